From an optimization exercise on the open Yosys and OpenROAD flow, aimed at small area; shortcuts taken in it are not production practice.
The RTL was checked by simulation tests, not by an equivalence proof against the original design.
Runs are listed by start time; runs that overlapped did not see each other's results, and the first one shown may already differ from the original design.
The series may have gaps, and a smaller design here may also do less where the tests do not look.
The clock port is modelled as an ideal driver; clocking choices that lean on that would not hold on a real chip.
Power figures rest on the tool's default switching activity, not on a simulated workload.

==> flow/config.mk <==
export PLATFORM = sky130hd
export DESIGN_NAME = snake_top
export DESIGN_NICKNAME = snake_top
export VERILOG_FILES = /design/flow/design.v
export SDC_FILE = /design/flow/constraint.sdc
export NUM_CORES = 4
export LEC_CHECK = 0
export CAP_MARGIN = 20
export CORE_MARGIN = 2
export CORE_UTILIZATION = 40
export SLEW_MARGIN = 20
==> flow/constraint.sdc <==
create_clock -name core_clock -period 5.0 [get_ports {clk}]
set_input_delay 1.0000 -clock core_clock [delete_from_list [all_inputs] [get_ports {clk}]]
set_output_delay 1.0000 -clock core_clock [all_outputs]
set_load 0.01 [all_outputs]
==> flow/design.v <==
module colors(sw, Rout, Gout, Bout);
  input[7:0] sw;
  output[3:0] Rout, Gout, Bout;
  reg[3:0] R, G, B;
  reg colorsIndex;
  assign {Rout, Gout, Bout} = {R, G, B};
  always@(*) begin 
    case(sw)
      1: begin {R, G, B} <= 12'h000; end
      2: begin {R, G, B} <= 12'hF0F; end
      4: begin {R, G, B} <= 12'h040; end
      8: begin {R, G, B} <= 12'h00F; end
      16: begin {R, G, B} <= 12'hF00; end
      32: begin {R, G, B} <= 12'hF60; end
      64: begin {R, G, B} <= 12'hFF0; end
      128: begin {R, G, B} <= 12'hFFF; end
      default: begin {R, G, B} <= 12'h000; end
    endcase
  end
endmodule
module vga_ctlr(pxlClk25Mhz, rst, Rin, Gin, Bin, R, G, B, hSync, vSync, x, y);
  input pxlClk25Mhz;
  input rst;
  input[3:0] Rin, Gin, Bin;
  output reg[3:0] R, G, B;
  output reg hSync, vSync;
  output[9:0] x, y;
  wire[3:0] RInternal, GInternal, BInternal; 
  reg[9:0] hSyncCtr;
  reg[9:0] vSyncCtr;  
  assign x = hSyncCtr;
  assign y = vSyncCtr;
  always@(posedge pxlClk25Mhz) begin
    if(rst) begin
      hSyncCtr <= 0;
      vSyncCtr <= 0;
      hSync <= 1;
      vSync <= 1;
      {R, G, B} <= {4'h0, 4'h0, 4'h0};
    end else begin
    hSyncCtr <= (hSyncCtr == 799)? 0: hSyncCtr + 1;
    hSync <= (hSyncCtr < 659 - 1)
              || (hSyncCtr >= 755);
    if(hSyncCtr == 799) begin 
      vSyncCtr <= (vSyncCtr == 524)? 0: vSyncCtr + 1;
    end
    vSync <= !(vSyncCtr == 493 - 1);
    {R, G, B} <= (((hSyncCtr < 639)
                || (hSyncCtr == 799))  
                && ((vSyncCtr < 479)
                ||(hSyncCtr == 524)))? {Rin, Gin, Bin}
                : {4'h0, 4'h0, 4'h0};      
    end
  end
endmodule
module snake_ctlr(start, pause, resume, stop, u, d, l, r, sw, x, y, clk, rst, tick, Rout, Gout, Bout);
  input start, pause, resume, stop, u, d, l, r, clk, rst, tick;
  input[7:0] sw;
  input[9:0] x, y;
  output[3:0] Rout, Gout, Bout;
  integer i;
  wire[7:0] pxl_color;
  reg[9:0] snakeX[0:20 - 1];
  reg[9:0] snakeY[0:20 - 1];
  reg[0:20 - 1] drawSnake;
  localparam[2:0] snakeSize = 5;
  reg[1:0] gameState;
  reg paused;
  reg gameOverState;
  reg stopped;
  reg[7:0] dir;
  reg[0:20 - 1] gameOver;
  reg[1:0] frameCtr;
  always@(posedge clk) begin
   if(rst) begin
    frameCtr <= 0;
    gameState <= 0;
    paused <= 0;
    gameOverState <= 0;
    stopped <= 1;
    dir <= 8'h74;
    for(i = 20 - 1; i >= 0; i = i - 1) begin 
      if(i < snakeSize) begin
          snakeX[(snakeSize - 1) - i] <= i * 10;
          snakeY[(snakeSize - 1) - i] <= 0;
      end
    end
   end else if(tick) begin
    frameCtr <= (frameCtr == 3)? 0: frameCtr + 1;
    case(gameState)
      0: begin
        if(paused) begin 
          if(resume) begin 
            paused <= 0;
            gameState <= 1;
          end
        end else if(gameOverState) begin 
            if(start) begin 
              gameOverState <= 0;  
            end
        end else if(stopped) begin
            if(start) begin 
                stopped <= 0;
            end
        end else begin
            dir <= 8'h74;
            for(i = 20 - 1; i >= 0; i = i - 1) begin 
              if(i < snakeSize) begin
                  snakeX[(snakeSize - 1) - i] <= i * 10;
                  snakeY[(snakeSize - 1) - i] <= 0;
              end
            end
            gameState <= 1;
        end    
      end
      1: begin
        if(start) begin 
            gameState <= 0;
        end else if(stop) begin 
          stopped <= 1;
          gameState <= 0;
        end else if(pause) begin 
          paused <= 1;
          gameState <= 0;
        end else if(|gameOver) begin
          gameOverState <= 1;
          gameState <= 0;
        end else begin
          if(u && (dir != 8'h72)) begin
            dir <= 8'h75;
          end if(r && (dir != 8'h6B)) begin 
            dir <= 8'h74;
          end if(l && (dir != 8'h74)) begin 
            dir <= 8'h6B;
          end if(d && (dir != 8'h75)) begin
            dir <= 8'h72;
          end
          if(frameCtr == 0) begin
              if(dir == 8'h75) begin 
                  snakeY[0] <= snakeY[0]
                                                  - 10;
                end if(dir == 8'h74) begin 
                  snakeX[0] <= snakeX[0]
                                                  + 10;
                end if(dir == 8'h6B) begin 
                  snakeX[0] <= snakeX[0]
                                                  - 10;
                end if(dir == 8'h72) begin 
                  snakeY[0] <= snakeY[0]
                                                  + 10;
                end
              for(i = 1; i < 20; i = i + 1) begin 
                if(i < snakeSize) begin
                    snakeX[i] <= snakeX[i - 1];
                    snakeY[i] <= snakeY[i - 1];
                end
              end
          end
        end
      end
    endcase
   end
  end
  always@(*) begin 
    drawSnake = 0;
    if(!stopped && (x < 640)
       && (y < 480)) begin
      for(i = 0; i < 20; i = i + 1) begin 
        if(i < snakeSize) begin
          drawSnake[i] = ((x < (snakeX[i] + 10)
                                 && x > snakeX[i]) &&
                                 (y < (snakeY[i] + 10)
                                 && y > snakeY[i]));
        end                           
      end 
    end
  end
  assign pxl_color = (|drawSnake)? 16: sw;
  colors vga_color(pxl_color, Rout, Gout, Bout);
  always@(*) begin 
    gameOver = ((snakeX[0] > 640)
                 || (snakeY[0] > 480));
    for(i = 1; i < 20; i = i + 1) begin 
      if(i < snakeSize) begin
        gameOver[i] = ((snakeX[0] < (snakeX[i] + 10)
                     && snakeX[0] > snakeX[i]) &&
                     (snakeY[0] < (snakeY[i] + 10)
                     && snakeY[0] > snakeY[i]));
      end
    end 
  end
endmodule
module snake_top(clk, rst, tick, start, pause, resume, stop, up, down, left, right,
                 sw, vgaRed, vgaGreen, vgaBlue, Hsync, Vsync);
  input clk, rst, tick;
  input start, pause, resume, stop, up, down, left, right;
  input[7:0] sw;
  output[3:0] vgaRed, vgaGreen, vgaBlue;
  output Hsync, Vsync;
  wire[9:0] x, y;
  wire[3:0] R, G, B;
  vga_ctlr top_vga_ctlr(clk, rst, R, G, B, vgaRed, vgaGreen, vgaBlue, Hsync, Vsync, x, y);
  snake_ctlr top_snake_ctlr(start, pause, resume, stop, up, down, left, right,
                            sw, x, y, clk, rst, tick, R, G, B);
endmodule
==> flow/run.sh <==
#!/bin/bash
# synth_recipe.tcl (not shown) runs the flow's synth.tcl, then flattens the netlist and writes it again
# the make line also repeats each setting of config.mk as NAME=value (left out here)
make -C /OpenROAD-flow-scripts/flow DESIGN_CONFIG=/design/flow/config.mk WORK_HOME=/design/flow/orfs CLKGATE_MAP_FILE= SYNTH_SCRIPT=/design/flow/synth_recipe.tcl finish
==> flow_summary.yaml, run 1 <==
cells_and_area:
  multiInputGateArea_um2: 11100
  final-seq-area_um2: 2560
  fin_nets: 2137
  finish.instance_area_um2: 15900
  diodes: 0
  finish.utilization: 0.446
  drive_gt1_frac: 0.0584
  fillerInstances: 3594
  synthToLayoutAreaGrowth_pct: 9.82
synth:
  synth_cells: 1856
  async_reset_ff_frac: 0
  synth_commonest_cells: "ha_1, nand2_1, dfxtp_1"
  synth_cell_type_count: 84
  synth_edf_count: 0
  synth.top_cells.by_area: "ha_1, dfxtp_1, o221ai_1"
  dominantRegCellSynth: "dfxtp_1"
  synth_largest_area_cell: "ha_1"
  avgSynthCellArea_um2: 7.81
  yosys.cell_count.top_type: "ha_1"
  synth_area_um2: 14500
  synth_top_cell_area_share: 0.228
  ys_ff_latch: 128
  ys_seq_area_frac: 0.177
  syn_nets: 2139
  ys_warn_count: 5
timing:
  rsz0062_at_grt: "no"
  fin_crit_ns: 4.35
  slew_violations: 0
  setup_viol: 0
  fmax_ghz: 0.230
  skew_ns: 0.00968
  finalHoldViolations: 0
  slew_headroom: 0.134
  tightest_slew_ns: 1.29
  timing.final.crit_share: 0.870
  setup_tns_ns: 0
die:
  io-pin-count: 33
  initial_core_util: 0.406
  core-area_um2: 35700
  num_rows: 69
  die_h_um: 194
  die_x_um: 194
  die-area_um2: 37800
cts:
  htreeDepth: 4
  cts_setup_buffers: 0
  numCtsBuffers: 17
  clockBufferDepth: 2
  cts.repair.resized: 0
  cts_sinks: 128
  root_buffer: "clkbuf_16"
  hold_buffers: 0
  clk_latency_ns: 0.44
  cts_tree: "done"
  cts.clk_slew.worst_paths_ns: 0.06
power:
  power.density_nw_per_um2: 154
  ir_drop_mv: 0.227
  leakagePower_nw: 6.64
  swShare: 0.271
  p_int_mw: 1.79
  seqPwrFrac: 0.425
  totalPowerFinal_mw: 2.46
  net-switching-power_uw: 665
  comb_power_share: 0.080
  clock_power_share: 0.495
routing:
  drt_iter0_markers: 1426
  routed_wl_um: 51700
  drc: 0
  drtPass1Iterations: 6
  top_layer: "met5"
  avgRoutedWirePerCell_um: 22.2
  route.met3.wl_um: 3830
  wl_met1_um: 23400
  met2_length_um: 22800
  final_antenna_net_count: 0
  vias: 14700
  routed_via_density: 6.33
place:
  place_hpwl_um: 39200
  placed_area_um2: 15400
  portBuffers: 32
  gp_congestion: 0.957
outcome:
  outcome: "complete, no violations"
grt:
  grt_pass1_vias: 13900
  grt_pass1_wl_um: 80500
  grt_max_degree: 76
  antenna_found_initial: 2
  grtUsageTotal: 0.270
  grt-ovfl-total: 0
setup_path:
  arrival_ns: 4.64
  path_class: "reg -> reg"
  path_max_fanout: 35
  cp-end-kind: "flop"
  required_ns: 5.29
  critPathLaunchType: "flop"
job:
  drv_cap: 0
hold_path:
  worst_hold_path_type: "reg -> reg"
[power groups by stage]
stage          Sequential [mW]  Clock (mW)  Combinational, mW
5_1_grt                   1.04        1.27              0.212
6_report                  1.04        1.22              0.196
4_1_cts                   1.04        1.22              0.193
3_3_place_gp              1.07           0              0.190
2_1_floorplan             1.06           0              0.116
3_5_place_dp              1.07           0              0.192
[metrics by stage]
step,setup slack [ns],std cells,hold WS [ns]
after floorplan,1.65,1856,0.449
final,0.651,2327,0.487
after detailed placement,0.744,2296,0.474
after global routing,0.342,2327,0.536
after global placement,0.799,2296,0.474
after CTS,0.739,2327,0.486
[layout make-up]
cell class | count | area share
Multi-Input combinational cell | 1502 | 0.695
Sequential cell | 128 | 0.161
Timing Repair Buffer | 80 | 0.0436
Tap cell | 461 | 0.0363
Inverter | 125 | 0.0295
Clock buffer | 20 | 0.0287
Clock inverter | 11 | 0.00574
[per-layer routing]
metal	GRT usage	up-vias
met5	0	-
met4	0.0917	2
met3	0.0423	90
met2	0.428	611
met1	0.373	7016
li1	-	7021
[worst max-delay path, cell delays in order, from the launching register on]
cell	delay, ns
dfxtp_1	0.45
ha_1	0.25
o2111ai_1	0.21
nor3_1	0.24
xnor2_1	0.13
ha_1	0.34
o21a_1	0.14
o22ai_1	0.06
a221o_1	0.38
or2_1	0.25
nand4b_1	0.25
nand3_2	0.28
nor2_4	0.78
buf_12	0.29
o221ai_1	0.15
[registers in the layout, summed over array words and instances (netlist names), 2 cells and up]
| name | flops |
|---|---|
| top_vga_ctlr.G | 3 |
| top_snake_ctlr.dir | 5 |
| top_vga_ctlr.hSyncCtr | 10 |
| top_snake_ctlr.snakeY | 45 |
| top_snake_ctlr.frameCtr | 2 |
| top_snake_ctlr.snakeX | 45 |
| top_vga_ctlr.vSyncCtr | 10 |
[layout by cell type (no fill, tap or decap), types with 18 or more instances in the layout]
cell | synthesis | routed
o211ai_1 | 22 | 22
nor2_1 | 117 | 115
clkdlybuf4s50_1 | 0 | 32
nand2_1 | 149 | 149
o221ai_1 | 70 | 70
o21ai_0 | 89 | 89
a21o_1 | 59 | 59
xor2_1 | 19 | 19
nor4_1 | 21 | 21
nand3_1 | 108 | 108
a211oi_1 | 27 | 27
o2111ai_1 | 18 | 18
buf_4 | 7 | 47
dfxtp_1 | 128 | 128
nor2b_1 | 19 | 19
inv_1 | 119 | 119
nand2b_1 | 24 | 24
xnor2_1 | 67 | 67
a21oi_1 | 76 | 76
nand4_1 | 49 | 49
ha_1 | 264 | 264
nor3_1 | 47 | 47
a31oi_1 | 24 | 24
[kinds of logic after synthesis]
kind of cell               count (synthesis)  share of synthesized area
adders and majority gates                270                      0.232
xor gates and xnor gates                  86                     0.0520
buffers and inverters                    226                     0.0615
and+or+nand+nor                          608                      0.209
DFF                                      128                      0.177
muxes                                     10                    0.00700
AOI/OAI and AO/OA                        528                      0.261
[path summary, 6_finish.rpt]
path                                    start                          end  slack [ns]  cells after the start
hold / removal         top_snake_ctlr.stopped       top_snake_ctlr.stopped        0.49                      2
setup / recovery  top_snake_ctlr.snakeX[2][1]  top_snake_ctlr.snakeY[2][1]        0.65                     14
hold reg to reg        top_snake_ctlr.stopped       top_snake_ctlr.stopped        0.49                      2
setup reg to reg  top_snake_ctlr.snakeX[2][1]  top_snake_ctlr.snakeY[2][1]        0.65                     14
==> inputs of run 2 (changes only) <==
==> flow/design.v (replaced) <==
module colors(sw, c);
  input[7:0] sw;
  output reg[4:0] c;
  always@(*) begin
    case(sw)
      2:   c = 5'b1_0_0_0_1;  
      4:   c = 5'b0_0_1_0_0;  
      8:   c = 5'b0_0_0_0_1;  
      16:  c = 5'b1_0_0_0_0;  
      32:  c = 5'b1_0_1_1_0;  
      64:  c = 5'b1_1_1_1_0;  
      128: c = 5'b1_1_1_1_1;  
      default: c = 5'b0_0_0_0_0;
    endcase
  end
endmodule
module vga_ctlr(clk, rst, hit, bg, R, G, B, hSync, vSync, hq, hr, vq, vr);
  input clk, rst;
  input hit;           
  input[4:0] bg;       
  output[3:0] R, G, B;
  output hSync, vSync;
  output reg[6:0] hq;
  output reg[3:0] hr;
  output reg[5:0] vq;
  output reg[3:0] vr;
  reg[4:0] c;
  wire hr9 = hr[3] & hr[0];
  wire hend = hr9 & hq[6] & (&hq[3:0]);             
  wire vr9 = vr[3] & vr[0];
  wire vend = vq[5] & vq[4] & vq[2] & vr[2];        
  always@(posedge clk) begin
    if(rst) begin
      hr <= 0; hq <= 0; vr <= 0; vq <= 0;
    end else begin
      if(hr9) begin
        hr <= 0;
        hq <= hend ? 7'd0 : hq + 7'd1;
      end else
        hr <= hr + 4'd1;
      if(hend) begin
        if(vend) begin
          vr <= 0; vq <= 0;
        end else if(vr9) begin
          vr <= 0; vq <= vq + 6'd1;
        end else
          vr <= vr + 4'd1;
      end
    end
  end
  wire hvis = (hq < 7'd63) | ((hq == 7'd63) & ~hr9) | hend;
  wire vvis = (vq < 6'd47) | ((vq == 6'd47) & ~vr9) | ((hq == 7'd52) & (hr == 4'd4));
  always@(posedge clk) begin
    if(rst | ~(hvis & vvis))
      c <= 0;
    else if(hit)
      c <= 5'b1_0_0_0_0;
    else
      c <= bg;
  end
  assign R = {4{c[4]}};
  assign G = {c[3], c[2], c[1], c[3]};
  assign B = {4{c[0]}};
  assign hSync = ~(((hq == 7'd65) & hr9) | ((hq > 7'd65) & (hq < 7'd75)) |
                   ((hq == 7'd75) & (hr <= 4'd5)));
  wire h0 = (hq == 7'd0) & (hr == 4'd0);
  assign vSync = ~((vq == 6'd49) & (h0 ? (vr == 4'd3) : (vr == 4'd2)));
endmodule
module snake_ctlr(start, pause, resume, stop, u, d, l, r, clk, rst, tick,
                  hq, hr, vq, vr, hit);
  input start, pause, resume, stop, u, d, l, r, clk, rst, tick;
  input[6:0] hq;
  input[3:0] hr;
  input[5:0] vq;
  input[3:0] vr;
  output hit;
  localparam[1:0] RT = 2'b00, LF = 2'b01, UP = 2'b10, DN = 2'b11;
  localparam[2:0] M_RUN = 3'd0, M_PAUSED = 3'd1, M_OVER = 3'd2, M_RESTART = 3'd3,
                  M_STOPPED = 3'd4;
  reg[2:0] mode;
  wire stopped = mode[2];
  reg[1:0] frameCtr;
  reg[1:0] dir;
  reg[6:0] hx;             
  reg[5:0] hy;             
  reg[1:0] md1, md2, md3, md4;   
  wire out = (hx[6] & hx[0]) | (hy[5] & hy[4] & hy[0]);
  reg[1:0] ndir;
  always@(*) begin
    ndir = dir;
    if(u && (dir != DN)) ndir = UP;
    if(r && (dir != LF)) ndir = RT;
    if(l && (dir != RT)) ndir = LF;
    if(d && (dir != UP)) ndir = DN;
  end
  always@(posedge clk) begin
    if(rst) begin
      frameCtr <= 0;
      mode <= M_STOPPED;
      dir <= RT;
      hx <= 7'd4; hy <= 6'd0;
      md1 <= RT; md2 <= RT; md3 <= RT; md4 <= RT;
    end else if(tick) begin
      frameCtr <= frameCtr + 2'd1;
      case(mode)
        M_PAUSED: if(resume) mode <= M_RUN;
        M_OVER, M_STOPPED: if(start) mode <= M_RESTART;
        M_RESTART: begin
          dir <= RT;
          hx <= 7'd4; hy <= 6'd0;
          md1 <= RT; md2 <= RT; md3 <= RT; md4 <= RT;
          mode <= M_RUN;
        end
        default: begin
          if(start) mode <= M_RESTART;
          else if(stop) mode <= M_STOPPED;
          else if(pause) mode <= M_PAUSED;
          else if(out) mode <= M_OVER;
          else begin
            dir <= ndir;
            if(frameCtr == 2'd0) begin
              case(dir)
                RT: hx <= hx + 7'd1;
                LF: hx <= hx - 7'd1;
                UP: hy <= hy - 6'd1;
                DN: hy <= hy + 6'd1;
              endcase
              md1 <= dir; md2 <= md1; md3 <= md2; md4 <= md3;
            end
          end
        end
      endcase
    end
  end
  function [3:0] ox(input[1:0] m);
    ox = (m == RT) ? 4'hF : (m == LF) ? 4'h1 : 4'h0;
  endfunction
  function [3:0] oy(input[1:0] m);
    oy = (m == DN) ? 4'hF : (m == UP) ? 4'h1 : 4'h0;
  endfunction
  wire[3:0] cx1 = ox(md1), cy1 = oy(md1);
  wire[3:0] cx2 = cx1 + ox(md2), cy2 = cy1 + oy(md2);
  wire[3:0] cx3 = cx2 + ox(md3), cy3 = cy2 + oy(md3);
  wire[3:0] cx4 = cx3 + ox(md4), cy4 = cy3 + oy(md4);
  wire[6:0] dx = hq - hx;
  wire[5:0] dy = vq - hy;
  wire near = ((dx[6:3] == 4'h0) | (dx[6:3] == 4'hF)) & ((dy[5:3] == 3'h0) | (dy[5:3] == 3'h7));
  wire on = ((dx[3:0] == 4'h0) & (dy[3:0] == 4'h0)) |
            ((dx[3:0] == cx1) & (dy[3:0] == cy1)) |
            ((dx[3:0] == cx2) & (dy[3:0] == cy2)) |
            ((dx[3:0] == cx3) & (dy[3:0] == cy3)) |
            ((dx[3:0] == cx4) & (dy[3:0] == cy4));
  assign hit = ~stopped & ~hq[6] & ~(vq[5] & vq[4]) & (hr != 4'd0) & (vr != 4'd0) & near & on;
endmodule
module snake_top(clk, rst, tick, start, pause, resume, stop, up, down, left, right,
                 sw, vgaRed, vgaGreen, vgaBlue, Hsync, Vsync);
  input clk, rst, tick;
  input start, pause, resume, stop, up, down, left, right;
  input[7:0] sw;
  output[3:0] vgaRed, vgaGreen, vgaBlue;
  output Hsync, Vsync;
  wire[6:0] hq;
  wire[3:0] hr;
  wire[5:0] vq;
  wire[3:0] vr;
  wire hit;
  wire[4:0] bg;
  vga_ctlr top_vga_ctlr(clk, rst, hit, bg, vgaRed, vgaGreen, vgaBlue, Hsync, Vsync,
                        hq, hr, vq, vr);
  snake_ctlr top_snake_ctlr(start, pause, resume, stop, up, down, left, right,
                            clk, rst, tick, hq, hr, vq, vr, hit);
  colors bg_color(sw, bg);
endmodule
==> flow_summary.yaml, run 2 <==
outcome:
  outcome: "complete, no violations"
timing:
  rsz0062_at_grt: "no"
  fin_crit_ns: 3.66
  setup_viol: 0
  setup_tns_ns: 0
  slew_violations: 0
  skew_ns: 0.00440
  finalHoldViolations: 0
  timing.final.crit_share: 0.731
  tightest_slew_ns: 0.871
  slew_headroom: 0.418
  fmax_ghz: 0.273
  setup_slack_ns: 1.34
cts:
  root_buffer: "clkbuf_16"
  numCtsBuffers: 5
  cts.repair.resized: 0
  clk_latency_ns: 0.30
  cts_tree: "done"
  hold_buffers: 0
  cts.clk_slew.worst_paths_ns: 0.07
  cts_setup_buffers: 0
  cts_sinks: 54
  htreeDepth: 2
  clockBufferDepth: 2
power:
  comb_power_share: 0.160
  totalPowerFinal_uw: 968
  leakagePower_nw: 2.07
  p_int_uw: 712
  seqPwrFrac: 0.471
  clock_power_share: 0.369
  swShare: 0.265
  ir_drop_mv: 0.125
  net-switching-power_uw: 256
  power.density_nw_per_um2: 183
place:
  dp.cells: 750
  gp_congestion: 0.803
  dp_slack_ns: 1.34
  place_hpwl_um: 7970
  portBuffers: 32
  placed_area_um2: 5140
synth:
  avgSynthCellArea_um2: 7.92
  synth_area_um2: 4800
  ys_ff_latch: 54
  synth_cells: 607
  synth_largest_area_cell: "dfxtp_1"
  dominantRegCellSynth: "dfxtp_1"
  synth_edf_count: 0
  synth_cell_type_count: 64
  yosys.cell_count.top_type: "dfxtp_1"
  ys_seq_area_frac: 0.225
  async_reset_ff_frac: 0
  synth_top_cell_area_share: 0.225
  syn_nets: 681
  ys_warn_count: 3
  synth.top_cells.by_area: "dfxtp_1, ha_1, xnor2_1"
  synth_commonest_cells: "dfxtp_1, nand2_1, inv_1"
grt:
  grt_pass1_wl_um: 17900
  antenna_found_initial: 0
  grt_max_degree: 27
  grtUsageTotal: 0.167
  grt-ovfl-total: 0
  grt_pass1_vias: 3945
cells_and_area:
  layout_common_cells: "dfxtp_1, nand2_1, inv_1"
  top_regs: "top_snake_ctlr.hx (7), top_vga_ctlr.hq (7)"
  drive_gt1_frac: 0.0475
  final-seq-area_um2: 1080
  diodes: 0
  fin_nets: 684
  multiInputGateArea_um2: 3370
  final_common_cell: "dfxtp_1"
  fillerInstances: 1165
  synthToLayoutAreaGrowth_pct: 10.2
  finish.instance_area_um2: 5290
  final-instance-count-excl-fill: 758
routing:
  vias: 4028
  routed_via_density: 5.31
  drt_iter0_markers: 207
  drc: 0
  routed_wl_um: 10200
  final_antenna_net_count: 0
  drtPass1Iterations: 4
  avgRoutedWirePerCell_um: 13.5
setup_path:
  path_max_fanout: 7
  critPathLaunchType: "flop"
  rr_endpoint: "top_vga_ctlr.c[2]"
  arrival_ns: 3.84
  reg2reg_slack_ns: 1.34
  path_class: "reg -> reg"
  required_ns: 5.18
  r2r_start: "top_snake_ctlr.md1[0]"
  r2r_cells: 15
  cp-end-kind: "flop"
job:
  drv_cap: 0
die:
  die_x_um: 114
  io-pin-count: 33
  core-area_um2: 11900
  num_rows: 40
  die_h_um: 114
  initial_core_util: 0.405
  die-area_um2: 12900
hold_path:
  hold_start: "top_snake_ctlr.hy[2]"
  worst_hold_path_type: "reg -> reg"
  holdPathEnd: "top_snake_ctlr.hy[2]"
  holdPathStages: 2
==> run 2: changes by cell type after synthesis, moves of 24 or more <==
| cell | before | now |
|---|---|---|
| nand4_1 | 49 | 9 |
| a211oi_1 | 27 | 3 |
| o21ai_0 | 89 | 15 |
| ha_1 | 264 | 47 |
| dfxtp_1 | 128 | 54 |
| nand3_1 | 108 | 26 |
| a21oi_1 | 76 | 47 |
| clkbuf_1 | 75 | 24 |
| xnor2_1 | 67 | 42 |
| nor2_1 | 117 | 46 |
| inv_1 | 119 | 48 |
| a21o_1 | 59 | 11 |
| nand2_1 | 149 | 49 |
| o221ai_1 | 70 | 2 |
==> run 2: final cells by class <==
class	instances	share of cell area
inverter	49	0.0348
clock inverter	1	0.000946
sequential	54	0.204
tap	147	0.0348
multi-input combinational	467	0.636
clock buffer	7	0.0270
timing repair buffer	33	0.0619
==> run 2: power groups by stage <==
| stage | logic (mW) | registers, mW | clock network, mW |
|---|---|---|---|
| 6_report | 0.155 | 0.456 | 0.357 |
| 4_1_cts | 0.157 | 0.456 | 0.370 |
| 3_5_place_dp | 0.156 | 0.466 | 0 |
| 2_1_floorplan | 0.123 | 0.456 | 0 |
| 3_3_place_gp | 0.152 | 0.465 | 0 |
| 5_1_grt | 0.177 | 0.459 | 0.387 |
==> run 2: through the flow <==
step,hold WS [ns],util
6_report,0.483,0.446
3_3_place_gp,0.470,0.434
4_1_cts,0.483,0.446
5_1_grt,0.500,0.446
2_1_floorplan,0.446,-
3_5_place_dp,0.475,0.434
==> run 2: cells by family (layout without fill, tap and decap cells) <==
kind of cell | after synthesis | after routing | share of synthesized area
AO/OA/AOI/OAI | 123 | 123 | 0.166
XOR/XNOR | 65 | 65 | 0.127
adder cells (fa/ha/maj) | 55 | 55 | 0.156
buffers and inverters | 86 | 90 | 0.0740
flip-flops | 54 | 54 | 0.225
multiplexers | 9 | 9 | 0.0224
AND/OR/NAND/NOR | 215 | 215 | 0.230
==> run 2: how the worst max path moves through the flow <==
stage / from / to / slack (ns) / cells after the start
after floorplan: top_snake_ctlr.md1[0] / top_vga_ctlr.c[2] / 1.63 / 16
after global placement: top_snake_ctlr.md1[1] / top_vga_ctlr.c[2] / 1.46 / 15
after detailed placement: top_snake_ctlr.md1[0] / top_vga_ctlr.c[2] / 1.34 / 15
after CTS: top_snake_ctlr.md1[0] / top_vga_ctlr.c[2] / 1.34 / 15
after global routing: top_snake_ctlr.md1[0] / top_vga_ctlr.c[1] / 1.02 / 15
final: top_snake_ctlr.md1[0] / top_vga_ctlr.c[2] / 1.34 / 15
==> run 2: per-layer routing <==
layer | wire (um) | GRT usage | vias to the layer above | part of all wire
met2 | 5150 | 0.301 | 32 | 0.50
li1 | - | - | 2104 | -
met5 | 0 | 0 | - | 0
met1 | 4870 | 0.214 | 1888 | 0.48
met3 | 146 | 0.0181 | 4 | 0.014
met4 | 50 | 0.0423 | 0 | 0.0049
==> run 2: worst max-delay path, stage by stage (launching register included) <==
cell      delay [ns]
dfxtp_1         0.45
and2_1          0.30
xnor2_1         0.12
ha_1            0.34
inv_1           0.07
fa_1            0.62
inv_1           0.07
ha_1            0.29
a21o_1          0.17
a21oi_1         0.17
xnor2_1         0.15
xnor3_1         0.25
nor3_2          0.13
nor3_2          0.07
o211ai_2        0.23
nor3_1          0.09
==> inputs of run 3 (changes only) <==
--- a/flow/design.v
+++ b/flow/design.v
@@ -2,15 +2,14 @@
   input[7:0] sw;
-  output reg[4:0] c;
-  always@(*) begin
-    case(sw)
-      2:   c = 5'b1_0_0_0_1;  
-      4:   c = 5'b0_0_1_0_0;  
-      8:   c = 5'b0_0_0_0_1;  
-      16:  c = 5'b1_0_0_0_0;  
-      32:  c = 5'b1_0_1_1_0;  
-      64:  c = 5'b1_1_1_1_0;  
-      128: c = 5'b1_1_1_1_1;  
-      default: c = 5'b0_0_0_0_0;
-    endcase
-  end
+  output[4:0] c;
+  wire lo0 = ~|sw[3:0];
+  wire hi0 = ~|sw[7:4];
+  wire lo1 = (sw[0] ^ sw[1]) & ~(sw[2] | sw[3]) | (sw[2] ^ sw[3]) & ~(sw[0] | sw[1]);
+  wire hi1 = (sw[4] ^ sw[5]) & ~(sw[6] | sw[7]) | (sw[6] ^ sw[7]) & ~(sw[4] | sw[5]);
+  wire lo = lo1 & hi0;    
+  wire hi = hi1 & lo0;    
+  assign c[4] = lo & sw[1] | hi;                     
+  assign c[3] = hi & (sw[6] | sw[7]);                
+  assign c[2] = lo & sw[2] | hi & ~sw[4];            
+  assign c[1] = hi & ~sw[4];                         
+  assign c[0] = lo & (sw[1] | sw[3]) | hi & sw[7];   
 endmodule
@@ -27,2 +26,12 @@
   reg[4:0] c;
+  function [6:0] inc7(input [6:0] a);
+    integer i; reg cy;
+    begin
+      cy = 1'b1;
+      for (i = 0; i < 7; i = i + 1) begin
+        inc7[i] = a[i] ^ cy;
+        cy = a[i] & cy;
+      end
+    end
+  endfunction
   wire hr9 = hr[3] & hr[0];
@@ -31,2 +40,6 @@
   wire vend = vq[5] & vq[4] & vq[2] & vr[2];        
+  wire[6:0] hq1 = inc7(hq);
+  wire[6:0] vq1 = inc7({1'b0, vq});
+  wire[6:0] hr1 = inc7({3'b0, hr});
+  wire[6:0] vr1 = inc7({3'b0, vr});
   always@(posedge clk) begin
@@ -37,5 +50,5 @@
         hr <= 0;
-        hq <= hend ? 7'd0 : hq + 7'd1;
+        hq <= hend ? 7'd0 : hq1;
       end else
-        hr <= hr + 4'd1;
+        hr <= hr1[3:0];
       if(hend) begin
@@ -44,10 +57,10 @@
         end else if(vr9) begin
-          vr <= 0; vq <= vq + 6'd1;
+          vr <= 0; vq <= vq1[5:0];
         end else
-          vr <= vr + 4'd1;
-      end
-    end
-  end
-  wire hvis = (hq < 7'd63) | ((hq == 7'd63) & ~hr9) | hend;
-  wire vvis = (vq < 6'd47) | ((vq == 6'd47) & ~vr9) | ((hq == 7'd52) & (hr == 4'd4));
+          vr <= vr1[3:0];
+      end
+    end
+  end
+  wire hvis = ~hq[6] & ~(&hq[5:0] & hr9) | hend;
+  wire vvis = ~(vq[5] & vq[4]) & ~(&vq[3:0] & ~vq[4] & vq[5] & vr9) | ((hq == 7'd52) & (hr == 4'd4));
   always@(posedge clk) begin
@@ -83,6 +96,36 @@
   reg[1:0] dir;
-  reg[6:0] hx;             
-  reg[5:0] hy;             
+  reg[6:0] hxn;            
+  reg[5:0] hyn;            
   reg[1:0] md1, md2, md3, md4;   
-  wire out = (hx[6] & hx[0]) | (hy[5] & hy[4] & hy[0]);
+  function [6:0] step7(input [6:0] a, input s);
+    integer i; reg cy;
+    begin
+      cy = 1'b1;
+      for (i = 0; i < 7; i = i + 1) begin
+        step7[i] = a[i] ^ cy;
+        cy = cy & (a[i] ^ s);
+      end
+    end
+  endfunction
+  function [6:0] add7(input [6:0] a, input [6:0] b);
+    integer i; reg cy;
+    begin
+      cy = 1'b0;
+      for (i = 0; i < 7; i = i + 1) begin
+        add7[i] = a[i] ^ b[i] ^ cy;
+        cy = (a[i] & b[i]) | (a[i] & cy) | (b[i] & cy);
+      end
+    end
+  endfunction
+  function [3:0] add4(input [3:0] a, input [3:0] b);
+    integer i; reg cy;
+    begin
+      cy = 1'b0;
+      for (i = 0; i < 4; i = i + 1) begin
+        add4[i] = a[i] ^ b[i] ^ cy;
+        cy = (a[i] & b[i]) | (a[i] & cy) | (b[i] & cy);
+      end
+    end
+  endfunction
+  wire out = (~hxn[6] & hxn[0]) | (~hyn[5] & ~hyn[4] & hyn[0]);
   reg[1:0] ndir;
@@ -95,2 +138,4 @@
   end
+  wire[6:0] hxs = step7(hxn, dir == RT);
+  wire[6:0] hys = step7({1'b0, hyn}, dir == DN);
   always@(posedge clk) begin
@@ -100,6 +145,6 @@
       dir <= RT;
-      hx <= 7'd4; hy <= 6'd0;
+      hxn <= 7'd124; hyn <= 6'd0;
       md1 <= RT; md2 <= RT; md3 <= RT; md4 <= RT;
     end else if(tick) begin
-      frameCtr <= frameCtr + 2'd1;
+      frameCtr <= {frameCtr[1] ^ frameCtr[0], ~frameCtr[0]};
       case(mode)
@@ -109,3 +154,3 @@
           dir <= RT;
-          hx <= 7'd4; hy <= 6'd0;
+          hxn <= 7'd124; hyn <= 6'd0;
           md1 <= RT; md2 <= RT; md3 <= RT; md4 <= RT;
@@ -121,8 +166,4 @@
             if(frameCtr == 2'd0) begin
-              case(dir)
-                RT: hx <= hx + 7'd1;
-                LF: hx <= hx - 7'd1;
-                UP: hy <= hy - 6'd1;
-                DN: hy <= hy + 6'd1;
-              endcase
+              if(dir[1]) hyn <= hys[5:0];
+              else hxn <= hxs;
               md1 <= dir; md2 <= md1; md3 <= md2; md4 <= md3;
@@ -141,7 +182,7 @@
   wire[3:0] cx1 = ox(md1), cy1 = oy(md1);
-  wire[3:0] cx2 = cx1 + ox(md2), cy2 = cy1 + oy(md2);
-  wire[3:0] cx3 = cx2 + ox(md3), cy3 = cy2 + oy(md3);
-  wire[3:0] cx4 = cx3 + ox(md4), cy4 = cy3 + oy(md4);
-  wire[6:0] dx = hq - hx;
-  wire[5:0] dy = vq - hy;
+  wire[3:0] cx2 = add4(cx1, ox(md2)), cy2 = add4(cy1, oy(md2));
+  wire[3:0] cx3 = add4(cx2, ox(md3)), cy3 = add4(cy2, oy(md3));
+  wire[3:0] cx4 = add4(cx3, ox(md4)), cy4 = add4(cy3, oy(md4));
+  wire[6:0] dx = add7(hq, hxn);
+  wire[6:0] dy = add7({1'b0, vq}, {1'b0, hyn});
   wire near = ((dx[6:3] == 4'h0) | (dx[6:3] == 4'hF)) & ((dy[5:3] == 3'h0) | (dy[5:3] == 3'h7));
==> flow/flow/run.sh (new file) <==
#!/bin/bash
# Own layout flow: the standard flow (standard.sh) with three changes.
#  1. Synthesis maps the logic for area: the abc call of the standard
#     synthesis script runs flow/abc_area.script instead of ORFS's script.
#     Everything else in synthesis (registers, flattening, renaming) is the
#     standard script, unchanged.
#  2. Full and half adder cells are not used, so the adder extraction step
#     leaves adders to abc as plain logic.
#  3. Ports are buffered with sky130_fd_sc_hd__buf_1.
# Each tool's log is in orfs/logs/; this script's own output is in run.log.
set -euo pipefail
W=$(pwd)
exec > >(tee -a "$W/run.log") 2>&1

# 1. synthesis script: the standard one, with abc's script replaced
{
  head -1 synth_recipe.tcl
  cat <<EOT
proc abc {args} {
  set i [lsearch -exact \$args -script]
  if { \$i >= 0 } { set args [lreplace \$args [expr {\$i + 1}] [expr {\$i + 1}] $W/flow/abc_area.script] }
  yosys abc {*}\$args
}
EOT
  tail -n +2 synth_recipe.tcl
} > own_synth.tcl

# 2. no adder cells (the platform's own list is appended to this one)
cat >> config.mk <<EOT
export DONT_USE_CELLS = sky130_fd_sc_hd__fa_1 sky130_fd_sc_hd__fa_2 sky130_fd_sc_hd__fa_4 sky130_fd_sc_hd__ha_1 sky130_fd_sc_hd__ha_2 sky130_fd_sc_hd__ha_4
EOT

# 3. port buffers
export BUFFER_PORTS_ARGS="-buffer_cell sky130_fd_sc_hd__buf_1"

bash standard.sh SYNTH_SCRIPT="$W/own_synth.tcl" finish > standard.log 2>&1
grep -c "abc_area.script" orfs/logs/*/*/*/1_2_yosys.log || true
==> flow/flow/abc_area.script (new file) <==
strash
&get -n
&deepsyn -T 20
&put
dch -f
amap
topo
==> flow/standard.sh (new file) <==
#!/bin/bash
# synth_recipe.tcl (not shown) runs the flow's synth.tcl, then flattens the netlist and writes it again
# the make line also repeats each setting of config.mk as NAME=value (left out here)
make -C /OpenROAD-flow-scripts/flow DESIGN_CONFIG=/design/flow/config.mk WORK_HOME=/design/flow/orfs CLKGATE_MAP_FILE= SYNTH_SCRIPT=/design/flow/synth_recipe.tcl "${@:-finish}"
--- a/flow/config.mk
+++ b/flow/config.mk
@@ -7,2 +7,3 @@
 export LEC_CHECK = 0
+export ABC_AREA = 1
 export CAP_MARGIN = 20
@@ -10,2 +11,4 @@
 export CORE_UTILIZATION = 40
+export CTS_BUF_LIST = sky130_fd_sc_hd__clkbuf_8
 export SLEW_MARGIN = 20
+export DONT_USE_CELLS = sky130_fd_sc_hd__fa_1 sky130_fd_sc_hd__fa_2 sky130_fd_sc_hd__fa_4 sky130_fd_sc_hd__ha_1 sky130_fd_sc_hd__ha_2 sky130_fd_sc_hd__ha_4
removed: flow/run.sh
==> flow_summary.yaml, run 3 <==
outcome:
  outcome: "complete, no violations"
timing:
  finalHoldViolations: 0
  hold_slack_ns: 0.455
  setup_slack_ns: 1.02
  skew_ns: 0.00821
  fin_crit_ns: 3.98
  setup_tns_ns: 0
  slew_headroom: 0.433
  rsz0062_at_grt: "no"
  tightest_slew_ns: 0.842
  fmax_ghz: 0.251
  timing.final.crit_share: 0.797
  setup_viol: 0
  slew_violations: 0
setup_path:
  critPathLaunchType: "flop"
  crit_start: "top_snake_ctlr.md1[1]"
  path_class: "reg -> reg"
  required_ns: 5.21
  cp.buffers_inverters: 4
  max_stage_delay_ns: 0.39
  reg2reg_slack_ns: 1.02
  crit_chain: "clkinv_1 > nor2_1 > nor2_1 > clkinv_1 > o22ai_1 > nand2_1 > o21ai_0 > clkinv_1 > o21a_1 > nor3_1 > clkinv_1 > o311a_1 > a2111oi_0 > a311oi_1 > nor4_1 > nand2b_1 > or2_0 > o22ai_1"
  path_max_fanout: 6
  critPathTopFamily: "compound AO/OA/AOI/OAI gates"
  critPathMostFrequentCell: "clkinv_1"
  cp_slowest_cell: "o22ai_1"
  arrival_ns: 4.19
  r2r_cells: 18
  path_depth: 18
  r2r_start: "top_snake_ctlr.md1[1]"
  cp-end-kind: "flop"
synth:
  yosys.cell_count.top_type: "nor2_1"
  ys_seq_area_frac: 0.338
  dominantRegCellSynth: "dfxtp_1"
  synth_edf_count: 0
  ys_ff_latch: 54
  avgSynthCellArea_um2: 6.74
  synth_cells: 474
  syn_nets: 493
  synth_top_cell_area_share: 0.338
  synth_largest_area_cell: "dfxtp_1"
  ys_warn_count: 2
  synth_cell_type_count: 39
  synth_area_um2: 3200
  synth.top_cells.by_area: "dfxtp_1, nor2_1, clkinv_1"
  async_reset_ff_frac: 0
  synth_commonest_cells: "nor2_1, clkinv_1, dfxtp_1"
routing:
  route.met3.wl_um: 335
  routed_wl_um: 8240
  final_antenna_net_count: 0
  wl_met1_um: 3830
  routed_via_density: 5.50
  drc: 0
  avgRoutedWirePerCell_um: 13.5
  drt_iter0_markers: 155
  drtPass1Iterations: 4
  met2_length_um: 3950
  top_layer: "met4"
  vias: 3352
cts:
  cts.repair.resized: 0
  cts.clk_slew.worst_paths_ns: 0.10
  numCtsBuffers: 5
  root_buffer: "clkbuf_8"
  cts_setup_buffers: 0
  hold_buffers: 0
  cts_sinks: 54
  clockBufferDepth: 2
  htreeDepth: 2
  clk_latency_ns: 0.31
  cts_tree: "done"
die:
  core-area_um2: 7730
  die-area_um2: 8720
  initial_core_util: 0.414
  io-pin-count: 33
  die_h_um: 93.4
  die_x_um: 93.4
  num_rows: 32
hold_path:
  holdPathStages: 1
  worst_hold_path_type: "reg -> reg"
  hold_start: "top_snake_ctlr.frameCtr[1]"
power:
  totalPowerFinal_uw: 800
  leakagePower_nw: 1.16
  ir_drop_mv: 0.0917
  power.density_nw_per_um2: 229
job:
  drv_cap: 0
cells_and_area:
  synthToLayoutAreaGrowth_pct: 9.40
  drive_gt1_frac: 0.0158
  final_common_cell: "nor2_1"
  diodes: 0
  layout_common_cells: "nor2_1, clkinv_1, dfxtp_1"
  fin_nets: 525
  top_regs: "top_snake_ctlr.hxn (7), top_vga_ctlr.hq (7)"
grt:
  grt_max_degree: 17
  grt_pass1_vias: 3007
  grtUsageTotal: 0.196
  antenna_found_initial: 0
  grt_pass1_wl_um: 13800
  grt-ovfl-total: 0
place:
  place_hpwl_um: 6570
  portBuffers: 32
  gp_congestion: 0.875
  dp_slack_ns: 1.05
==> run 3: cell count changes after synthesis, moves of 27 or more <==
cell	delta
inv_1	-48
o21ai_0	+27
nor2_1	+51
ha_1	-47
xnor2_1	-42
clkinv_1	+69
==> run 3: path summary, 6_finish.rpt <==
check / endpoint
min reg2reg: top_snake_ctlr.frameCtr[1]
max: top_vga_ctlr.c[2]
max reg2reg: top_vga_ctlr.c[2]
min: top_snake_ctlr.frameCtr[1]
==> run 3: cell type report <==
class / count / area (um2)
clock inverter: 1 / 8.76
timing repair buffer: 32 / 120
tap: 102 / 128
clock buffer: 7 / 96.3
inverter: 69 / 259
fill: 803 / 4230
multi-input combinational: 344 / 1800
sequential: 54 / 1080
==> run 3: logic make-up (layout without fill, tap and decap cells) <==
logic type             Yosys count  in the layout  share of synthesized area
AOI/OAI and AO/OA              152            152                      0.305
buffers and inverters           76            109                     0.0975
DFF                             54             54                      0.338
and+or+nand+nor                192            192                      0.259
==> run 3: power breakdown <==
part	total, mW	switching, mW	internal [mW]
clock network	0.272	0.145	0.127
registers	0.446	0.00851	0.437
logic	0.0820	0.0528	0.0292
==> run 3: per-stage QoR <==
stage	util	cell area, um2	std cells
3_3_place_gp	0.439	3390	601
5_1_grt	0.452	3500	609
2_1_floorplan	-	3200	474
6_report	0.452	3500	609
3_5_place_dp	0.439	3390	601
4_1_cts	0.452	3500	609
==> run 3: per-layer routing <==
metal | track usage | up-vias
li1 | - | 1750
met1 | 0.247 | 1518
met2 | 0.348 | 74
met3 | 0.0274 | 10
met4 | 0.0576 | 0
met5 | 0 | -
==> inputs of run 4 (changes only) <==
--- a/flow/design.v
+++ b/flow/design.v
@@ -2,3 +2,3 @@
   input[7:0] sw;
-  output[4:0] c;
+  output[2:0] c;
   wire lo0 = ~|sw[3:0];
@@ -7,9 +7,6 @@
   wire hi1 = (sw[4] ^ sw[5]) & ~(sw[6] | sw[7]) | (sw[6] ^ sw[7]) & ~(sw[4] | sw[5]);
-  wire lo = lo1 & hi0;    
-  wire hi = hi1 & lo0;    
-  assign c[4] = lo & sw[1] | hi;                     
-  assign c[3] = hi & (sw[6] | sw[7]);                
-  assign c[2] = lo & sw[2] | hi & ~sw[4];            
-  assign c[1] = hi & ~sw[4];                         
-  assign c[0] = lo & (sw[1] | sw[3]) | hi & sw[7];   
+  wire oh = lo1 & hi0 | hi1 & lo0;    
+  assign c[2] = oh & (sw[2] | sw[5] | sw[6] | sw[7]);    
+  assign c[1] = oh & (sw[1] | sw[4] | sw[6] | sw[7]);    
+  assign c[0] = oh & (sw[1] | sw[3] | sw[5] | sw[7]);    
 endmodule
@@ -18,3 +15,3 @@
   input hit;           
-  input[4:0] bg;       
+  input[2:0] bg;       
   output[3:0] R, G, B;
@@ -25,3 +22,3 @@
   output reg[3:0] vr;
-  reg[4:0] c;
+  reg[2:0] c;          
   function [6:0] inc7(input [6:0] a);
@@ -69,3 +66,3 @@
     else if(hit)
-      c <= 5'b1_0_0_0_0;
+      c <= 3'b010;
     else
@@ -73,5 +70,10 @@
   end
-  assign R = {4{c[4]}};
-  assign G = {c[3], c[2], c[1], c[3]};
-  assign B = {4{c[0]}};
+  wire g = c[2], a = c[1], b = c[0];
+  wire r4 = a | (g & b);
+  wire g3 = g & a;
+  wire g1 = g & (a | b);
+  wire b4 = b & (~g | a);
+  assign R = {4{r4}};
+  assign G = {g3, g, g1, g3};
+  assign B = {4{b4}};
   assign hSync = ~(((hq == 7'd65) & hr9) | ((hq > 7'd65) & (hq < 7'd75)) |
@@ -95,3 +97,3 @@
   reg[1:0] frameCtr;
-  reg[1:0] dir;
+  reg[1:0] dir;            
   reg[6:0] hxn;            
@@ -144,3 +146,2 @@
       mode <= M_STOPPED;
-      dir <= RT;
       hxn <= 7'd124; hyn <= 6'd0;
@@ -207,3 +208,3 @@
   wire hit;
-  wire[4:0] bg;
+  wire[2:0] bg;
   vga_ctlr top_vga_ctlr(clk, rst, hit, bg, vgaRed, vgaGreen, vgaBlue, Hsync, Vsync,
--- a/flow/config.mk
+++ b/flow/config.mk
@@ -11,3 +11,5 @@
 export CORE_UTILIZATION = 40
-export CTS_BUF_LIST = sky130_fd_sc_hd__clkbuf_8
+export CTS_BUF_LIST = sky130_fd_sc_hd__clkbuf_16
+export CTS_CLUSTER_DIAMETER = 500
+export CTS_CLUSTER_SIZE = 60
 export SLEW_MARGIN = 20
==> flow_summary.yaml, run 4 <==
outcome:
  outcome: "complete, no violations"
synth:
  ys_ff_latch: 52
  yosys.cell_count.top_type: "nor2_1"
  synth_top_cell_area_share: 0.303
  synthAdderAreaFrac: 0
  avgSynthCellArea_um2: 6.63
  synth_commonest_cells: "nor2_1, clkinv_1, dfxtp_1"
  synth_area_um2: 3300
  syn_nets: 517
  ys_warn_count: 2
  synth_largest_area_cell: "dfxtp_1"
  synth_edf_count: 2
  synth_mux_area_frac: 0
  synth_cell_type_count: 41
  synthXorXnorAreaFrac: 0
  synth_cells: 498
  synth_top_family_by_area: "compound AO/OA/AOI/OAI gates"
  synth_simple_gate_area_share: 0.281
  dominantRegCellSynth: "dfxtp_1"
  synth_compound_area_frac: 0.287
  async_reset_ff_frac: 0
  ys_seq_area_frac: 0.322
  synth.top_cells.by_area: "dfxtp_1, nor2_1, clkinv_1"
place:
  gp_congestion: 0.894
  place_hpwl_um: 6530
  dp.cells: 624
  portBuffers: 32
power:
  ir_drop_mv: 0.168
  swShare: 0.210
  net-switching-power_uw: 188
  seqPwrFrac: 0.478
  p_int_uw: 709
  power.density_nw_per_um2: 246
  comb_power_share: 0.062
  leakagePower_nw: 1.18
  clock_power_share: 0.460
setup_path:
  path_class: "in -> reg"
  cp_slowest_cell: "a2111oi_0"
  critPathTopFamily: "simple AND/OR/NAND/NOR gates"
  max_stage_delay_ns: 0.71
  arrival_ns: 4.28
  required_ns: 5.12
  crit_chain: "buf_1 > nor2_1 > o21ai_0 > nor4_1 > o211ai_1 > nor3_1 > clkinv_1 > nor2_1 > clkinv_1 > a2111oi_0 > o22ai_1 > nor3_1 > or2_0 > o21ai_0 > nand2_1 > o211ai_1"
  cp.buffers_inverters: 3
  critPathLaunchType: "input port"
  path_max_fanout: 6
  cp-end-kind: "flop"
cts:
  hold_buffers: 0
  clk_latency_ns: 0.29
  cts.repair.resized: 0
  cts_setup_buffers: 0
  cts_tree: "done"
  clockBufferDepth: 2
  numCtsBuffers: 5
  cts_sinks: 52
  root_buffer: "clkbuf_16"
  htreeDepth: 2
  cts.clk_slew.worst_paths_ns: 0.07
timing:
  slew_violations: 0
  tightest_slew_ns: 0.807
  skew_ns: 0.0105
  slew_headroom: 0.462
  fmax_ghz: 0.241
  rsz0062_at_grt: "no"
  setup_tns_ns: 0
  fin_crit_ns: 4.15
  timing.final.crit_share: 0.830
  finalHoldViolations: 0
  setup_viol: 0
cells_and_area:
  finish.utilization: 0.451
  final_common_cell: "nor2_1"
  final-seq-area_um2: 1060
  synthToLayoutAreaGrowth_pct: 10.7
  final-instance-count-excl-fill: 632
  fin_nets: 545
  fillerInstances: 895
  diodes: 0
  drive_gt1_frac: 0.0152
  multiInputGateArea_um2: 1870
  top_regs: "top_snake_ctlr.hxn (7), top_vga_ctlr.hq (7)"
  layout_common_cells: "nor2_1, clkinv_1, dfxtp_1"
routing:
  routed_via_density: 5.45
  final_antenna_net_count: 0
  routed_wl_um: 8120
  vias: 3444
  drc: 0
  drtPass1Iterations: 5
  avgRoutedWirePerCell_um: 12.8
  drt_iter0_markers: 154
die:
  die_h_um: 94.8
  die_x_um: 94.8
  core-area_um2: 8090
  initial_core_util: 0.408
  die-area_um2: 8990
  io-pin-count: 33
  num_rows: 33
hold_path:
  worst_hold_path_type: "reg -> reg"
grt:
  grt_pass1_wl_um: 13700
  grt_pass1_vias: 3014
  grt_max_degree: 17
  grtUsageTotal: 0.187
  antenna_found_initial: 0
  grt-ovfl-total: 0
job:
  drv_cap: 0
[run 4: changes by cell type in the layout (fill, tap and decap cells not counted), moves of 4 or more]
| cell | delta |
|---|---|
| o211ai_1 | +4 |
| nand2_1 | -10 |
| clkbuf_16 | +6 |
| dfxtp_1 | -4 |
| clkinv_1 | +4 |
| a31oi_1 | -8 |
| clkbuf_8 | -7 |
| nor3_1 | +17 |
| nor2_1 | +19 |
[run 4: area by class of cell]
class,count,share of cell area
multi-input combinational,361,0.513
sequential,52,0.291
inverter,73,0.0750
clock buffer,6,0.0411
tap,105,0.0360
timing repair buffer,33,0.0349
clock inverter,2,0.00925
[run 4: through the flow]
step / setup slack [ns] / area (um2) / power (mW) / hold WS, ns
after floorplan: 1.25 / 3300 / 0.474 / 0.431
after global placement: 0.794 / 3470 / 0.492 / 0.447
after detailed placement: 0.621 / 3470 / 0.494 / 0.453
after CTS: 0.918 / 3650 / 0.909 / 0.471
after global routing: 0.475 / 3650 / 0.934 / 0.497
final: 0.848 / 3650 / 0.897 / 0.464
[run 4: path summary, 6_finish.rpt]
| check | startpoint | endpoint | slack (ns) | depth (start not counted) |
|---|---|---|---|---|
| max | stop | top_snake_ctlr.hxn[6] | 0.85 | 16 |
| max reg2reg | top_snake_ctlr.md1[1] | top_vga_ctlr.c[0] | 1.09 | 16 |
| min reg2reg | top_vga_ctlr.hr[0] | top_vga_ctlr.hr[0] | 0.46 | 1 |
| min | top_vga_ctlr.hr[0] | top_vga_ctlr.hr[0] | 0.46 | 1 |
[run 4: power by group through the flow]
stage,logic [mW],registers (mW),clock network [mW]
2_1_floorplan,0.0374,0.436,0
3_3_place_gp,0.0544,0.438,0
3_5_place_dp,0.0556,0.438,0
4_1_cts,0.0558,0.428,0.425
5_1_grt,0.0634,0.429,0.441
6_report,0.0557,0.429,0.413
[run 4: layer usage]
metal,up-vias,GRT usage,part of all wire
li1,1815,-,-
met1,1559,0.264,0.50
met2,64,0.312,0.45
met3,6,0.0192,0.036
met4,0,0.0362,0.0075
met5,-,0,0
[run 4: cells by family after synthesis]
| group | after synthesis |
|---|---|
| simple gates | 215 |
| flops | 52 |
| buf+inv | 85 |
| compound gates | 146 |
[run 4: worst register-to-register path, delay by kind of cell (launching register included)]
kind,cells,cell delay (ns)
buf+inv,3,0.49
flops,1,0.41
compound gates,9,1.86
simple gates,4,1.04
==> inputs of run 5 (changes only) <==
--- a/flow/config.mk
+++ b/flow/config.mk
@@ -11,5 +11,3 @@
 export CORE_UTILIZATION = 40
-export CTS_BUF_LIST = sky130_fd_sc_hd__clkbuf_16
-export CTS_CLUSTER_DIAMETER = 500
-export CTS_CLUSTER_SIZE = 60
+export CTS_BUF_LIST = sky130_fd_sc_hd__clkbuf_8
 export SLEW_MARGIN = 20
==> flow_summary.yaml, run 5 <==
cells_and_area:
  final-instance-count-excl-fill: 632
  top_regs: "top_snake_ctlr.hxn (7), top_vga_ctlr.hq (7)"
  diodes: 0
  drive_gt1_frac: 0.0152
  finish.utilization: 0.445
  fin_nets: 545
  synthToLayoutAreaGrowth_pct: 9.14
  layout_common_cells: "nor2_1, clkinv_1, dfxtp_1"
  final_common_cell: "nor2_1"
routing:
  routed_via_density: 5.46
  drtPass1Iterations: 5
  routed_wl_um: 8110
  avgRoutedWirePerCell_um: 12.8
  vias: 3453
  drt_iter0_markers: 161
  drc: 0
  final_antenna_net_count: 0
timing:
  setup_viol: 0
  finalHoldViolations: 0
  rsz0062_at_grt: "no"
  slew_violations: 0
  hold_slack_ns: 0.470
  setup_tns_ns: 0
  timing.final.crit_share: 0.822
  fin_crit_ns: 4.11
  skew_ns: 0.0110
  fmax_ghz: 0.243
  slew_headroom: 0.473
  tightest_slew_ns: 0.790
setup_path:
  reg2reg_slack_ns: 1.11
  cp.buffers_inverters: 3
  critPathTopFamily: "simple AND/OR/NAND/NOR gates"
  path_class: "in -> reg"
  cp-end-kind: "flop"
  max_stage_delay_ns: 0.70
  crit_chain: "buf_1 > nor2_1 > o21ai_0 > nor4_1 > o211ai_1 > nor3_1 > clkinv_1 > nor2_1 > clkinv_1 > a2111oi_0 > o22ai_1 > nor3_1 > or2_0 > o21ai_0 > nand2_1 > o211ai_1"
  critPathLaunchType: "input port"
  required_ns: 5.15
  cp_slowest_cell: "a2111oi_0"
  path_max_fanout: 6
  arrival_ns: 4.26
die:
  die_h_um: 94.8
  initial_core_util: 0.408
  io-pin-count: 33
  die-area_um2: 8990
  num_rows: 33
  core-area_um2: 8090
  die_x_um: 94.8
hold_path:
  worst_hold_path_type: "reg -> reg"
grt:
  grt_pass1_vias: 3015
  grt-ovfl-total: 0
  grt.met1_usage: 0.265
  grt_max_degree: 17
  grt_busiest_layer: "met2"
  grtUsageTotal: 0.187
  grt_use_met3: 0.0239
  antenna_found_initial: 0
  met2_usage: 0.311
  grt_pass1_wl_um: 13700
synth:
  yosys.cell_count.top_type: "nor2_1"
  ys_ff_latch: 52
  avgSynthCellArea_um2: 6.63
  synth_area_um2: 3300
  async_reset_ff_frac: 0
  ys_warn_count: 2
  syn_nets: 517
  synth_top_cell_area_share: 0.303
  synth_largest_area_cell: "dfxtp_1"
  synth_cells: 498
  dominantRegCellSynth: "dfxtp_1"
  synth.top_cells.by_area: "dfxtp_1, nor2_1, clkinv_1"
  synth_commonest_cells: "nor2_1, clkinv_1, dfxtp_1"
  ys_seq_area_frac: 0.322
  synth_edf_count: 2
  synth_cell_type_count: 41
cts:
  clockBufferDepth: 2
  htreeDepth: 2
  numCtsBuffers: 5
  root_buffer: "clkbuf_8"
  cts.repair.resized: 0
  cts.clk_slew.worst_paths_ns: 0.09
  clk_latency_ns: 0.30
  cts_tree: "done"
  cts_setup_buffers: 0
  cts_sinks: 52
  hold_buffers: 0
power:
  leakagePower_nw: 1.16
  power.density_nw_per_um2: 228
  ir_drop_mv: 0.150
place:
  place_hpwl_um: 6530
  dp.cells: 624
  gp_congestion: 0.894
  portBuffers: 32
outcome:
  outcome: "complete, no violations"
job:
  drv_cap: 0
==> run 5: cell counts after synthesis <==
Identical to the previous run, type by type.
==> run 5: metrics by stage <==
| stage | total power, mW | cell area [um2] | worst slack (ns) |
|---|---|---|---|
| 2_1_floorplan | 0.474 | 3300 | 1.25 |
| 6_report | 0.820 | 3600 | 0.889 |
| 3_3_place_gp | 0.492 | 3470 | 0.794 |
| 3_5_place_dp | 0.494 | 3470 | 0.621 |
| 5_1_grt | 0.856 | 3600 | 0.504 |
| 4_1_cts | 0.830 | 3600 | 0.943 |
==> run 5: cell families (layout without fill, tap and decap cells) <==
family	after synthesis	in the layout	synth area share
flip-flops	52	52	0.322
buffers and inverters	85	114	0.110
AO/OA/AOI/OAI	146	146	0.287
AND/OR/NAND/NOR	215	215	0.281
==> run 5: report_power, final <==
group	total (mW)	switching [mW]	internal (mW)	leakage, nW
clock	0.336	0.138	0.198	0.0695
combinational	0.0558	0.0343	0.0215	0.665
sequential	0.428	0.00605	0.422	0.422
==> run 5: final timing paths <==
path,from,end,cells after the start
worst max-delay path,stop,top_snake_ctlr.hxn[6],16
worst min-delay path,top_vga_ctlr.hr[0],top_vga_ctlr.hr[0],1
worst max register to register,top_snake_ctlr.md1[1],top_vga_ctlr.c[0],16
worst min register to register,top_vga_ctlr.hr[0],top_vga_ctlr.hr[0],1
==> run 5: per-layer routing <==
layer	wire length [um]	part of all wire
met3	295	0.036
met1	4060	0.50
met2	3710	0.46
met4	48	0.0059
met5	0	0
==> run 5: final cells by class <==
cell class                 instances  area, um2
multi-input combinational        361       1870
sequential                        52       1060
fill                             899       4490
timing repair buffer              33        128
clock inverter                     3       63.8
clock buffer                       5       68.8
inverter                          73        274
tap                              105        131
==> inputs of run 6 (changes only) <==
--- a/flow/design.v
+++ b/flow/design.v
@@ -2,3 +2,3 @@
   input[7:0] sw;
-  output[2:0] c;
+  output[4:0] c;
   wire lo0 = ~|sw[3:0];
@@ -7,6 +7,9 @@
   wire hi1 = (sw[4] ^ sw[5]) & ~(sw[6] | sw[7]) | (sw[6] ^ sw[7]) & ~(sw[4] | sw[5]);
-  wire oh = lo1 & hi0 | hi1 & lo0;    
-  assign c[2] = oh & (sw[2] | sw[5] | sw[6] | sw[7]);    
-  assign c[1] = oh & (sw[1] | sw[4] | sw[6] | sw[7]);    
-  assign c[0] = oh & (sw[1] | sw[3] | sw[5] | sw[7]);    
+  wire lo = lo1 & hi0;    
+  wire hi = hi1 & lo0;    
+  assign c[4] = lo & sw[1] | hi;                     
+  assign c[3] = hi & (sw[6] | sw[7]);                
+  assign c[2] = lo & sw[2] | hi & ~sw[4];            
+  assign c[1] = hi & ~sw[4];                         
+  assign c[0] = lo & (sw[1] | sw[3]) | hi & sw[7];   
 endmodule
@@ -15,3 +18,3 @@
   input hit;           
-  input[2:0] bg;       
+  input[4:0] bg;       
   output[3:0] R, G, B;
@@ -22,3 +25,3 @@
   output reg[3:0] vr;
-  reg[2:0] c;          
+  reg[4:0] c;
   function [6:0] inc7(input [6:0] a);
@@ -66,3 +69,3 @@
     else if(hit)
-      c <= 3'b010;
+      c <= 5'b1_0_0_0_0;
     else
@@ -70,10 +73,5 @@
   end
-  wire g = c[2], a = c[1], b = c[0];
-  wire r4 = a | (g & b);
-  wire g3 = g & a;
-  wire g1 = g & (a | b);
-  wire b4 = b & (~g | a);
-  assign R = {4{r4}};
-  assign G = {g3, g, g1, g3};
-  assign B = {4{b4}};
+  assign R = {4{c[4]}};
+  assign G = {c[3], c[2], c[1], c[3]};
+  assign B = {4{c[0]}};
   assign hSync = ~(((hq == 7'd65) & hr9) | ((hq > 7'd65) & (hq < 7'd75)) |
@@ -97,3 +95,3 @@
   reg[1:0] frameCtr;
-  reg[1:0] dir;            
+  reg[1:0] dir;
   reg[6:0] hxn;            
@@ -146,2 +144,3 @@
       mode <= M_STOPPED;
+      dir <= RT;
       hxn <= 7'd124; hyn <= 6'd0;
@@ -208,3 +207,3 @@
   wire hit;
-  wire[2:0] bg;
+  wire[4:0] bg;
   vga_ctlr top_vga_ctlr(clk, rst, hit, bg, vgaRed, vgaGreen, vgaBlue, Hsync, Vsync,
==> flow/flow/run.sh (replaced) <==
#!/bin/bash
# Own layout flow: the standard flow (standard.sh) with these changes.
#  1. Synthesis maps the logic for area: the abc call of the standard
#     synthesis script runs abc with each of flow/abc_*.script and keeps the
#     smallest netlist (flow/abc_pick.tcl). Everything else in synthesis
#     (registers, flattening, renaming) is the standard script, unchanged.
#  2. Full and half adder cells are not used, so the adder extraction step
#     leaves adders to abc as plain logic.
#  3. Ports are buffered with sky130_fd_sc_hd__buf_1.
#  4. Clock tree options from flow/cts_args, if that file exists.
# Each tool's log is in orfs/logs/; this script's own output is in run.log,
# standard.sh's in standard.log.
set -euo pipefail
W=$(pwd)
exec > >(tee -a "$W/run.log") 2>&1
export OWN_FLOW_DIR="$W/flow"

{
  head -1 synth_recipe.tcl
  cat flow/abc_pick.tcl
  tail -n +2 synth_recipe.tcl
} > own_synth.tcl

cat >> config.mk <<EOT
export DONT_USE_CELLS = sky130_fd_sc_hd__fa_1 sky130_fd_sc_hd__fa_2 sky130_fd_sc_hd__fa_4 sky130_fd_sc_hd__ha_1 sky130_fd_sc_hd__ha_2 sky130_fd_sc_hd__ha_4
EOT

export BUFFER_PORTS_ARGS="-buffer_cell sky130_fd_sc_hd__buf_1"
if [[ -f flow/cts_args ]]; then
  export CTS_ARGS="$(cat flow/cts_args)"
fi

bash standard.sh SYNTH_SCRIPT="$W/own_synth.tcl" finish > standard.log 2>&1
grep "OWN_FLOW" orfs/logs/*/*/*/1_2_yosys.log || true
==> flow/flow/abc_a.script (new file) <==
strash
&get -n
&deepsyn -T 20
&put
dch -f
amap
topo
==> flow/flow/abc_b.script (new file) <==
strash
&get -n
&deepsyn -T 20
&put
dch
amap
topo
==> flow/flow/abc_c.script (new file) <==
strash
&get -n
&deepsyn -T 20
&put
dch -f
amap
topo
strash
dch -f
amap
topo
==> flow/flow/abc_d.script (new file) <==
strash
&get -n
&deepsyn -T 20
&dch -f
&nf -a -R 1000
&put
topo
==> flow/flow/abc_e.script (new file) <==
strash
dch -f
amap
topo
==> flow/flow/abc_pick.tcl (new file) <==
# Replaces the abc call of the standard synthesis script: runs abc with each
# of the flow's area scripts on the same netlist and keeps the smallest result.
proc abc {args} {
  set i [lsearch -exact $args -script]
  set lib [lindex $args [expr {[lsearch -exact $args -liberty] + 1}]]
  yosys design -save my_pre_abc
  set best_area 1e18
  set best ""
  foreach s [lsort [glob $::env(OWN_FLOW_DIR)/abc_*.script]] {
    yosys design -load my_pre_abc
    yosys abc {*}[lreplace $args [expr {$i + 1}] [expr {$i + 1}] $s]
    set st [yosys tee -q -s result.string stat -liberty $lib]
    if { [regexp {Chip area for module '[^']*': ([0-9.]+)} $st -> area] } {
      puts "OWN_FLOW abc script [file tail $s]: area $area"
      if { $area < $best_area } { set best_area $area; set best $s }
    }
  }
  puts "OWN_FLOW abc script chosen: [file tail $best] ($best_area)"
  yosys design -load my_pre_abc
  yosys abc {*}[lreplace $args [expr {$i + 1}] [expr {$i + 1}] $best]
}
==> flow/flow/cts_args (new file) <==
-sink_clustering_enable -repair_clock_nets -buf_list sky130_fd_sc_hd__clkbuf_8 -sink_buffer_max_cap_derate 1.0
removed: flow/flow/abc_area.script
==> flow_summary.yaml, run 6 <==
grt:
  grt_max_degree: 17
  grt-ovfl-total: 0
  grtUsageTotal: 0.196
  grt_pass1_vias: 3007
  grt_pass1_wl_um: 13800
  antenna_found_initial: 0
power:
  ir_drop_mv: 0.0917
  clock_power_share: 0.340
  totalPowerFinal_uw: 800
  seqPwrFrac: 0.557
  swShare: 0.258
  net-switching-power_uw: 206
  leakagePower_nw: 1.16
  p_int_uw: 594
  power.density_nw_per_um2: 229
  comb_power_share: 0.103
routing:
  routed_wl_um: 8240
  route.met3.wl_um: 335
  drtPass1Iterations: 4
  avgRoutedWirePerCell_um: 13.5
  drc: 0
  final_antenna_net_count: 0
  vias: 3352
  routed_via_density: 5.50
  drt_iter0_markers: 155
  met2_length_um: 3950
  wl_met1_um: 3830
  top_layer: "met4"
cells_and_area:
  drive_gt1_frac: 0.0158
  layout_common_cells: "nor2_1, clkinv_1, dfxtp_1"
  final-seq-area_um2: 1080
  final_common_cell: "nor2_1"
  fin_nets: 525
  final-instance-count-excl-fill: 609
  finish.utilization: 0.452
  multiInputGateArea_um2: 1800
  fillerInstances: 803
  diodes: 0
  synthToLayoutAreaGrowth_pct: 9.40
  top_regs: "top_snake_ctlr.hxn (7), top_vga_ctlr.hq (7)"
place:
  dp.cells: 601
  place_hpwl_um: 6570
  gp_congestion: 0.875
  portBuffers: 32
synth:
  synth_area_um2: 3200
  ys_seq_area_frac: 0.338
  avgSynthCellArea_um2: 6.74
  synth_largest_area_cell: "dfxtp_1"
  dominantRegCellSynth: "dfxtp_1"
  synth_edf_count: 0
  synth_commonest_cells: "nor2_1, clkinv_1, dfxtp_1"
  syn_nets: 493
  synth_cells: 474
  synth_top_cell_area_share: 0.338
  synth.top_cells.by_area: "dfxtp_1, nor2_1, clkinv_1"
  synth_cell_type_count: 39
  async_reset_ff_frac: 0
  ys_ff_latch: 54
  yosys.cell_count.top_type: "nor2_1"
  ys_warn_count: 2
timing:
  skew_ns: 0.00821
  timing.final.crit_share: 0.797
  rsz0062_at_grt: "no"
  setup_tns_ns: 0
  fin_crit_ns: 3.98
  setup_viol: 0
  slew_headroom: 0.433
  finalHoldViolations: 0
  tightest_slew_ns: 0.842
  fmax_ghz: 0.251
  slew_violations: 0
  hold_slack_ns: 0.455
cts:
  hold_buffers: 0
  cts.clk_slew.worst_paths_ns: 0.10
  clk_latency_ns: 0.31
  cts.repair.resized: 0
  htreeDepth: 2
  numCtsBuffers: 5
  root_buffer: "clkbuf_8"
  cts_sinks: 54
  cts_tree: "done"
  clockBufferDepth: 2
  cts_setup_buffers: 0
die:
  die_x_um: 93.4
  io-pin-count: 33
  initial_core_util: 0.414
  core-area_um2: 7730
  num_rows: 32
  die-area_um2: 8720
  die_h_um: 93.4
hold_path:
  worst_hold_path_type: "reg -> reg"
  hold_start: "top_snake_ctlr.frameCtr[1]"
  holdPathEnd: "top_snake_ctlr.frameCtr[1]"
  holdPathStages: 1
setup_path:
  arrival_ns: 4.19
  r2r_cells: 18
  max_stage_delay_ns: 0.39
  cp_slowest_cell: "o22ai_1"
  cp-end-kind: "flop"
  critPathMostFrequentCell: "clkinv_1"
  path_max_fanout: 6
  path_class: "reg -> reg"
  reg2reg_slack_ns: 1.02
  r2r_start: "top_snake_ctlr.md1[1]"
  critPathLaunchType: "flop"
  rr_endpoint: "top_vga_ctlr.c[2]"
  crit_chain: "clkinv_1 > nor2_1 > nor2_1 > clkinv_1 > o22ai_1 > nand2_1 > o21ai_0 > clkinv_1 > o21a_1 > nor3_1 > clkinv_1 > o311a_1 > a2111oi_0 > a311oi_1 > nor4_1 > nand2b_1 > or2_0 > o22ai_1"
  required_ns: 5.21
outcome:
  outcome: "complete, no violations"
job:
  drv_cap: 0
-- run 6: changes by cell type after synthesis, sizes merged, moves of 4 or more --
cell / previous run / this run
nand2: 33 / 43
nor2: 116 / 97
clkinv: 73 / 69
nor3: 34 / 17
o211ai: 5 / 1
buf: 12 / 7
a31oi: 2 / 10
dfxtp: 50 / 54
-- run 6: area by class of cell --
cell class,count,share of cell area
well taps,102,0.0365
clock buffers,7,0.0276
multi-input cells,344,0.516
repair buffers,32,0.0344
inverters,69,0.0741
flip-flops and latches,54,0.309
clock inverters,1,0.00251
-- run 6: layer usage --
layer,vias up,global-route usage
met5,-,0
met4,0,0.0576
met3,10,0.0274
met2,74,0.348
met1,1518,0.247
li1,1750,-
-- run 6: cell families after synthesis --
kind of cell | after synthesis | synth area share
simple gates | 192 | 0.259
compound gates | 152 | 0.305
buf+inv | 76 | 0.0975
flops | 54 | 0.338
-- run 6: worst max-delay path by stage --
stage | startpoint | endpoint | slack [ns]
finish | top_snake_ctlr.md1[1] | top_vga_ctlr.c[2] | 1.02
global route | top_snake_ctlr.md1[1] | top_vga_ctlr.c[2] | 0.33
CTS | top_snake_ctlr.md1[1] | top_vga_ctlr.c[2] | 1.00
detailed placement | top_snake_ctlr.md1[1] | top_vga_ctlr.c[2] | 1.05
global placement | top_snake_ctlr.md1[1] | top_vga_ctlr.c[2] | 1.28
floorplan | top_snake_ctlr.md1[1] | top_vga_ctlr.c[2] | 1.69
-- run 6: worst max-delay path, delay by kind of cell (launching register included) --
family	cells	cell delay, ns
AO/OA/AOI/OAI	7	1.62
buffers and inverters	4	0.53
AND/OR/NAND/NOR	7	1.38
flip-flops	1	0.36
-- run 6: power groups by stage --
stage | registers (mW) | clock network, mW | logic [mW]
2_1_floorplan | 0.454 | 0 | 0.0577
3_3_place_gp | 0.456 | 0 | 0.0805
3_5_place_dp | 0.456 | 0 | 0.0813
4_1_cts | 0.446 | 0.284 | 0.0818
5_1_grt | 0.447 | 0.299 | 0.0940
6_report | 0.446 | 0.272 | 0.0820
-- run 6: through the flow --
| stage | instance area [um2] | setup slack, ns |
|---|---|---|
| final | 3500 | 1.02 |
| after global routing | 3500 | 0.325 |
| after CTS | 3500 | 1.00 |
| after detailed placement | 3390 | 1.05 |
| after global placement | 3390 | 1.28 |
| after floorplan | 3200 | 1.69 |
==> inputs of run 7 (changes only) <==
==> flow/flow/cts_args (replaced) <==
-sink_clustering_enable -repair_clock_nets -buf_list sky130_fd_sc_hd__clkbuf_16 -root_buf sky130_fd_sc_hd__clkbuf_16 -sink_clustering_size 60 -sink_clustering_max_diameter 500 -sink_buffer_max_cap_derate 1.0 -dont_use_dummy_load
==> flow_summary.yaml, run 7 <==
routing:
  routed_via_density: 5.53
  vias: 3351
  drtPass1Iterations: 5
  drc: 0
  drt_iter0_markers: 152
  avgRoutedWirePerCell_um: 13.5
  routed_wl_um: 8190
  final_antenna_net_count: 0
die:
  die_x_um: 93.4
  num_rows: 32
  core-area_um2: 7730
  initial_core_util: 0.414
  die_h_um: 93.4
  io-pin-count: 33
  die-area_um2: 8720
setup_path:
  crit_start: "top_snake_ctlr.md1[1]"
  arrival_ns: 4.12
  path_class: "reg -> reg"
  path_max_fanout: 6
  r2r_start: "top_snake_ctlr.md1[1]"
  required_ns: 5.17
  cp-end-kind: "flop"
  critPathLaunchType: "flop"
power:
  p_int_uw: 644
  power.density_nw_per_um2: 241
  leakagePower_nw: 1.16
  ir_drop_mv: 0.119
  seqPwrFrac: 0.527
  swShare: 0.239
  clock_power_share: 0.376
  net-switching-power_uw: 202
  comb_power_share: 0.097
  totalPowerFinal_uw: 847
timing:
  timing.final.crit_share: 0.789
  tightest_slew_ns: 0.847
  fin_crit_ns: 3.95
  slew_headroom: 0.429
  rsz0062_at_grt: "no"
  skew_ns: 0.0173
  setup_tns_ns: 0
  fmax_ghz: 0.253
  slew_violations: 0
  setup_viol: 0
  finalHoldViolations: 0
cells_and_area:
  layout_common_cells: "nor2_1, clkinv_1, dfxtp_1"
  diodes: 0
  final_common_cell: "nor2_1"
  drive_gt1_frac: 0.00992
  fin_nets: 525
  synthToLayoutAreaGrowth_pct: 10.0
  finish.utilization: 0.455
  top_regs: "top_snake_ctlr.hxn (7), top_vga_ctlr.hq (7)"
  finish.instance_area_um2: 3520
cts:
  root_buffer: "clkbuf_16"
  hold_buffers: 0
  clockBufferDepth: 2
  cts_tree: "done"
  clk_latency_ns: 0.29
  numCtsBuffers: 5
  cts.repair.resized: 0
  cts_setup_buffers: 0
  htreeDepth: 2
  cts.clk_slew.worst_paths_ns: 0.07
  cts_sinks: 54
synth:
  synth_top_cell_area_share: 0.338
  synth_edf_count: 0
  synth.top_cells.by_area: "dfxtp_1, nor2_1, clkinv_1"
  syn_nets: 493
  synth_cell_type_count: 39
  avgSynthCellArea_um2: 6.74
  dominantRegCellSynth: "dfxtp_1"
  ys_seq_area_frac: 0.338
  yosys.cell_count.top_type: "nor2_1"
  async_reset_ff_frac: 0
  ys_warn_count: 2
  synth_area_um2: 3200
  synth_commonest_cells: "nor2_1, clkinv_1, dfxtp_1"
  synth_largest_area_cell: "dfxtp_1"
  synth_cells: 474
  ys_ff_latch: 54
hold_path:
  hold_start: "top_snake_ctlr.frameCtr[1]"
  worst_hold_path_type: "reg -> reg"
job:
  drv_cap: 0
grt:
  grt-ovfl-total: 0
  grt_pass1_vias: 3034
  grtUsageTotal: 0.195
  grt_max_degree: 17
  antenna_found_initial: 0
  grt_pass1_wl_um: 13800
outcome:
  outcome: "complete, no violations"
place:
  placed_area_um2: 3390
  portBuffers: 32
  gp_congestion: 0.875
  place_hpwl_um: 6570
## run 7: power by group through the flow
stage,logic [mW],clock network (mW),registers [mW]
after floorplan,0.0577,0,0.454
after global placement,0.0805,0,0.456
after detailed placement,0.0813,0,0.456
after CTS,0.0818,0.328,0.446
after global routing,0.0940,0.343,0.447
final,0.0821,0.318,0.446
## run 7: logic make-up after synthesis
kind of cell	share of synthesized area
buffers and inverters	0.0975
DFF	0.338
and+or+nand+nor	0.259
AOI/OAI and AO/OA	0.305
## run 7: worst paths after layout
path	endpoint	slack, ns	cells past startpoint
setup / recovery	top_vga_ctlr.c[2]	1.05	18
hold / removal	top_snake_ctlr.frameCtr[1]	0.45	1
setup reg to reg	top_vga_ctlr.c[2]	1.05	18
hold reg to reg	top_snake_ctlr.frameCtr[1]	0.45	1
## run 7: worst max-delay path, stage by stage, from the launching register on
cell       delay [ns]
dfxtp_1          0.35
clkinv_1         0.11
nor2_1           0.06
nor2_1           0.22
clkinv_1         0.18
o22ai_1          0.39
nand2_1          0.13
o21ai_0          0.15
clkinv_1         0.11
o21a_1           0.17
nor3_1           0.24
clkinv_1         0.13
o311a_1          0.30
a2111oi_0        0.33
a311oi_1         0.18
nor4_1           0.31
nand2b_1         0.17
or2_0            0.22
o22ai_1          0.11
## run 7: cell type report
type	instances	area, um2
Clock buffer	5	125
Tap cell	102	128
Inverter	69	259
Sequential cell	54	1080
Multi-Input combinational cell	344	1800
Fill cell	801	4210
Timing Repair Buffer	32	120
## run 7: routing by layer
layer | global-route usage | part of all wire | vias up
li1 | - | - | 1745
met1 | 0.245 | 0.47 | 1517
met2 | 0.345 | 0.47 | 75
met3 | 0.0250 | 0.038 | 14
met4 | 0.0650 | 0.021 | 0
met5 | 0 | 0 | -
## run 7: through the flow
| step | setup WS (ns) | hold WS [ns] | cells |
|---|---|---|---|
| finish | 1.05 | 0.451 | 606 |
| global route | 0.331 | 0.494 | 606 |
| global placement | 1.28 | 0.428 | 601 |
| floorplan | 1.69 | 0.411 | 474 |
| detailed placement | 1.05 | 0.435 | 601 |
| CTS | 1.01 | 0.447 | 606 |
==> inputs of run 8 (changes only) <==
--- a/flow/flow/run.sh
+++ b/flow/flow/run.sh
@@ -9,3 +9,5 @@
 #  3. Ports are buffered with sky130_fd_sc_hd__buf_1.
-#  4. Clock tree options from flow/cts_args, if that file exists.
+#  4. Clock tree options from flow/cts_args, if that file exists, and
+#     flow/post_cts.tcl run after clock tree synthesis (shrinks the root
+#     clock buffer).
 # Each tool's log is in orfs/logs/; this script's own output is in run.log,
@@ -31,2 +33,5 @@
 fi
+if [[ -f flow/post_cts.tcl ]]; then
+  export POST_CTS_TCL="$W/flow/post_cts.tcl"
+fi
 
==> flow/flow/abc_f.script (new file) <==
strash
&get -n
&deepsyn -T 40
&put
dch
amap
topo
==> flow/flow/abc_g.script (new file) <==
strash
&get -n
&deepsyn -T 20
&put
dch -f
map -a
topo
==> flow/flow/abc_h.script (new file) <==
strash
dc2
&get -n
&deepsyn -T 20
&put
dch -f
amap
topo
==> flow/flow/cts_args (replaced) <==
-sink_clustering_enable -repair_clock_nets -buf_list sky130_fd_sc_hd__clkbuf_8 -dont_use_dummy_load
==> flow/flow/post_cts.tcl (new file) <==
# After clock tree synthesis: the root buffer of the clock tree only drives
# the few leaf buffers, so it is made the smallest clock buffer. The leaf
# buffers that drive the registers are left as they are.
foreach inst [[ord::get_db_block] getInsts] {
  if { [[$inst getMaster] getName] eq "sky130_fd_sc_hd__clkbuf_8" && [string match "clkbuf_0_*" [$inst getName]] } {
    puts "post_cts: [$inst getName] -> sky130_fd_sc_hd__clkbuf_1"
    replace_cell [$inst getName] sky130_fd_sc_hd__clkbuf_1
  }
}
estimate_parasitics -placement
==> flow_summary.yaml, run 8 <==
synth:
  synth_edf_count: 0
  synth_cells: 474
  ys_seq_area_frac: 0.338
  ys_warn_count: 2
  yosys.cell_count.top_type: "nor2_1"
  avgSynthCellArea_um2: 6.74
  dominantRegCellSynth: "dfxtp_1"
  syn_nets: 493
  synth_commonest_cells: "nor2_1, clkinv_1, dfxtp_1"
  synth_top_cell_area_share: 0.338
  synth_area_um2: 3200
  async_reset_ff_frac: 0
  synth.top_cells.by_area: "dfxtp_1, nor2_1, clkinv_1"
  ys_ff_latch: 54
  synth_cell_type_count: 39
  synth_largest_area_cell: "dfxtp_1"
routing:
  drt_iter0_markers: 152
  drtPass1Iterations: 5
  final_antenna_net_count: 0
  routed_via_density: 5.54
  routed_wl_um: 8200
  drc: 0
  vias: 3360
  avgRoutedWirePerCell_um: 13.5
setup_path:
  cp-end-kind: "flop"
  rr_endpoint: "top_vga_ctlr.c[2]"
  reg2reg_slack_ns: 1.01
  r2r_cells: 18
  critPathLaunchType: "flop"
  path_class: "reg -> reg"
  crit_path_end: "top_vga_ctlr.c[2]"
  r2r_start: "top_snake_ctlr.md1[1]"
  crit_start: "top_snake_ctlr.md1[1]"
  arrival_ns: 4.42
  required_ns: 5.44
  path_max_fanout: 6
grt:
  grt-ovfl-total: 0
  grtUsageTotal: 0.196
  grt_max_degree: 17
  antenna_found_initial: 0
  grt_pass1_vias: 3032
  grt_pass1_wl_um: 13800
place:
  gp_congestion: 0.875
  place_hpwl_um: 6570
  placed_area_um2: 3390
  portBuffers: 32
power:
  power.density_nw_per_um2: 212
  leakagePower_nw: 1.13
  ir_drop_mv: 0.101
  totalPowerFinal_uw: 733
timing:
  setup_tns_ns: 0
  finalHoldViolations: 0
  slew_headroom: 0.432
  slew_violations: 0
  fmax_ghz: 0.251
  fin_crit_ns: 3.99
  skew_ns: 0.0279
  tightest_slew_ns: 0.844
  rsz0062_at_grt: "no"
  timing.final.crit_share: 0.797
  setup_viol: 0
cells_and_area:
  final_common_cell: "nor2_1"
  top_regs: "top_snake_ctlr.hxn (7), top_vga_ctlr.hq (7)"
  drive_gt1_frac: 0.00794
  multiInputGateArea_um2: 1800
  synthToLayoutAreaGrowth_pct: 7.95
  diodes: 0
  layout_common_cells: "nor2_1, clkinv_1, dfxtp_1"
  fillerInstances: 806
  fin_nets: 525
  final-seq-area_um2: 1080
  finish.instance_area_um2: 3450
job:
  drv_cap: 0
die:
  num_rows: 32
  die-area_um2: 8720
  initial_core_util: 0.414
  die_h_um: 93.4
  die_x_um: 93.4
  core-area_um2: 7730
  io-pin-count: 33
outcome:
  outcome: "complete, no violations"
hold_path:
  holdPathStages: 1
  worst_hold_path_type: "reg -> reg"
cts:
  clk_latency_ns: 0.55
  cts.clk_slew.worst_paths_ns: 0.10
  cts_tree: "done"
  cts_sinks: 54
==> run 8: cell count changes in the layout (fill, tap and decap cells not counted) <==
| cell | before | now |
|---|---|---|
| clkbuf_1 | 0 | 1 |
| clkbuf_8 | 0 | 4 |
| clkbuf_16 | 5 | 0 |
==> run 8: per-stage QoR <==
step	utilization	worst slack (ns)	hold slack [ns]	std cells
finish	0.446	1.01	0.457	606
global placement	0.439	1.28	0.428	601
detailed placement	0.439	1.05	0.435	601
floorplan	-	1.69	0.411	474
global route	0.446	0.324	0.501	606
==> run 8: metal layers <==
layer,up-vias,global-route usage,share of wire
met5,-,0,0
met2,70,0.340,0.47
li1,1752,-,-
met3,14,0.0306,0.037
met4,0,0.0748,0.023
met1,1524,0.245,0.47
==> run 8: how the worst min path moves through the flow <==
stage,endpoint,start,slack (ns)
global route,top_vga_ctlr.hr[0],top_vga_ctlr.hr[0],0.50
floorplan,top_snake_ctlr.frameCtr[1],top_snake_ctlr.frameCtr[1],0.41
detailed placement,top_snake_ctlr.frameCtr[1],top_snake_ctlr.frameCtr[1],0.43
global placement,top_snake_ctlr.frameCtr[1],top_snake_ctlr.frameCtr[1],0.43
finish,top_snake_ctlr.frameCtr[1],top_snake_ctlr.frameCtr[1],0.46
==> run 8: cells by family (layout without fill, tap and decap cells) <==
kind of cell / count (synthesis) / in the layout / synth area share
flip-flops: 54 / 54 / 0.338
buffers and inverters: 76 / 106 / 0.0975
AND/OR/NAND/NOR: 192 / 192 / 0.259
AO/OA/AOI/OAI: 152 / 152 / 0.305
==> run 8: layout make-up <==
cell class	instances	share of cell area
clock buffer	5	0.0170
sequential	54	0.313
inverter	69	0.0751
multi-input combinational	344	0.523
tap	102	0.0370
timing repair buffer	32	0.0348
==> run 8: where the power goes <==
part | switching, mW | internal, mW
Clock | 0.131 | 0.0738
Combinational | 0.0528 | 0.0292
Sequential | 0.00846 | 0.437
Total | 0.192 | 0.541
==> run 8: worst max-delay path: stages, from the launching register on <==
cell and delay (ns):
dfxtp_1 0.36, clkinv_1 0.11, nor2_1 0.06, nor2_1 0.22
clkinv_1 0.18, o22ai_1 0.39, nand2_1 0.13, o21ai_0 0.15
clkinv_1 0.11, o21a_1 0.17, nor3_1 0.24, clkinv_1 0.13
o311a_1 0.30, a2111oi_0 0.33, a311oi_1 0.17, nor4_1 0.34
nand2b_1 0.17, or2_0 0.22, o22ai_1 0.11
==> inputs of run 9 (changes only) <==
--- a/flow/design.v
+++ b/flow/design.v
@@ -193,3 +193,3 @@
             ((dx[3:0] == cx4) & (dy[3:0] == cy4));
-  assign hit = ~stopped & ~hq[6] & ~(vq[5] & vq[4]) & (hr != 4'd0) & (vr != 4'd0) & near & on;
+  assign hit = ~stopped & ~(vq[5] & vq[4]) & (hr != 4'd0) & (vr != 4'd0) & near & on;
 endmodule
==> flow_summary.yaml, run 9 <==
synth:
  synth_edf_count: 0
  ys_seq_area_frac: 0.334
  async_reset_ff_frac: 0
  dominantRegCellSynth: "dfxtp_1"
  yosys.cell_count.top_type: "nor2_1"
  syn_nets: 498
  synth.top_cells.by_area: "dfxtp_1, nor2_1, clkinv_1"
  synth_cell_type_count: 41
  ys_warn_count: 2
  synth_top_cell_area_share: 0.334
  avgSynthCellArea_um2: 6.76
  synth_largest_area_cell: "dfxtp_1"
  ys_ff_latch: 54
  synth_cells: 479
  synth_commonest_cells: "nor2_1, clkinv_1, dfxtp_1"
  synth_area_um2: 3240
hold_path:
  worst_hold_path_type: "reg -> reg"
job:
  drv_cap: 0
grt:
  grt_pass1_vias: 3117
  grt-ovfl-total: 0
  grt_pass1_wl_um: 14000
  antenna_found_initial: 0
  grt_max_degree: 17
  grtUsageTotal: 0.197
outcome:
  outcome: "complete, no violations"
place:
  dp.cells: 607
  portBuffers: 32
  placed_area_um2: 3440
  gp_congestion: 0.913
  place_hpwl_um: 6710
cts:
  clk_latency_ns: 0.57
  cts_sinks: 54
  cts_tree: "done"
  cts.clk_slew.worst_paths_ns: 0.10
die:
  die_x_um: 94.0
  initial_core_util: 0.417
  die-area_um2: 8830
  num_rows: 32
  core-area_um2: 7770
  io-pin-count: 33
  die_h_um: 94.0
routing:
  avgRoutedWirePerCell_um: 13.7
  drc: 0
  drtPass1Iterations: 5
  routed_via_density: 5.61
  vias: 3432
  final_antenna_net_count: 0
  drt_iter0_markers: 152
  routed_wl_um: 8360
setup_path:
  path_max_fanout: 6
  cp-end-kind: "flop"
  critPathLaunchType: "flop"
  path_class: "reg -> reg"
  arrival_ns: 4.58
  required_ns: 5.48
power:
  leakagePower_nw: 1.09
  power.density_nw_per_um2: 218
  ir_drop_mv: 0.116
  totalPowerFinal_uw: 762
cells_and_area:
  diodes: 0
  fin_nets: 531
  top_regs: "top_snake_ctlr.hxn (7), top_vga_ctlr.hq (7)"
  finish.utilization: 0.451
  final-instance-count-excl-fill: 612
  finish.instance_area_um2: 3500
  final_common_cell: "nor2_1"
  drive_gt1_frac: 0.00980
  fillerInstances: 821
  synthToLayoutAreaGrowth_pct: 8.11
  layout_common_cells: "nor2_1, clkinv_1, dfxtp_1"
timing:
  finalHoldViolations: 0
  setup_viol: 0
  slew_violations: 0
  tightest_slew_ns: 1.02
  rsz0062_at_grt: "no"
  timing.final.crit_share: 0.820
  setup_tns_ns: 0
  skew_ns: 0.0131
  fmax_ghz: 0.244
  slew_headroom: 0.314
  fin_crit_ns: 4.10
[run 9: cell types whose count changed after synthesis, moves of 4 or more]
cell      delta
nor3_1      +11
nor2b_1      +4
a31oi_1      -5
clkinv_1     +6
nand2_1     -14
nor2_1       +6
o21ai_0     -17
o22ai_1     +11
[run 9: power by group]
group          switching (mW)  internal [mW]
registers              0.0104          0.440
clock network           0.140         0.0739
logic                  0.0639         0.0342
total                   0.214          0.548
[run 9: logic make-up after synthesis]
family / Yosys count / synth area share
AO/OA/AOI/OAI: 146 / 0.296
AND/OR/NAND/NOR: 197 / 0.267
buffers and inverters: 82 / 0.103
flip-flops: 54 / 0.334
[run 9: area by class of cell]
type,instances,area (um2),share of cell area
clock buffer,5,58.8,0.0168
tap,102,128,0.0365
inverter,75,282,0.0804
multi-input combinational,343,1820,0.521
sequential,54,1080,0.309
timing repair buffer,33,128,0.0365
[run 9: worst paths after layout]
path	startpoint	endpoint	slack, ns	cells past startpoint
worst max-delay path	top_snake_ctlr.md1[1]	top_vga_ctlr.c[2]	0.90	20
worst min-delay path	top_snake_ctlr.frameCtr[1]	top_snake_ctlr.frameCtr[1]	0.46	1
worst max register to register	top_snake_ctlr.md1[1]	top_vga_ctlr.c[2]	0.90	20
worst min register to register	top_snake_ctlr.frameCtr[1]	top_snake_ctlr.frameCtr[1]	0.46	1
[run 9: stage by stage]
stage / setup WS, ns / hold slack [ns]
2_1_floorplan: 1.82 / 0.411
3_3_place_gp: 1.08 / 0.431
3_5_place_dp: 1.03 / 0.437
5_1_grt: 0.538 / 0.508
6_report: 0.902 / 0.457
[run 9: worst max-delay path, cell delays in order (launching register included)]
cell      delay (ns)
dfxtp_1         0.36
clkinv_1        0.12
nor2_1          0.06
nor2_1          0.24
clkinv_1        0.24
o22ai_1         0.25
or2_0           0.17
nand2_1         0.07
a31oi_1         0.29
clkinv_1        0.13
a22oi_1         0.24
o21ai_0         0.16
a21oi_1         0.18
o211ai_1        0.12
nor4_1          0.29
nor4_1          0.11
nor4bb_1        0.48
nor4_1          0.14
clkinv_1        0.11
nor3_1          0.06
a31o_1          0.18
[run 9: per-layer routing]
| layer | track usage | part of all wire | wire [um] |
|---|---|---|---|
| met5 | 0 | 0 | 0 |
| met4 | 0.0592 | 0.016 | 135 |
| met3 | 0.0305 | 0.038 | 316 |
| met2 | 0.340 | 0.47 | 3940 |
| met1 | 0.251 | 0.47 | 3970 |
==> inputs of run 10 (changes only) <==
--- a/flow/design.v
+++ b/flow/design.v
@@ -2,3 +2,3 @@
   input[7:0] sw;
-  output[4:0] c;
+  output[2:0] c;
   wire lo0 = ~|sw[3:0];
@@ -7,9 +7,6 @@
   wire hi1 = (sw[4] ^ sw[5]) & ~(sw[6] | sw[7]) | (sw[6] ^ sw[7]) & ~(sw[4] | sw[5]);
-  wire lo = lo1 & hi0;    
-  wire hi = hi1 & lo0;    
-  assign c[4] = lo & sw[1] | hi;                     
-  assign c[3] = hi & (sw[6] | sw[7]);                
-  assign c[2] = lo & sw[2] | hi & ~sw[4];            
-  assign c[1] = hi & ~sw[4];                         
-  assign c[0] = lo & (sw[1] | sw[3]) | hi & sw[7];   
+  wire oh = lo1 & hi0 | hi1 & lo0;    
+  assign c[2] = oh & (sw[2] | sw[5] | sw[6] | sw[7]);    
+  assign c[1] = oh & (sw[1] | sw[4] | sw[6] | sw[7]);    
+  assign c[0] = oh & (sw[1] | sw[3] | sw[5] | sw[7]);    
 endmodule
@@ -18,3 +15,3 @@
   input hit;           
-  input[4:0] bg;       
+  input[2:0] bg;       
   output[3:0] R, G, B;
@@ -25,3 +22,3 @@
   output reg[3:0] vr;
-  reg[4:0] c;
+  reg[2:0] c;          
   function [6:0] inc7(input [6:0] a);
@@ -69,3 +66,3 @@
     else if(hit)
-      c <= 5'b1_0_0_0_0;
+      c <= 3'b010;
     else
@@ -73,5 +70,10 @@
   end
-  assign R = {4{c[4]}};
-  assign G = {c[3], c[2], c[1], c[3]};
-  assign B = {4{c[0]}};
+  wire g = c[2], a = c[1], b = c[0];
+  wire r4 = a | (g & b);
+  wire g3 = g & a;
+  wire g1 = g & (a | b);
+  wire b4 = b & (~g | a);
+  assign R = {4{r4}};
+  assign G = {g3, g, g1, g3};
+  assign B = {4{b4}};
   assign hSync = ~(((hq == 7'd65) & hr9) | ((hq > 7'd65) & (hq < 7'd75)) |
@@ -95,3 +97,3 @@
   reg[1:0] frameCtr;
-  reg[1:0] dir;
+  reg[1:0] dir;            
   reg[6:0] hxn;            
@@ -144,3 +146,2 @@
       mode <= M_STOPPED;
-      dir <= RT;
       hxn <= 7'd124; hyn <= 6'd0;
@@ -193,3 +194,3 @@
             ((dx[3:0] == cx4) & (dy[3:0] == cy4));
-  assign hit = ~stopped & ~(vq[5] & vq[4]) & (hr != 4'd0) & (vr != 4'd0) & near & on;
+  assign hit = ~stopped & ~hq[6] & ~(vq[5] & vq[4]) & (hr != 4'd0) & (vr != 4'd0) & near & on;
 endmodule
@@ -207,3 +208,3 @@
   wire hit;
-  wire[4:0] bg;
+  wire[2:0] bg;
   vga_ctlr top_vga_ctlr(clk, rst, hit, bg, vgaRed, vgaGreen, vgaBlue, Hsync, Vsync,
==> flow_summary.yaml, run 10 <==
die:
  initial_core_util: 0.416
  num_rows: 32
  die-area_um2: 8850
  core-area_um2: 7810
  die_x_um: 94.1
  io-pin-count: 33
  die_h_um: 94.1
cts:
  cts.clk_slew.worst_paths_ns: 0.10
  clk_latency_ns: 0.52
  cts_tree: "done"
  cts_sinks: 52
setup_path:
  arrival_ns: 4.20
  crit_chain: "clkinv_1 > nor2_1 > or3_1 > o21ai_0 > nor3_1 > a221oi_1 > clkinv_1 > o22ai_1 > nor2_1 > clkinv_1 > o21ai_0 > a2111oi_0 > o221ai_1 > o21a_1 > nor2b_1 > nor2_1 > nand3b_1 > nand2_1 > a21oi_1"
  path_max_fanout: 8
  path_class: "reg -> reg"
  cp-end-kind: "flop"
  required_ns: 5.41
  critPathTopFamily: "compound AO/OA/AOI/OAI gates"
  critPathLaunchType: "flop"
  cp.buffers_inverters: 3
  cp_slowest_cell: "a221oi_1"
  max_stage_delay_ns: 0.46
power:
  totalPowerFinal_uw: 686
  power.density_nw_per_um2: 197
  leakagePower_nw: 1.10
  ir_drop_mv: 0.119
synth:
  ys_seq_area_frac: 0.327
  synth_mux_area_frac: 0
  synth_cells: 492
  synth_largest_area_cell: "dfxtp_1"
  synth_commonest_cells: "nor2_1, clkinv_1, dfxtp_1"
  synth_cell_type_count: 40
  synthXorXnorAreaFrac: 0
  ys_ff_latch: 52
  synth_top_cell_area_share: 0.308
  synth_compound_area_frac: 0.279
  dominantRegCellSynth: "dfxtp_1"
  ys_warn_count: 2
  async_reset_ff_frac: 0
  synthAdderAreaFrac: 0
  yosys.cell_count.top_type: "nor2_1"
  synth_simple_gate_area_share: 0.287
  syn_nets: 511
  synth_top_family_by_area: "simple AND/OR/NAND/NOR gates"
  synth_edf_count: 2
  synth_area_um2: 3250
  avgSynthCellArea_um2: 6.60
  synth.top_cells.by_area: "dfxtp_1, nor2_1, clkinv_1"
routing:
  routed_wl_um: 8330
  drtPass1Iterations: 5
  drt_iter0_markers: 154
  drc: 0
  final_antenna_net_count: 0
  avgRoutedWirePerCell_um: 13.4
  routed_via_density: 5.52
  vias: 3426
cells_and_area:
  final_common_cell: "nor2_1"
  diodes: 0
  final-instance-count-excl-fill: 621
  fin_nets: 540
  drive_gt1_frac: 0.0116
  top_regs: "top_snake_ctlr.hxn (7), top_vga_ctlr.hq (7)"
  synthToLayoutAreaGrowth_pct: 7.13
  layout_common_cells: "nor2_1, clkinv_1, dfxtp_1"
grt:
  grtUsageTotal: 0.191
  antenna_found_initial: 0
  grt_pass1_wl_um: 13600
  grt_pass1_vias: 2956
  grt-ovfl-total: 0
  grt_max_degree: 17
timing:
  fin_crit_ns: 3.79
  setup_tns_ns: 0
  finalHoldViolations: 0
  skew_ns: 0.0282
  tightest_slew_ns: 0.594
  setup_viol: 0
  timing.final.crit_share: 0.758
  slew_violations: 0
  fmax_ghz: 0.264
  slew_headroom: 0.594
  rsz0062_at_grt: "no"
place:
  portBuffers: 32
  dp.cells: 616
  gp_congestion: 0.912
  place_hpwl_um: 6660
hold_path:
  worst_hold_path_type: "reg -> reg"
job:
  drv_cap: 0
outcome:
  outcome: "complete, no violations"
run 10: final cells by class:
cell class              count  area, um2
inverters                  69        259
well taps                 102        128
fillers                   826       4330
multi-input cells         359       1840
flip-flops and latches     52       1060
clock buffers               5       58.8
repair buffers             34        135
run 10: power by group:
group / internal (mW) / switching (mW)
Sequential: 0.423 / 0.00604
Combinational: 0.0221 / 0.0351
Clock: 0.0738 / 0.126
run 10: final timing paths:
check	startpoint	endpoint	slack (ns)	cells past startpoint
max reg2reg	top_snake_ctlr.md1[1]	top_vga_ctlr.c[0]	1.21	19
min	top_snake_ctlr.frameCtr[1]	top_snake_ctlr.frameCtr[1]	0.47	1
min reg2reg	top_snake_ctlr.frameCtr[1]	top_snake_ctlr.frameCtr[1]	0.47	1
max	top_snake_ctlr.md1[1]	top_vga_ctlr.c[0]	1.21	19
run 10: metal layers:
layer  up-vias  wire length [um]  global-route usage  part of all wire
met4         0                68              0.0411            0.0082
li1       1798                 -                   -                 -
met5         -                 0                   0                 0
met1      1522              4060               0.267              0.49
met3         6               421              0.0289             0.051
met2       100              3780               0.311              0.45
run 10: cells by family (layout without fill, tap and decap cells):
| family | Yosys count | in the layout |
|---|---|---|
| and+or+nand+nor | 217 | 217 |
| AOI/OAI and AO/OA | 142 | 142 |
| buffers and inverters | 81 | 108 |
| DFF | 52 | 52 |
run 10: metrics by stage:
step | setup slack, ns | util | cell area, um2 | hold WS, ns
finish | 1.21 | 0.446 | 3480 | 0.474
global route | 0.735 | 0.446 | 3480 | 0.506
floorplan | 1.62 | - | 3250 | 0.431
global placement | 1.25 | 0.438 | 3420 | 0.452
detailed placement | 1.01 | 0.438 | 3420 | 0.458
==> inputs of run 11 (changes only) <==
--- a/flow/design.v
+++ b/flow/design.v
@@ -2,3 +2,3 @@
   input[7:0] sw;
-  output[2:0] c;
+  output[4:0] c;
   wire lo0 = ~|sw[3:0];
@@ -7,6 +7,9 @@
   wire hi1 = (sw[4] ^ sw[5]) & ~(sw[6] | sw[7]) | (sw[6] ^ sw[7]) & ~(sw[4] | sw[5]);
-  wire oh = lo1 & hi0 | hi1 & lo0;    
-  assign c[2] = oh & (sw[2] | sw[5] | sw[6] | sw[7]);    
-  assign c[1] = oh & (sw[1] | sw[4] | sw[6] | sw[7]);    
-  assign c[0] = oh & (sw[1] | sw[3] | sw[5] | sw[7]);    
+  wire lo = lo1 & hi0;    
+  wire hi = hi1 & lo0;    
+  assign c[4] = lo & sw[1] | hi;                     
+  assign c[3] = hi & (sw[6] | sw[7]);                
+  assign c[2] = lo & sw[2] | hi & ~sw[4];            
+  assign c[1] = hi & ~sw[4];                         
+  assign c[0] = lo & (sw[1] | sw[3]) | hi & sw[7];   
 endmodule
@@ -15,3 +18,3 @@
   input hit;           
-  input[2:0] bg;       
+  input[4:0] bg;       
   output[3:0] R, G, B;
@@ -22,3 +25,3 @@
   output reg[3:0] vr;
-  reg[2:0] c;          
+  reg[4:0] c;
   function [6:0] inc7(input [6:0] a);
@@ -66,3 +69,3 @@
     else if(hit)
-      c <= 3'b010;
+      c <= 5'b1_0_0_0_0;
     else
@@ -70,10 +73,5 @@
   end
-  wire g = c[2], a = c[1], b = c[0];
-  wire r4 = a | (g & b);
-  wire g3 = g & a;
-  wire g1 = g & (a | b);
-  wire b4 = b & (~g | a);
-  assign R = {4{r4}};
-  assign G = {g3, g, g1, g3};
-  assign B = {4{b4}};
+  assign R = {4{c[4]}};
+  assign G = {c[3], c[2], c[1], c[3]};
+  assign B = {4{c[0]}};
   assign hSync = ~(((hq == 7'd65) & hr9) | ((hq > 7'd65) & (hq < 7'd75)) |
@@ -97,3 +95,3 @@
   reg[1:0] frameCtr;
-  reg[1:0] dir;            
+  reg[1:0] dir;
   reg[6:0] hxn;            
@@ -146,2 +144,3 @@
       mode <= M_STOPPED;
+      dir <= RT;
       hxn <= 7'd124; hyn <= 6'd0;
@@ -208,3 +207,3 @@
   wire hit;
-  wire[2:0] bg;
+  wire[4:0] bg;
   vga_ctlr top_vga_ctlr(clk, rst, hit, bg, vgaRed, vgaGreen, vgaBlue, Hsync, Vsync,
==> flow/flow/abc_s01.script (new file) <==
strash
&get -n
&deepsyn -T 20 -S 1
&put
dch -f
amap
topo
==> flow/flow/abc_s02.script (new file) <==
strash
&get -n
&deepsyn -T 20 -S 2
&put
dch -f
amap
topo
==> flow/flow/abc_s03.script (new file) <==
strash
&get -n
&deepsyn -T 20 -S 3
&put
dch -f
amap
topo
==> flow/flow/abc_s04.script (new file) <==
strash
&get -n
&deepsyn -T 20 -S 4
&put
dch -f
amap
topo
==> flow/flow/abc_s05.script (new file) <==
strash
&get -n
&deepsyn -T 20 -S 5
&put
dch -f
amap
topo
==> flow/flow/abc_s06.script (new file) <==
strash
&get -n
&deepsyn -T 20 -S 6
&put
dch -f
amap
topo
==> flow/flow/abc_s07.script (new file) <==
strash
&get -n
&deepsyn -T 20 -S 7
&put
dch -f
amap
topo
==> flow/flow/abc_s08.script (new file) <==
strash
&get -n
&deepsyn -T 20 -S 8
&put
dch -f
amap
topo
==> flow/flow/abc_s09.script (new file) <==
strash
&get -n
&deepsyn -T 20 -S 9
&put
dch -f
amap
topo
==> flow/flow/abc_s10.script (new file) <==
strash
&get -n
&deepsyn -T 20 -S 10
&put
dch -f
amap
topo
==> flow/flow/abc_s11.script (new file) <==
strash
&get -n
&deepsyn -T 20 -S 11
&put
dch -f
amap
topo
==> flow/flow/abc_s12.script (new file) <==
strash
&get -n
&deepsyn -T 20 -S 12
&put
dch -f
amap
topo
removed: flow/flow/abc_e.script
removed: flow/flow/abc_g.script
==> flow_summary.yaml, run 11 <==
setup_path:
  arrival_ns: 4.46
  path_class: "reg -> reg"
  r2r_start: "top_snake_ctlr.md2[1]"
  crit_chain: "clkinv_1 > nor2_1 > nor2_1 > nor2_1 > clkinv_1 > a31oi_1 > nor2_1 > o32ai_1 > a21oi_1 > a21oi_1 > nor2_1 > nor4b_1 > a31oi_1 > a2111o_1 > o211a_1 > nor4_1 > nand2b_1 > or2_0 > o22ai_1"
  critPathTopFamily: "compound AO/OA/AOI/OAI gates"
  cp-end-kind: "flop"
  max_stage_delay_ns: 0.40
  critPathMostFrequentCell: "nor2_1"
  cp_slowest_cell: "o32ai_1"
  crit_start: "top_snake_ctlr.md2[1]"
  cp.buffers_inverters: 2
  required_ns: 5.40
  path_max_fanout: 5
  r2r_cells: 19
  critPathLaunchType: "flop"
  rr_endpoint: "top_vga_ctlr.c[0]"
  reg2reg_slack_ns: 0.94
grt:
  grt_max_degree: 18
  antenna_found_initial: 0
  grt_pass1_wl_um: 13700
  grt_pass1_vias: 3058
  grtUsageTotal: 0.194
  grt-ovfl-total: 0
place:
  gp_congestion: 0.849
  dp.cells: 595
  place_hpwl_um: 6370
  dp_slack_ns: 1.02
  portBuffers: 32
hold_path:
  holdPathEnd: "top_snake_ctlr.frameCtr[1]"
  hold_start: "top_snake_ctlr.frameCtr[1]"
  worst_hold_path_type: "reg -> reg"
  holdPathStages: 1
cells_and_area:
  synthToLayoutAreaGrowth_pct: 8.20
  drive_gt1_frac: 0.0100
  final_common_cell: "nor2_1"
  final-instance-count-excl-fill: 600
  top_regs: "top_snake_ctlr.hxn (7), top_vga_ctlr.hq (7)"
  finish.utilization: 0.447
  diodes: 0
  fin_nets: 519
  layout_common_cells: "nor2_1, clkinv_1, dfxtp_1"
synth:
  synth.top_cells.by_area: "dfxtp_1, nor2_1, clkinv_1"
  synth_edf_count: 0
  synth_cells: 467
  syn_nets: 486
  ys_ff_latch: 54
  ys_warn_count: 2
  avgSynthCellArea_um2: 6.83
  synth_largest_area_cell: "dfxtp_1"
  synth_commonest_cells: "nor2_1, clkinv_1, dfxtp_1"
  yosys.cell_count.top_type: "nor2_1"
  ys_seq_area_frac: 0.339
  async_reset_ff_frac: 0
  synth_cell_type_count: 41
  synth_top_cell_area_share: 0.339
  dominantRegCellSynth: "dfxtp_1"
  synth_area_um2: 3190
routing:
  vias: 3266
  met2_length_um: 3650
  routed_via_density: 5.44
  drtPass1Iterations: 4
  drc: 0
  route.met3.wl_um: 263
  routed_wl_um: 7920
  wl_met1_um: 3850
  avgRoutedWirePerCell_um: 13.2
  final_antenna_net_count: 0
  top_layer: "met4"
  drt_iter0_markers: 188
power:
  power.density_nw_per_um2: 221
  leakagePower_nw: 1.12
  ir_drop_mv: 0.132
timing:
  rsz0062_at_grt: "no"
  finalHoldViolations: 0
  fmax_ghz: 0.246
  slew_violations: 0
  fin_crit_ns: 4.06
  tightest_slew_ns: 0.632
  setup_tns_ns: 0
  slew_headroom: 0.577
  timing.final.crit_share: 0.812
  hold_slack_ns: 0.455
  setup_slack_ns: 0.942
  skew_ns: 0.0235
  setup_viol: 0
cts:
  cts_tree: "done"
  clk_latency_ns: 0.53
  cts_sinks: 54
  cts.clk_slew.worst_paths_ns: 0.10
outcome:
  outcome: "complete, no violations"
die:
  die_h_um: 93.3
  core-area_um2: 7730
  io-pin-count: 33
  initial_core_util: 0.413
  die-area_um2: 8700
  num_rows: 32
  die_x_um: 93.3
job:
  drv_cap: 0
## run 11: cell count changes in the layout (fill, tap and decap cells not counted), moves of 4 or more
cell     before  now
dfxtp_1      50   54
nand3_1       3    8
o22ai_1      25   12
a22oi_1       2    6
a21oi_1      24   33
a31oi_1       2    8
nor3_1       32   24
nor2_1      116  107
nand2_1      38   24
## run 11: cell type report
cell class	count	area [um2]
repair buffers	33	128
inverters	70	263
clock buffers	5	58.8
well taps	102	128
multi-input cells	336	1790
flip-flops and latches	54	1080
fillers	815	4280
## run 11: cells by family after synthesis
kind of cell | synth area share
DFF | 0.339
and+or+nand+nor | 0.241
buffers and inverters | 0.0989
AOI/OAI and AO/OA | 0.321
## run 11: power breakdown
group | internal [mW] | switching [mW] | total, mW | leakage [nW]
clock network | 0.0738 | 0.130 | 0.203 | 0.0299
logic | 0.0424 | 0.0660 | 0.108 | 0.657
registers | 0.440 | 0.0102 | 0.450 | 0.437
## run 11: stage by stage
step	cell area (um2)	power, mW
after floorplan	3190	0.538
after global placement	3390	0.565
after global routing	3450	0.809
after detailed placement	3390	0.568
final	3450	0.762
## run 11: worst max-delay path by stage
stage | to | slack (ns) | depth (start not counted)
floorplan | top_vga_ctlr.c[2] | 1.62 | 19
global placement | top_snake_ctlr.hyn[5] | 1.16 | 15
detailed placement | top_vga_ctlr.c[0] | 1.02 | 19
global route | top_vga_ctlr.c[0] | 0.38 | 19
finish | top_vga_ctlr.c[0] | 0.94 | 19
## run 11: metal layers
metal	vias up	global-route usage
li1	1742	-
met1	1454	0.254
met2	56	0.328
met3	14	0.0282
met4	0	0.0613
met5	-	0
==> inputs of run 12 (changes only) <==
--- a/flow/design.v
+++ b/flow/design.v
@@ -2,3 +2,3 @@
   input[7:0] sw;
-  output[4:0] c;
+  output[2:0] c;
   wire lo0 = ~|sw[3:0];
@@ -7,9 +7,6 @@
   wire hi1 = (sw[4] ^ sw[5]) & ~(sw[6] | sw[7]) | (sw[6] ^ sw[7]) & ~(sw[4] | sw[5]);
-  wire lo = lo1 & hi0;    
-  wire hi = hi1 & lo0;    
-  assign c[4] = lo & sw[1] | hi;                     
-  assign c[3] = hi & (sw[6] | sw[7]);                
-  assign c[2] = lo & sw[2] | hi & ~sw[4];            
-  assign c[1] = hi & ~sw[4];                         
-  assign c[0] = lo & (sw[1] | sw[3]) | hi & sw[7];   
+  wire oh = lo1 & hi0 | hi1 & lo0;    
+  assign c[2] = oh & (sw[2] | sw[5] | sw[6] | sw[7]);    
+  assign c[1] = oh & (sw[1] | sw[4] | sw[6] | sw[7]);    
+  assign c[0] = oh & (sw[1] | sw[3] | sw[5] | sw[7]);    
 endmodule
@@ -18,3 +15,3 @@
   input hit;           
-  input[4:0] bg;       
+  input[2:0] bg;       
   output[3:0] R, G, B;
@@ -25,3 +22,3 @@
   output reg[3:0] vr;
-  reg[4:0] c;
+  reg[2:0] c;          
   function [6:0] inc7(input [6:0] a);
@@ -69,3 +66,3 @@
     else if(hit)
-      c <= 5'b1_0_0_0_0;
+      c <= 3'b010;
     else
@@ -73,5 +70,10 @@
   end
-  assign R = {4{c[4]}};
-  assign G = {c[3], c[2], c[1], c[3]};
-  assign B = {4{c[0]}};
+  wire g = c[2], a = c[1], b = c[0];
+  wire r4 = a | (g & b);
+  wire g3 = g & a;
+  wire g1 = g & (a | b);
+  wire b4 = b & (~g | a);
+  assign R = {4{r4}};
+  assign G = {g3, g, g1, g3};
+  assign B = {4{b4}};
   assign hSync = ~(((hq == 7'd65) & hr9) | ((hq > 7'd65) & (hq < 7'd75)) |
@@ -95,3 +97,3 @@
   reg[1:0] frameCtr;
-  reg[1:0] dir;
+  reg[1:0] dir;            
   reg[6:0] hxn;            
@@ -144,3 +146,2 @@
       mode <= M_STOPPED;
-      dir <= RT;
       hxn <= 7'd124; hyn <= 6'd0;
@@ -207,3 +208,3 @@
   wire hit;
-  wire[4:0] bg;
+  wire[2:0] bg;
   vga_ctlr top_vga_ctlr(clk, rst, hit, bg, vgaRed, vgaGreen, vgaBlue, Hsync, Vsync,
==> flow_summary.yaml, run 12 <==
timing:
  rsz0062_at_grt: "no"
  setup_viol: 0
  slew_violations: 0
  tightest_slew_ns: 0.570
  fmax_ghz: 0.279
  fin_crit_ns: 3.59
  setup_tns_ns: 0
  slew_headroom: 0.616
  timing.final.crit_share: 0.718
  skew_ns: 0.0258
  setup_slack_ns: 1.41
  finalHoldViolations: 0
cells_and_area:
  layout_common_cells: "nor2_1, clkinv_1, dfxtp_1"
  multiInputGateArea_um2: 1770
  fin_nets: 532
  diodes: 0
  drive_gt1_frac: 0.0117
  fillerInstances: 869
  final_common_cell: "nor2_1"
  final-seq-area_um2: 1060
  top_regs: "top_snake_ctlr.hxn (7), top_vga_ctlr.hq (7)"
  synthToLayoutAreaGrowth_pct: 7.20
synth:
  yosys.cell_count.top_type: "nor2_1"
  synth_top_cell_area_share: 0.311
  synth_area_um2: 3220
  ys_ff_latch: 52
  ys_seq_area_frac: 0.330
  avgSynthCellArea_um2: 6.64
  synth_cells: 484
  dominantRegCellSynth: "dfxtp_1"
  synth_edf_count: 2
  synth.top_cells.by_area: "dfxtp_1, nor2_1, clkinv_1"
  async_reset_ff_frac: 0
  syn_nets: 503
  ys_warn_count: 2
  synth_largest_area_cell: "dfxtp_1"
  synth_commonest_cells: "nor2_1, clkinv_1, dfxtp_1"
  synth_cell_type_count: 37
place:
  gp_congestion: 0.893
  dp_slack_ns: 1.30
  place_hpwl_um: 6610
  portBuffers: 32
routing:
  drc: 0
  drtPass1Iterations: 5
  final_antenna_net_count: 0
  routed_via_density: 5.51
  avgRoutedWirePerCell_um: 13.2
  drt_iter0_markers: 219
  vias: 3378
  routed_wl_um: 8100
hold_path:
  holdPathStages: 1
  worst_hold_path_type: "reg -> reg"
grt:
  antenna_found_initial: 0
  grt_pass1_wl_um: 13800
  grt_max_degree: 17
  grt_pass1_vias: 3020
  grtUsageTotal: 0.194
  grt-ovfl-total: 0
cts:
  cts_sinks: 52
  cts_tree: "done"
  cts.clk_slew.worst_paths_ns: 0.10
  clk_latency_ns: 0.53
die:
  die-area_um2: 8770
  initial_core_util: 0.414
  num_rows: 32
  io-pin-count: 33
  die_h_um: 93.7
  die_x_um: 93.7
  core-area_um2: 7770
setup_path:
  required_ns: 4.00
  path_class: "reg -> out"
  path_max_fanout: 5
  critPathLaunchType: "flop"
  reg2reg_slack_ns: 1.51
  r2r_cells: 15
  cp-end-kind: "output port"
  arrival_ns: 2.59
outcome:
  outcome: "complete, no violations"
job:
  drv_cap: 0
power:
  ir_drop_mv: 0.107
  power.density_nw_per_um2: 201
  leakagePower_nw: 1.07
  totalPowerFinal_uw: 692
## run 12: cell types whose count changed after synthesis, moves of 5 or more
cell      previous run  this run
nor3_1              24        31
nor2_1             107       101
o21ai_0             36        41
o22ai_1             12        21
clkinv_1            70        78
a21oi_1             33        22
buf_4                7        12
nand2_1             24        38
a31oi_1              8         2
## run 12: worst max-delay path: stages (launching register included)
cell	delay [ns]
dfxtp_1	0.37
clkinv_1	0.14
nor2_1	0.25
clkinv_1	0.18
or4_1	0.48
nor4_1	0.24
o221ai_1	0.21
buf_1	0.19
## run 12: layout make-up
class,instances,area share
multi-input combinational,342,0.514
sequential,52,0.308
inverter,78,0.0849
timing repair buffer,34,0.0392
tap,102,0.0370
clock buffer,5,0.0171
## run 12: report_power, final
| part | internal (mW) | switching [mW] |
|---|---|---|
| sequential | 0.423 | 0.00551 |
| combinational | 0.0227 | 0.0394 |
| clock | 0.0738 | 0.127 |
| total | 0.520 | 0.172 |
## run 12: cell families (layout without fill, tap and decap cells)
kind of cell           after synthesis  after routing  synth area share
and+or+nand+nor                    203            203             0.274
AOI/OAI and AO/OA                  139            139             0.277
DFF                                 52             52             0.330
buffers and inverters               90            117             0.119
## run 12: layer usage
metal	GRT usage	vias to the layer above	part of all wire	wire length (um)
met3	0.0281	6	0.041	331
met5	0	-	0	0
met1	0.254	1543	0.47	3780
met2	0.338	64	0.48	3910
met4	0.0435	0	0.0094	76
li1	-	1765	-	-
## run 12: worst paths after layout
check | from | end
min | top_vga_ctlr.hr[0] | top_vga_ctlr.hr[0]
max | top_vga_ctlr.vq[4] | Vsync
min reg2reg | top_vga_ctlr.hr[0] | top_vga_ctlr.hr[0]
max reg2reg | top_snake_ctlr.md1[1] | top_vga_ctlr.c[2]
## run 12: stage by stage
step	instance area, um2	hold slack, ns	utilization	std cells
after floorplan	3220	0.431	-	484
after global placement	3390	0.451	0.436	608
after detailed placement	3390	0.451	0.436	608
after global routing	3450	0.501	0.444	613
final	3450	0.471	0.444	613
==> inputs of run 13 (changes only) <==
--- a/flow/flow/run.sh
+++ b/flow/flow/run.sh
@@ -3,4 +3,4 @@
 #  1. Synthesis maps the logic for area: the abc call of the standard
-#     synthesis script runs abc with each of flow/abc_*.script and keeps the
-#     smallest netlist (flow/abc_pick.tcl). Everything else in synthesis
+#     synthesis script runs abc with each of flow/abc_*.script and 30 seeds
+#     of a deepsyn script, and keeps the smallest netlist (flow/abc_pick.tcl). Everything else in synthesis
 #     (registers, flattening, renaming) is the standard script, unchanged.
@@ -17,3 +17,10 @@
 exec > >(tee -a "$W/run.log") 2>&1
-export OWN_FLOW_DIR="$W/flow"
+export OWN_FLOW_DIR="$W/abc_scripts"
+
+# abc scripts to try: the fixed ones in flow/, and deepsyn with seeds 1..30
+mkdir -p abc_scripts
+cp flow/abc_*.script abc_scripts/
+for s in $(seq 1 30); do
+  printf 'strash\n&get -n\n&deepsyn -T 20 -S %d\n&put\ndch -f\namap\ntopo\n' $s > abc_scripts/abc_s$(printf %02d $s).script
+done
 
removed: flow/flow/abc_s01.script
removed: flow/flow/abc_s02.script
removed: flow/flow/abc_s03.script
removed: flow/flow/abc_s04.script
removed: flow/flow/abc_s05.script
removed: flow/flow/abc_s06.script
removed: flow/flow/abc_s07.script
removed: flow/flow/abc_s08.script
removed: flow/flow/abc_s09.script
removed: flow/flow/abc_s10.script
removed: flow/flow/abc_s11.script
removed: flow/flow/abc_s12.script
==> flow_summary.yaml, run 13 <==
outcome:
  outcome: "complete, no violations"
grt:
  grtUsageTotal: 0.192
  met2_usage: 0.344
  grt-ovfl-total: 0
  grt_use_met3: 0.0322
  grt_pass1_vias: 3061
  grt_max_degree: 17
  grt_busiest_layer: "met2"
  grt_pass1_wl_um: 13600
  grt.met1_usage: 0.240
  antenna_found_initial: 0
timing:
  tightest_slew_ns: 0.810
  skew_ns: 0.0191
  slew_violations: 0
  finalHoldViolations: 0
  hold_slack_ns: 0.476
  setup_tns_ns: 0
  fin_crit_ns: 3.70
  setup_viol: 0
  fmax_ghz: 0.270
  timing.final.crit_share: 0.741
  slew_headroom: 0.453
  rsz0062_at_grt: "no"
synth:
  synth_mux_area_frac: 0
  synth_area_um2: 3200
  synth_compound_area_frac: 0.316
  synth_top_cell_area_share: 0.313
  synth_largest_area_cell: "dfxtp_1"
  ys_ff_latch: 52
  ys_warn_count: 2
  async_reset_ff_frac: 0
  yosys.cell_count.top_type: "nor2_1"
  synth_cells: 470
  synth_top_family_by_area: "compound AO/OA/AOI/OAI gates"
  avgSynthCellArea_um2: 6.81
  synthXorXnorAreaFrac: 0
  synth_edf_count: 2
  syn_nets: 489
  synth_simple_gate_area_share: 0.250
  synth.top_cells.by_area: "dfxtp_1, nor2_1, clkinv_1"
  synth_commonest_cells: "nor2_1, clkinv_1, dfxtp_1"
  synthAdderAreaFrac: 0
  ys_seq_area_frac: 0.332
  dominantRegCellSynth: "dfxtp_1"
  synth_cell_type_count: 39
setup_path:
  arrival_ns: 4.11
  critPathTopFamily: "compound AO/OA/AOI/OAI gates"
  max_stage_delay_ns: 0.52
  path_class: "reg -> reg"
  crit_chain: "clkinv_1 > a22oi_1 > a22oi_1 > o21ai_0 > clkinv_1 > nor2_1 > a21oi_1 > or2_0 > nor4_1 > a31oi_1 > a211oi_1 > a31oi_1 > nor3_1 > nor2_1 > a2111oi_0 > nor2_1 > o41a_1"
  path_max_fanout: 6
  critPathMostFrequentCell: "nor2_1"
  cp-end-kind: "flop"
  required_ns: 5.40
  cp.buffers_inverters: 2
  critPathLaunchType: "flop"
  cp_slowest_cell: "a2111oi_0"
routing:
  routed_wl_um: 8080
  drc: 0
  routed_via_density: 5.56
  avgRoutedWirePerCell_um: 13.5
  drtPass1Iterations: 5
  vias: 3333
  drt_iter0_markers: 175
  final_antenna_net_count: 0
place:
  gp_congestion: 0.863
  place_hpwl_um: 6340
  portBuffers: 32
job:
  drv_cap: 0
die:
  initial_core_util: 0.414
  io-pin-count: 33
  core-area_um2: 7730
  die_x_um: 93.4
  die_h_um: 93.4
  num_rows: 32
  die-area_um2: 8730
cells_and_area:
  drive_gt1_frac: 0.0121
  top_regs: "top_snake_ctlr.hxn (7), top_vga_ctlr.hq (7)"
  final_common_cell: "nor2_1"
  fin_nets: 518
  layout_common_cells: "nor2_1, clkinv_1, dfxtp_1"
  synthToLayoutAreaGrowth_pct: 7.24
  fillerInstances: 811
  diodes: 0
power:
  totalPowerFinal_uw: 702
  leakagePower_nw: 1.10
  ir_drop_mv: 0.149
  power.density_nw_per_um2: 205
cts:
  clk_latency_ns: 0.53
  cts_tree: "done"
  cts.clk_slew.worst_paths_ns: 0.09
  cts_sinks: 52
hold_path:
  worst_hold_path_type: "reg -> reg"
run 13: worst paths after layout:
check / slack (ns) / start / depth (start not counted) / to
worst min-delay path: 0.48 / top_snake_ctlr.frameCtr[1] / 1 / top_snake_ctlr.frameCtr[1]
worst max-delay path: 1.30 / top_snake_ctlr.hyn[1] / 17 / top_vga_ctlr.c[2]
worst max register to register: 1.30 / top_snake_ctlr.hyn[1] / 17 / top_vga_ctlr.c[2]
worst min register to register: 0.48 / top_snake_ctlr.frameCtr[1] / 1 / top_snake_ctlr.frameCtr[1]
run 13: stage by stage:
| stage | instance area, um2 | util | cells | setup WS [ns] |
|---|---|---|---|---|
| floorplan | 3200 | - | 470 | 1.98 |
| global placement | 3370 | 0.436 | 594 | 1.38 |
| detailed placement | 3370 | 0.436 | 594 | 1.36 |
| global route | 3430 | 0.444 | 599 | 0.733 |
| finish | 3430 | 0.444 | 599 | 1.30 |
run 13: cells by family (layout without fill, tap and decap cells):
kind of cell	Yosys count	count (layout)
DFF	52	52
AOI/OAI and AO/OA	155	155
buffers and inverters	76	103
and+or+nand+nor	187	187
run 13: area by class of cell:
class	count	area (um2)	area share
flip-flops and latches	52	1060	0.309
inverters	64	240	0.0700
well taps	102	128	0.0372
multi-input cells	342	1810	0.527
clock buffers	5	58.8	0.0171
repair buffers	34	135	0.0394
run 13: per-layer routing:
layer / wire length [um] / part of all wire
met1: 3800 / 0.47
met2: 3920 / 0.48
met3: 308 / 0.038
met4: 49 / 0.0061
met5: 0 / 0
run 13: power by group:
group	switching [mW]	total, mW	internal (mW)
clock	0.127	0.200	0.0738
combinational	0.0434	0.0700	0.0265
sequential	0.00790	0.432	0.424
total	0.178	0.702	0.524
==> inputs of run 14 (changes only) <==
--- a/flow/design.v
+++ b/flow/design.v
@@ -97,3 +97,3 @@
   reg[1:0] frameCtr;
-  reg[1:0] dir;            
+  reg[1:0] dir;
   reg[6:0] hxn;            
@@ -146,2 +146,3 @@
       mode <= M_STOPPED;
+      dir <= RT;
       hxn <= 7'd124; hyn <= 6'd0;
@@ -189,7 +190,8 @@
   wire near = ((dx[6:3] == 4'h0) | (dx[6:3] == 4'hF)) & ((dy[5:3] == 3'h0) | (dy[5:3] == 3'h7));
-  wire on = ((dx[3:0] == 4'h0) & (dy[3:0] == 4'h0)) |
-            ((dx[3:0] == cx1) & (dy[3:0] == cy1)) |
-            ((dx[3:0] == cx2) & (dy[3:0] == cy2)) |
-            ((dx[3:0] == cx3) & (dy[3:0] == cy3)) |
-            ((dx[3:0] == cx4) & (dy[3:0] == cy4));
+  wire odd = dx[0] ^ dy[0];
+  wire on = odd ? (((dx[3:0] == cx1) & (dy[3:1] == cy1[3:1])) |
+                   ((dx[3:0] == cx3) & (dy[3:1] == cy3[3:1])))
+                : (((dx[3:0] == 4'h0) & (dy[3:1] == 3'h0)) |
+                   ((dx[3:0] == cx2) & (dy[3:1] == cy2[3:1])) |
+                   ((dx[3:0] == cx4) & (dy[3:1] == cy4[3:1])));
   assign hit = ~stopped & ~hq[6] & ~(vq[5] & vq[4]) & (hr != 4'd0) & (vr != 4'd0) & near & on;
==> flow_summary.yaml, run 14 <==
setup_path:
  cp-end-kind: "flop"
  path_class: "reg -> reg"
  arrival_ns: 4.22
  crit_chain: "clkinv_1 > o21ai_0 > clkinv_1 > nor3_1 > a31oi_1 > o21ai_0 > clkinv_1 > o22ai_1 > nor2b_1 > o32ai_1 > a311oi_1 > a31oi_1 > a2111oi_0 > or3_1 > a21oi_1"
  required_ns: 5.41
  critPathMostFrequentCell: "clkinv_1"
  max_stage_delay_ns: 0.55
  critPathTopFamily: "compound AO/OA/AOI/OAI gates"
  r2r_start: "top_snake_ctlr.md1[1]"
  crit_start: "top_snake_ctlr.md1[1]"
  critPathLaunchType: "flop"
  cp.buffers_inverters: 3
  cp_slowest_cell: "a2111oi_0"
  path_max_fanout: 7
timing:
  setup_tns_ns: 0
  tightest_slew_ns: 0.747
  setup_viol: 0
  finalHoldViolations: 0
  hold_slack_ns: 0.446
  slew_headroom: 0.497
  rsz0062_at_grt: "no"
  fin_crit_ns: 3.82
  timing.final.crit_share: 0.763
  slew_violations: 0
  skew_ns: 0.0123
  fmax_ghz: 0.262
routing:
  routed_via_density: 5.49
  drtPass1Iterations: 6
  routed_wl_um: 7730
  drt_iter0_markers: 182
  final_antenna_net_count: 0
  drc: 0
  vias: 3297
  avgRoutedWirePerCell_um: 12.9
synth:
  synth_area_um2: 3210
  synth.top_cells.by_area: "dfxtp_1, clkinv_1, nor2_1"
  synth_largest_area_cell: "dfxtp_1"
  synth_edf_count: 0
  yosys.cell_count.top_type: "clkinv_1"
  dominantRegCellSynth: "dfxtp_1"
  synth_top_cell_area_share: 0.324
  avgSynthCellArea_um2: 6.78
  async_reset_ff_frac: 0
  synth_cells: 473
  synth_commonest_cells: "clkinv_1, nor2_1, dfxtp_1"
  ys_seq_area_frac: 0.324
  ys_warn_count: 2
  synth_cell_type_count: 38
  ys_ff_latch: 52
  syn_nets: 492
power:
  seqPwrFrac: 0.613
  swShare: 0.252
  leakagePower_nw: 1.08
  clock_power_share: 0.289
  comb_power_share: 0.099
  p_int_uw: 519
  net-switching-power_uw: 175
  totalPowerFinal_uw: 694
  power.density_nw_per_um2: 202
  ir_drop_mv: 0.0910
die:
  die_x_um: 93.6
  die-area_um2: 8750
  core-area_um2: 7770
  die_h_um: 93.6
  io-pin-count: 33
  initial_core_util: 0.413
  num_rows: 32
cells_and_area:
  synthToLayoutAreaGrowth_pct: 6.98
  fin_nets: 520
  finish.instance_area_um2: 3430
  final_common_cell: "clkinv_1"
  diodes: 0
  drive_gt1_frac: 0.0100
  top_regs: "top_snake_ctlr.hxn (7), top_vga_ctlr.hq (7)"
  layout_common_cells: "clkinv_1, nor2_1, dfxtp_1"
cts:
  clk_latency_ns: 0.53
  cts_tree: "done"
  cts_sinks: 52
  cts.clk_slew.worst_paths_ns: 0.09
hold_path:
  hold_start: "top_snake_ctlr.frameCtr[1]"
  worst_hold_path_type: "reg -> reg"
grt:
  grt_pass1_wl_um: 13200
  met2_usage: 0.313
  grt-ovfl-total: 0
  antenna_found_initial: 0
  grt_busiest_layer: "met2"
  grtUsageTotal: 0.186
  grt_use_met3: 0.0250
  grt_max_degree: 17
  grt_pass1_vias: 2987
  grt.met1_usage: 0.250
place:
  placed_area_um2: 3370
  gp_congestion: 0.899
  portBuffers: 32
  place_hpwl_um: 6160
job:
  drv_cap: 0
outcome:
  outcome: "complete, no violations"
## run 14: cell count changes in the layout (fill, tap and decap cells not counted), moves of 3 or more
cell	previous run	this run
a211oi_1	21	11
clkinv_1	64	83
nand2_1	34	42
nand3_1	5	13
nor2_1	101	77
nor3_1	24	17
o211ai_1	5	1
o21ai_0	40	36
o221ai_1	9	12
o22ai_1	17	22
o32ai_1	1	5
## run 14: final timing paths
path	to	slack, ns	cells after the start
setup reg to reg	top_vga_ctlr.c[2]	1.18	15
hold reg to reg	top_snake_ctlr.frameCtr[1]	0.45	1
hold / removal	top_snake_ctlr.frameCtr[1]	0.45	1
setup / recovery	top_vga_ctlr.c[2]	1.18	15
## run 14: worst reg2reg max path: cells and delay by family (launching register included)
kind | cells | cell delay (ns)
DFF | 1 | 0.40
and+or+nand+nor | 3 | 0.68
AOI/OAI and AO/OA | 9 | 2.06
buffers and inverters | 3 | 0.58
## run 14: per-stage QoR
| step | worst slack (ns) | utilization | std cells |
|---|---|---|---|
| after floorplan | 1.82 | - | 473 |
| after global placement | 1.45 | 0.434 | 596 |
| after detailed placement | 1.24 | 0.434 | 596 |
| after global routing | 0.665 | 0.442 | 601 |
| final | 1.18 | 0.442 | 601 |
## run 14: kinds of logic after synthesis
kind of cell / count (synthesis) / synth area share
buffers and inverters: 95 / 0.125
AO/OA/AOI/OAI: 154 / 0.319
AND/OR/NAND/NOR: 172 / 0.231
flip-flops: 52 / 0.324
## run 14: final cells by class
class	count	area (um2)
multi-input cells	326	1770
flip-flops and latches	52	1040
well taps	102	128
clock buffers	5	58.8
fillers	848	4340
repair buffers	33	128
inverters	83	312
## run 14: per-layer routing
layer	part of all wire	vias up
li1	-	1760
met1	0.50	1458
met2	0.45	69
met3	0.037	10
met4	0.013	0
met5	0	-
## run 14: power groups by stage
stage                     clock network, mW  logic (mW)  registers [mW]
after floorplan                           0      0.0478           0.433
after global placement                    0      0.0671           0.435
after detailed placement                  0      0.0674           0.435
after global routing                  0.226      0.0785           0.426
final                                 0.200      0.0685           0.425
==> inputs of run 15 (changes only) <==
--- a/flow/design.v
+++ b/flow/design.v
@@ -96,4 +96,4 @@
   wire stopped = mode[2];
-  reg[1:0] frameCtr;
-  reg[1:0] dir;
+  reg[1:0] frameCtr;       
+  reg[1:0] dir;            
   reg[6:0] hxn;            
@@ -146,3 +146,2 @@
       mode <= M_STOPPED;
-      dir <= RT;
       hxn <= 7'd124; hyn <= 6'd0;
@@ -150,3 +149,3 @@
     end else if(tick) begin
-      frameCtr <= {frameCtr[1] ^ frameCtr[0], ~frameCtr[0]};
+      frameCtr <= {frameCtr[0], ~frameCtr[1]};    
       case(mode)
==> flow_summary.yaml, run 15 <==
outcome:
  outcome: "complete, no violations"
timing:
  tightest_slew_ns: 1.03
  slew_headroom: 0.308
  timing.final.crit_share: 0.741
  slew_violations: 0
  setup_viol: 0
  setup_tns_ns: 0
  skew_ns: 0.00626
  finalHoldViolations: 0
  fin_crit_ns: 3.71
  rsz0062_at_grt: "no"
  fmax_ghz: 0.270
synth:
  synth_cell_type_count: 42
  syn_nets: 488
  ys_ff_latch: 52
  synth.top_cells.by_area: "dfxtp_1, nor2_1, clkinv_1"
  synth_largest_area_cell: "dfxtp_1"
  synth_edf_count: 2
  ys_warn_count: 2
  async_reset_ff_frac: 0
  ys_seq_area_frac: 0.330
  synth_area_um2: 3210
  synth_top_cell_area_share: 0.312
  avgSynthCellArea_um2: 6.85
  dominantRegCellSynth: "dfxtp_1"
  yosys.cell_count.top_type: "nor2_1"
  synth_commonest_cells: "nor2_1, clkinv_1, dfxtp_1"
  synth_cells: 469
power:
  p_int_uw: 523
  comb_power_share: 0.102
  ir_drop_mv: 0.0975
  power.density_nw_per_um2: 203
  seqPwrFrac: 0.613
  clock_power_share: 0.284
  swShare: 0.251
  totalPowerFinal_uw: 699
  leakagePower_nw: 1.09
  net-switching-power_uw: 175
cells_and_area:
  synthToLayoutAreaGrowth_pct: 6.98
  top_regs: "top_snake_ctlr.hxn (7), top_vga_ctlr.hq (7)"
  final_common_cell: "nor2_1"
  diodes: 0
  fin_nets: 516
  layout_common_cells: "nor2_1, clkinv_1, dfxtp_1"
  drive_gt1_frac: 0.0101
  finish.utilization: 0.442
grt:
  antenna_found_initial: 0
  grt_pass1_vias: 3033
  grt_max_degree: 14
  grt-ovfl-total: 0
  grtUsageTotal: 0.189
  grt_pass1_wl_um: 13400
hold_path:
  holdPathStages: 1
  worst_hold_path_type: "reg -> reg"
routing:
  drtPass1Iterations: 5
  routed_wl_um: 7790
  routed_via_density: 5.55
  final_antenna_net_count: 0
  avgRoutedWirePerCell_um: 13.0
  drc: 0
  drt_iter0_markers: 202
  vias: 3312
setup_path:
  cp_slowest_cell: "a2111oi_0"
  max_stage_delay_ns: 0.46
  path_class: "in -> reg"
  cp-end-kind: "flop"
  r2r_cells: 14
  path_max_fanout: 6
  critPathMostFrequentCell: "o21ai_0"
  critPathLaunchType: "input port"
  arrival_ns: 4.10
  required_ns: 5.39
  crit_chain: "buf_1 > nor2_1 > o21ai_0 > a2111oi_0 > o21ai_0 > nor4_1 > clkinv_1 > nor2_1 > o221ai_1 > clkinv_1 > o221ai_1 > nor3_1 > or2_0 > o21ai_0 > nand2_1 > o211ai_1"
die:
  initial_core_util: 0.413
  die_h_um: 93.6
  core-area_um2: 7770
  io-pin-count: 33
  die_x_um: 93.6
  num_rows: 32
  die-area_um2: 8760
place:
  place_hpwl_um: 6220
  gp_congestion: 0.829
  portBuffers: 32
cts:
  cts_sinks: 52
  cts_tree: "done"
  clk_latency_ns: 0.51
  cts.clk_slew.worst_paths_ns: 0.09
job:
  drv_cap: 0
[run 15: cell types whose count changed in the layout (fill, tap and decap cells not counted), sizes merged, moves of 4 or more]
| cell | change |
|---|---|
| clkinv | -6 |
| nand2 | -6 |
| nand3 | -6 |
| nor2 | +5 |
| o21a | +4 |
| o21ai | +5 |
[run 15: stage by stage]
stage | worst slack [ns] | area, um2 | cells | hold slack (ns)
5_1_grt | 0.881 | 3430 | 597 | 0.497
3_3_place_gp | 1.02 | 3380 | 592 | 0.453
2_1_floorplan | 1.43 | 3210 | 469 | 0.431
6_report | 1.29 | 3430 | 597 | 0.465
3_5_place_dp | 0.838 | 3380 | 592 | 0.457
[run 15: area by class of cell]
class	count	area [um2]
clock buffer	5	58.8
fill	834	4330
inverter	77	289
multi-input combinational	328	1770
sequential	52	1060
tap	102	128
timing repair buffer	33	128
[run 15: worst max-delay path: cells and delay by family]
family,cells,cell delay (ns)
buffers and inverters,3,0.39
AO/OA/AOI/OAI,7,1.41
AND/OR/NAND/NOR,6,1.30
[run 15: final timing paths]
kind / from / endpoint / slack [ns]
hold / removal: top_snake_ctlr.frameCtr[1] / top_snake_ctlr.frameCtr[0] / 0.46
setup / recovery: start / top_snake_ctlr.hxn[6] / 1.29
setup reg to reg: top_snake_ctlr.hxn[6] / top_snake_ctlr.hxn[6] / 1.49
hold reg to reg: top_snake_ctlr.frameCtr[1] / top_snake_ctlr.frameCtr[0] / 0.46
[run 15: routing by layer]
layer	up-vias	GRT usage	share of wire
met5	-	0	0
met4	0	0.0592	0.019
met3	9	0.0282	0.034
met2	59	0.319	0.47
met1	1510	0.248	0.47
li1	1734	-	-
[run 15: power groups by stage]
stage               Combinational (mW)  Clock, mW  Sequential, mW
floorplan                       0.0505          0           0.437
global placement                0.0703          0           0.438
detailed placement              0.0709          0           0.438
global route                    0.0824      0.223           0.430
finish                          0.0715      0.199           0.428
[run 15: cell families after synthesis]
group,after synthesis,share of synthesized area
AOI/OAI and AO/OA,161,0.326
buffers and inverters,89,0.118
DFF,52,0.330
and+or+nand+nor,167,0.226
==> inputs of run 16 (changes only) <==
--- a/flow/design.v
+++ b/flow/design.v
@@ -2,3 +2,3 @@
   input[7:0] sw;
-  output[2:0] c;
+  output[4:0] c;
   wire lo0 = ~|sw[3:0];
@@ -7,6 +7,9 @@
   wire hi1 = (sw[4] ^ sw[5]) & ~(sw[6] | sw[7]) | (sw[6] ^ sw[7]) & ~(sw[4] | sw[5]);
-  wire oh = lo1 & hi0 | hi1 & lo0;    
-  assign c[2] = oh & (sw[2] | sw[5] | sw[6] | sw[7]);    
-  assign c[1] = oh & (sw[1] | sw[4] | sw[6] | sw[7]);    
-  assign c[0] = oh & (sw[1] | sw[3] | sw[5] | sw[7]);    
+  wire lo = lo1 & hi0;    
+  wire hi = hi1 & lo0;    
+  assign c[4] = lo & sw[1] | hi;                     
+  assign c[3] = hi & (sw[6] | sw[7]);                
+  assign c[2] = lo & sw[2] | hi & ~sw[4];            
+  assign c[1] = hi & ~sw[4];                         
+  assign c[0] = lo & (sw[1] | sw[3]) | hi & sw[7];   
 endmodule
@@ -15,3 +18,3 @@
   input hit;           
-  input[2:0] bg;       
+  input[4:0] bg;       
   output[3:0] R, G, B;
@@ -22,3 +25,3 @@
   output reg[3:0] vr;
-  reg[2:0] c;          
+  reg[4:0] c;
   function [6:0] inc7(input [6:0] a);
@@ -66,3 +69,3 @@
     else if(hit)
-      c <= 3'b010;
+      c <= 5'b1_0_0_0_0;
     else
@@ -70,10 +73,5 @@
   end
-  wire g = c[2], a = c[1], b = c[0];
-  wire r4 = a | (g & b);
-  wire g3 = g & a;
-  wire g1 = g & (a | b);
-  wire b4 = b & (~g | a);
-  assign R = {4{r4}};
-  assign G = {g3, g, g1, g3};
-  assign B = {4{b4}};
+  assign R = {4{c[4]}};
+  assign G = {c[3], c[2], c[1], c[3]};
+  assign B = {4{c[0]}};
   assign hSync = ~(((hq == 7'd65) & hr9) | ((hq > 7'd65) & (hq < 7'd75)) |
@@ -97,3 +95,3 @@
   reg[1:0] frameCtr;       
-  reg[1:0] dir;            
+  reg[1:0] dir;
   reg[6:0] hxn;            
@@ -146,2 +144,3 @@
       mode <= M_STOPPED;
+      dir <= RT;
       hxn <= 7'd124; hyn <= 6'd0;
@@ -209,3 +208,3 @@
   wire hit;
-  wire[2:0] bg;
+  wire[4:0] bg;
   vga_ctlr top_vga_ctlr(clk, rst, hit, bg, vgaRed, vgaGreen, vgaBlue, Hsync, Vsync,
==> flow_summary.yaml, run 16 <==
outcome:
  outcome: "complete, no violations"
timing:
  finalHoldViolations: 0
  setup_tns_ns: 0
  fmax_ghz: 0.265
  tightest_slew_ns: 0.858
  slew_violations: 0
  rsz0062_at_grt: "no"
  fin_crit_ns: 3.77
  timing.final.crit_share: 0.754
  skew_ns: 0.0191
  slew_headroom: 0.422
  setup_viol: 0
  setup_slack_ns: 1.23
  hold_slack_ns: 0.460
synth:
  synth_area_um2: 3180
  ys_seq_area_frac: 0.340
  ys_warn_count: 2
  async_reset_ff_frac: 0
  yosys.cell_count.top_type: "nor2_1"
  syn_nets: 493
  synth.top_cells.by_area: "dfxtp_1, nor2_1, clkinv_1"
  synth_commonest_cells: "nor2_1, clkinv_1, dfxtp_1"
  synth_edf_count: 0
  ys_ff_latch: 54
  avgSynthCellArea_um2: 6.70
  dominantRegCellSynth: "dfxtp_1"
  synth_largest_area_cell: "dfxtp_1"
  synth_cell_type_count: 38
  synth_cells: 474
  synth_top_cell_area_share: 0.340
place:
  portBuffers: 32
  dp_slack_ns: 0.651
  gp_congestion: 0.895
  dp.cells: 603
  place_hpwl_um: 6450
routing:
  avgRoutedWirePerCell_um: 13.2
  top_layer: "met4"
  final_antenna_net_count: 0
  drc: 0
  vias: 3287
  routed_wl_um: 8000
  wl_met1_um: 3660
  drtPass1Iterations: 5
  met2_length_um: 3970
  route.met3.wl_um: 315
  routed_via_density: 5.41
  drt_iter0_markers: 126
grt:
  grt_max_degree: 16
  grtUsageTotal: 0.187
  grt_pass1_wl_um: 13100
  grt_pass1_vias: 3001
  antenna_found_initial: 0
  grt-ovfl-total: 0
cells_and_area:
  fin_nets: 527
  synthToLayoutAreaGrowth_pct: 8.46
  final_common_cell: "nor2_1"
  final-instance-count-excl-fill: 608
  diodes: 0
  final-seq-area_um2: 1080
  fillerInstances: 796
  top_regs: "top_snake_ctlr.hxn (7), top_vga_ctlr.hq (7)"
  drive_gt1_frac: 0.0119
  layout_common_cells: "nor2_1, clkinv_1, dfxtp_1"
  multiInputGateArea_um2: 1780
die:
  die_h_um: 93.1
  die-area_um2: 8670
  io-pin-count: 33
  initial_core_util: 0.411
  num_rows: 32
  die_x_um: 93.1
  core-area_um2: 7730
power:
  ir_drop_mv: 0.118
  leakagePower_nw: 1.13
  totalPowerFinal_uw: 737
  power.density_nw_per_um2: 214
setup_path:
  path_class: "reg -> reg"
  critPathLaunchType: "flop"
  arrival_ns: 4.22
  required_ns: 5.45
  cp-end-kind: "flop"
  path_max_fanout: 6
cts:
  cts.clk_slew.worst_paths_ns: 0.10
  cts_tree: "done"
  clk_latency_ns: 0.57
  cts_sinks: 54
job:
  drv_cap: 0
hold_path:
  worst_hold_path_type: "reg -> reg"
==> run 16: cell count changes after synthesis, sizes merged, moves of 4 or more <==
cell / delta
nand2: +16
nor2: +9
clkinv: -7
o21a: -7
buf: -5
nor3: +5
dfxtp: +4
nand3: -4
==> run 16: area by class of cell <==
class                           instances  area share
Multi-Input combinational cell        343       0.517
Sequential cell                        54       0.314
Inverter                               70      0.0762
Timing Repair Buffer                   34      0.0392
Tap cell                              102      0.0370
Clock buffer                            5      0.0171
==> run 16: worst paths after layout <==
check        slack [ns]              startpoint  depth (start not counted)                     to
max                1.23  top_snake_ctlr.mode[2]                         17  top_snake_ctlr.hxn[6]
min                0.46      top_vga_ctlr.hr[0]                          1     top_vga_ctlr.hr[0]
max reg2reg        1.23  top_snake_ctlr.mode[2]                         17  top_snake_ctlr.hxn[6]
min reg2reg        0.46      top_vga_ctlr.hr[0]                          1     top_vga_ctlr.hr[0]
==> run 16: power by group <==
part	leakage [nW]	total (mW)	internal, mW	switching, mW
Sequential	0.437	0.446	0.437	0.00908
Combinational	0.667	0.0819	0.0299	0.0520
Clock	0.0299	0.209	0.0739	0.135
Total	1.13	0.737	0.541	0.196
==> run 16: cell families (layout without fill, tap and decap cells) <==
family,after synthesis,in the layout,synth area share
flops,54,54,0.340
buf+inv,77,109,0.0992
simple gates,191,191,0.254
compound gates,152,152,0.306
==> run 16: through the flow <==
step                 util  area (um2)
global route        0.446        3450
detailed placement  0.438        3390
finish              0.446        3450
global placement    0.438        3390
floorplan               -        3180
==> run 16: worst max-delay path: stages, from the launching register on <==
cell      delay (ns)
dfxtp_1         0.43
nor2_1          0.13
a21oi_1         0.15
nand2_1         0.07
a31oi_1         0.15
nor2_1          0.07
nor4_1          0.55
clkinv_1        0.20
or4_1           0.55
nor2_1          0.15
clkinv_1        0.12
nor3_1          0.25
a22oi_1         0.18
nor3_1          0.23
nand2b_1        0.15
o21ai_0         0.12
nand2_1         0.09
o211ai_1        0.08
==> run 16: per-layer routing <==
metal  track usage  up-vias
met5             0        -
met3        0.0274        5
met4        0.0453        0
met2         0.341       45
li1              -     1755
met1         0.232     1482

==> what the ideal ports hide <==
How much do the figures lean on ideal ports? The routed layouts below were timed once more, with nothing changed but the port constraints. Step 1 assumes that a clkbuf_16 drives the clock port and a buf_2 every other input. Step 2 also shifts input and output timing later by t, the mid clock arrival at the registers, as if the neighbouring blocks saw the same clock. a / b / c = ideal ports / drivers / drivers and shift; a / b = the first two.
run	t (ns)	setup WS [ns]	hold slack, ns
run 1	0.489	0.651 / 0.651 / 0.651	0.487 / 0.487 / 0.487
run 2	0.327	1.343 / 1.343 / 1.343	0.483 / 0.483 / 0.483
run 3	0.339	1.016 / 1.016 / 1.016	0.455 / 0.455 / 0.455
run 4	0.316	0.848 / 0.859 / 0.543	0.464 / 0.464 / 0.464
run 5	0.327	0.889 / 0.896 / 0.570	0.470 / 0.470 / 0.470
run 6	0.339	1.016 / 1.016 / 1.016	0.455 / 0.455 / 0.455
run 7	0.317	1.053 / 1.053 / 1.053	0.451 / 0.451 / 0.451
run 8	0.567	1.015 / 1.015 / 1.015	0.457 / 0.457 / 0.457
run 9	0.599	0.902 / 0.902 / 0.902	0.457 / 0.457 / 0.457
run 10	0.530	1.211 / 1.211 / 1.003	0.474 / 0.474 / 0.474
run 11	0.544	0.942 / 0.942 / 0.942	0.455 / 0.455 / 0.455
run 12	0.548	1.411 / 1.382 / 1.313	0.471 / 0.471 / 0.471
run 13	0.550	1.296 / 1.296 / 1.296	0.476 / 0.476 / 0.476
run 14	0.546	1.185 / 1.185 / 1.185	0.446 / 0.446 / 0.446
run 15	0.540	1.294 / 1.306 / 0.766	0.465 / 0.465 / 0.465
run 16	0.589	1.229 / 1.229 / 0.692	0.460 / 0.460 / 0.460
After both steps every run listed still meets setup and hold. The setup slack of run 16, which loses most, moves by 0.000 ns with the drivers and by -0.537 ns with both steps.
